This is an optimization exercise on Yosys and OpenROAD, whose aim is small area, not a production implementation.
At most, simulation tests tie the RTL to the original design; equivalence was not proved.
Runs are listed by start time; runs that overlapped did not see each other's results, and the first one shown may already differ from the original design.
Not every run is shown, and edits may drop behaviour that the tests do not exercise.
Function not checked in runs 3 and 4: the RTL went through the layout flow alone.
No activity file was given, so power comes from the tool's default toggle rates.

===== flow/design.v =====
module tang_nano_9k_riscv_monitor
(
  input clk_27mhz,
  input button_s1,
  input uart_rx,
  output [6-1:0] led,
  output uart_tx
);
  wire rst;
  wire running;
  assign rst = ~button_s1;
  assign running = ~rst;
  wire rx_bsy;
  wire tx_bsy;
  assign led[0] = uart_rx;
  assign led[1] = ~rx_bsy;
  assign led[2] = uart_tx;
  assign led[3] = ~tx_bsy;
  assign led[4] = ~rst;
  assign led[5] = ~running;
  io_riscv_controller
  io_riscv_controller
  (
    .clk(clk_27mhz),
    .rst(~button_s1),
    .rx(uart_rx),
    .rx_bsy(rx_bsy),
    .tx(uart_tx),
    .tx_bsy(tx_bsy)
  );
endmodule
module io_riscv_controller
(
  input clk,
  input rst,
  input rx,
  output rx_bsy,
  output tx,
  output tx_bsy
);
  reg risc_rst;
  reg risc_clk;
  wire rx_block_timeout;
  wire rx_data_valid;
  wire [8-1:0] rx_data_out;
  reg send_trig;
  reg [8-1:0] send_data;
  wire rx_fifo_we;
  wire [8-1:0] rx_fifo_in_data;
  reg rx_fifo_re;
  wire rx_fifo_out_valid;
  wire [8-1:0] rx_fifo_out_data;
  wire rx_fifo_empty;
  assign rx_fifo_we = rx_data_valid;
  assign rx_fifo_in_data = rx_data_out;
  reg [8-1:0] monitor_addr;
  reg config_on;
  wire [8-1:0] mem_dataout;
  wire [8-1:0] reg_dataout;
  reg [3-1:0] imem_cnt;
  reg [5-1:0] imem_waddr;
  reg [32-1:0] imem_wdata;
  reg imem_we;
  localparam [8-1:0] PROT_PC_B_RESET = 8'h0;
  localparam [8-1:0] PROT_PC_B_CLOCK = 8'h1;
  localparam [8-1:0] PROT_PC_B_IMEM_WR = 8'h2;
  reg [4-1:0] fsm_io;
  localparam [4-1:0] FSM_IDLE = 4'h0;
  localparam [4-1:0] FSM_DECODE_PROTOCOL = 4'h1;
  localparam [4-1:0] FSM_RESET = 4'h2;
  localparam [4-1:0] FSM_EXEC_CLOCK = 4'h3;
  localparam [4-1:0] FSM_SEND_REG_TAM = 4'h4;
  localparam [4-1:0] FSM_SEND_REG_DATA = 4'h5;
  localparam [4-1:0] FSM_SEND_REG_BYTES = 4'h6;
  localparam [4-1:0] FSM_SEND_MEM_TAM = 4'h7;
  localparam [4-1:0] FSM_SEND_MEM_DATA = 4'h8;
  localparam [4-1:0] FSM_SEND_MEM_BYTES = 4'h9;
  localparam [4-1:0] FSM_IMEM_GET = 4'ha;
  localparam [4-1:0] FSM_IMEM_RECV = 4'hb;
  localparam [4-1:0] FSM_IMEM_WRITE = 4'hc;
  always @(posedge clk) begin
    if(rst) begin
      fsm_io <= FSM_IDLE;
      rx_fifo_re <= 1'b0;
      risc_clk <= 1'b0;
      risc_rst <= 1'b0;
      send_trig <= 1'b0;
      send_data <= 8'd0;
      monitor_addr <= 8'd0;
      config_on <= 1'b0;
      imem_cnt <= 3'd0;
      imem_waddr <= 5'd0;
      imem_wdata <= 32'd0;
      imem_we <= 1'b0;
    end else begin
      rx_fifo_re <= 1'b0;
      risc_clk <= 1'b0;
      risc_rst <= 1'b0;
      send_trig <= 1'b0;
      imem_we <= 1'b0;
      case(fsm_io)
        FSM_IDLE: begin
          if(~rx_fifo_empty) begin
            rx_fifo_re <= 1'b1;
            fsm_io <= FSM_DECODE_PROTOCOL;
          end
        end
        FSM_DECODE_PROTOCOL: begin
          if(rx_fifo_out_valid) begin
            case(rx_fifo_out_data)
              PROT_PC_B_RESET: begin
                fsm_io <= FSM_RESET;
              end
              PROT_PC_B_CLOCK: begin
                fsm_io <= FSM_EXEC_CLOCK;
              end
              PROT_PC_B_IMEM_WR: begin
                imem_cnt <= 3'd0;
                fsm_io <= FSM_IMEM_GET;
              end
              default: begin
                fsm_io <= FSM_IDLE;
              end
            endcase
          end
        end
        FSM_RESET: begin
          risc_rst <= 1'b1;
          risc_clk <= 1'b1;
          fsm_io <= FSM_IDLE;
        end
        FSM_EXEC_CLOCK: begin
          risc_clk <= 1'b1;
          fsm_io <= FSM_SEND_REG_TAM;
        end
        FSM_SEND_REG_TAM: begin
          if(~tx_bsy) begin
            send_trig <= 1'b1;
            send_data <= 8'd32;
            monitor_addr <= 8'd0;
            fsm_io <= FSM_SEND_REG_DATA;
          end
        end
        FSM_SEND_REG_DATA: begin
          if(monitor_addr == 32) begin
            config_on <= 1'b0;
            fsm_io <= FSM_IDLE;
          end else begin
            config_on <= 1'b1;
            fsm_io <= FSM_SEND_REG_BYTES;
          end
        end
        FSM_SEND_REG_BYTES: begin
          if(~tx_bsy) begin
            monitor_addr <= monitor_addr + 8'd1;
            send_trig <= 1;
            send_data <= reg_dataout;
            fsm_io <= FSM_SEND_REG_DATA;
          end
        end
        FSM_SEND_MEM_TAM: begin
          if(~tx_bsy) begin
            send_trig <= 1'b1;
            send_data <= 8'd32;
            monitor_addr <= 8'd0;
            fsm_io <= FSM_SEND_MEM_DATA;
          end
        end
        FSM_SEND_MEM_DATA: begin
          if(monitor_addr == 32) begin
            config_on <= 1'b0;
            fsm_io <= FSM_IDLE;
          end else begin
            config_on <= 1'b1;
            fsm_io <= FSM_SEND_MEM_BYTES;
          end
        end
        FSM_SEND_MEM_BYTES: begin
          if(~tx_bsy) begin
            monitor_addr <= monitor_addr + 8'd1;
            send_trig <= 1;
            send_data <= mem_dataout;
            fsm_io <= FSM_SEND_MEM_DATA;
          end
        end
        FSM_IMEM_GET: begin
          if(~rx_fifo_empty) begin
            rx_fifo_re <= 1'b1;
            fsm_io <= FSM_IMEM_RECV;
          end
        end
        FSM_IMEM_RECV: begin
          if(rx_fifo_out_valid) begin
            imem_cnt <= imem_cnt + 3'd1;
            if(imem_cnt == 3'd0) begin
              imem_waddr <= rx_fifo_out_data[4:0];
            end else begin
              imem_wdata <= { rx_fifo_out_data, imem_wdata[31:8] };
            end
            if(imem_cnt == 3'd4) begin
              fsm_io <= FSM_IMEM_WRITE;
            end else begin
              fsm_io <= FSM_IMEM_GET;
            end
          end
        end
        FSM_IMEM_WRITE: begin
          imem_we <= 1'b1;
          fsm_io <= FSM_IDLE;
        end
        default: begin
          fsm_io <= FSM_IDLE;
        end
      endcase
    end
  end
  fifo
  #(
    .FIFO_WIDTH(8),
    .FIFO_DEPTH_BITS(5)
  )
  rx_fifo
  (
    .clk(clk),
    .rst(rst),
    .we(rx_fifo_we),
    .in_data(rx_fifo_in_data),
    .re(rx_fifo_re),
    .out_valid(rx_fifo_out_valid),
    .out_data(rx_fifo_out_data),
    .empty(rx_fifo_empty)
  );
  uart_rx
  uart_rx
  (
    .clk(clk),
    .rst(rst),
    .rx(rx),
    .rx_bsy(rx_bsy),
    .block_timeout(rx_block_timeout),
    .data_valid(rx_data_valid),
    .data_out(rx_data_out)
  );
  uart_tx
  uart_tx
  (
    .clk(clk),
    .rst(rst),
    .send_trig(send_trig),
    .send_data(send_data),
    .tx(tx),
    .tx_bsy(tx_bsy)
  );
  riscv_rd_5_ird_6
  riscv_rd_5_ird_6
  (
    .clk(clk),
    .en(risc_clk),
    .sys_rst(rst),
    .rst(risc_rst),
    .monitor_read_on(config_on),
    .monitor_write_on(1'b0),
    .monitor_addr(monitor_addr),
    .imem_we(imem_we),
    .imem_waddr(imem_waddr),
    .imem_wdata(imem_wdata),
    .mem_dataout(mem_dataout),
    .reg_dataout(reg_dataout)
  );
endmodule
module fifo #
(
  parameter FIFO_WIDTH = 32,
  parameter FIFO_DEPTH_BITS = 2,
  parameter FIFO_ALMOSTFULL_THRESHOLD = 2 ** FIFO_DEPTH_BITS - 2,
  parameter FIFO_ALMOSTEMPTY_THRESHOLD = 2
)
(
  input clk,
  input rst,
  input we,
  input [FIFO_WIDTH-1:0] in_data,
  input re,
  output reg out_valid,
  output reg [FIFO_WIDTH-1:0] out_data,
  output reg empty,
  output reg almostempty,
  output reg full,
  output reg almostfull,
  output reg [FIFO_DEPTH_BITS+1-1:0] data_count
);
  reg [FIFO_DEPTH_BITS-1:0] read_pointer;
  reg [FIFO_DEPTH_BITS-1:0] write_pointer;
  reg [FIFO_WIDTH-1:0] mem [0:2**FIFO_DEPTH_BITS-1];
  always @(posedge clk) begin
    if(rst) begin
      empty <= 1;
      almostempty <= 1;
      full <= 0;
      almostfull <= 0;
      read_pointer <= 0;
      write_pointer <= 0;
      data_count <= 0;
    end else begin
      case({ we, re })
        3: begin
          read_pointer <= read_pointer + 1;
          write_pointer <= write_pointer + 1;
        end
        2: begin
          if(~full) begin
            write_pointer <= write_pointer + 1;
            data_count <= data_count + 1;
            empty <= 0;
            if(data_count == FIFO_ALMOSTEMPTY_THRESHOLD - 1) begin
              almostempty <= 0;
            end
            if(data_count == 2 ** FIFO_DEPTH_BITS - 1) begin
              full <= 1;
            end
            if(data_count == FIFO_ALMOSTFULL_THRESHOLD - 1) begin
              almostfull <= 1;
            end
          end
        end
        1: begin
          if(~empty) begin
            read_pointer <= read_pointer + 1;
            data_count <= data_count - 1;
            full <= 0;
            if(data_count == FIFO_ALMOSTFULL_THRESHOLD) begin
              almostfull <= 0;
            end
            if(data_count == 1) begin
              empty <= 1;
            end
            if(data_count == FIFO_ALMOSTEMPTY_THRESHOLD) begin
              almostempty <= 1;
            end
          end
        end
      endcase
    end
  end
  always @(posedge clk) begin
    if(rst) begin
      out_valid <= 0;
    end else begin
      out_valid <= 0;
      if(we == 1) begin
        mem[write_pointer] <= in_data;
      end
      if(re == 1) begin
        out_data <= mem[read_pointer];
        out_valid <= 1;
      end
    end
  end
endmodule
module uart_rx
(
  input clk,
  input rst,
  input rx,
  output reg rx_bsy,
  output reg block_timeout,
  output reg data_valid,
  output reg [8-1:0] data_out
);
  localparam CLKPERFRM = 86;
  localparam TBITAT = 5;
  localparam BIT0AT = 11;
  localparam BIT1AT = 20;
  localparam BIT2AT = 29;
  localparam BIT3AT = 38;
  localparam BIT4AT = 47;
  localparam BIT5AT = 56;
  localparam BIT6AT = 65;
  localparam BIT7AT = 74;
  localparam PBITAT = 80;
  localparam BLK_TIMEOUT = 20;
  reg [8-1:0] rx_cnt;
  reg rx_hold;
  reg timeout;
  wire frame_begin;
  wire frame_end;
  wire start_invalid;
  wire stop_invalid;
  always @(posedge clk) begin
    if(rst) begin
      rx_hold <= 1'b0;
    end else begin
      rx_hold <= rx;
    end
  end
  assign frame_begin = &{ ~rx_bsy, ~rx, rx_hold };
  assign frame_end = &{ rx_bsy, rx_cnt == CLKPERFRM };
  assign start_invalid = &{ rx_bsy, rx_cnt < TBITAT, rx };
  assign stop_invalid = &{ rx_bsy, rx_cnt > PBITAT, ~rx };
  always @(posedge clk) begin
    if(rst) begin
      rx_bsy <= 1'b0;
    end else begin
      if(frame_begin) begin
        rx_bsy <= 1'b1;
      end else if(|{ start_invalid, stop_invalid }) begin
        rx_bsy <= 1'b0;
      end else if(frame_end) begin
        rx_bsy <= 1'b0;
      end
    end
  end
  always @(posedge clk) begin
    if(rst) begin
      rx_cnt <= 8'd0;
    end else begin
      if(frame_begin) begin
        rx_cnt <= 8'd0;
      end else if(|{ start_invalid, stop_invalid, frame_end }) begin
        rx_cnt <= 8'd0;
      end else if(~timeout) begin
        rx_cnt <= rx_cnt + 1;
      end else begin
        rx_cnt <= 8'd0;
      end
    end
  end
  always @(posedge clk) begin
    if(rst) begin
      timeout <= 1'b0;
    end else begin
      if(frame_begin) begin
        timeout <= 1'b0;
      end else if(&{ ~rx_bsy, rx_cnt == BLK_TIMEOUT }) begin
        timeout <= 1'b1;
      end
    end
  end
  always @(posedge clk) begin
    if(rst) begin
      block_timeout <= 1'b0;
    end else begin
      if(&{ ~rx_bsy, rx_cnt == BLK_TIMEOUT }) begin
        block_timeout <= 1'b1;
      end else begin
        block_timeout <= 1'b0;
      end
    end
  end
  always @(posedge clk) begin
    if(rst) begin
      data_valid <= 1'b0;
    end else begin
      if(frame_end) begin
        data_valid <= 1'b1;
      end else begin
        data_valid <= 1'b0;
      end
    end
  end
  always @(posedge clk) begin
    if(rst) begin
      data_out <= 8'd0;
    end else begin
      if(rx_bsy) begin
        case(rx_cnt)
          BIT0AT: begin
            data_out[0] <= rx;
          end
          BIT1AT: begin
            data_out[1] <= rx;
          end
          BIT2AT: begin
            data_out[2] <= rx;
          end
          BIT3AT: begin
            data_out[3] <= rx;
          end
          BIT4AT: begin
            data_out[4] <= rx;
          end
          BIT5AT: begin
            data_out[5] <= rx;
          end
          BIT6AT: begin
            data_out[6] <= rx;
          end
          BIT7AT: begin
            data_out[7] <= rx;
          end
        endcase
      end
    end
  end
endmodule
module uart_tx
(
  input clk,
  input rst,
  input send_trig,
  input [8-1:0] send_data,
  output reg tx,
  output reg tx_bsy
);
  localparam CLKPERFRM = 90;
  localparam TBITAT = 1;
  localparam BIT0AT = 10;
  localparam BIT1AT = 19;
  localparam BIT2AT = 28;
  localparam BIT3AT = 37;
  localparam BIT4AT = 46;
  localparam BIT5AT = 55;
  localparam BIT6AT = 64;
  localparam BIT7AT = 73;
  localparam PBITAT = 82;
  reg [8-1:0] tx_cnt;
  reg [8-1:0] data2send;
  wire frame_begin;
  wire frame_end;
  assign frame_begin = &{ send_trig, ~tx_bsy };
  assign frame_end = &{ tx_bsy, tx_cnt == CLKPERFRM };
  always @(posedge clk) begin
    if(rst) begin
      tx_bsy <= 1'b0;
    end else begin
      if(frame_begin) begin
        tx_bsy <= 1'b1;
      end else if(frame_end) begin
        tx_bsy <= 1'b0;
      end
    end
  end
  always @(posedge clk) begin
    if(rst) begin
      tx_cnt <= 8'd0;
    end else begin
      if(frame_end) begin
        tx_cnt <= 8'd0;
      end else if(tx_bsy) begin
        tx_cnt <= tx_cnt + 1;
      end
    end
  end
  always @(posedge clk) begin
    if(rst) begin
      data2send <= 8'd0;
    end else begin
      data2send <= send_data;
    end
  end
  always @(posedge clk) begin
    if(rst) begin
      tx <= 1'b1;
    end else begin
      if(tx_bsy) begin
        case(tx_cnt)
          TBITAT: begin
            tx <= 1'b0;
          end
          BIT0AT: begin
            tx <= data2send[0];
          end
          BIT1AT: begin
            tx <= data2send[1];
          end
          BIT2AT: begin
            tx <= data2send[2];
          end
          BIT3AT: begin
            tx <= data2send[3];
          end
          BIT4AT: begin
            tx <= data2send[4];
          end
          BIT5AT: begin
            tx <= data2send[5];
          end
          BIT6AT: begin
            tx <= data2send[6];
          end
          BIT7AT: begin
            tx <= data2send[7];
          end
          PBITAT: begin
            tx <= 1'b1;
          end
        endcase
      end else begin
        tx <= 1'b1;
      end
    end
  end
endmodule
module riscv_rd_5_ird_6
(
  input clk,
  input en,
  input sys_rst,
  input rst,
  input monitor_read_on,
  input monitor_write_on,
  input [8-1:0] monitor_addr,
  input imem_we,
  input [5-1:0] imem_waddr,
  input [32-1:0] imem_wdata,
  output [8-1:0] mem_dataout,
  output [8-1:0] reg_dataout
);
  wire [32-1:0] writedata;
  wire [32-1:0] inst;
  wire [32-1:0] sigext;
  wire [32-1:0] data1;
  wire [32-1:0] data2;
  wire [32-1:0] aluout;
  wire [32-1:0] readdata;
  wire zero;
  wire memread;
  wire memwrite;
  wire memtoreg;
  wire branch;
  wire alusrc;
  wire [10-1:0] funct;
  wire [2-1:0] aluop;
  wire mrd;
  wire [32-1:0] maddr;
  assign mrd = |{ memread, monitor_read_on };
  assign maddr = (monitor_read_on)? { 24'd0, monitor_addr } : aluout;
  assign mem_dataout = readdata[7:0];
  assign reg_dataout = data1[7:0];
  fetch
  fetch
  (
    .clk(clk),
    .en(en),
    .sys_rst(sys_rst),
    .rst(rst),
    .zero(zero),
    .branch(branch),
    .sigext(sigext),
    .imem_we(imem_we),
    .imem_waddr(imem_waddr),
    .imem_wdata(imem_wdata),
    .inst(inst)
  );
  decode
  decode
  (
    .clk(clk),
    .en(en),
    .sys_rst(sys_rst),
    .inst(inst),
    .writedata(writedata),
    .data1(data1),
    .data2(data2),
    .immgen(sigext),
    .alusrc(alusrc),
    .memread(memread),
    .memwrite(memwrite),
    .memtoreg(memtoreg),
    .branch(branch),
    .aluop(aluop),
    .funct(funct),
    .monitor_read_on(monitor_read_on),
    .monitor_addr(monitor_addr[4:0])
  );
  execute
  execute
  (
    .in1(data1),
    .in2(data2),
    .immgen(sigext),
    .alusrc(alusrc),
    .aluop(aluop),
    .funct(funct),
    .zero(zero),
    .aluout(aluout)
  );
  memory
  memory
  (
    .clk(clk),
    .address(maddr),
    .writedata(data2),
    .memread(mrd),
    .memwrite(memwrite & en),
    .readdata(readdata)
  );
  writeback
  writeback
  (
    .aluout(aluout),
    .readdata(readdata),
    .memtoreg(memtoreg),
    .writedata(writedata)
  );
endmodule
module fetch
(
  input clk,
  input en,
  input sys_rst,
  input rst,
  input zero,
  input branch,
  input [32-1:0] sigext,
  input imem_we,
  input [5-1:0] imem_waddr,
  input [32-1:0] imem_wdata,
  output [32-1:0] inst
);
  wire [32-1:0] pc;
  wire [32-1:0] pc_4;
  wire [32-1:0] new_pc;
  assign pc_4 = 32'd4 + pc;
  assign new_pc = (branch && zero)? pc + sigext : pc_4;
  pc
  fetch
  (
    .clk(clk),
    .en(en),
    .sys_rst(sys_rst),
    .rst(rst),
    .pc_in(new_pc),
    .pc_out(pc)
  );
  memory
  memory
  (
    .clk(clk),
    .address((imem_we)? { 25'd0, imem_waddr, 2'd0 } : pc),
    .writedata(imem_wdata),
    .memread(1'b1),
    .memwrite(imem_we),
    .readdata(inst)
  );
endmodule
module pc
(
  input clk,
  input en,
  input sys_rst,
  input rst,
  input [32-1:0] pc_in,
  output reg [32-1:0] pc_out
);
  always @(posedge clk) begin
    if(sys_rst) begin
      pc_out <= 32'd0;
    end else if(en) begin
      pc_out <= pc_in;
      if(rst) begin
        pc_out <= 32'd0;
      end
    end
  end
endmodule
module memory
(
  input clk,
  input [32-1:0] address,
  input [32-1:0] writedata,
  input memread,
  input memwrite,
  output [32-1:0] readdata
);
  reg [32-1:0] memory [0:32-1];
  assign readdata = (memread)? memory[address[6:2]] : 32'd0;
  always @(posedge clk) begin
    if(memwrite) begin
      memory[address[6:2]] <= writedata;
    end
  end
endmodule
module decode
(
  input clk,
  input en,
  input sys_rst,
  input [32-1:0] inst,
  input [32-1:0] writedata,
  output [32-1:0] data1,
  output [32-1:0] data2,
  output [32-1:0] immgen,
  output alusrc,
  output memread,
  output memwrite,
  output memtoreg,
  output branch,
  output [2-1:0] aluop,
  output [10-1:0] funct,
  input monitor_read_on,
  input [5-1:0] monitor_addr
);
  wire regwrite;
  wire [5-1:0] rs1;
  wire [5-1:0] rs2;
  wire [5-1:0] rd;
  wire [7-1:0] opcode;
  wire [7-1:0] funct7;
  wire [3-1:0] funct3;
  assign opcode = inst[6:0];
  assign rs1 = inst[19:15];
  assign rs2 = inst[24:20];
  assign rd = inst[11:7];
  assign funct7 = inst[31:25];
  assign funct3 = inst[14:12];
  assign funct = { funct7, funct3 };
  wire [5-1:0] raddr;
  assign raddr = (monitor_read_on)? monitor_addr : rs1;
  control_unit
  control_unit
  (
    .opcode(opcode),
    .inst(inst),
    .alusrc(alusrc),
    .memtoreg(memtoreg),
    .regwrite(regwrite),
    .memread(memread),
    .memwrite(memwrite),
    .branch(branch),
    .aluop(aluop),
    .immgen(immgen)
  );
  register_bank
  register_bank
  (
    .clk(clk),
    .rst(sys_rst),
    .regwrite(regwrite & en),
    .read_reg1(raddr),
    .read_reg2(rs2),
    .write_reg(rd),
    .writedata(writedata),
    .read_data1(data1),
    .read_data2(data2)
  );
endmodule
module control_unit
(
  input [7-1:0] opcode,
  input [32-1:0] inst,
  output reg alusrc,
  output reg memtoreg,
  output reg regwrite,
  output reg memread,
  output reg memwrite,
  output reg branch,
  output reg [2-1:0] aluop,
  output reg [32-1:0] immgen
);
  wire [19-1:0] catbits;
  assign catbits = (inst[31])? 19'b1111111111111111111 : 19'b0;
  always @(*) begin
    alusrc = 1'd0;
    memtoreg = 1'd0;
    regwrite = 1'd0;
    memread = 1'd0;
    memwrite = 1'd0;
    branch = 1'd0;
    aluop = 2'd0;
    immgen = 32'd0;
    case(opcode)
      7'b110011: begin
        regwrite = 1'd1;
        aluop = 2'd2;
      end
      7'b1100011: begin
        branch = 1'd1;
        aluop = 2'd1;
        immgen = { catbits, inst[31], inst[7], inst[30:25], inst[11:8], 1'b0 };
      end
      7'b10011: begin
        alusrc = 1'd1;
        regwrite = 1'd1;
        aluop = 2'd3;
        immgen = { inst[31], catbits, inst[31:20] };
      end
      7'b11: begin
        alusrc = 1'd1;
        memtoreg = 1'd1;
        regwrite = 1'd1;
        memread = 1'd1;
        immgen = { inst[31], catbits, inst[31:20] };
      end
      7'b100011: begin
        alusrc = 1'd1;
        memwrite = 1'd1;
        immgen = { inst[31], catbits, inst[31:25], inst[11:7] };
      end
    endcase
  end
endmodule
module register_bank
(
  input clk,
  input rst,
  input regwrite,
  input [5-1:0] read_reg1,
  input [5-1:0] read_reg2,
  input [5-1:0] write_reg,
  input [32-1:0] writedata,
  output [32-1:0] read_data1,
  output [32-1:0] read_data2
);
  reg [32-1:0] reg_bank [0:32-1];
  assign read_data1 = reg_bank[read_reg1];
  assign read_data2 = reg_bank[read_reg2];
  integer i;
  always @(posedge clk) begin
    if(rst) begin
      for(i=0; i<32; i=i+1) begin
        reg_bank[i] <= 32'd0;
      end
    end else if(regwrite) begin
      reg_bank[write_reg] <= writedata;
    end
  end
endmodule
module execute
(
  input [32-1:0] in1,
  input [32-1:0] in2,
  input [32-1:0] immgen,
  input alusrc,
  input [2-1:0] aluop,
  input [10-1:0] funct,
  output zero,
  output [32-1:0] aluout
);
  wire [32-1:0] alub;
  wire [4-1:0] aluctrl;
  assign alub = (alusrc)? immgen : in2;
  wire zero1;
  wire [3-1:0] f3;
  assign f3 = funct[2:0];
  assign zero = (f3 == 3'b0)? zero1 :
                (f3 == 3'b1)? ~zero1 :
                (f3 == 3'b100)? aluout[31] :
                (f3 == 3'b101)? ~aluout[31] :
                (f3 == 3'b110)? in1 < alub :
                (f3 == 3'b111)? ~(in1 < alub) : 0;
  alucontrol
  alucontrol
  (
    .aluop(aluop),
    .funct(funct),
    .alucontrol(aluctrl)
  );
  alu
  alu
  (
    .alucontrol(aluctrl),
    .a(in1),
    .b(alub),
    .aluout(aluout),
    .zero(zero1)
  );
endmodule
module alucontrol
(
  input [2-1:0] aluop,
  input [10-1:0] funct,
  output reg [4-1:0] alucontrol
);
  wire [8-1:0] funct7;
  wire [3-1:0] funct3;
  wire [4-1:0] aluopcode;
  assign funct3 = funct[2:0];
  assign funct7 = funct[9:3];
  assign aluopcode = { funct[5], funct3 };
  always @(*) begin
    case(aluop)
      2'd0: begin
        alucontrol = 4'd2;
      end
      2'd1: begin
        alucontrol = 4'd6;
      end
      2'd2: begin
        case(funct3)
          3'd0: begin
            alucontrol = (funct7 == 0)? 4'd2 : 4'd6;
          end
          3'd1: begin
            alucontrol = 4'd3;
          end
          3'd2: begin
            alucontrol = 4'd7;
          end
          3'd3: begin
            alucontrol = 4'd9;
          end
          3'd4: begin
            alucontrol = 4'd4;
          end
          3'd5: begin
            alucontrol = (funct7[5])? 4'd5 : 4'd8;
          end
          3'd6: begin
            alucontrol = 4'd1;
          end
          3'd7: begin
            alucontrol = 4'd0;
          end
          default: begin
            alucontrol = 4'd15;
          end
        endcase
      end
      2'd3: begin
        case(funct3)
          3'd0: begin
            alucontrol = 4'd2;
          end
          3'd1: begin
            alucontrol = 4'd3;
          end
          3'd2: begin
            alucontrol = 4'd7;
          end
          3'd3: begin
            alucontrol = 4'd9;
          end
          3'd4: begin
            alucontrol = 4'd4;
          end
          3'd5: begin
            alucontrol = (funct7[5])? 4'd5 : 4'd8;
          end
          3'd6: begin
            alucontrol = 4'd1;
          end
          3'd7: begin
            alucontrol = 4'd0;
          end
          default: begin
            alucontrol = 4'd15;
          end
        endcase
      end
    endcase
  end
endmodule
module alu
(
  input [4-1:0] alucontrol,
  input [32-1:0] a,
  input [32-1:0] b,
  output reg [32-1:0] aluout,
  output zero
);
  assign zero = aluout == 0;
  wire [32-1:0] t;
  wire [32-1:0] sh;
  wire [32-1:0] p;
  slt
  slt
  (
    .a(a),
    .b(b),
    .s(t)
  );
  shiftra
  shiftra
  (
    .a(a),
    .b(b[4:0]),
    .o(sh)
  );
  always @(*) begin
    case(alucontrol)
      4'd0: begin
        aluout = a & b;
      end
      4'd1: begin
        aluout = a | b;
      end
      4'd2: begin
        aluout = a + b;
      end
      4'd3: begin
        aluout = a << b[4:0];
      end
      4'd4: begin
        aluout = a ^ b;
      end
      4'd5: begin
        aluout = sh;
      end
      4'd6: begin
        aluout = a - b;
      end
      4'd7: begin
        aluout = t;
      end
      4'd8: begin
        aluout = a >> b[4:0];
      end
      4'd9: begin
        aluout = { 31'd0, a < b };
      end
      default: begin
        aluout = 32'd0;
      end
    endcase
  end
endmodule
module slt
(
  input [32-1:0] a,
  input [32-1:0] b,
  output [32-1:0] s
);
  wire [32-1:0] sub;
  assign sub = a - b;
  assign s = (sub[31])? 32'd1 : 32'd0;
endmodule
module shiftra
(
  input [32-1:0] a,
  input [5-1:0] b,
  output [32-1:0] o
);
  wire [32-1:0] s;
  wire [32-1:0] t;
  wire [32-1:0] m;
  assign m = 32'b11111111111111111111111111111111;
  assign s = m >> b;
  assign t = a >> b;
  assign o = (a[31])? ~s | t : t;
endmodule
module writeback
(
  input [32-1:0] aluout,
  input [32-1:0] readdata,
  input memtoreg,
  output [32-1:0] writedata
);
  assign writedata = (memtoreg)? readdata : aluout;
endmodule

===== flow/run.sh =====
#!/bin/bash
# synth_recipe.tcl (not shown) runs the flow's synth.tcl, then flattens the netlist and writes it again
# the make line also repeats each setting of config.mk as NAME=value (left out here)
make -C /OpenROAD-flow-scripts/flow DESIGN_CONFIG=/design/flow/config.mk WORK_HOME=/design/flow/orfs CLKGATE_MAP_FILE= SYNTH_SCRIPT=/design/flow/synth_recipe.tcl finish

===== flow/config.mk =====
export PLATFORM = sky130hd
export DESIGN_NAME = tang_nano_9k_riscv_monitor
export DESIGN_NICKNAME = tang_nano_9k_riscv_monitor
export VERILOG_FILES = /design/flow/design.v
export SDC_FILE = /design/flow/constraint.sdc
export NUM_CORES = 4
export LEC_CHECK = 0
export CAP_MARGIN = 20
export CORE_MARGIN = 2
export CORE_UTILIZATION = 40
export PLACE_DENSITY = 0.6
export SLEW_MARGIN = 20

===== flow/constraint.sdc =====
create_clock -name core_clock -period 37.0 [get_ports {clk_27mhz}]
set_input_delay 7.4000 -clock core_clock [delete_from_list [all_inputs] [get_ports {clk_27mhz}]]
set_output_delay 7.4000 -clock core_clock [all_outputs]
set_load 0.01 [all_outputs]

==> run summary, run 1 <==
Setup TNS = 0 ps
Clock slew at reported path FFs = 50 ps
Setup ws final = 20760 ps
Vias per cell = 6.17
Ports = 10
Grt met2 use = 0.412
Hold Path Class = register to register
Core area = 406000 um2
DP Cell Count = 17920
Pre-CTS WS = 20700 ps
Worst-Skew Late Latency = 1010 ps
Synth Warn # = 10
Met3 Use GR = 0.0569
Area share of the largest cell type after synthesis = 0.614
Die ar. = 413000 um2
Worst R2R Path Depth = 33
Met1 usage = 0.373
Worst Path Max Fanout = 13
HPWL after detailed placement = 336000 um
Cell row count = 234
Port bufs = 9
CP Launch Type = input port
Post-route ant nets = 0
CTS Sinks = 3466
Drt pass-1 iters = 8
Most common cell in the netlist = edfxtp_1
Area growth syn-to-layout = 11.2%
Yosys cell types = 129
Initial antenna violation count = 15
Setup bufs post-CTS = 0
Number of synthesized register bits = 3466
TritonCTS clock tree = done
Crit-path leading delay family = buffers and inverters
Post-synth top cells = edfxtp_1, nand2_1, nor2_1
Setup crit end kind = output port
Largest net degree at the start of global routing = 171
Routed wire length = 581000 um
Vias in the first global route = 108286
Cts bufs inserted = 372
Routed len/inst = 31.2 um
Layout Nets = 13013
Syn Nets = 13238
Worst VDD drop = 0.0391 mV
Tmin final = 16240 ps
Tot Pwr = 8.25 mW
Post-cts sizing count = 0
Height of the die = 643 um
Pwr Density = 45.5 nW/um2
DRT iter0 DRCs = 17042
Cells on Worst Hold Path = 2
# DRC = 0
Most used routing layer = met2
Post-synth EDFFs = 3336
Fin. max-slew vios = 0
Register area share after synthesis = 0.630
Critical path arrival = 8840 ps
Starting density of the core = 0.402
First-pass GRT wire length = 813000 um
Ys async rst share = 0
Status = timing/DRC/antenna clean
Actual slew at the worst max-slew pin = 1240 ps
Post-Syn Area per Cell = 12.5 um2
Flop2flop setup slack = 21710 ps
Clk root buf = clkbuf_16
Crit path max-delay cell type = clkdlybuf4s50_1
H-tree Lvls = 5
Max-cap violations = 0
Remaining global-route overflow = 0
Setup Skew = 100 ps
Final setup viols = 0
Leak pwr = 62.0 nW
Hold_buf cts = 0
Worst path most repeated cell = clkdlybuf4s50_1
Synth area leader = edfxtp_1
Fin. Hold Viols = 0
Synth area leaders = edfxtp_1, mux2i_1, nand2_1
CP peak stage delay = 800 ps
Post-Syn Area = 163000 um2
Dominant synthesized flop cell = edfxtp_1
CP Class = input port to output port
Die width = 643 um
Worst EP required = 29600 ps
Non-Filler Instances = 18615
Fraction of layout cells with a size suffix above 1 = 0.127
GR Util All Layers = 0.272
Gpl congestion = 1.01
CP Cell Sequence = clkdlybuf4s50_1 -> clkdlybuf4s50_1
WP buf/inv = 2
Max Clock Freq = 61.6 MHz
Final Cycle Share = 0.439
RSZ-0062 raised after global routing = false
Via count = 114861
Relative slew slack = 0.172
CTS Buffer Depth = 4
Post-Syn Instances = 13092
Number of cells on the critical path = 2
[cell usage in the layout, fill, tap and decap left out, drive strengths merged, types with 70 or more instances in the layout]
| master | n |
|---|---|
| mux2 | 108 |
| nand2 | 1987 |
| nor3 | 94 |
| ha | 140 |
| inv | 190 |
| nand3 | 840 |
| a32oi | 72 |
| a311oi | 75 |
| buf | 424 |
| a211oi | 207 |
| nor2 | 1167 |
| edfxtp | 3336 |
| mux4 | 250 |
| a21oi | 361 |
| a31oi | 211 |
| and2 | 206 |
| clkbuf | 479 |
| clkinv | 160 |
| a22oi | 70 |
| o21ai | 320 |
| dfxtp | 130 |
| mux2i | 813 |
| nor2b | 300 |
| o22ai | 191 |
| o211ai | 117 |
[worst paths after layout]
| path | start | to |
|---|---|---|
| max | uart_rx | led[0] |
| min | io_riscv_controller.send_trig | io_riscv_controller.uart_tx.tx_bsy |
| max reg2reg | io_riscv_controller.imem_we | register |
| min reg2reg | io_riscv_controller.send_trig | io_riscv_controller.uart_tx.tx_bsy |
[cells by family after synthesis]
group / synth area share
buf+inv: 0.0363
fa+ha+maj: 0.0111
flops: 0.630
simple gates: 0.140
mux: 0.0922
xor+xnor: 0.00311
compound gates: 0.0868
[through the flow]
stage | area [um2] | hold WS (ps) | util
floorplan | 163000 | 404 | -
global placement | 169000 | 419 | 0.417
detailed placement | 169000 | 429 | 0.417
CTS | 181000 | 442 | 0.446
global route | 181000 | 469 | 0.446
finish | 181000 | 437 | 0.446
[cell type report]
| cell class | count | area, um2 |
|---|---|---|
| tap | 5428 | 6790 |
| sequential | 3466 | 103000 |
| antenna | 13 | 32.5 |
| timing repair buffer | 432 | 3380 |
| fill | 36530 | 225000 |
| inverter | 175 | 658 |
| multi-input combinational | 8420 | 55900 |
| clock buffer | 479 | 9880 |
| clock inverter | 202 | 1830 |
[power by group]
group | switching [mW] | internal, mW
Combinational | 0.218 | 0.0824
Clock | 1.60 | 2.04
Sequential | 0.0210 | 4.29
[per-layer routing]
layer	vias to the layer above	routed length, um
li1	48561	-
met1	57583	231000
met2	7163	254000
met3	1548	64400
met4	6	32100
met5	-	36
==> run 2: changes to the inputs <==
==> flow/design.v (replaced) <==
module tang_nano_9k_riscv_monitor
(
  input clk_27mhz,
  input button_s1,
  input uart_rx,
  output [6-1:0] led,
  output uart_tx
);
  wire clk = clk_27mhz;
  wire rst = ~button_s1;
  reg rx_hold;
  reg rx_bsy;
  reg data_valid;
  reg [6:0] rx_cnt;
  reg [7:0] rx_data;
  wire rx_begin = ~rx_bsy & ~uart_rx & rx_hold;
  wire rx_end = rx_bsy & (rx_cnt == 7'd86);
  wire start_invalid = rx_bsy & (rx_cnt < 7'd5) & uart_rx;
  wire stop_invalid = rx_bsy & (rx_cnt > 7'd80) & ~uart_rx;
  always @(posedge clk) begin
    if(rst) begin
      rx_hold <= 1'b0;
      rx_bsy <= 1'b0;
      data_valid <= 1'b0;
    end else begin
      rx_hold <= uart_rx;
      if(rx_begin) begin
        rx_bsy <= 1'b1;
      end else if(start_invalid | stop_invalid | rx_end) begin
        rx_bsy <= 1'b0;
      end
      data_valid <= rx_end;
    end
  end
  always @(posedge clk) begin
    rx_cnt <= rx_bsy ? rx_cnt + 7'd1 : 7'd0;
  end
  always @(posedge clk) begin
    if(rx_bsy) begin
      case(rx_cnt)
        7'd11: rx_data[0] <= uart_rx;
        7'd20: rx_data[1] <= uart_rx;
        7'd29: rx_data[2] <= uart_rx;
        7'd38: rx_data[3] <= uart_rx;
        7'd47: rx_data[4] <= uart_rx;
        7'd56: rx_data[5] <= uart_rx;
        7'd65: rx_data[6] <= uart_rx;
        7'd74: rx_data[7] <= uart_rx;
        default: ;
      endcase
    end
  end
  reg fifo_full;
  reg fifo_ov;
  reg fifo_re;
  always @(posedge clk) begin
    if(rst) begin
      fifo_full <= 1'b0;
      fifo_ov <= 1'b0;
    end else begin
      if(data_valid) begin
        fifo_full <= 1'b1;
      end else if(fifo_re) begin
        fifo_full <= 1'b0;
      end
      fifo_ov <= fifo_re;
    end
  end
  localparam [3:0] FSM_IDLE = 4'd0;
  localparam [3:0] FSM_DECODE = 4'd1;
  localparam [3:0] FSM_RESET = 4'd2;
  localparam [3:0] FSM_EXEC = 4'd3;
  localparam [3:0] FSM_TAM = 4'd4;
  localparam [3:0] FSM_DATA = 4'd5;
  localparam [3:0] FSM_BYTES = 4'd6;
  localparam [3:0] FSM_IGET = 4'd7;
  localparam [3:0] FSM_IRECV = 4'd8;
  localparam [3:0] FSM_IWRITE = 4'd9;
  reg [3:0] fsm;
  reg risc_clk;
  reg risc_rst;
  reg send_trig;
  reg imem_we;
  reg [5:0] monitor_addr;
  reg [2:0] imem_cnt;
  reg [4:0] imem_waddr;
  reg [31:0] imem_wdata;
  reg tx_bsy;
  always @(posedge clk) begin
    if(rst) begin
      fsm <= FSM_IDLE;
      fifo_re <= 1'b0;
      risc_clk <= 1'b0;
      risc_rst <= 1'b0;
      send_trig <= 1'b0;
      imem_we <= 1'b0;
    end else begin
      fifo_re <= 1'b0;
      risc_clk <= 1'b0;
      risc_rst <= 1'b0;
      send_trig <= 1'b0;
      imem_we <= 1'b0;
      case(fsm)
        FSM_IDLE: begin
          if(fifo_full) begin
            fifo_re <= 1'b1;
            fsm <= FSM_DECODE;
          end
        end
        FSM_DECODE: begin
          if(fifo_ov) begin
            case(rx_data)
              8'h00: fsm <= FSM_RESET;
              8'h01: fsm <= FSM_EXEC;
              8'h02: begin
                imem_cnt <= 3'd0;
                fsm <= FSM_IGET;
              end
              default: fsm <= FSM_IDLE;
            endcase
          end
        end
        FSM_RESET: begin
          risc_rst <= 1'b1;
          risc_clk <= 1'b1;
          fsm <= FSM_IDLE;
        end
        FSM_EXEC: begin
          risc_clk <= 1'b1;
          fsm <= FSM_TAM;
        end
        FSM_TAM: begin
          if(~tx_bsy) begin
            send_trig <= 1'b1;
            monitor_addr <= 6'd0;
            fsm <= FSM_DATA;
          end
        end
        FSM_DATA: begin
          if(monitor_addr == 6'd32) begin
            fsm <= FSM_IDLE;
          end else begin
            fsm <= FSM_BYTES;
          end
        end
        FSM_BYTES: begin
          if(~tx_bsy) begin
            monitor_addr <= monitor_addr + 6'd1;
            send_trig <= 1'b1;
            fsm <= FSM_DATA;
          end
        end
        FSM_IGET: begin
          if(fifo_full) begin
            fifo_re <= 1'b1;
            fsm <= FSM_IRECV;
          end
        end
        FSM_IRECV: begin
          if(fifo_ov) begin
            imem_cnt <= imem_cnt + 3'd1;
            if(imem_cnt == 3'd0) begin
              imem_waddr <= rx_data[4:0];
            end else begin
              imem_wdata <= { rx_data, imem_wdata[31:8] };
            end
            if(imem_cnt == 3'd4) begin
              fsm <= FSM_IWRITE;
            end else begin
              fsm <= FSM_IGET;
            end
          end
        end
        FSM_IWRITE: begin
          imem_we <= 1'b1;
          fsm <= FSM_IDLE;
        end
        default: begin
          fsm <= FSM_IDLE;
        end
      endcase
    end
  end
  reg [4:0] ph;
  wire [3:0] p16 = ph[3:0];
  always @(posedge clk) begin
    ph <= ph + 5'd1;
  end
  reg tx;
  reg [6:0] tx_cnt;
  reg [7:0] sbuf;
  wire [1:0] a_pair;
  wire tx_begin = send_trig & ~tx_bsy;
  wire tx_end = tx_bsy & (tx_cnt == 7'd90);
  always @(posedge clk) begin
    if(rst) begin
      tx_bsy <= 1'b0;
      tx <= 1'b1;
      tx_cnt <= 7'd0;
    end else begin
      if(tx_begin) begin
        tx_bsy <= 1'b1;
      end else if(tx_end) begin
        tx_bsy <= 1'b0;
      end
      tx_cnt <= (tx_bsy & ~tx_end) ? tx_cnt + 7'd1 : 7'd0;
      if(tx_bsy) begin
        case(tx_cnt)
          7'd1: tx <= 1'b0;
          7'd10: tx <= sbuf[0];
          7'd19: tx <= sbuf[1];
          7'd28: tx <= sbuf[2];
          7'd37: tx <= sbuf[3];
          7'd46: tx <= sbuf[4];
          7'd55: tx <= sbuf[5];
          7'd64: tx <= sbuf[6];
          7'd73: tx <= sbuf[7];
          7'd82: tx <= 1'b1;
          default: ;
        endcase
      end else begin
        tx <= 1'b1;
      end
    end
  end
  always @(posedge clk) begin
    if(fsm == FSM_TAM && ~tx_bsy) begin
      sbuf <= 8'd32;
    end else if(tx_bsy && tx_cnt >= 7'd74) begin
      case(p16)
        4'd0: sbuf[1:0] <= a_pair;
        4'd1: sbuf[3:2] <= a_pair;
        4'd2: sbuf[5:4] <= a_pair;
        4'd3: sbuf[7:6] <= a_pair;
        default: ;
      endcase
    end
  end
  assign uart_tx = tx;
  assign led[0] = uart_rx;
  assign led[1] = ~rx_bsy;
  assign led[2] = tx;
  assign led[3] = ~tx_bsy;
  assign led[4] = button_s1;
  assign led[5] = ~button_s1;
  wire [31:0] w = imem_wdata;
  wire [2:0] wf3 = w[14:12];
  reg [24:0] enc;
  always @(*) begin
    enc = w[31:7];
    case(w[6:0])
      7'h13: begin
        if(wf3 == 3'd1) enc[24:18] = 7'd0;
      end
      7'h33: begin
        enc[7:5] = 3'd1;
        enc[24:18] = { 3'b100, wf3, (wf3 == 3'd0) ? |w[31:25] : w[30] };
      end
      7'h03: begin
        enc[7:5] = 3'd1;
        enc[24:18] = { 5'b10100, w[26:25] };
      end
      7'h23: begin
        enc[7:5] = 3'd1;
        enc[24:18] = { 5'b10110, w[26:25] };
      end
      7'h63: begin
        enc[7:5] = 3'd1;
        if(wf3[2:1] == 2'b01) begin
          enc[24:18] = 7'b1110000;
        end else begin
          enc[24:18] = { 3'b110, wf3[2:1], w[26:25] };
          enc[0] = wf3[0];
        end
      end
      default: begin
        enc[7:5] = 3'd1;
        enc[24:18] = 7'b1110000;
      end
    endcase
  end
  reg [32*25-1:0] imr;
  reg imem_pend;
  wire [24:0] im_head = imr[24:0];
  wire im_hit = (ph == imem_waddr);
  wire im_wr = (imem_we | imem_pend) & im_hit;
  always @(posedge clk) begin
    imr <= { im_wr ? enc : im_head, imr[32*25-1:25] };
    imem_pend <= (imem_we | imem_pend) & ~im_hit;
  end
  localparam [2:0] C_IDLE = 3'd0;
  localparam [2:0] C_WAIT = 3'd1;
  localparam [2:0] C_P1 = 3'd2;
  localparam [2:0] C_P2 = 3'd3;
  localparam [2:0] C_EX = 3'd4;
  reg [2:0] cst;
  reg kill;
  reg crst;
  reg [5:0] pc;       
  reg [24:0] ir;
  reg cy;
  reg nz;
  reg sres;
  reg sgn;
  reg [4:0] shamt;
  reg [4:0] daddr;
  reg [31:0] tsh;
  wire busy = (cst != C_IDLE);
  always @(posedge clk) begin
    if(~busy && (ph == pc[5:1])) begin
      ir <= im_head;
    end
  end
  wire [6:0] F7 = ir[24:18];
  wire [4:0] RS2 = ir[17:13];
  wire [4:0] RS1 = ir[12:8];
  wire [2:0] F3 = ir[7:5];
  wire [4:0] RD = ir[4:0];
  wire other = (F3 == 3'd1) & F7[6];
  wire is_i = ~other;
  wire is_r = other & (F7[5:4] == 2'd0);
  wire is_ls = other & (F7[5:4] == 2'd1);
  wire is_b = other & (F7[5:4] == 2'd2);
  wire is_s = is_ls & F7[3];
  wire is_l = is_ls & ~F7[3];
  wire is_alu = is_i | is_r;
  wire [2:0] af3 = is_r ? F7[3:1] : F3;
  wire is_slt = is_alu & (af3[2:1] == 2'b01);
  wire is_shift = is_alu & (af3[1:0] == 2'b01);
  wire sub = is_b | (is_alu & (af3[2:1] == 2'b01)) | (is_r & (af3 == 3'd0) & F7[0]);
  wire arith = is_r ? F7[0] : F7[5];
  wire use_imm = is_i | is_ls;
  wire two_pass = is_shift | is_ls;
  wire [11:0] imm = { F7, is_s ? RD : RS2 };
  wire [2:0] bf3 = { F7[3:2], RD[0] };
  wire [5:0] boff = { F7[1:0], RD[4:1] };
  reg [1023:0] rf;
  reg [1023:0] dm;
  reg clr_pend;
  reg clr_act;
  wire [4:0] a_addr = busy ? RS1 : monitor_addr[4:0];
  wire [1:0] rf_head [0:31];
  wire [1:0] dm_head [0:31];
  wire rd_we;
  wire [1:0] rd_wd;
  wire st_we;
  wire [1:0] b_pair;
  genvar k;
  generate
    for(k = 0; k < 32; k = k + 1) begin : g_ring
      assign rf_head[k] = rf[32*k +: 2];
      assign dm_head[k] = dm[32*k +: 2];
      wire rf_ins = clr_act | (rd_we & (RD == k));
      wire dm_ins = st_we & (daddr == k);
      always @(posedge clk) begin
        rf[32*k +: 32] <= { rf_ins ? (clr_act ? 2'b00 : rd_wd) : rf[32*k +: 2], rf[32*k+2 +: 30] };
        dm[32*k +: 32] <= { dm_ins ? b_pair : dm[32*k +: 2], dm[32*k+2 +: 30] };
      end
    end
  endgenerate
  assign a_pair = rf_head[a_addr];
  assign b_pair = rf_head[RS2];
  wire [1:0] d_pair = dm_head[daddr];
  always @(posedge clk) begin
    if(rst) begin
      clr_pend <= 1'b1;
      clr_act <= 1'b0;
    end else if(clr_act) begin
      if(p16 == 4'd15) begin
        clr_act <= 1'b0;
        clr_pend <= 1'b0;
      end
    end else if(clr_pend && ~busy && p16 == 4'd15) begin
      clr_act <= 1'b1;
    end
  end
  reg [1:0] imm_pair;
  always @(*) begin
    case(p16)
      4'd0: imm_pair = imm[1:0];
      4'd1: imm_pair = imm[3:2];
      4'd2: imm_pair = imm[5:4];
      4'd3: imm_pair = imm[7:6];
      4'd4: imm_pair = imm[9:8];
      4'd5: imm_pair = imm[11:10];
      default: imm_pair = { imm[11], imm[11] };
    endcase
  end
  wire [1:0] bsrc = use_imm ? imm_pair : b_pair;
  wire [1:0] bb = sub ? ~bsrc : bsrc;
  wire cin = (p16 == 4'd0) ? sub : cy;
  wire s0 = a_pair[0] ^ bb[0] ^ cin;
  wire c0 = (a_pair[0] & bb[0]) | (a_pair[0] & cin) | (bb[0] & cin);
  wire s1 = a_pair[1] ^ bb[1] ^ c0;
  wire c1 = (a_pair[1] & bb[1]) | (a_pair[1] & c0) | (bb[1] & c0);
  reg [1:0] alu_pair;
  always @(*) begin
    case(af3)
      3'd4: alu_pair = a_pair ^ bsrc;
      3'd6: alu_pair = a_pair | bsrc;
      3'd7: alu_pair = a_pair & bsrc;
      default: alu_pair = { s1, s0 };
    endcase
  end
  wire eq = ~(nz | s0 | s1);
  wire lt = s1;
  wire ltu = ~c1;
  reg taken_c;
  always @(*) begin
    case(bf3)
      3'd0: taken_c = eq;
      3'd1: taken_c = ~eq;
      3'd4: taken_c = lt;
      3'd5: taken_c = ~lt;
      3'd6: taken_c = ltu;
      3'd7: taken_c = ~ltu;
      default: taken_c = 1'b0;
    endcase
  end
  wire taken = is_b & taken_c;
  wire right = af3[2];
  wire [4:0] x0 = right ? shamt : (5'd0 - shamt);
  wire [4:0] x1 = x0 + 5'd1;
  wire [5:0] j0 = { 1'b0, p16, 1'b0 };
  wire [5:0] j1 = { 1'b0, p16, 1'b1 };
  wire v0 = right ? (j0 + { 1'b0, shamt } < 6'd32) : (j0 >= { 1'b0, shamt });
  wire v1 = right ? (j1 + { 1'b0, shamt } < 6'd32) : (j1 >= { 1'b0, shamt });
  wire fill = right & arith & sgn;
  wire [1:0] sh_pair = { v1 ? tsh[x1] : fill, v0 ? tsh[x0] : fill };
  wire last = (p16 == 4'd15);
  wire in_p1 = (cst == C_P1);
  wire in_p2 = (cst == C_P2);
  wire in_ex = (cst == C_EX);
  wire done = (in_p1 & last & ~two_pass & ~is_slt) | (in_p2 & last) | in_ex;
  assign rd_we = ~kill & ((in_p1 & is_alu & ~is_shift) | (in_p2 & (is_shift | is_l)) | in_ex);
  assign rd_wd = in_ex ? { 1'b0, sres } :
                 in_p1 ? (is_slt ? 2'b00 : alu_pair) :
                 (is_l ? d_pair : sh_pair);
  assign st_we = in_p2 & is_s;
  always @(posedge clk) begin
    if(risc_clk) begin
      cst <= C_WAIT;
      kill <= rst;
      crst <= risc_rst;
    end else begin
      if(rst) kill <= 1'b1;
      case(cst)
        C_IDLE: ;
        C_WAIT: if(last) cst <= C_P1;
        C_P1: if(last) cst <= two_pass ? C_P2 : (is_slt ? C_EX : C_IDLE);
        C_P2: if(last) cst <= C_IDLE;
        default: cst <= C_IDLE;
      endcase
    end
  end
  always @(posedge clk) begin
    cy <= c1;
    nz <= ((p16 == 4'd0) ? 1'b0 : nz) | s0 | s1;
    if(in_p1 & last) begin
      sres <= (af3[0]) ? ltu : lt;
      sgn <= a_pair[1];
    end
    if(in_p1) begin
      case(p16)
        4'd0: shamt[1:0] <= bsrc;
        4'd1: begin
          shamt[3:2] <= bsrc;
          daddr[1:0] <= { s1, s0 };
        end
        4'd2: begin
          shamt[4] <= bsrc[0];
          daddr[3:2] <= { s1, s0 };
        end
        4'd3: daddr[4] <= s0;
        default: ;
      endcase
    end
    tsh <= { in_p2 ? tsh[1:0] : a_pair, tsh[31:2] };
  end
  always @(posedge clk) begin
    if(rst) begin
      pc <= 6'd0;
    end else if(done & ~kill) begin
      if(crst) begin
        pc <= 6'd0;
      end else if(taken) begin
        pc <= pc + boff;
      end else begin
        pc <= pc + 6'd2;
      end
    end
  end
endmodule
==> run 2 against run 1 <==
  * Still clean on timing, DRC and antenna
  * Worst setup slack got worse by 390 ps
  * Register-to-register slack improved by 8800 ps
  * Routed wire length fell by 81%
  * Synthesized area fell by 56%
  * Fmax fell by 2.4%
  * Sequential share of layout area rose by 17 points
  * First-iteration DRC count fell by 89%
  * Clock power fell by 21%
  * Global-route usage fell by 15 points
  * Flip-flop and latch count fell by 436
  * Critical path type unchanged
  * Largest cell class unchanged
  * Largest power group unchanged
==> run summary, run 2 <==
# DRC = 0 (unchanged)
Critical path arrival = 9240 ps (was 8840 ps)
Pre-CTS WS = 20300 ps (was 20700 ps)
Clock slew at reported path FFs = 70 ps (was 50 ps)
Synth Warn # = 1 (was 10)
Post-cts sizing count = 0 (unchanged)
Setup crit end kind = output port (unchanged)
Setup TNS = 0 ps (unchanged)
Worst setup path start = button_s1 (was uart_rx)
Gpl congestion = 0.844 (was 1.01)
Dominant synthesized flop cell = dfxtp_1 (was edfxtp_1)
Hold path startpoint = dm[534] (was io_riscv_controller.send_trig)
Worst setup path end = led[5] (was led[0])
Most common cell in the netlist = dfxtp_1 (was edfxtp_1)
Final Cycle Share = 0.450 (was 0.439)
Largest net degree at the start of global routing = 68 (was 171)
Flop2flop setup slack = 30550 ps (was 21710 ps)
Worst R2R Path Depth = 18 (was 33)
HPWL after detailed placement = 66400 um (was 336000 um)
Post-Syn Area = 71000 um2 (was 163000 um2)
H-tree Lvls = 5 (unchanged)
Final setup viols = 0 (unchanged)
Post-synth top cells = dfxtp_1, nand2_1, nor2_1 (was edfxtp_1, nand2_1, nor2_1)
Post-synth EDFFs = 93 (was 3336)
Fin. Hold Viols = 0 (unchanged)
Most frequent cells in the layout = dfxtp_1, clkbuf_16, nand2_1, nor2_1, edfxtp_1 (was edfxtp_1, nand2_1, nor2_1, nand3_1, mux2i_1)
RSZ-0062 raised after global routing = false (unchanged)
Clk root buf = clkbuf_16 (unchanged)
Port bufs = 9 (unchanged)
Cell row count = 154 (was 234)
Tmin final = 16640 ps (was 16240 ps)
Worst EP required = 29600 ps (about the same)
Area growth syn-to-layout = 17.5% (was 11.2%)
Initial antenna violation count = 1 (was 15)
Height of the die = 425 um (was 643 um)
CP Launch Type = input port (unchanged)
TritonCTS clock tree = done (unchanged)
Die width = 425 um (was 643 um)
GR Util All Layers = 0.121 (was 0.272)
FF-to-FF End = pc[4]
Post-route ant nets = 0 (unchanged)
FF-to-FF Start = cst[0] (was io_riscv_controller.imem_we)
Worst VDD drop = 0.0552 mV (was 0.0391 mV)
Max-cap violations = 0 (unchanged)
Via count = 30895 (was 114861)
Cts bufs inserted = 289 (was 372)
CTS Sinks = 3030 (was 3466)
Tot Pwr = 6.37 mW (was 8.25 mW)
Drt pass-1 iters = 7 (was 8)
Actual slew at the worst max-slew pin = 1140 ps (was 1240 ps)
Layout Nets = 4713 (was 13013)
Ports = 10 (unchanged)
Post-Syn Instances = 4440 (was 13092)
Synth area leaders = dfxtp_1, edfxtp_1, mux2_2 (was edfxtp_1, mux2i_1, nand2_1)
Core area = 176000 um2 (was 406000 um2)
Number of synthesized register bits = 3030 (was 3466)
Regs by FF count = dm: 1024 flops, rf: 1024 flops, imr: 800 flops
Status = timing/DRC/antenna clean (unchanged)
Fillers = 14857 (was 36530)
Syn Nets = 4483 (was 13238)
Die ar. = 181000 um2 (was 413000 um2)
Routed wire length = 109000 um (was 581000 um)
Worst-Skew Late Latency = 910 ps (was 1010 ps)
DRT iter0 DRCs = 1844 (was 17042)
Remaining global-route overflow = 0 (unchanged)
Max Clock Freq = 60.1 MHz (was 61.6 MHz)
Synth area leader = dfxtp_1 (was edfxtp_1)
Routed len/inst = 15.0 um (was 31.2 um)
Hold_buf cts = 0 (unchanged)
Post-Syn Area per Cell = 16.0 um2 (was 12.5 um2)
Setup Skew = 80.0 ps (was 100 ps)
Fin. max-slew vios = 0 (unchanged)
Relative slew slack = 0.241 (was 0.172)
Worst Path Max Fanout = 17 (was 13)
Setup bufs post-CTS = 0 (unchanged)
CTS Buffer Depth = 4 (unchanged)
Area share of the largest cell type after synthesis = 0.828 (was 0.614)
Register area share after synthesis = 0.868 (was 0.630)
Vias per cell = 4.28 (was 6.17)
Ys async rst share = 0 (unchanged)
Starting density of the core = 0.403 (was 0.402)
Pwr Density = 76.5 nW/um2 (was 45.5 nW/um2)
Vias in the first global route = 30538 (was 108286)
First-pass GRT wire length = 169000 um (was 813000 um)
CP Class = input port to output port (unchanged)
Commonest non-fill, non-tap cell in the layout = dfxtp_1 (was edfxtp_1)
Leak pwr = 32.6 nW (was 62.0 nW)
Setup ws final = 20360 ps (was 20760 ps)
Fraction of layout cells with a size suffix above 1 = 0.127 (about the same)
Hold Path Class = register to register (unchanged)
Yosys cell types = 106 (was 129)
run 2: routing by layer:
metal	GRT usage	part of all wire
met5	0	0
met1	0.165	0.49
met3	0.0308	0.049
met4	0.0581	0.037
met2	0.178	0.43
run 2: critical path, cell delays in order:
cell and delay, ps:
clkdlybuf4s50_1 410, buf_4 220, inv_1 420, clkdlybuf4s50_1 740
run 2: cell type report:
cell class / count / area (um2) / share of cell area
tap: 2340 / 2930 / 0.0351
clock buffer: 408 / 8440 / 0.101
clock inverter: 85 / 1120 / 0.0134
antenna: 4 / 10.0 / 0.000120
multi-input combinational: 1252 / 8730 / 0.105
sequential: 3030 / 61600 / 0.739
timing repair buffer: 38 / 308 / 0.00369
inverter: 59 / 221 / 0.00266
run 2: stage by stage:
stage               cell area, um2  hold WS [ps]   util  instances
floorplan                    71000           310      -       4440
global placement             73800           310  0.418       6719
detailed placement           73800           312  0.418       6719
CTS                          83300           256  0.473       7212
global route                 83300           263  0.473       7212
finish                       83400           257  0.473       7216
run 2: logic make-up (layout without fill, tap and decap cells):
group	after synthesis	in the layout	synth area share
other	0	4	0
DFF	3030	3030	0.868
adders and majority gates	41	41	0.00751
xor gates and xnor gates	44	44	0.00599
AOI/OAI and AO/OA	406	406	0.0400
and+or+nand+nor	638	638	0.0480
muxes	123	123	0.0209
buffers and inverters	158	590	0.00977
run 2: how the worst min path moves through the flow:
| stage | slack (ps) | cells after the start | to |
|---|---|---|---|
| after floorplan | 310 | 0 | dm[0] |
| after global placement | 310 | 0 | dm[748] |
| after detailed placement | 310 | 0 | dm[192] |
| after CTS | 260 | 0 | dm[532] |
| after global routing | 260 | 0 | dm[784] |
| final | 260 | 0 | dm[532] |
run 2: where the power goes:
group / internal [mW] / total, mW / switching [mW]
clock network: 1.75 / 2.89 / 1.14
logic: 0.0535 / 0.157 / 0.104
registers: 3.30 / 3.33 / 0.0255
total: 5.11 / 6.37 / 1.27
==> run 3: changes to the inputs <==
--- a/flow/design.v
+++ b/flow/design.v
@@ -13,8 +13,9 @@
   reg data_valid;
-  reg [6:0] rx_cnt;
+  reg [3:0] rx_q;
+  reg [3:0] rx_b;
   reg [7:0] rx_data;
   wire rx_begin = ~rx_bsy & ~uart_rx & rx_hold;
-  wire rx_end = rx_bsy & (rx_cnt == 7'd86);
-  wire start_invalid = rx_bsy & (rx_cnt < 7'd5) & uart_rx;
-  wire stop_invalid = rx_bsy & (rx_cnt > 7'd80) & ~uart_rx;
+  wire rx_end = rx_bsy & (rx_b == 4'd9) & (rx_q == 4'd5);
+  wire start_invalid = rx_bsy & (rx_b == 4'd0) & (rx_q < 4'd5) & uart_rx;
+  wire stop_invalid = rx_bsy & (rx_b == 4'd9) & ~uart_rx;
   always @(posedge clk) begin
@@ -35,17 +36,15 @@
   always @(posedge clk) begin
-    rx_cnt <= rx_bsy ? rx_cnt + 7'd1 : 7'd0;
+    if(~rx_bsy) begin
+      rx_q <= 4'd0;
+      rx_b <= 4'd0;
+    end else if(rx_q == 4'd8) begin
+      rx_q <= 4'd0;
+      rx_b <= rx_b + 4'd1;
+    end else begin
+      rx_q <= rx_q + 4'd1;
+    end
   end
   always @(posedge clk) begin
-    if(rx_bsy) begin
-      case(rx_cnt)
-        7'd11: rx_data[0] <= uart_rx;
-        7'd20: rx_data[1] <= uart_rx;
-        7'd29: rx_data[2] <= uart_rx;
-        7'd38: rx_data[3] <= uart_rx;
-        7'd47: rx_data[4] <= uart_rx;
-        7'd56: rx_data[5] <= uart_rx;
-        7'd65: rx_data[6] <= uart_rx;
-        7'd74: rx_data[7] <= uart_rx;
-        default: ;
-      endcase
+    if(rx_bsy && rx_q == 4'd2 && rx_b != 4'd0 && rx_b != 4'd9) begin
+      rx_data <= { uart_rx, rx_data[7:1] };
     end
@@ -86,3 +85,3 @@
   reg [4:0] imem_waddr;
-  reg [31:0] imem_wdata;
+  reg [24:0] xr;
   reg tx_bsy;
@@ -163,4 +162,2 @@
               imem_waddr <= rx_data[4:0];
-            end else begin
-              imem_wdata <= { rx_data, imem_wdata[31:8] };
             end
@@ -189,3 +186,4 @@
   reg tx;
-  reg [6:0] tx_cnt;
+  reg [3:0] tx_q;
+  reg [3:0] tx_b;
   reg [7:0] sbuf;
@@ -193,3 +191,3 @@
   wire tx_begin = send_trig & ~tx_bsy;
-  wire tx_end = tx_bsy & (tx_cnt == 7'd90);
+  wire tx_end = tx_bsy & (tx_b == 4'd10) & (tx_q == 4'd0);
   always @(posedge clk) begin
@@ -198,3 +196,4 @@
       tx <= 1'b1;
-      tx_cnt <= 7'd0;
+      tx_q <= 4'd0;
+      tx_b <= 4'd0;
     end else begin
@@ -205,17 +204,26 @@
       end
-      tx_cnt <= (tx_bsy & ~tx_end) ? tx_cnt + 7'd1 : 7'd0;
+      if(~tx_bsy | tx_end) begin
+        tx_q <= 4'd0;
+        tx_b <= 4'd0;
+      end else if(tx_q == 4'd8) begin
+        tx_q <= 4'd0;
+        tx_b <= tx_b + 4'd1;
+      end else begin
+        tx_q <= tx_q + 4'd1;
+      end
       if(tx_bsy) begin
-        case(tx_cnt)
-          7'd1: tx <= 1'b0;
-          7'd10: tx <= sbuf[0];
-          7'd19: tx <= sbuf[1];
-          7'd28: tx <= sbuf[2];
-          7'd37: tx <= sbuf[3];
-          7'd46: tx <= sbuf[4];
-          7'd55: tx <= sbuf[5];
-          7'd64: tx <= sbuf[6];
-          7'd73: tx <= sbuf[7];
-          7'd82: tx <= 1'b1;
-          default: ;
-        endcase
+        if(tx_q == 4'd1) begin
+          case(tx_b)
+            4'd0: tx <= 1'b0;
+            4'd1: tx <= sbuf[0];
+            4'd2: tx <= sbuf[1];
+            4'd3: tx <= sbuf[2];
+            4'd4: tx <= sbuf[3];
+            4'd5: tx <= sbuf[4];
+            4'd6: tx <= sbuf[5];
+            4'd7: tx <= sbuf[6];
+            4'd8: tx <= sbuf[7];
+            default: tx <= 1'b1;
+          endcase
+        end
       end else begin
@@ -228,3 +236,3 @@
       sbuf <= 8'd32;
-    end else if(tx_bsy && tx_cnt >= 7'd74) begin
+    end else if(tx_bsy && ((tx_b == 4'd8 && tx_q >= 4'd2) || tx_b >= 4'd9)) begin
       case(p16)
@@ -245,3 +253,3 @@
   assign led[5] = ~button_s1;
-  wire [31:0] w = imem_wdata;
+  wire [31:0] w = { rx_data, xr[24:1] };
   wire [2:0] wf3 = w[14:12];
@@ -287,3 +295,3 @@
   always @(posedge clk) begin
-    imr <= { im_wr ? enc : im_head, imr[32*25-1:25] };
+    imr <= { im_wr ? xr : im_head, imr[32*25-1:25] };
     imem_pend <= (imem_we | imem_pend) & ~im_hit;
@@ -299,3 +307,2 @@
   reg [5:0] pc;       
-  reg [24:0] ir;
   reg cy;
@@ -308,7 +315,15 @@
   wire busy = (cst != C_IDLE);
+  wire in_p1 = (cst == C_P1);
+  wire in_p2 = (cst == C_P2);
+  wire x_shift = ~rst & (fsm == FSM_IRECV) & fifo_ov & (imem_cnt != 3'd0);
+  wire loading = (fsm == FSM_IGET) | (fsm == FSM_IRECV) | (fsm == FSM_IWRITE) | imem_we | imem_pend;
+  wire x_fetch = ~busy & ~loading & (ph == pc[5:1]);
   always @(posedge clk) begin
-    if(~busy && (ph == pc[5:1])) begin
-      ir <= im_head;
+    if(x_shift) begin
+      xr <= (imem_cnt == 3'd4) ? enc : { rx_data, xr[24:8] };
+    end else if(x_fetch) begin
+      xr <= im_head;
     end
   end
+  wire [24:0] ir = xr[24:0];
   wire [6:0] F7 = ir[24:18];
@@ -421,13 +436,9 @@
   wire right = af3[2];
-  wire [4:0] x0 = right ? shamt : (5'd0 - shamt);
-  wire [4:0] x1 = x0 + 5'd1;
-  wire [5:0] j0 = { 1'b0, p16, 1'b0 };
-  wire [5:0] j1 = { 1'b0, p16, 1'b1 };
-  wire v0 = right ? (j0 + { 1'b0, shamt } < 6'd32) : (j0 >= { 1'b0, shamt });
-  wire v1 = right ? (j1 + { 1'b0, shamt } < 6'd32) : (j1 >= { 1'b0, shamt });
   wire fill = right & arith & sgn;
-  wire [1:0] sh_pair = { v1 ? tsh[x1] : fill, v0 ? tsh[x0] : fill };
+  wire [5:0] u = right ? (6'd32 - { 1'b0, shamt }) : { 1'b0, shamt };
+  wire [33:0] wv = { tsh, right ? { fill, fill } : { a_pair[0], a_pair[1] } };
+  wire [1:0] sh_pair = { wv[u], wv[u + 6'd1] };
+  wire t_load = (in_p1 & right) | (in_p2 & ~right);
+  wire [1:0] t_in = t_load ? { a_pair[0], a_pair[1] } : { 2{ in_p2 & fill } };
   wire last = (p16 == 4'd15);
-  wire in_p1 = (cst == C_P1);
-  wire in_p2 = (cst == C_P2);
   wire in_ex = (cst == C_EX);
@@ -477,3 +488,3 @@
     end
-    tsh <= { in_p2 ? tsh[1:0] : a_pair, tsh[31:2] };
+    tsh <= { tsh[29:0], t_in };
   end
--- a/flow/config.mk
+++ b/flow/config.mk
@@ -7,2 +7,3 @@
 export LEC_CHECK = 0
+export ABC_AREA = 1
 export CAP_MARGIN = 20
@@ -10,2 +11,5 @@
 export CORE_UTILIZATION = 40
+export CTS_BUF_LIST = sky130_fd_sc_hd__clkbuf_16
+export CTS_CLUSTER_DIAMETER = 60
+export CTS_CLUSTER_SIZE = 30
 export PLACE_DENSITY = 0.6
==> run 3 against run 2 <==
  * Still clean
  * Global-route usage down 0.27 points
  * Cell area shrank 7.6%
  * Utilization down 2.9 points
  * Critical path depth down 1
==> run summary, run 3 <==
Status = timing/DRC/antenna clean (unchanged)
Yosys cell types = 59 (was 106)
Cells on Worst Hold Path = 0 (unchanged)
Post-cts sizing count = 0 (unchanged)
WHS Endpoint = dm[650] (was dm[532])
Post-route design area = 77000 um2 (was 83400 um2)
HPWL after detailed placement = 68200 um (was 66400 um)
Cell row count = 153 (was 154)
GR Util All Layers = 0.118 (was 0.121)
Clock slew at reported path FFs = 100 ps (was 70 ps)
Setup TNS = 0 ps (unchanged)
CP peak stage delay = 640 ps (was 740 ps)
First-pass GRT wire length = 164000 um (was 169000 um)
Worst R2R Path Depth = 26 (was 18)
Area share of the largest cell type after synthesis = 0.843 (was 0.828)
Max-cap violations = 0 (unchanged)
Tmin final = 16300 ps (was 16640 ps)
Setup Skew = 41.6 ps (was 80.0 ps)
Post-route ant nets = 0 (unchanged)
Worst path most repeated cell = clkdlybuf4s50_1 (unchanged)
Critical path arrival = 8900 ps (was 9240 ps)
Cts bufs inserted = 134 (was 289)
Ports = 10 (unchanged)
Hold Path Class = register to register (unchanged)
Worst EP required = 29600 ps (about the same)
CP Cell Sequence = clkdlybuf4s50_1 -> inv_1 -> clkdlybuf4s50_1 (was clkdlybuf4s50_1 -> buf_4 -> inv_1 -> clkdlybuf4s50_1)
Die ar. = 178000 um2 (was 181000 um2)
Remaining global-route overflow = 0 (unchanged)
Fin. Hold Viols = 0 (unchanged)
Crit path max-delay cell type = clkdlybuf4s50_1 (unchanged)
TritonCTS clock tree = done (unchanged)
Actual slew at the worst max-slew pin = 936 ps (was 1140 ps)
Port bufs = 9 (unchanged)
Drt pass-1 iters = 5 (was 7)
Most common cell in the netlist = dfxtp_1 (unchanged)
Post-synth EDFFs = 61 (was 93)
Area of the multi-input gates = 7690 um2 (was 8730 um2)
Relative slew slack = 0.374 (was 0.241)
Final Cycle Share = 0.440 (was 0.450)
Via count = 31006 (was 30895)
Die width = 422 um (was 425 um)
Synth area leaders = dfxtp_1, nand2_1, edfxtp_1 (was dfxtp_1, edfxtp_1, mux2_2)
Hold path startpoint = dm[652] (was dm[534])
Starting density of the core = 0.402 (was 0.403)
Gpl congestion = 0.876 (was 0.844)
Post-Syn Area per Cell = 14.2 um2 (was 16.0 um2)
Ys async rst share = 0 (unchanged)
Setup crit end kind = output port (unchanged)
Commonest non-fill, non-tap cell in the layout = dfxtp_1 (unchanged)
Post-Syn Area = 69800 um2 (was 71000 um2)
Routed wire length = 105000 um (was 109000 um)
Flop2flop setup slack = 30460 ps (was 30550 ps)
DRT iter0 DRCs = 1686 (was 1844)
Worst Path Max Fanout = 16 (was 17)
Register area share after synthesis = 0.870 (was 0.868)
RSZ-0062 raised after global routing = false (unchanged)
CP Class = input port to output port (unchanged)
Fillers = 15435 (was 14857)
# DRC = 0 (unchanged)
Clk root buf = clkbuf_16 (unchanged)
CTS Sinks = 3000 (was 3030)
Number of synthesized register bits = 3000 (was 3030)
Layout Nets = 5042 (was 4713)
Regs by FF count = dm: 1024 flops, rf: 1024 flops, imr: 800 flops (unchanged)
Synth Warn # = 1 (unchanged)
Largest net degree at the start of global routing = 49 (was 68)
CP Launch Type = input port (unchanged)
Placed inst area = 72600 um2 (was 73800 um2)
Hold_buf cts = 0 (unchanged)
Post-Syn Instances = 4904 (was 4440)
Vias per cell = 4.19 (was 4.28)
FF-to-FF End = pc[5] (was pc[4])
Dominant synthesized flop cell = dfxtp_1 (unchanged)
Setup bufs post-CTS = 0 (unchanged)
Fin. max-slew vios = 0 (unchanged)
FF-to-FF Start = xr[17] (was cst[0])
Worst-Skew Late Latency = 800 ps (was 910 ps)
Most frequent cells in the layout = dfxtp_1, nand2_1, inv_1, nor2_1, nand3_1 (was dfxtp_1, clkbuf_16, nand2_1, nor2_1, edfxtp_1)
Syn Nets = 4945 (was 4483)
Initial antenna violation count = 6 (was 1)
Register area = 60700 um2 (was 61600 um2)
H-tree Lvls = 4 (was 5)
Core area = 174000 um2 (was 176000 um2)
Vias in the first global route = 29826 (was 30538)
Final setup viols = 0 (unchanged)
Synth area leader = dfxtp_1 (unchanged)
CTS Buffer Depth = 3 (was 4)
Max Clock Freq = 61.4 MHz (was 60.1 MHz)
Routed len/inst = 14.2 um (was 15.0 um)
Post-synth top cells = dfxtp_1, nand2_1, inv_1 (was dfxtp_1, nand2_1, nor2_1)
Height of the die = 422 um (was 425 um)
Area growth syn-to-layout = 10.4% (was 17.5%)
Final hold slack = 308 ps (was 257 ps)
Fraction of layout cells with a size suffix above 1 = 0.0521 (was 0.127)
## run 3: kinds of logic after synthesis
group                    Yosys count  share of synthesized area
flip-flops                      3000                      0.870
AND/OR/NAND/NOR                 1114                     0.0686
AO/OA/AOI/OAI                    365                     0.0300
buffers and inverters            357                     0.0205
adder cells (fa/ha/maj)           38                    0.00714
XOR/XNOR                          24                    0.00323
multiplexers                       6                   0.000950
## run 3: routing by layer
metal / global-route usage / vias up / routed length (um)
met5: 0 / - / 13
met4: 0.0498 / 2 / 3850
met3: 0.0249 / 214 / 4100
met2: 0.179 / 513 / 44700
met1: 0.163 / 14590 / 52400
li1: - / 15687 / -
## run 3: area by class of cell
cell class | instances | share of cell area
Sequential cell | 3000 | 0.788
Tap cell | 2325 | 0.0378
Timing Repair Buffer | 25 | 0.00273
Multi-Input combinational cell | 1547 | 0.0998
Inverter | 293 | 0.0143
Clock buffer | 142 | 0.0461
Antenna cell | 4 | 0.000130
Clock inverter | 63 | 0.0116
## run 3: worst max path at each step
stage	start	end	slack, ps
5_1_grt	button_s1	led[5]	20660
3_5_place_dp	button_s1	led[5]	20690
2_1_floorplan	button_s1	led[5]	21620
6_report	button_s1	led[5]	20700
3_3_place_gp	button_s1	led[5]	20690
4_1_cts	button_s1	led[5]	20690
## run 3: metrics by stage
step,setup WS [ps],std cells,utilization
2_1_floorplan,21620,4904,-
3_3_place_gp,20690,7190,0.418
3_5_place_dp,20690,7190,0.418
4_1_cts,20690,7395,0.444
5_1_grt,20660,7395,0.444
6_report,20700,7399,0.444
## run 3: worst max-delay path: cells and delay by family
kind     cells  cell delay, ps
buf+inv      3            1490
Power of run 3 is not shown: the default activity estimate is doubtful for this run.
==> run 4: changes to the inputs <==
--- a/flow/config.mk
+++ b/flow/config.mk
@@ -10,7 +10,7 @@
 export CORE_MARGIN = 2
-export CORE_UTILIZATION = 40
-export CTS_BUF_LIST = sky130_fd_sc_hd__clkbuf_16
-export CTS_CLUSTER_DIAMETER = 60
-export CTS_CLUSTER_SIZE = 30
-export PLACE_DENSITY = 0.6
+export CORE_UTILIZATION = 60
+export CTS_BUF_LIST = sky130_fd_sc_hd__clkbuf_8
+export CTS_CLUSTER_DIAMETER = 40
+export CTS_CLUSTER_SIZE = 16
+export PLACE_DENSITY = 0.7
 export SLEW_MARGIN = 20
==> run 4 against run 3 <==
  * Fmax shrank 0.22%
  * Highest routed layer is now met4
  * Flip-flop and latch count unchanged
  * Still clean
  * Synthesized area is the same
  * Cell area down 1.5%
  * Sequential share of layout area increased by 1.2 points
  * Routed wire length fell by 1.5%
  * Critical path depth unchanged
  * Cell count fell by 9.1%
  * Synthesized cell count unchanged
==> run summary, run 4 <==
HPWL after detailed placement = 66800 um (was 68200 um)
Status = timing/DRC/antenna clean (unchanged)
Gpl congestion = 0.896 (was 0.876)
CTS Buffer Depth = 3 (unchanged)
Post-synth top cells = dfxtp_1, nand2_1, inv_1 (unchanged)
Tmin final = 16330 ps (was 16300 ps)
Clk root buf = clkbuf_8 (was clkbuf_16)
Via count = 31506 (was 31006)
Area growth syn-to-layout = 8.75% (was 10.4%)
Synth area leaders = dfxtp_1, nand2_1, edfxtp_1 (unchanged)
Fin. Hold Viols = 0 (unchanged)
Post-Syn Area = 69800 um2 (unchanged)
Synth area leader = dfxtp_1 (unchanged)
Drt pass-1 iters = 5 (unchanged)
Most common cell in the netlist = dfxtp_1 (unchanged)
Commonest non-fill, non-tap cell in the layout = dfxtp_1 (unchanged)
Setup TNS = 0 ps (unchanged)
Syn Nets = 4945 (unchanged)
Routed len/inst = 15.4 um (was 14.2 um)
CP Class = input port to output port (unchanged)
Fin. max-slew vios = 0 (unchanged)
Final Cycle Share = 0.441 (was 0.440)
Hold Path Class = register to register (unchanged)
Cell row count = 125 (was 153)
Critical path arrival = 8930 ps (was 8900 ps)
Post-cts sizing count = 0 (unchanged)
Ys async rst share = 0 (unchanged)
Relative slew slack = 0.367 (was 0.374)
Core area = 116000 um2 (was 174000 um2)
Clock slew at reported path FFs = 90 ps (was 100 ps)
Max-cap violations = 0 (unchanged)
Setup Skew = 47.6 ps (was 41.6 ps)
Worst Path Max Fanout = 16 (unchanged)
Setup bufs post-CTS = 0 (unchanged)
Routed wire length = 104000 um (was 105000 um)
Worst-Skew Late Latency = 920 ps (was 800 ps)
Die width = 345 um (was 422 um)
Post-Syn Instances = 4904 (unchanged)
Final setup viols = 0 (unchanged)
Starting density of the core = 0.603 (was 0.402)
# DRC = 0 (unchanged)
H-tree Lvls = 4 (unchanged)
Area share of the largest cell type after synthesis = 0.843 (unchanged)
Remaining global-route overflow = 0 (unchanged)
RSZ-0062 raised after global routing = false (unchanged)
Height of the die = 345 um (was 422 um)
Regs by FF count = dm: 1024 flops, rf: 1024 flops, imr: 800 flops (unchanged)
Die ar. = 119000 um2 (was 178000 um2)
Layout Nets = 5140 (was 5042)
DRT iter0 DRCs = 2109 (was 1686)
Post-Syn Area per Cell = 14.2 um2 (unchanged)
Worst EP required = 29600 ps (about the same)
Fraction of layout cells with a size suffix above 1 = 0.0747 (was 0.0521)
Synth Warn # = 1 (unchanged)
Cts bufs inserted = 232 (was 134)
CP Launch Type = input port (unchanged)
TritonCTS clock tree = done (unchanged)
Post-route ant nets = 0 (unchanged)
Setup crit end kind = output port (unchanged)
Register area share after synthesis = 0.870 (unchanged)
Ports = 10 (unchanged)
Largest net degree at the start of global routing = 49 (unchanged)
Vias per cell = 4.68 (was 4.19)
Number of synthesized register bits = 3000 (unchanged)
Hold_buf cts = 0 (unchanged)
Max Clock Freq = 61.2 MHz (was 61.4 MHz)
First-pass GRT wire length = 163000 um (was 164000 um)
Dominant synthesized flop cell = dfxtp_1 (unchanged)
Most frequent cells in the layout = dfxtp_1, nand2_1, inv_1, nor2_1, clkbuf_8 (was dfxtp_1, nand2_1, inv_1, nor2_1, nand3_1)
CTS Sinks = 3000 (unchanged)
Yosys cell types = 59 (unchanged)
Port bufs = 9 (unchanged)
Initial antenna violation count = 2 (was 6)
Vias in the first global route = 31013 (was 29826)
Post-synth EDFFs = 61 (unchanged)
GR Util All Layers = 0.176 (was 0.118)
Actual slew at the worst max-slew pin = 949 ps (was 936 ps)
-- run 4: final timing paths --
path | start | endpoint | slack [ps] | cells after the start
worst max-delay path | button_s1 | led[5] | 20670 | 3
worst min-delay path | rf[280] | rf[278] | 300 | 0
worst max register to register | xr[17] | pc[5] | 30440 | 24
worst min register to register | rf[280] | rf[278] | 300 | 0
-- run 4: final cells by class --
type,instances,area (um2)
Clock buffer,249,3430
Fill cell,8244,39900
Antenna cell,8,20.0
Sequential cell,3000,60700
Clock inverter,83,850
Inverter,293,1100
Tap cell,1524,1910
Multi-Input combinational cell,1547,7700
Timing Repair Buffer,25,210
-- run 4: cell families after synthesis --
kind of cell | after synthesis | share of synthesized area
fa+ha+maj | 38 | 0.00714
simple gates | 1114 | 0.0686
mux | 6 | 0.000950
xor+xnor | 24 | 0.00323
buf+inv | 357 | 0.0205
compound gates | 365 | 0.0300
flops | 3000 | 0.870
-- run 4: worst max-delay path, stage by stage --
cell and delay [ps]:
clkdlybuf4s50_1 420, inv_1 450, clkdlybuf4s50_1 660
-- run 4: through the flow --
step	utilization	setup slack [ps]	cell area (um2)	hold slack [ps]	std cells
CTS	0.655	20660	75800	290	6721
detailed placement	0.618	20670	71600	312	6389
global placement	0.618	20680	71600	309	6389
global route	0.655	20590	75900	289	6722
floorplan	-	21620	69800	310	4904
finish	0.656	20670	75900	296	6729
-- run 4: metal layers --
metal | part of all wire | wire (um) | global-route usage | vias to the layer above
met2 | 0.42 | 43600 | 0.261 | 712
met1 | 0.49 | 50800 | 0.250 | 14649
li1 | - | - | - | 15887
met5 | 0 | 0 | 0 | -
met3 | 0.052 | 5350 | 0.0389 | 258
met4 | 0.037 | 3810 | 0.0751 | 0
Power of run 4 is not shown: the default activity estimate is doubtful for this run.
==> run 5: changes to the inputs <==
--- a/flow/design.v
+++ b/flow/design.v
@@ -84,3 +84,3 @@
   reg [2:0] imem_cnt;
-  reg [4:0] imem_waddr;
+  reg [4:0] ar;
   reg [24:0] xr;
@@ -160,5 +160,2 @@
             imem_cnt <= imem_cnt + 3'd1;
-            if(imem_cnt == 3'd0) begin
-              imem_waddr <= rx_data[4:0];
-            end
             if(imem_cnt == 3'd4) begin
@@ -181,5 +178,11 @@
   reg [4:0] ph;
+  reg ph_run;
   wire [3:0] p16 = ph[3:0];
   always @(posedge clk) begin
-    ph <= ph + 5'd1;
+    if(ph_run) begin
+      ph <= ph + 5'd1;
+    end else begin
+      ph <= 5'd0;
+    end
+    ph_run <= ph_run | rst;
   end
@@ -292,3 +295,3 @@
   wire [24:0] im_head = imr[24:0];
-  wire im_hit = (ph == imem_waddr);
+  wire im_hit = (ph == ar);
   wire im_wr = (imem_we | imem_pend) & im_hit;
@@ -303,2 +306,3 @@
   localparam [2:0] C_EX = 3'd4;
+  localparam [2:0] C_P0 = 3'd5;
   reg [2:0] cst;
@@ -311,11 +315,11 @@
   reg sgn;
-  reg [4:0] shamt;
-  reg [4:0] daddr;
   reg [31:0] tsh;
   wire busy = (cst != C_IDLE);
+  wire in_p0 = (cst == C_P0);
   wire in_p1 = (cst == C_P1);
   wire in_p2 = (cst == C_P2);
+  wire in_wait = (cst == C_WAIT);
   wire x_shift = ~rst & (fsm == FSM_IRECV) & fifo_ov & (imem_cnt != 3'd0);
   wire loading = (fsm == FSM_IGET) | (fsm == FSM_IRECV) | (fsm == FSM_IWRITE) | imem_we | imem_pend;
-  wire x_fetch = ~busy & ~loading & (ph == pc[5:1]);
+  wire x_fetch = (~busy | (in_wait & (p16 != 4'd15))) & ~loading & (ph == pc[5:1]);
   always @(posedge clk) begin
@@ -355,3 +359,3 @@
   reg clr_act;
-  wire [4:0] a_addr = busy ? RS1 : monitor_addr[4:0];
+  wire [4:0] a_addr = ~busy ? monitor_addr[4:0] : (in_p0 | (in_p2 & is_s)) ? RS2 : RS1;
   wire [1:0] rf_head [0:31];
@@ -361,3 +365,2 @@
   wire st_we;
-  wire [1:0] b_pair;
   genvar k;
@@ -368,6 +371,6 @@
       wire rf_ins = clr_act | (rd_we & (RD == k));
-      wire dm_ins = st_we & (daddr == k);
+      wire dm_ins = st_we & (ar == k);
       always @(posedge clk) begin
         rf[32*k +: 32] <= { rf_ins ? (clr_act ? 2'b00 : rd_wd) : rf[32*k +: 2], rf[32*k+2 +: 30] };
-        dm[32*k +: 32] <= { dm_ins ? b_pair : dm[32*k +: 2], dm[32*k+2 +: 30] };
+        dm[32*k +: 32] <= { dm_ins ? a_pair : dm[32*k +: 2], dm[32*k+2 +: 30] };
       end
@@ -376,4 +379,3 @@
   assign a_pair = rf_head[a_addr];
-  assign b_pair = rf_head[RS2];
-  wire [1:0] d_pair = dm_head[daddr];
+  wire [1:0] d_pair = dm_head[ar];
   always @(posedge clk) begin
@@ -403,3 +405,3 @@
   end
-  wire [1:0] bsrc = use_imm ? imm_pair : b_pair;
+  wire [1:0] bsrc = use_imm ? imm_pair : { tsh[30], tsh[31] };
   wire [1:0] bb = sub ? ~bsrc : bsrc;
@@ -437,7 +439,8 @@
   wire fill = right & arith & sgn;
-  wire [5:0] u = right ? (6'd32 - { 1'b0, shamt }) : { 1'b0, shamt };
+  wire [5:0] u = right ? (6'd32 - { 1'b0, ar }) : { 1'b0, ar };
   wire [33:0] wv = { tsh, right ? { fill, fill } : { a_pair[0], a_pair[1] } };
   wire [1:0] sh_pair = { wv[u], wv[u + 6'd1] };
-  wire t_load = (in_p1 & right) | (in_p2 & ~right);
-  wire [1:0] t_in = t_load ? { a_pair[0], a_pair[1] } : { 2{ in_p2 & fill } };
+  wire t_rot = in_p1 & (is_b | (is_r & ~is_shift));
+  wire t_load = in_p0 | (in_p1 & right) | (in_p2 & ~right);
+  wire [1:0] t_in = t_rot ? tsh[31:30] : t_load ? { a_pair[0], a_pair[1] } : { 2{ in_p2 & fill } };
   wire last = (p16 == 4'd15);
@@ -459,3 +462,4 @@
         C_IDLE: ;
-        C_WAIT: if(last) cst <= C_P1;
+        C_WAIT: if(last) cst <= (is_r | is_b) ? C_P0 : C_P1;
+        C_P0: if(last) cst <= C_P1;
         C_P1: if(last) cst <= two_pass ? C_P2 : (is_slt ? C_EX : C_IDLE);
@@ -473,14 +477,16 @@
     end
-    if(in_p1) begin
+    if(~rst && fsm == FSM_IRECV && fifo_ov && imem_cnt == 3'd0) begin
+      ar <= rx_data[4:0];
+    end else if(in_p0 | (in_p1 & is_i)) begin
       case(p16)
-        4'd0: shamt[1:0] <= bsrc;
-        4'd1: begin
-          shamt[3:2] <= bsrc;
-          daddr[1:0] <= { s1, s0 };
-        end
-        4'd2: begin
-          shamt[4] <= bsrc[0];
-          daddr[3:2] <= { s1, s0 };
-        end
-        4'd3: daddr[4] <= s0;
+        4'd0: ar[1:0] <= in_p0 ? a_pair : bsrc;
+        4'd1: ar[3:2] <= in_p0 ? a_pair : bsrc;
+        4'd2: ar[4] <= in_p0 ? a_pair[0] : bsrc[0];
+        default: ;
+      endcase
+    end else if(in_p1 & is_ls) begin
+      case(p16)
+        4'd1: ar[1:0] <= { s1, s0 };
+        4'd2: ar[3:2] <= { s1, s0 };
+        4'd3: ar[4] <= s0;
         default: ;
==> flow/flow/run.sh (new file) <==
#!/bin/bash
# The standard layout, with clock tree synthesis told not to add dummy loads.
set -euo pipefail
export CTS_ARGS="-sink_clustering_enable -repair_clock_nets -dont_use_dummy_load -buf_list sky130_fd_sc_hd__clkbuf_8 -sink_clustering_size 22 -sink_clustering_max_diameter 40"
bash standard.sh > standard.log 2>&1
==> flow/standard.sh (new file) <==
#!/bin/bash
# synth_recipe.tcl (not shown) runs the flow's synth.tcl, then flattens the netlist and writes it again
# the make line also repeats each setting of config.mk as NAME=value (left out here)
make -C /OpenROAD-flow-scripts/flow DESIGN_CONFIG=/design/flow/config.mk WORK_HOME=/design/flow/orfs CLKGATE_MAP_FILE= SYNTH_SCRIPT=/design/flow/synth_recipe.tcl "${@:-finish}"
==> flow/config.mk (replaced) <==
export PLATFORM = sky130hd
export DESIGN_NAME = tang_nano_9k_riscv_monitor
export DESIGN_NICKNAME = tang_nano_9k_riscv_monitor
export VERILOG_FILES = /design/flow/design.v
export SDC_FILE = /design/flow/constraint.sdc
export NUM_CORES = 4
export LEC_CHECK = 0
export CAP_MARGIN = 20
export CORE_MARGIN = 2
export CORE_UTILIZATION = 70
export PLACE_DENSITY = 0.8
export SLEW_MARGIN = 20
removed: flow/run.sh
==> run 5 against run 4 <==
  * Critical endpoint unchanged
  * Cell count shrank 13%
  * Sequential share of layout area grew 2.3 points
  * Fmax shrank 1.6%
  * Utilization grew 9.1 points
  * Critical path type unchanged
==> run summary, run 5 <==
Number of cells on the critical path = 4 (was 3)
Post-cts sizing count = 0 (unchanged)
Regs by FF count = dm: 1024 flops, rf: 1024 flops, imr: 800 flops (unchanged)
Final hold slack = 216 ps (was 296 ps)
Setup bufs post-CTS = 0 (unchanged)
Setup TNS = 0 ps (unchanged)
Largest family of logic cells by synthesized area = simple AND/OR/NAND/NOR gates (unchanged)
CP Class = input port to output port (unchanged)
Setup crit end kind = output port (unchanged)
CTS Sinks = 2991 (was 3000)
RSZ-0062 raised after global routing = false (unchanged)
Core area = 98300 um2 (was 116000 um2)
Register area share after synthesis = 0.870 (about the same)
Post-Syn Instances = 4432 (was 4904)
Worst-Skew Late Latency = 900 ps (was 920 ps)
Clock slew at reported path FFs = 110 ps (was 90 ps)
Dominant synthesized flop cell = dfxtp_1 (unchanged)
Port bufs = 9 (unchanged)
Fraction of layout cells with a size suffix above 1 = 0.0733 (was 0.0747)
Cell row count = 115 (was 125)
Remaining global-route overflow = 0 (unchanged)
Post-Synth XOR/XNOR Area = 0.00555 (was 0.00323)
Crit-path leading delay family = buffers and inverters (unchanged)
Die ar. = 102000 um2 (was 119000 um2)
Post-synthesis compound-gate area fraction = 0.0392 (was 0.0300)
Starting density of the core = 0.706 (was 0.603)
CTS Buffer Depth = 3 (unchanged)
CP Launch Type = input port (unchanged)
Leak pwr = 28.5 nW
Worst Path Max Fanout = 21 (was 16)
Layout Nets = 4593 (was 5140)
FF-to-FF End = pc[5] (unchanged)
Post-Synth Simple-Gate Area = 0.0514 (was 0.0686)
Cts bufs inserted = 189 (was 232)
Clk root buf = clkbuf_8 (unchanged)
Fillers = 5444 (was 8244)
FF-to-FF Start = xr[6] (was xr[17])
GR Util All Layers = 0.208 (was 0.176)
CP Cell Sequence = clkdlybuf4s50_1 -> inv_1 -> buf_4 -> clkdlybuf4s50_1 (was clkdlybuf4s50_1 -> inv_1 -> clkdlybuf4s50_1)
Critical path arrival = 9200 ps (was 8930 ps)
Setup Skew = 127 ps (was 47.6 ps)
Synth area leaders = dfxtp_1, edfxtp_1, nand2_1 (was dfxtp_1, nand2_1, edfxtp_1)
Most common cell in the netlist = dfxtp_1 (unchanged)
Post-synth top cells = dfxtp_1, nand2_1, nor2_1 (was dfxtp_1, nand2_1, inv_1)
Initial antenna violation count = 9 (was 2)
Relative slew slack = 0.289 (was 0.367)
Post-Syn Area = 69400 um2 (was 69800 um2)
Routed len/inst = 18.1 um (was 15.4 um)
Post-Syn Area per Cell = 15.7 um2 (was 14.2 um2)
H-tree Lvls = 4 (unchanged)
DRT iter0 DRCs = 2103 (was 2109)
Worst setup path start = button_s1 (unchanged)
Vias per cell = 5.11 (was 4.68)
Tmin final = 16600 ps (was 16330 ps)
Final Cycle Share = 0.449 (was 0.441)
Adder-cell share of the synthesized area = 0.00822 (was 0.00714)
Max-cap violations = 0 (unchanged)
Drt pass-1 iters = 6 (was 5)
Worst EP required = 29600 ps (about the same)
Multiplexer area fraction after synthesis = 0.0154 (was 0.000950)
Max Clock Freq = 60.3 MHz (was 61.2 MHz)
Pwr Density = 65.6 nW/um2
Via count = 29824 (was 31506)
Fin. Hold Viols = 0 (unchanged)
Post-route ant nets = 0 (unchanged)
Yosys cell types = 85 (was 59)
Final setup viols = 0 (unchanged)
HPWL after detailed placement = 67900 um (was 66800 um)
Most frequent cells in the layout = dfxtp_1, nand2_1, clkbuf_8, nor2_1, o21ai_0 (was dfxtp_1, nand2_1, inv_1, nor2_1, clkbuf_8)
Placed inst area = 70700 um2 (was 71600 um2)
Height of the die = 319 um (was 345 um)
Worst VDD drop = 0.0559 mV
Hold Path Class = register to register (unchanged)
Pre-CTS WS = 20420 ps (was 20670 ps)
Actual slew at the worst max-slew pin = 1060 ps (was 949 ps)
Routed wire length = 106000 um (was 104000 um)
First-pass GRT wire length = 163000 um (about the same)
Tot Pwr = 4.81 mW
TritonCTS clock tree = done (unchanged)
Synth Warn # = 1 (unchanged)
Setup ws final = 20400 ps (was 20670 ps)
Syn Nets = 4478 (was 4945)
Worst R2R Path Depth = 23 (was 24)
Gpl congestion = 0.885 (was 0.896)
Status = timing/DRC/antenna clean (unchanged)
# DRC = 0 (unchanged)
Post-route design area = 73400 um2 (was 75900 um2)
Area growth syn-to-layout = 5.73% (was 8.75%)
Ys async rst share = 0 (unchanged)
Synth area leader = dfxtp_1 (unchanged)
Post-synth EDFFs = 51 (was 61)
Crit path max-delay cell type = clkdlybuf4s50_1 (unchanged)
Area share of the largest cell type after synthesis = 0.848 (was 0.843)
WP buf/inv = 4 (was 3)
Worst path most repeated cell = clkdlybuf4s50_1 (unchanged)
Flop2flop setup slack = 29030 ps (was 30440 ps)
Die width = 319 um (was 345 um)
Largest net degree at the start of global routing = 70 (was 49)
Worst setup path end = led[5] (unchanged)
CP peak stage delay = 710 ps (was 660 ps)
Commonest non-fill, non-tap cell in the layout = dfxtp_1 (unchanged)
Hold_buf cts = 0 (unchanged)
Number of synthesized register bits = 2991 (was 3000)
Vias in the first global route = 30191 (was 31013)
Ports = 10 (unchanged)
Fin. max-slew vios = 0 (unchanged)
==> run 5: cell types whose count changed after synthesis, moves of 18 or more <==
cell / delta
o21ai_0: -70
mux2i_1: +34
mux2_2: +33
clkbuf_1: +24
nand3_1: -173
o21ai_2: +41
nor2_1: -105
o22ai_1: -18
nand2b_1: +26
o21ai_1: +25
nand2_1: -288
nand3b_1: +74
nor2b_1: +24
inv_1: -234
==> run 5: cell type report <==
| cell class | instances | area, um2 | share of cell area |
|---|---|---|---|
| Sequential cell | 2991 | 60400 | 0.823 |
| Multi-Input combinational cell | 1289 | 8340 | 0.114 |
| Clock buffer | 189 | 2600 | 0.0355 |
| Tap cell | 1287 | 1610 | 0.0219 |
| Timing Repair Buffer | 28 | 236 | 0.00322 |
| Inverter | 48 | 180 | 0.00246 |
| Antenna cell | 8 | 20.0 | 0.000273 |
==> run 5: worst register-to-register path, delay by kind of cell, from the launching register on <==
| kind | cells | cell delay (ps) |
|---|---|---|
| buffers and inverters | 2 | 570 |
| adders and majority gates | 2 | 1180 |
| and+or+nand+nor | 9 | 3170 |
| DFF | 1 | 570 |
| AOI/OAI and AO/OA | 9 | 2240 |
| xor gates and xnor gates | 1 | 100 |
==> run 5: layer usage <==
metal | wire, um | vias up | GRT usage
met1 | 49400 | 14184 | 0.287
met3 | 4710 | 281 | 0.0344
li1 | - | 14560 | -
met4 | 3840 | 0 | 0.0899
met2 | 47900 | 799 | 0.329
met5 | 0 | - | 0
==> run 5: per-stage QoR <==
step,instances,utilization
floorplan,4432,-
global placement,5642,0.720
detailed placement,5642,0.720
CTS,5831,0.746
global route,5840,0.747
finish,5840,0.747
==> run 5: how the worst min path moves through the flow <==
stage / start / to / cells after the start
floorplan: dm[2] / dm[0] / 0
global placement: rf[322] / rf[320] / 0
detailed placement: dm[734] / dm[732] / 0
CTS: rf[877] / rf[875] / 0
global route: rf[802] / rf[800] / 0
finish: rf[877] / rf[875] / 0
==> run 5: cells by family (layout without fill, tap and decap cells) <==
logic type,Yosys count,in the layout
and+or+nand+nor,708,708
adders and majority gates,44,44
DFF,2991,2991
buffers and inverters,152,265
other,0,8
xor gates and xnor gates,44,44
AOI/OAI and AO/OA,407,407
muxes,86,86
==> run 5: where the power goes <==
| part | leakage [nW] | switching [mW] | total (mW) | internal (mW) |
|---|---|---|---|---|
| sequential | 24.1 | 0.0232 | 3.27 | 3.25 |
| clock | 1.36 | 0.863 | 1.32 | 0.459 |
| combinational | 2.98 | 0.146 | 0.217 | 0.0710 |
==> run 6: changes to the inputs <==
==> flow/flow/run.sh (replaced) <==
#!/bin/bash
# The standard layout, with clock tree synthesis told not to add dummy loads.
set -euo pipefail
export CTS_ARGS="-sink_clustering_enable -repair_clock_nets -dont_use_dummy_load -buf_list sky130_fd_sc_hd__clkbuf_16 -sink_clustering_size 36 -sink_clustering_max_diameter 50"
bash standard.sh > standard.log 2>&1
--- a/flow/config.mk
+++ b/flow/config.mk
@@ -9,4 +9,4 @@
 export CORE_MARGIN = 2
-export CORE_UTILIZATION = 70
-export PLACE_DENSITY = 0.8
+export CORE_UTILIZATION = 60
+export PLACE_DENSITY = 0.7
 export SLEW_MARGIN = 20
==> run 6 against run 5 <==
  * Cell count increased by 3.0%
  * Clock power increased by about 20%
  * Via count decreased by 3.1%
  * Power increased by 5.4%
  * Register-to-register slack about the same
  * Largest cell class unchanged
==> run summary, run 6 <==
Status = timing/DRC/antenna clean (unchanged)
Core area = 115000 um2 (was 98300 um2)
Non-Filler Instances = 6015 (was 5840)
Final setup viols = 0 (unchanged)
Regs by FF count = dm: 1024 flops, rf: 1024 flops, imr: 800 flops (unchanged)
Post-cts sizing count = 0 (unchanged)
Setup bufs post-CTS = 0 (unchanged)
Largest net degree at the start of global routing = 68 (was 70)
Grt met2 use = 0.254 (was 0.329)
CTS Buffer Depth = 3 (unchanged)
# DRC = 0 (unchanged)
Adder-cell share of the synthesized area = 0.00822 (unchanged)
Worst path most repeated cell = clkdlybuf4s50_1 (unchanged)
Post-route ant nets = 0 (unchanged)
H-tree Lvls = 4 (unchanged)
Post-Syn Area = 69400 um2 (unchanged)
Initial antenna violation count = 5 (was 9)
Fin. Hold Viols = 0 (unchanged)
Multiplexer area fraction after synthesis = 0.0154 (unchanged)
Post-synthesis compound-gate area fraction = 0.0392 (unchanged)
Clock slew at reported path FFs = 90 ps (was 110 ps)
Synth area leaders = dfxtp_1, edfxtp_1, nand2_1 (unchanged)
Setup ws final = 20350 ps (was 20400 ps)
Fillers = 7991 (was 5444)
HPWL after detailed placement = 61700 um (was 67900 um)
Post-Synth XOR/XNOR Area = 0.00555 (unchanged)
Max-cap violations = 0 (unchanged)
Routed len/inst = 16.6 um (was 18.1 um)
Remaining global-route overflow = 0 (unchanged)
Gpl congestion = 0.876 (was 0.885)
Area of the multi-input gates = 8340 um2 (about the same)
Leak pwr = 28.9 nW (was 28.5 nW)
Synth area leader = dfxtp_1 (unchanged)
DRT iter0 DRCs = 1658 (was 2103)
CP Launch Type = input port (unchanged)
Port bufs = 9 (unchanged)
Number of synthesized register bits = 2991 (unchanged)
Register area = 60400 um2 (about the same)
Hold Path Class = register to register (unchanged)
Dominant synthesized flop cell = dfxtp_1 (unchanged)
Yosys cell types = 85 (unchanged)
Worst Path Max Fanout = 19 (was 21)
Pwr Density = 67.9 nW/um2 (was 65.6 nW/um2)
Commonest non-fill, non-tap cell in the layout = dfxtp_1 (unchanged)
Hold_buf cts = 0 (unchanged)
Fin. max-slew vios = 0 (unchanged)
CTS Sinks = 2991 (unchanged)
Met1 usage = 0.246 (was 0.287)
CP Class = input port to output port (unchanged)
Max Clock Freq = 60.1 MHz (was 60.3 MHz)
Setup TNS = 0 ps (unchanged)
Most frequent cells in the layout = dfxtp_1, nand2_1, nor2_1, clkbuf_16, o21ai_0 (was dfxtp_1, nand2_1, clkbuf_8, nor2_1, o21ai_0)
Final Cycle Share = 0.450 (was 0.449)
Post-synth EDFFs = 51 (unchanged)
Setup Skew = 125 ps (was 127 ps)
CP peak stage delay = 710 ps (about the same)
Area share of the largest cell type after synthesis = 0.848 (unchanged)
GR Util All Layers = 0.169 (was 0.208)
CP Cell Sequence = clkdlybuf4s50_1 -> inv_1 -> buf_4 -> clkdlybuf4s50_1 (unchanged)
Post-synth top cells = dfxtp_1, nand2_1, nor2_1 (unchanged)
Cell row count = 124 (was 115)
Setup crit end kind = output port (unchanged)
Area growth syn-to-layout = 7.59% (was 5.73%)
Register area share after synthesis = 0.870 (unchanged)
Drt pass-1 iters = 5 (was 6)
Post-Syn Instances = 4432 (unchanged)
Worst VDD drop = 0.0520 mV (was 0.0559 mV)
Post-Synth Simple-Gate Area = 0.0514 (unchanged)
Syn Nets = 4478 (unchanged)
First-pass GRT wire length = 154000 um (was 163000 um)
Crit path max-delay cell type = clkdlybuf4s50_1 (unchanged)
RSZ-0062 raised after global routing = false (unchanged)
Most common cell in the netlist = dfxtp_1 (unchanged)
Via count = 28897 (was 29824)
Fraction of layout cells with a size suffix above 1 = 0.0644 (was 0.0733)
Final hold slack = 237 ps (was 216 ps)
Worst EP required = 29600 ps (about the same)
Starting density of the core = 0.606 (was 0.706)
Met3 Use GR = 0.0306 (was 0.0344)
Height of the die = 344 um (was 319 um)
Die width = 344 um (was 319 um)
Largest family of logic cells by synthesized area = simple AND/OR/NAND/NOR gates (unchanged)
Actual slew at the worst max-slew pin = 1150 ps (was 1060 ps)
Placed inst area = 71000 um2 (was 70700 um2)
Synth Warn # = 1 (unchanged)
Relative slew slack = 0.232 (was 0.289)
Layout Nets = 4549 (was 4593)
Ports = 10 (unchanged)
Ys async rst share = 0 (unchanged)
TritonCTS clock tree = done (unchanged)
Pre-CTS WS = 20320 ps (was 20420 ps)
Post-route design area = 74700 um2 (was 73400 um2)
Vias in the first global route = 28088 (was 30191)
Most used routing layer = met2 (unchanged)
Worst-Skew Late Latency = 790 ps (was 900 ps)
DP Cell Count = 5868 (was 5642)
Critical path arrival = 9250 ps (was 9200 ps)
Routed wire length = 99900 um (was 106000 um)
Tmin final = 16650 ps (was 16600 ps)
Vias per cell = 4.80 (was 5.11)
Post-Syn Area per Cell = 15.7 um2 (unchanged)
Die ar. = 118000 um2 (was 102000 um2)
Cts bufs inserted = 145 (was 189)
Clk root buf = clkbuf_16 (was clkbuf_8)
-- run 6: cell counts after synthesis --
Identical to the previous run, type by type.
-- run 6: kinds of logic after synthesis --
family | after synthesis
AO/OA/AOI/OAI | 407
XOR/XNOR | 44
adder cells (fa/ha/maj) | 44
buffers and inverters | 152
flip-flops | 2991
multiplexers | 86
AND/OR/NAND/NOR | 708
-- run 6: path summary, 6_finish.rpt --
kind | from | to | slack [ps] | depth (start not counted)
worst max-delay path | button_s1 | led[5] | 20350 | 4
worst min-delay path | dm[540] | dm[538] | 240 | 0
worst max register to register | xr[5] | pc[4] | 29020 | 23
worst min register to register | dm[540] | dm[538] | 240 | 0
-- run 6: per-stage QoR --
step | power, mW | util
detailed placement | 3.56 | 0.620
CTS | 5.11 | 0.652
finish | 5.07 | 0.652
floorplan | 3.50 | -
global route | 5.24 | 0.652
global placement | 3.55 | 0.620
-- run 6: metal layers --
layer  wire length, um  share of wire
met5                10        0.00010
met4              3110          0.031
met3              4160          0.042
met2             42500           0.43
met1             50100           0.50
-- run 6: area by class of cell --
type	instances	area share
inverter	48	0.00241
timing repair buffer	28	0.00312
antenna	2	0.0000670
clock buffer	145	0.0486
multi-input combinational	1289	0.112
tap	1512	0.0253
sequential	2991	0.809
-- run 6: critical path: cells and delay by family --
family / cells / cell delay (ps)
buffers and inverters: 4 / 1830
-- run 6: report_power, final --
group / leakage (nW) / internal [mW] / switching (mW) / total [mW]
clock network: 1.79 / 0.699 / 0.880 / 1.58
logic: 2.97 / 0.0698 / 0.144 / 0.214
registers: 24.1 / 3.25 / 0.0268 / 3.27
==> run 7: changes to the inputs <==
==> flow/flow/run.sh (replaced) <==
#!/bin/bash
# The standard layout, with clock tree synthesis told not to add dummy loads
# and to cluster the flip-flops under clkbuf_8 buffers.
set -euo pipefail
export CTS_ARGS="-sink_clustering_enable -repair_clock_nets -dont_use_dummy_load -buf_list sky130_fd_sc_hd__clkbuf_8 -sink_clustering_size 18 -sink_clustering_max_diameter 40"
bash standard.sh > standard.log 2>&1
--- a/flow/config.mk
+++ b/flow/config.mk
@@ -9,4 +9,4 @@
 export CORE_MARGIN = 2
-export CORE_UTILIZATION = 60
-export PLACE_DENSITY = 0.7
+export CORE_UTILIZATION = 70
+export PLACE_DENSITY = 0.8
 export SLEW_MARGIN = 20
==> run 7 against run 6 <==
  * Clock power fell by 14%
  * Die area shrank 14%
  * Clock skew up 20 ps
  * Clock-buffer cell count grew 60
  * Synthesized area did not move
  * Power down 4.3%
  * Largest cell class unchanged
==> run summary, run 7 <==
Layout Nets = 4609 (was 4549)
Post-Syn Instances = 4432 (unchanged)
Register area share after synthesis = 0.870 (unchanged)
Comb power frac = 0.045 (was 0.042)
Yosys cell types = 85 (unchanged)
Synth area leaders = dfxtp_1, edfxtp_1, nand2_1 (unchanged)
Post-Syn Area per Cell = 15.7 um2 (unchanged)
P_sw = 1.04 mW (was 1.05 mW)
RSZ-0062 raised after global routing = false (unchanged)
Most common cell in the netlist = dfxtp_1 (unchanged)
Post-route ant nets = 0 (unchanged)
CTS Sinks = 2991 (unchanged)
Vias per cell = 5.13 (was 4.80)
Critical path arrival = 9190 ps (was 9250 ps)
Area share of the largest cell type after synthesis = 0.848 (unchanged)
Worst Path Max Fanout = 21 (was 19)
Setup Skew = 144 ps (was 125 ps)
Flop2flop setup slack = 29120 ps (was 29020 ps)
Worst-Skew Late Latency = 910 ps (was 790 ps)
GR Util All Layers = 0.209 (was 0.169)
Setup bufs post-CTS = 0 (unchanged)
Cts bufs inserted = 205 (was 145)
Max-cap violations = 0 (unchanged)
First-pass GRT wire length = 164000 um (was 154000 um)
Clock slew at reported path FFs = 100 ps (was 90 ps)
Fin. Hold Viols = 0 (unchanged)
Hold_buf cts = 0 (unchanged)
Actual slew at the worst max-slew pin = 1070 ps (was 1150 ps)
Clock share of power = 0.281 (was 0.312)
Setup ws final = 20410 ps (was 20350 ps)
Syn Nets = 4478 (unchanged)
Starting density of the core = 0.706 (was 0.606)
Crit-path leading delay family = buffers and inverters (unchanged)
Seq pwr share = 0.674 (was 0.646)
Via count = 30030 (was 28897)
Vias in the first global route = 30509 (was 28088)
Final Cycle Share = 0.448 (was 0.450)
Post-Syn Area = 69400 um2 (unchanged)
Final setup viols = 0 (unchanged)
TritonCTS clock tree = done (unchanged)
Tmin final = 16590 ps (was 16650 ps)
Height of the die = 319 um (was 344 um)
Pint = 3.81 mW (was 4.02 mW)
Fraction of layout cells with a size suffix above 1 = 0.0765 (was 0.0644)
Pre-CTS WS = 20420 ps (was 20320 ps)
Cell row count = 115 (was 124)
Routed len/inst = 18.2 um (was 16.6 um)
Die width = 319 um (was 344 um)
Worst path most repeated cell = clkdlybuf4s50_1 (unchanged)
CP Launch Type = input port (unchanged)
CP peak stage delay = 710 ps (about the same)
Most frequent cells in the layout = dfxtp_1, nand2_1, clkbuf_8, nor2_1, o21ai_0 (was dfxtp_1, nand2_1, nor2_1, clkbuf_16, o21ai_0)
Worst VDD drop = 0.0566 mV (was 0.0520 mV)
HPWL after detailed placement = 67900 um (was 61700 um)
CP Cell Sequence = clkdlybuf4s50_1 -> inv_1 -> buf_4 -> clkdlybuf4s50_1 (unchanged)
Crit path max-delay cell type = clkdlybuf4s50_1 (unchanged)
Dominant synthesized flop cell = dfxtp_1 (unchanged)
DRT iter0 DRCs = 2245 (was 1658)
Initial antenna violation count = 6 (was 5)
Fin. max-slew vios = 0 (unchanged)
Largest net degree at the start of global routing = 70 (was 68)
Clk root buf = clkbuf_8 (was clkbuf_16)
Post-synth top cells = dfxtp_1, nand2_1, nor2_1 (unchanged)
Post-cts sizing count = 0 (unchanged)
Leak pwr = 28.6 nW (was 28.9 nW)
Ys async rst share = 0 (unchanged)
Relative slew slack = 0.287 (was 0.232)
Area growth syn-to-layout = 6.02% (was 7.59%)
Synth Warn # = 1 (unchanged)
WP buf/inv = 4 (unchanged)
Tot Pwr = 4.85 mW (was 5.07 mW)
Routed wire length = 106000 um (was 99900 um)
Fillers = 5385 (was 7991)
Setup crit end kind = output port (unchanged)
# DRC = 0 (unchanged)
Net Sw Frac = 0.214 (was 0.207)
Pwr Density = 65.9 nW/um2 (was 67.9 nW/um2)
Die ar. = 102000 um2 (was 118000 um2)
Gpl congestion = 0.885 (was 0.876)
Regs by FF count = dm: 1024 flops, rf: 1024 flops, imr: 800 flops (unchanged)
Number of synthesized register bits = 2991 (unchanged)
Max Clock Freq = 60.3 MHz (was 60.1 MHz)
Post-synth EDFFs = 51 (unchanged)
Setup TNS = 0 ps (unchanged)
Synth area leader = dfxtp_1 (unchanged)
Core area = 98300 um2 (was 115000 um2)
H-tree Lvls = 4 (unchanged)
Remaining global-route overflow = 0 (unchanged)
Worst EP required = 29600 ps (about the same)
Port bufs = 9 (unchanged)
Status = timing/DRC/antenna clean (unchanged)
CTS Buffer Depth = 3 (unchanged)
Commonest non-fill, non-tap cell in the layout = dfxtp_1 (unchanged)
CP Class = input port to output port (unchanged)
Ports = 10 (unchanged)
Drt pass-1 iters = 6 (was 5)
Hold Path Class = register to register (unchanged)
==> run 7: area by class of cell <==
cell class	instances	area, um2	area share
well taps	1287	1610	0.0219
diodes	3	7.51	0.000102
multi-input cells	1289	8340	0.113
flip-flops and latches	2991	60400	0.821
clock buffers	205	2820	0.0383
inverters	48	180	0.00245
repair buffers	28	236	0.00321
==> run 7: kinds of logic after synthesis <==
group / after synthesis / synth area share
flops: 2991 / 0.870
simple gates: 708 / 0.0514
compound gates: 407 / 0.0392
xor+xnor: 44 / 0.00555
mux: 86 / 0.0154
fa+ha+maj: 44 / 0.00822
buf+inv: 152 / 0.0101
==> run 7: worst paths after layout <==
path | from | endpoint | cells after the start
setup / recovery | button_s1 | led[5] | 4
hold / removal | dm[652] | dm[650] | 0
setup reg to reg | xr[7] | pc[4] | 24
hold reg to reg | dm[652] | dm[650] | 0
==> run 7: layer usage <==
layer,vias up,routed length [um],track usage
met3,309,4980,0.0349
met2,842,48500,0.333
met5,-,0,0
met4,0,4040,0.0946
met1,14292,49000,0.286
li1,14587,-,-
==> run 7: worst reg2reg max path: stages (launching register included) <==
cell and delay (ps):
edfxtp_1 380, buf_4 210, nand4bb_1 500, nor2_1 660
o221ai_1 610, nor3_1 710, a22oi_1 220, a211oi_1 440
a21oi_1 90, and3_2 260, nor2_1 120, buf_4 280
inv_2 300, fa_1 540, fa_1 640, nor2b_1 80
a31oi_1 220, xor2_1 100, nor2_1 100, a31oi_1 80
nor2_1 590, nor2_1 110, a2111oi_0 390, a21oi_1 70
nor2_1 100
==> run 7: metrics by stage <==
step                instances  utilization  hold WS [ps]  instance area, um2
finish                   5851        0.749           268               73600
global route             5850        0.749           279               73600
CTS                      5847        0.749           265               73600
detailed placement       5642        0.720           312               70700
global placement         5642        0.720           309               70700
floorplan                4432            -           310               69400
==> run 7: power by group through the flow <==
stage | logic, mW | clock network, mW | registers [mW]
after CTS | 0.214 | 1.40 | 3.27
after global routing | 0.234 | 1.50 | 3.27
final | 0.218 | 1.36 | 3.27
after detailed placement | 0.214 | 0 | 3.34
after floorplan | 0.171 | 0 | 3.33
after global placement | 0.208 | 0 | 3.34
==> run 8: changes to the inputs <==
==> flow/flow/run.sh (replaced) <==
#!/bin/bash
# The standard layout, with clock tree synthesis told not to add dummy loads
# and to cluster the flip-flops under clkbuf_8 buffers.
set -euo pipefail
export CTS_ARGS="-sink_clustering_enable -repair_clock_nets -dont_use_dummy_load -buf_list sky130_fd_sc_hd__clkbuf_8 -sink_clustering_size 20 -sink_clustering_max_diameter 30"
bash standard.sh > standard.log 2>&1
--- a/flow/config.mk
+++ b/flow/config.mk
@@ -9,4 +9,4 @@
 export CORE_MARGIN = 2
-export CORE_UTILIZATION = 70
-export PLACE_DENSITY = 0.8
+export CORE_UTILIZATION = 80
+export PLACE_DENSITY = 0.9
 export SLEW_MARGIN = 20
==> run 8 against run 7 <==
  * Sequential share of layout area decreased by 1.6 points
  * Largest cell class unchanged
  * Still clean on timing, DRC and antenna
  * Routed wire length increased by 46%
  * Worst setup slack got worse by 150 ps
  * Largest power group unchanged
  * Cell count decreased by 0.21%
  * Power increased by 9.3%
  * Die area decreased by 12%
  * Synthesized cell count unchanged
  * Global-route usage increased by 14 points
  * Combinational power increased by 7%
  * Synthesized area unchanged
  * Clock-buffer cell count increased by 118
  * First-iteration DRC count increased by 82%
==> run summary, run 8 <==
Ports = 10 (unchanged)
Actual slew at the worst max-slew pin = 1200 ps (was 1070 ps)
Tmin final = 16740 ps (was 16590 ps)
Ys async rst share = 0 (unchanged)
Leak pwr = 29.4 nW (was 28.6 nW)
Final setup viols = 0 (unchanged)
Regs by FF count = dm: 1024 flops, rf: 1024 flops, imr: 800 flops (unchanged)
HPWL after detailed placement = 86000 um (was 67900 um)
Worst EP required = 29600 ps (about the same)
Adder-cell share of the synthesized area = 0.00822 (unchanged)
Max-cap violations = 0 (unchanged)
Post-Syn Area = 69400 um2 (unchanged)
Post-synth top cells = dfxtp_1, nand2_1, nor2_1 (unchanged)
CP Class = input port to output port (unchanged)
Clock share of power = 0.338 (was 0.281)
H-tree Lvls = 5 (was 4)
Setup bufs post-CTS = 0 (unchanged)
Height of the die = 299 um (was 319 um)
Routed wire length = 155000 um (was 106000 um)
Post-synth EDFFs = 51 (unchanged)
Largest net degree at the start of global routing = 68 (was 70)
Post-Syn Area per Cell = 15.7 um2 (unchanged)
Most common cell in the netlist = dfxtp_1 (unchanged)
Max Clock Freq = 59.7 MHz (was 60.3 MHz)
Cts bufs inserted = 323 (was 205)
Gpl congestion = 0.894 (was 0.885)
Post-Synth XOR/XNOR Area = 0.00555 (unchanged)
Remaining global-route overflow = 0 (unchanged)
Routed len/inst = 26.6 um (was 18.2 um)
CP Launch Type = input port (unchanged)
Vias in the first global route = 37293 (was 30509)
Net Sw Frac = 0.228 (was 0.214)
Post-Synth Simple-Gate Area = 0.0514 (unchanged)
Synth area leader = dfxtp_1 (unchanged)
Drt pass-1 iters = 11 (was 6)
Setup Skew = 106 ps (was 144 ps)
Relative slew slack = 0.198 (was 0.287)
Synth area leaders = dfxtp_1, edfxtp_1, nand2_1 (unchanged)
Worst-Skew Late Latency = 1010 ps (was 910 ps)
Setup ws final = 20260 ps (was 20410 ps)
Starting density of the core = 0.804 (was 0.706)
Via count = 34699 (was 30030)
Commonest non-fill, non-tap cell in the layout = dfxtp_1 (unchanged)
Seq pwr share = 0.618 (was 0.674)
Setup crit end kind = output port (unchanged)
Vias per cell = 5.94 (was 5.13)
Fin. Hold Viols = 0 (unchanged)
Hold_buf cts = 0 (unchanged)
Setup TNS = 0 ps (unchanged)
Fin. max-slew vios = 0 (unchanged)
Area share of the largest cell type after synthesis = 0.848 (unchanged)
CTS Buffer Depth = 4 (was 3)
Area growth syn-to-layout = 8.14% (was 6.02%)
Clk root buf = clkbuf_8 (unchanged)
Syn Nets = 4478 (unchanged)
Register area share after synthesis = 0.870 (unchanged)
CTS Sinks = 2991 (unchanged)
Pwr Density = 70.7 nW/um2 (was 65.9 nW/um2)
GR Util All Layers = 0.353 (was 0.209)
Initial antenna violation count = 10 (was 6)
Hold Path Class = register to register (unchanged)
Die ar. = 89100 um2 (was 102000 um2)
Worst Path Max Fanout = 14 (was 21)
Dominant synthesized flop cell = dfxtp_1 (unchanged)
Most frequent cells in the layout = dfxtp_1, clkbuf_8, nand2_1, nor2_1, o21ai_0 (was dfxtp_1, nand2_1, clkbuf_8, nor2_1, o21ai_0)
Cell row count = 108 (was 115)
Final Cycle Share = 0.452 (was 0.448)
Status = timing/DRC/antenna clean (unchanged)
Fraction of layout cells with a size suffix above 1 = 0.100 (was 0.0765)
Die width = 299 um (was 319 um)
Post-cts sizing count = 0 (unchanged)
Critical path arrival = 9340 ps (was 9190 ps)
P_sw = 1.21 mW (was 1.04 mW)
Comb power frac = 0.044 (was 0.045)
Pre-CTS WS = 20470 ps (was 20420 ps)
Post-route ant nets = 0 (unchanged)
Largest family of logic cells by synthesized area = simple AND/OR/NAND/NOR gates (unchanged)
First-pass GRT wire length = 230000 um (was 164000 um)
Post-Syn Instances = 4432 (unchanged)
Yosys cell types = 85 (unchanged)
Worst VDD drop = 0.0642 mV (was 0.0566 mV)
DRT iter0 DRCs = 4084 (was 2245)
Port bufs = 9 (unchanged)
Multiplexer area fraction after synthesis = 0.0154 (unchanged)
Clock slew at reported path FFs = 90 ps (was 100 ps)
Pint = 4.10 mW (was 3.81 mW)
# DRC = 0 (unchanged)
Fillers = 2720 (was 5385)
Post-synthesis compound-gate area fraction = 0.0392 (unchanged)
Number of synthesized register bits = 2991 (unchanged)
RSZ-0062 raised after global routing = false (unchanged)
Core area = 86300 um2 (was 98300 um2)
Layout Nets = 4728 (was 4609)
Synth Warn # = 1 (unchanged)
TritonCTS clock tree = done (unchanged)
run 8: kinds of logic (layout without fill, tap and decap cells):
logic type | after synthesis | in the layout
AND/OR/NAND/NOR | 708 | 708
multiplexers | 86 | 86
AO/OA/AOI/OAI | 407 | 407
adder cells (fa/ha/maj) | 44 | 44
other | 0 | 4
flip-flops | 2991 | 2991
buffers and inverters | 152 | 400
XOR/XNOR | 44 | 44
run 8: worst paths after layout:
check / start / to / slack (ps) / cells after the start
hold / removal: dm[599] / dm[597] / 260 / 0
setup / recovery: button_s1 / led[5] / 20260 / 3
hold reg to reg: dm[599] / dm[597] / 260 / 0
setup reg to reg: xr[7] / pc[5] / 28560 / 24
run 8: worst max-delay path: stages:
cell and delay (ps):
clkdlybuf4s50_1 1140, inv_1 220, clkdlybuf4s50_1 560
run 8: metal layers:
layer / vias to the layer above / share of wire / track usage
li1: 14826 / - / -
met1: 16499 / 0.36 / 0.413
met2: 2412 / 0.49 / 0.582
met3: 950 / 0.085 / 0.0891
met4: 12 / 0.072 / 0.233
met5: - / 0.00052 / 0
run 8: stage by stage:
stage	power, mW	utilization	hold WS [ps]	cells	instance area, um2
floorplan	3.50	-	310	4432	69400
global placement	3.55	0.817	309	5511	70600
detailed placement	3.56	0.817	312	5511	70600
CTS	5.30	0.869	252	5834	75000
global route	5.43	0.869	250	5836	75000
finish	5.31	0.869	259	5839	75100
run 8: power by group through the flow:
stage	clock [mW]	combinational [mW]	sequential (mW)
final	1.79	0.233	3.28
after global routing	1.91	0.241	3.28
after CTS	1.81	0.221	3.28
after detailed placement	0	0.210	3.35
after global placement	0	0.201	3.35
after floorplan	0	0.171	3.33
run 8: cell type report:
class                   count  area [um2]  area share
clock buffers             323        4450      0.0592
well taps                1155        1450      0.0193
flip-flops and latches   2991       60400       0.805
multi-input cells        1289        8340       0.111
diodes                      4        10.0    0.000133
repair buffers             29         244     0.00325
inverters                  48         180     0.00240
==> run 9: changes to the inputs <==
==> flow/flow/run.sh (replaced) <==
#!/bin/bash
# The standard layout, with clock tree synthesis told not to add dummy loads
# and how to cluster the flip-flops.
set -euo pipefail
export CTS_ARGS="-sink_clustering_enable -repair_clock_nets -dont_use_dummy_load -buf_list sky130_fd_sc_hd__clkbuf_16 -sink_clustering_size 30 -sink_clustering_max_diameter 40"
bash standard.sh > standard.log 2>&1
--- a/flow/config.mk
+++ b/flow/config.mk
@@ -9,4 +9,4 @@
 export CORE_MARGIN = 2
-export CORE_UTILIZATION = 80
-export PLACE_DENSITY = 0.9
+export CORE_UTILIZATION = 70
+export PLACE_DENSITY = 0.8
 export SLEW_MARGIN = 20
==> run 9 against run 8 <==
  * Sequential power about the same
  * Register-to-register slack improved by 420 ps
  * Power down 0.59%
  * Fmax grew 0.91%
  * Critical endpoint unchanged
  * Via count shrank 11%
  * First-iteration DRC count decreased by 36%
  * Clock skew grew 17 ps
  * Die area grew 14%
  * Sequential share of layout area shrank 0.11 points
  * Combinational power shrank 6%
  * Non-clock buffer count is 1 lower
  * Worst setup slack gained 150 ps
==> run summary, run 9 <==
CP Launch Type = input port (unchanged)
Post-Syn Area per Cell = 15.7 um2 (unchanged)
Largest family of logic cells by synthesized area = simple AND/OR/NAND/NOR gates (unchanged)
Final setup viols = 0 (unchanged)
Syn Nets = 4478 (unchanged)
H-tree Lvls = 4 (was 5)
Post-Syn Area = 69400 um2 (unchanged)
Post-route design area = 75200 um2 (was 75100 um2)
Vias per cell = 5.28 (was 5.94)
Fillers = 5131 (was 2720)
Ports = 10 (unchanged)
Max-cap violations = 0 (unchanged)
Drt pass-1 iters = 6 (was 11)
CP Cell Sequence = clkdlybuf4s50_1 -> inv_1 -> buf_4 -> clkdlybuf4s50_1 (was clkdlybuf4s50_1 -> inv_1 -> clkdlybuf4s50_1)
Setup crit end kind = output port (unchanged)
CP Class = input port to output port (unchanged)
First-pass GRT wire length = 186000 um (was 230000 um)
Hold_buf cts = 0 (unchanged)
Final Cycle Share = 0.448 (was 0.452)
Commonest non-fill, non-tap cell in the layout = dfxtp_1 (unchanged)
Worst-Skew Late Latency = 800 ps (was 1010 ps)
Via count = 30722 (was 34699)
Core area = 98300 um2 (was 86300 um2)
Synth area leader = dfxtp_1 (unchanged)
Die ar. = 102000 um2 (was 89100 um2)
Placed inst area = 70700 um2 (was 70600 um2)
Worst Path Max Fanout = 21 (was 14)
Port bufs = 9 (unchanged)
Fin. max-slew vios = 0 (unchanged)
Setup TNS = 0 ps (unchanged)
Max Clock Freq = 60.3 MHz (was 59.7 MHz)
Pwr Density = 70.2 nW/um2 (was 70.7 nW/um2)
Setup bufs post-CTS = 0 (unchanged)
Actual slew at the worst max-slew pin = 1120 ps (was 1200 ps)
Multiplexer area fraction after synthesis = 0.0154 (unchanged)
Post-Syn Instances = 4432 (unchanged)
Relative slew slack = 0.249 (was 0.198)
Post-synth EDFFs = 51 (unchanged)
Remaining global-route overflow = 0 (unchanged)
Ys async rst share = 0 (unchanged)
Most common cell in the netlist = dfxtp_1 (unchanged)
HPWL after detailed placement = 67900 um (was 86000 um)
Register area share after synthesis = 0.870 (unchanged)
Setup ws final = 20410 ps (was 20260 ps)
Cts bufs inserted = 176 (was 323)
Synth area leaders = dfxtp_1, edfxtp_1, nand2_1 (unchanged)
Dominant synthesized flop cell = dfxtp_1 (unchanged)
Leak pwr = 29.3 nW (was 29.4 nW)
Post-Synth Simple-Gate Area = 0.0514 (unchanged)
Tmin final = 16590 ps (was 16740 ps)
Most frequent cells in the layout = dfxtp_1, nand2_1, clkbuf_16, nor2_1, o21ai_0 (was dfxtp_1, clkbuf_8, nand2_1, nor2_1, o21ai_0)
Status = timing/DRC/antenna clean (unchanged)
Crit path max-delay cell type = clkdlybuf4s50_1 (unchanged)
# DRC = 0 (unchanged)
Die width = 319 um (was 299 um)
Yosys cell types = 85 (unchanged)
Worst VDD drop = 0.0755 mV (was 0.0642 mV)
Clk root buf = clkbuf_16 (was clkbuf_8)
CTS Sinks = 2991 (unchanged)
Routed len/inst = 20.7 um (was 26.6 um)
Post-Synth XOR/XNOR Area = 0.00555 (unchanged)
Area growth syn-to-layout = 8.29% (was 8.14%)
GR Util All Layers = 0.240 (was 0.353)
Post-synth top cells = dfxtp_1, nand2_1, nor2_1 (unchanged)
CP peak stage delay = 710 ps (was 1140 ps)
CTS Buffer Depth = 3 (was 4)
Adder-cell share of the synthesized area = 0.00822 (unchanged)
Starting density of the core = 0.706 (was 0.804)
Final hold slack = 243 ps (was 259 ps)
TritonCTS clock tree = done (unchanged)
Vias in the first global route = 32287 (was 37293)
Regs by FF count = dm: 1024 flops, rf: 1024 flops, imr: 800 flops (unchanged)
Worst EP required = 29600 ps (about the same)
Post-cts sizing count = 0 (unchanged)
Fraction of layout cells with a size suffix above 1 = 0.0706 (was 0.100)
Number of synthesized register bits = 2991 (unchanged)
Clock slew at reported path FFs = 80 ps (was 90 ps)
Fin. Hold Viols = 0 (unchanged)
Ant diodes = 0 (was 4)
Largest net degree at the start of global routing = 70 (was 68)
Initial antenna violation count = 7 (was 10)
Cell row count = 115 (was 108)
Layout Nets = 4580 (was 4728)
Routed wire length = 120000 um (was 155000 um)
RSZ-0062 raised after global routing = false (unchanged)
Synth Warn # = 1 (unchanged)
Worst path most repeated cell = clkdlybuf4s50_1 (unchanged)
Post-synthesis compound-gate area fraction = 0.0392 (unchanged)
Height of the die = 319 um (was 299 um)
Hold Path Class = register to register (unchanged)
DRT iter0 DRCs = 2608 (was 4084)
Post-route ant nets = 0 (unchanged)
Tot Pwr = 5.27 mW (was 5.31 mW)
Gpl congestion = 0.885 (was 0.894)
Pre-CTS WS = 20420 ps (was 20470 ps)
Critical path arrival = 9190 ps (was 9340 ps)
Area share of the largest cell type after synthesis = 0.848 (unchanged)
Setup Skew = 124 ps (was 106 ps)
-- run 9: cell count changes in the layout (fill, tap and decap cells not counted) --
cell,delta
dfxtp_2,-1
clkbuf_8,-323
buf_4,-1
diode_2,-4
clkbuf_16,+176
dfxtp_1,+1
-- run 9: per-stage QoR --
stage,util,std cells
2_1_floorplan,-,4432
3_3_place_gp,0.720,5642
3_5_place_dp,0.720,5642
4_1_cts,0.765,5818
5_1_grt,0.765,5819
6_report,0.765,5819
-- run 9: layer usage --
layer  vias up  routed length (um)  track usage
li1      14568                   -            -
met1     14820               52000        0.314
met2       976               57600        0.397
met3       356                5890       0.0425
met4         2                4750        0.101
met5         -                  13            0
-- run 9: kinds of logic after synthesis --
group / Yosys count
AO/OA/AOI/OAI: 407
buffers and inverters: 152
XOR/XNOR: 44
adder cells (fa/ha/maj): 44
multiplexers: 86
flip-flops: 2991
AND/OR/NAND/NOR: 708
-- run 9: cell type report --
cell class	instances	area, um2	area share
Clock buffer	176	4400	0.0586
Inverter	48	180	0.00240
Multi-Input combinational cell	1289	8340	0.111
Sequential cell	2991	60400	0.803
Tap cell	1287	1610	0.0214
Timing Repair Buffer	28	236	0.00315
-- run 9: final timing paths --
check	slack, ps	cells past startpoint	from	endpoint
hold reg to reg	240	0	rf[34]	rf[32]
setup / recovery	20410	4	button_s1	led[5]
setup reg to reg	28980	23	xr[6]	pc[4]
hold / removal	240	0	rf[34]	rf[32]
-- run 9: power by group --
group / internal [mW] / leakage (nW) / total [mW] / switching [mW]
Clock: 0.842 / 2.17 / 1.78 / 0.942
Sequential: 3.25 / 24.1 / 3.27 / 0.0239
Combinational: 0.0710 / 2.98 / 0.220 / 0.149
-- run 9: critical path, delay by kind of cell --
family / cells / cell delay [ps]
buffers and inverters: 4 / 1760
==> run 10: changes to the inputs <==
==> flow/flow/run.sh (replaced) <==
#!/bin/bash
# The standard layout, with clock tree synthesis told not to add dummy loads
# and to cluster the flip-flops under clkbuf_8 buffers.
set -euo pipefail
export CTS_ARGS="-sink_clustering_enable -repair_clock_nets -dont_use_dummy_load -buf_list sky130_fd_sc_hd__clkbuf_8 -sink_clustering_size 20 -sink_clustering_max_diameter 35"
bash standard.sh > standard.log 2>&1
--- a/flow/config.mk
+++ b/flow/config.mk
@@ -9,4 +9,4 @@
 export CORE_MARGIN = 2
-export CORE_UTILIZATION = 70
-export PLACE_DENSITY = 0.8
+export CORE_UTILIZATION = 65
+export PLACE_DENSITY = 0.75
 export SLEW_MARGIN = 20
==> run 10 against run 9 <==
  * Still clean
  * Critical path depth unchanged
  * Register-to-register slack worse by 170 ps
  * Flip-flop and latch count unchanged
  * Combinational power about the same
  * Utilization decreased by 5.7 points
  * Sequential power barely moved
  * Critical path type unchanged
==> run summary, run 10 <==
Vias per cell = 4.97 (was 5.28)
CTS Sinks = 2991 (unchanged)
Syn Nets = 4478 (unchanged)
Clk root buf = clkbuf_8 (was clkbuf_16)
Die ar. = 109000 um2 (was 102000 um2)
Routed len/inst = 17.1 um (was 20.7 um)
RSZ-0062 raised after global routing = false (unchanged)
Most frequent cells in the layout = dfxtp_1, clkbuf_8, nand2_1, nor2_1, o21ai_0 (was dfxtp_1, nand2_1, clkbuf_16, nor2_1, o21ai_0)
Flop2flop setup slack = 28810 ps (was 28980 ps)
CP Class = input port to output port (unchanged)
Max Clock Freq = 60.4 MHz (was 60.3 MHz)
Largest net degree at the start of global routing = 67 (was 70)
First-pass GRT wire length = 160000 um (was 186000 um)
Routed wire length = 103000 um (was 120000 um)
Non-Filler Instances = 6030 (was 5819)
Yosys cell types = 85 (unchanged)
Fin. max-slew vios = 0 (unchanged)
Post-Syn Area = 69400 um2 (unchanged)
Drt pass-1 iters = 5 (was 6)
Worst VDD drop = 0.0531 mV (was 0.0755 mV)
Fin util = 0.708 (was 0.765)
Most common cell in the netlist = dfxtp_1 (unchanged)
Post-synth EDFFs = 51 (unchanged)
Placed inst area = 70900 um2 (was 70700 um2)
Core area = 106000 um2 (was 98300 um2)
TritonCTS clock tree = done (unchanged)
Starting density of the core = 0.657 (was 0.706)
Leak pwr = 29.1 nW (was 29.3 nW)
Ports = 10 (unchanged)
DRT iter0 DRCs = 1933 (was 2608)
WHS Endpoint = dm[717] (was rf[32])
Final hold slack = 238 ps (was 243 ps)
Actual slew at the worst max-slew pin = 1080 ps (was 1120 ps)
Ys async rst share = 0 (unchanged)
Max-cap violations = 0 (unchanged)
Post-cts sizing count = 0 (unchanged)
Remaining global-route overflow = 0 (unchanged)
Post-synth top cells = dfxtp_1, nand2_1, nor2_1 (unchanged)
# DRC = 0 (unchanged)
Synth area leaders = dfxtp_1, edfxtp_1, nand2_1 (unchanged)
FF-to-FF Start = xr[7] (was xr[6])
Dominant synthesized flop cell = dfxtp_1 (unchanged)
Final Cycle Share = 0.448 (about the same)
Port bufs = 9 (unchanged)
Layout Nets = 4683 (was 4580)
Hold path startpoint = dm[719] (was rf[34])
Hold Path Class = register to register (unchanged)
FF-to-FF End = pc[4] (unchanged)
CTS Buffer Depth = 4 (was 3)
Critical path arrival = 9170 ps (was 9190 ps)
Cts bufs inserted = 274 (was 176)
CP Launch Type = input port (unchanged)
CP Cell Sequence = clkdlybuf4s50_1 -> inv_1 -> buf_4 -> clkdlybuf4s50_1 (unchanged)
Area share of the largest cell type after synthesis = 0.848 (unchanged)
Height of the die = 331 um (was 319 um)
Worst-Skew Late Latency = 970 ps (was 800 ps)
CP peak stage delay = 690 ps (was 710 ps)
Worst Path Max Fanout = 21 (unchanged)
Clock slew at reported path FFs = 100 ps (was 80 ps)
Hold_buf cts = 0 (unchanged)
Setup bufs post-CTS = 0 (unchanged)
Commonest non-fill, non-tap cell in the layout = dfxtp_1 (unchanged)
Regs by FF count = dm: 1024 flops, rf: 1024 flops, imr: 800 flops (unchanged)
Status = timing/DRC/antenna clean (unchanged)
Setup Skew = 120 ps (was 124 ps)
Cells on Worst Hold Path = 0 (unchanged)
Crit-path leading delay family = buffers and inverters (unchanged)
Gpl congestion = 0.872 (was 0.885)
Crit path max-delay cell type = clkdlybuf4s50_1 (unchanged)
Worst EP required = 29600 ps (about the same)
Fin. Hold Viols = 0 (unchanged)
Initial antenna violation count = 6 (was 7)
Vias in the first global route = 29945 (was 32287)
Tmin final = 16570 ps (was 16590 ps)
Pwr Density = 67.7 nW/um2 (was 70.2 nW/um2)
H-tree Lvls = 5 (was 4)
Die width = 331 um (was 319 um)
Worst R2R Path Depth = 23 (unchanged)
Post-route ant nets = 0 (unchanged)
DP Cell Count = 5752 (was 5642)
Post-Syn Instances = 4432 (unchanged)
Post-route design area = 74700 um2 (was 75200 um2)
Setup crit end kind = output port (unchanged)
Relative slew slack = 0.277 (was 0.249)
Setup TNS = 0 ps (unchanged)
WP buf/inv = 4 (unchanged)
Number of synthesized register bits = 2991 (unchanged)
Fillers = 6413 (was 5131)
Final setup viols = 0 (unchanged)
Post-Syn Area per Cell = 15.7 um2 (unchanged)
Synth area leader = dfxtp_1 (unchanged)
HPWL after detailed placement = 63400 um (was 67900 um)
Fraction of layout cells with a size suffix above 1 = 0.0913 (was 0.0706)
Synth Warn # = 1 (unchanged)
Cell row count = 119 (was 115)
Via count = 29976 (was 30722)
Register area share after synthesis = 0.870 (unchanged)
GR Util All Layers = 0.190 (was 0.240)
Worst path most repeated cell = clkdlybuf4s50_1 (unchanged)
Area growth syn-to-layout = 7.63% (was 8.29%)
run 10: changes by cell type in the layout (fill, tap and decap cells not counted), sizes merged:
cell	change
clkbuf	+98
buf	+5
diode	+4
run 10: how the worst max path moves through the flow:
stage | from | to | cells after the start
after floorplan | button_s1 | led[5] | 4
after global placement | button_s1 | led[5] | 4
after detailed placement | button_s1 | led[5] | 4
after CTS | button_s1 | led[5] | 4
after global routing | button_s1 | led[5] | 4
final | button_s1 | led[5] | 4
run 10: logic make-up (layout without fill, tap and decap cells):
| group | count (synthesis) | count (layout) | share of synthesized area |
|---|---|---|---|
| buffers and inverters | 152 | 355 | 0.0101 |
| AO/OA/AOI/OAI | 407 | 407 | 0.0392 |
| other | 0 | 4 | 0 |
| XOR/XNOR | 44 | 44 | 0.00555 |
| AND/OR/NAND/NOR | 708 | 708 | 0.0514 |
| flip-flops | 2991 | 2991 | 0.870 |
| adder cells (fa/ha/maj) | 44 | 44 | 0.00822 |
| multiplexers | 86 | 86 | 0.0154 |
run 10: cell type report:
type	count	area, um2	area share
flip-flops and latches	2991	60400	0.808
multi-input cells	1289	8340	0.112
clock buffers	274	3770	0.0505
well taps	1391	1740	0.0233
repair buffers	33	270	0.00362
inverters	48	180	0.00241
diodes	4	10.0	0.000134
run 10: power breakdown:
| part | switching [mW] | total [mW] | internal, mW | leakage (nW) |
|---|---|---|---|---|
| Sequential | 0.0233 | 3.27 | 3.25 | 24.1 |
| Clock | 0.903 | 1.57 | 0.662 | 1.97 |
| Combinational | 0.148 | 0.220 | 0.0724 | 3.00 |
| Total | 1.07 | 5.06 | 3.98 | 29.1 |
run 10: per-layer routing:
| layer | track usage | vias to the layer above | wire (um) |
|---|---|---|---|
| met2 | 0.289 | 727 | 45000 |
| met4 | 0.0956 | 0 | 4260 |
| li1 | - | 14757 | - |
| met1 | 0.268 | 14199 | 49200 |
| met3 | 0.0321 | 293 | 4370 |
| met5 | 0 | - | 0 |
run 10: metrics by stage:
stage	worst slack (ps)	total power [mW]
4_1_cts	20410	5.10
2_1_floorplan	21410	3.50
3_5_place_dp	20420	3.56
3_3_place_gp	20380	3.56
5_1_grt	20330	5.24
6_report	20430	5.06
==> run 11: changes to the inputs <==
==> flow/flow/run.sh (replaced) <==
#!/bin/bash
# The standard layout, with clock tree synthesis told not to add dummy loads
# and to cluster the flip-flops under clkbuf_8 buffers.
set -euo pipefail
export CTS_ARGS="-sink_clustering_enable -repair_clock_nets -dont_use_dummy_load -buf_list sky130_fd_sc_hd__clkbuf_8 -sink_clustering_size 20 -sink_clustering_max_diameter 40"
bash standard.sh > standard.log 2>&1
--- a/flow/config.mk
+++ b/flow/config.mk
@@ -9,4 +9,4 @@
 export CORE_MARGIN = 2
-export CORE_UTILIZATION = 65
-export PLACE_DENSITY = 0.75
+export CORE_UTILIZATION = 70
+export PLACE_DENSITY = 0.8
 export SLEW_MARGIN = 20
==> run 11 against run 10 <==
  * Largest cell class unchanged
  * Via count fell by 0.21%
  * Combinational power is essentially flat
  * Utilization rose by 3.9 points
  * Critical path type unchanged
  * Hold slack better by 9.5 ps
  * Register-to-register slack improved by 230 ps
==> run summary, run 11 <==
Status = timing/DRC/antenna clean (unchanged)
Fillers = 5443 (was 6413)
Routed len/inst = 18.1 um (was 17.1 um)
# DRC = 0 (unchanged)
HPWL after detailed placement = 67900 um (was 63400 um)
Die width = 319 um (was 331 um)
Ports = 10 (unchanged)
Fin. Hold Viols = 0 (unchanged)
Port bufs = 9 (unchanged)
Synth area leaders = dfxtp_1, edfxtp_1, nand2_1 (unchanged)
Post-route ant nets = 0 (unchanged)
CP Cell Sequence = clkdlybuf4s50_1 -> inv_1 -> buf_4 -> clkdlybuf4s50_1 (unchanged)
Number of synthesized register bits = 2991 (unchanged)
FF-to-FF End = pc[5] (was pc[4])
Remaining global-route overflow = 0 (unchanged)
Final Cycle Share = 0.448 (about the same)
Fin. max-slew vios = 0 (unchanged)
Register area = 60400 um2 (unchanged)
Core area = 98300 um2 (was 106000 um2)
Net Sw Frac = 0.214 (was 0.212)
Cell row count = 115 (was 119)
Regs by FF count = dm: 1024 flops, rf: 1024 flops, imr: 800 flops (unchanged)
Yosys cell types = 85 (unchanged)
Post-route design area = 73400 um2 (was 74700 um2)
CP Class = input port to output port (unchanged)
Via count = 29913 (was 29976)
DRT iter0 DRCs = 2241 (was 1933)
Placed inst area = 70700 um2 (was 70900 um2)
Dominant synthesized flop cell = dfxtp_1 (unchanged)
Ys async rst share = 0 (unchanged)
CTS Sinks = 2991 (unchanged)
Worst R2R Path Depth = 23 (unchanged)
FF-to-FF Start = xr[6] (was xr[7])
RSZ-0062 raised after global routing = false (unchanged)
CTS Buffer Depth = 3 (was 4)
Leak pwr = 28.5 nW (was 29.1 nW)
Max Clock Freq = 60.3 MHz (was 60.4 MHz)
Comb power frac = 0.045 (was 0.044)
Critical path arrival = 9190 ps (was 9170 ps)
Worst EP required = 29600 ps (about the same)
CP Launch Type = input port (unchanged)
Pre-CTS WS = 20420 ps (about the same)
Routed wire length = 106000 um (was 103000 um)
TritonCTS clock tree = done (unchanged)
Hold_buf cts = 0 (unchanged)
Cts bufs inserted = 192 (was 274)
Worst VDD drop = 0.0550 mV (was 0.0531 mV)
Area of the multi-input gates = 8340 um2 (about the same)
Area share of the largest cell type after synthesis = 0.848 (unchanged)
Clock slew at reported path FFs = 100 ps (about the same)
Post-Syn Area = 69400 um2 (unchanged)
First-pass GRT wire length = 163000 um (was 160000 um)
Height of the die = 319 um (was 331 um)
Worst Path Max Fanout = 21 (unchanged)
Post-Syn Instances = 4432 (unchanged)
Hold Path Class = register to register (unchanged)
Vias per cell = 5.12 (was 4.97)
CP peak stage delay = 710 ps (was 690 ps)
Largest net degree at the start of global routing = 70 (was 67)
Gpl congestion = 0.885 (was 0.872)
Area growth syn-to-layout = 5.78% (was 7.63%)
GR Util All Layers = 0.208 (was 0.190)
Starting density of the core = 0.706 (was 0.657)
Setup ws final = 20410 ps (was 20430 ps)
Worst-Skew Late Latency = 900 ps (was 970 ps)
Flop2flop setup slack = 29040 ps (was 28810 ps)
Most frequent cells in the layout = dfxtp_1, nand2_1, clkbuf_8, nor2_1, o21ai_0 (was dfxtp_1, clkbuf_8, nand2_1, nor2_1, o21ai_0)
Fraction of layout cells with a size suffix above 1 = 0.0739 (was 0.0913)
Synth area leader = dfxtp_1 (unchanged)
Clk root buf = clkbuf_8 (unchanged)
Initial antenna violation count = 8 (was 6)
Actual slew at the worst max-slew pin = 1100 ps (was 1080 ps)
Tmin final = 16590 ps (was 16570 ps)
Commonest non-fill, non-tap cell in the layout = dfxtp_1 (unchanged)
Pwr Density = 65.6 nW/um2 (was 67.7 nW/um2)
Worst path most repeated cell = clkdlybuf4s50_1 (unchanged)
Relative slew slack = 0.267 (was 0.277)
Vias in the first global route = 30205 (was 29945)
Most common cell in the netlist = dfxtp_1 (unchanged)
Crit path max-delay cell type = clkdlybuf4s50_1 (unchanged)
Syn Nets = 4478 (unchanged)
H-tree Lvls = 4 (was 5)
Post-cts sizing count = 0 (unchanged)
Drt pass-1 iters = 6 (was 5)
Fin util = 0.747 (was 0.708)
Setup crit end kind = output port (unchanged)
Seq pwr share = 0.679 (was 0.647)
Hold path startpoint = imr[467] (was dm[719])
WHS Endpoint = imr[442] (was dm[717])
Register area share after synthesis = 0.870 (unchanged)
Clock share of power = 0.276 (was 0.310)
Final setup viols = 0 (unchanged)
Cells on Worst Hold Path = 0 (unchanged)
Tot Pwr = 4.81 mW (was 5.06 mW)
Setup bufs post-CTS = 0 (unchanged)
Post-synth top cells = dfxtp_1, nand2_1, nor2_1 (unchanged)
Max-cap violations = 0 (unchanged)
Post-synth EDFFs = 51 (unchanged)
Die ar. = 102000 um2 (was 109000 um2)
Post-Syn Area per Cell = 15.7 um2 (unchanged)
P_sw = 1.03 mW (was 1.07 mW)
Synth Warn # = 1 (unchanged)
Layout Nets = 4596 (was 4683)
Setup TNS = 0 ps (unchanged)
Pint = 3.78 mW (was 3.98 mW)
Setup Skew = 104 ps (was 120 ps)
## run 11: power by group through the flow
stage / Combinational [mW] / Clock [mW] / Sequential, mW
after global routing: 0.234 / 1.47 / 3.27
final: 0.218 / 1.33 / 3.27
after detailed placement: 0.214 / 0 / 3.34
after floorplan: 0.171 / 0 / 3.33
after global placement: 0.208 / 0 / 3.34
after CTS: 0.215 / 1.36 / 3.27
## run 11: worst max path at each step
stage,endpoint,cells after the start,slack (ps),startpoint
floorplan,led[5],4,21410,button_s1
global placement,led[5],4,20400,button_s1
detailed placement,led[5],4,20420,button_s1
CTS,led[5],4,20420,button_s1
global route,led[5],4,20340,button_s1
finish,led[5],4,20410,button_s1
## run 11: routing by layer
metal	wire length, um	GRT usage	part of all wire
met1	49100	0.286	0.47
met2	47700	0.329	0.45
met3	4810	0.0358	0.046
met4	3880	0.0907	0.037
met5	12	0	0.00011
## run 11: area by class of cell
class,instances,area share
timing repair buffer,28,0.00322
tap,1287,0.0219
sequential,2991,0.823
multi-input combinational,1289,0.114
antenna,6,0.000205
inverter,48,0.00245
clock buffer,192,0.0360
## run 11: kinds of logic (layout without fill, tap and decap cells)
logic type / after synthesis / count (layout) / share of synthesized area
simple gates: 708 / 708 / 0.0514
mux: 86 / 86 / 0.0154
compound gates: 407 / 407 / 0.0392
xor+xnor: 44 / 44 / 0.00555
buf+inv: 152 / 268 / 0.0101
flops: 2991 / 2991 / 0.870
fa+ha+maj: 44 / 44 / 0.00822
other cells: 0 / 6 / 0
## run 11: critical path: cells and delay by family
family / cells / cell delay (ps)
buffers and inverters: 4 / 1760
## run 11: metrics by stage
step	std cells	hold WS [ps]
CTS	5834	251
detailed placement	5642	312
finish	5841	248
floorplan	4432	310
global route	5840	257
global placement	5642	309

[separate check: timing with driven ports]
No port has a modelled driver above. Below, the same layouts with a new extraction and two added sets of constraints.
Step 1 sets driving cells, clkbuf_16 on the clock port and buf_2 on the other inputs (assumed; they add their load-dependent delay and slew).
Step 2 adds t to the input delays and takes it off the output delays; t is the mean of the earliest and latest rising clock arrival at the registers after step 1. Input paths then give back, and output paths get back, about the clock's delay inside the block.
a / b / c = ideal / step 1 / step 2; a / b = the first two.
run	t (ns)	setup WS [ns]	pins driven straight from the clock port
run 1	1.075	20.755 / 20.732 / 20.732	1
run 2	0.948	20.363 / 20.334 / 20.334	1
run 3	0.855	20.704 / 20.683 / 20.683	1
run 4	0.950	20.667 / 20.646 / 20.646	1
run 5	0.904	20.404 / 20.381 / 20.381	1
run 6	0.803	20.350 / 20.329 / 20.329	1
run 7	0.903	20.409 / 20.387 / 20.387	1
run 8	1.028	20.262 / 20.195 / 20.195	1
run 9	0.810	20.414 / 20.392 / 20.392	1
run 10	0.978	20.431 / 20.411 / 20.411	1
run 11	0.914	20.411 / 20.388 / 20.388	1
After both steps setup and hold are still met in every run listed. The setup slack of run 8, which loses most, moves by -0.067 ns with the drivers and by -0.067 ns with both steps.
